What follows belongs to an exercise in optimizing a design on an open flow for small area, a short achievable clock period and few clock cycles per item; a production flow would make more cautious choices. At most, simulation tests tie the RTL to the original design; equivalence was not proved. Order is by start time. A run may have started before the one above it ended, and the first run may already hold edits. Some runs may be left out. An edit can pass the tests and still lose a function that they never use. Only the layout flow was run in runs 2 to 6, 9, 11 and 16; the RTL was not checked for function there. Power figures rest on the tool's default switching activity, not on a simulated workload.

==> config.mk <==
export PLATFORM = sky130hd
export DESIGN_NAME = top
export DESIGN_NICKNAME = top
export VERILOG_FILES = /design/flow/design.v
export SDC_FILE = /design/flow/constraint.sdc
export NUM_CORES = 4
export LEC_CHECK = 0
export CAP_MARGIN = 20
export CORE_MARGIN = 2
export CORE_UTILIZATION = 40
export SLEW_MARGIN = 20
==> constraint.sdc <==
create_clock -name core_clock -period 9.0 [get_ports {clock}]
set_input_delay 1.8000 -clock core_clock [delete_from_list [all_inputs] [get_ports {clock}]]
set_output_delay 1.8000 -clock core_clock [all_outputs]
set_load 0.01 [all_outputs]
==> design.v <==
module top(
    input start, op, reset, clock,
    input [31:0] data_a, data_b,
    output busy, ready,
    output [31:0] data_o
);
reg [1:0] EA;
reg [23:0] mantissa_a, mantissa_b;
reg [22:0] mantissa_o;
reg [24:0] mantissa_soma;
reg [7:0] expoente_a, expoente_b, expoente_o;
wire[7:0] expoente_calculo;
reg [1:0] count;
reg sinal_o;
wire complemento;
reg erro;
reg [23:0] mantissa_a_inv, mantissa_b_inv;
wire [23:0] mantissa_b_inv_wire, mantissa_a_inv_wire;
wire [7:0] expoente_calculo_1;
always @(posedge clock or posedge reset)
begin
    if(reset == 1'b1)
    begin
        EA <= 2'd0;
    end
    else
    begin
        case(EA)
            2'd0 : begin
                if(start == 1'b1)
                begin
                    EA <= 2'd1;
                end
            end
            2'd1 : begin
                if(count == 2'd3)
                begin
                    EA <= 2'd2;
                end
            end
            2'd2 : begin
                if(ready == 1'b1)
                begin
                    EA <= 2'd0;
                end
            end
        endcase   
    end
end
always @(posedge clock)
begin
    if((EA == 2'd0 || EA == 2'd2 || start == 1'b1) && EA != 2'd1)
    begin
        count <= 2'd0;
    end
    else
    begin
        count <= count + 1'd1;
    end
end
always @(posedge clock or posedge reset)
begin
    if(reset == 1'b1)
    begin
        mantissa_a <= 23'd0;
        mantissa_b <= 23'd0;
        mantissa_o <= 23'd0;
        expoente_a <= 8'd0;
        expoente_b <= 8'd0;
        expoente_o <= 8'd0;
    end
    else
    begin
        case(count)
        2'd0 : begin  
            mantissa_a <= data_a[22:0];
            mantissa_b <= data_b[22:0];
            expoente_a <= data_a[30:23] - 127;
            expoente_b <= data_b[30:23] - 127;
            if(expoente_a < 8'd127)
            begin
                mantissa_a[23] <= 1'b1;
            end
            else
            begin
                mantissa_a[23] <= 1'b1;
            end
            if(expoente_b < 8'd127)
            begin
                mantissa_b[23] <= 1'b1;
            end
            else
            begin
                mantissa_b[23] <= 1'b1;
            end
            if(complemento == 1'b1)
            begin   
                    if(expoente_a > expoente_b)
                    begin
                        sinal_o <= data_a[31];
                    end
                    else
                    begin
                        if(op == 1'b1)
                        begin
                        sinal_o <= ~data_b[31];
                        end
                        else
                        begin
                        sinal_o <= data_b[31];
                        end
                    end
            end
            else if(complemento == 1'b0)
            begin           
            sinal_o <= data_a[31];
            end
            mantissa_b_inv <= ~mantissa_b + 1'b1;
            mantissa_a_inv <= ~mantissa_a + 1'b1;
        end
        2'd1 : begin  
            if(expoente_a > expoente_b)
            begin
                mantissa_b <= mantissa_b >> expoente_calculo;
            end
            else
            begin
                mantissa_a <= mantissa_a >> expoente_calculo;
            end
            if(expoente_calculo > 8'd24)
                begin
                    erro <= 1'b0;
                end
                else
                begin
            if(complemento == 1'b0)
            begin
                if(expoente_a > expoente_b)
                begin
                    erro <= (expoente_calculo_1 < 8'd24) ? mantissa_b[expoente_calculo_1[4:0]] : 1'b0;
                end
                else
                begin
                    erro <= (expoente_calculo_1 < 8'd24) ? mantissa_a[expoente_calculo_1[4:0]] : 1'b0;
                end
            end
                end
                if(expoente_calculo > 8'd24)
                begin
                    erro <= 1'b0;
                end
                else
                begin
            if(complemento == 1'b1)
            begin
                if(expoente_a > expoente_b)
                begin
                    erro <= (expoente_calculo_1 < 8'd24) ? mantissa_b_inv[expoente_calculo_1[4:0]] : 1'b0;
                end
                else
                begin
                    erro <= (expoente_calculo_1 < 8'd24) ? mantissa_a_inv[expoente_calculo_1[4:0]] : 1'b0;
                end
            end
                end
        end
        2'd2 : begin  
              if(expoente_a > expoente_b)
            begin
                expoente_o <= data_a[30:23];
            end
            else
            begin
                expoente_o <= data_b[30:23];
            end  
            if(complemento == 1'b1)
                begin
                    if(expoente_a > expoente_b)
                    begin
                        mantissa_soma <= mantissa_a + mantissa_b_inv_wire;
                    end
                    else
                    begin
                        mantissa_soma <= mantissa_a_inv_wire + mantissa_b;
                    end
                    mantissa_soma[24] <= 1'b0;
                end
                else
                begin
                    mantissa_soma <= mantissa_a + mantissa_b;
                end 
        end
        2'd3 : begin  
            if(mantissa_soma[24] == 1'b1)
            begin
                expoente_o <= expoente_o + 1'd1;
                if(complemento == 1'b1)
                begin
                    mantissa_o <= mantissa_soma[23:1] - erro;
                end
                else
                begin
                    mantissa_o <= mantissa_soma[23:1] + erro;
                end
            end
            else
            begin
                if(complemento == 1'b1)
                begin
                    mantissa_o <= mantissa_soma[22:0] - erro;
                end
                else
                begin
                    mantissa_o <= mantissa_soma[22:0] + erro;
                end
            end
        end
        endcase
    end
end
assign data_o[31] = (EA == 2'd2) ? sinal_o : 1'b0;
assign data_o[30:23] = (EA == 2'd2) ? expoente_o : 8'd0;
assign data_o[22:0] = (EA == 2'd2) ? mantissa_o : 8'd0;
assign expoente_calculo = (expoente_a > expoente_b) ? (expoente_a - expoente_b) : (expoente_b > expoente_a) ? (expoente_b - expoente_a) : 8'd0;
assign busy = (EA == 2'd1) ? 1'b1 : 1'b0;
assign ready = (EA == 2'd2) ? 1'b1 : 1'b0;
assign complemento = ((op == 1'b1 && data_a[31] == data_b[31]) || (op == 1'b0 && data_a[31] != data_b[31])) ? 1'b1 : 1'b0;
assign mantissa_b_inv_wire = (expoente_calculo < 8'd24 && expoente_calculo_1 < 8'd24 && mantissa_b_inv[expoente_calculo_1[4:0]] == 1'b1) ? ~mantissa_b + 1'b1 : ~mantissa_b;
assign mantissa_a_inv_wire = (expoente_calculo < 8'd24 && expoente_calculo_1 < 8'd24 && mantissa_a_inv[expoente_calculo_1[4:0]] == 1'b1) ? ~mantissa_a + 1'b1 : ~mantissa_a;
assign expoente_calculo_1 = expoente_calculo - 8'd1;
endmodule
==> run.sh <==
#!/bin/bash
# synth_recipe.tcl (not shown) runs the flow's synth.tcl, then flattens the netlist and writes it again
# the make line also repeats each setting of config.mk as NAME=value (left out here)
make -C /OpenROAD-flow-scripts/flow DESIGN_CONFIG=/design/flow/config.mk WORK_HOME=/design/flow/orfs CLKGATE_MAP_FILE= SYNTH_SCRIPT=/design/flow/synth_recipe.tcl finish
==> results of run 1 <==
logic make-up after synthesis:
kind of cell    synth area share
fa+ha+maj                 0.0970
buf+inv                   0.0448
xor+xnor                  0.0955
simple gates               0.195
compound gates             0.197
flops                      0.276
mux                       0.0951
per-stage QoR:
step	util	hold slack, ns
finish	0.460	0.474
global route	0.460	0.498
CTS	0.460	0.476
detailed placement	0.445	0.461
global placement	0.445	0.450
floorplan	-	0.433
per-layer routing:
metal  track usage  up-vias  wire length [um]
met3        0.0385      110              4190
met1         0.344     7519             25000
met5             0        -                 0
li1              -     7470                 -
met4        0.0862        0              1520
met2         0.419      684             25800
synth_stat cells, types with 41 or more instances:
cell type and n:
xnor2_1 107, nand2_1 252, mux2_2 41, o21ai_0 129, ha_1 123, dfrtp_1 97, and2_1 46, nand3_1 49
inv_1 59, edfxtp_1 75, a21oi_1 172, nor3_1 41, clkbuf_1 107, nor2_1 185, xor2_1 77, mux2i_1 67
path summary, 6_finish.rpt:
kind / start / endpoint / slack, ns
setup / recovery: expoente_a[5]$_DFFE_PP0P_ / mantissa_soma[23]$_DFFE_PP_ / 0.63
hold / removal: count[0]$_SDFF_PP0_ / count[0]$_SDFF_PP0_ / 0.47
setup reg to reg: expoente_a[5]$_DFFE_PP0P_ / mantissa_soma[23]$_DFFE_PP_ / 0.63
hold reg to reg: count[0]$_SDFF_PP0_ / count[0]$_SDFF_PP0_ / 0.47
max in group asynchronous: reset / mantissa_b[11]$_DFFE_PP0P_ / 5.86
min in group asynchronous: reset / expoente_o[2]$_DFFE_PP0P_ / 1.86
final cells by class:
type,instances,share of cell area
tap,539,0.0349
inverter,60,0.0118
sequential,174,0.244
clock buffer,23,0.0258
clock inverter,9,0.00544
timing repair buffer,152,0.0721
multi-input combinational,1692,0.606
worst reg2reg max path, delay by kind of cell (launching register included):
kind            cells  cell delay [ns]
mux                 1             0.40
compound gates     16             4.17
simple gates        6             0.91
flops               1             0.38
fa+ha+maj           3             1.38
xor+xnor            1             0.34
buf+inv             4             0.53
state kept, by name, summed over array words and instances (netlist names), 23 cells and up:
signal / flops
mantissa_o: 23
mantissa_soma: 25
mantissa_a: 24
mantissa_b: 24
mantissa_b_inv: 24
mantissa_a_inv: 24
repair_timing:
| item | CTS | global route |
|---|---|---|
| hold buffers | 0 | 0 |
| setup endpoints to repair | 0 | 2 |
| resized for setup | 0 | 1 |
==> reports/qor.yml, run 1 <==
dpl_cell_area_um2: 18700
io_pins: 102
antenna_cells: 0
status: "no timing/DRC/antenna violations"
syn_avg_cell_area_um2: 8.29
cp_data_required_time_ns: 9.19
die_h_um: 211
hpwl_mm: 42.7
wl_per_cell_um: 21.3
synth.area.top_cells: "dfrtp_1, edfxtp_1, ha_1, nand2_1, xnor2_1"
syn_to_final_growth_pct: 13.0
path_depth: 31
io_buffer_count: 101
cts_tree: "yes"
drive_above_1_share: 0.0877
grt_overflow: 0
grt_pass1_wl_mm: 88.0
fin_skew_ns: 0.0185
n_fill_cell: 4099
fin_crit_sh: 0.930
clock_sinks: 174
min_delay_path_depth: 1
seq_area_um2: 4720
path_common_cell: "a21oi_1"
crit_arrival_ns: 8.56
crit_path_end_kind: "flip-flop"
grt_pass1_vias: 15604
synthDistinctLibCells: 76
setup_violations: 0
synth-main-ff-cell: "dfrtp_1"
grt_usage: 0.255
final_cell_mix: "nand2_1, nor2_1, a21oi_1"
ys_ff_latch: 174
ys_seq_area_frac: 0.276
cp_num_buf_inv: 4
crit_path_max_incr_delay_ns: 0.64
fin_ws_ns: 0.633
hp-class: "reg2reg"
worstMarginPinSlew_ns: 1.01
cts_root_buffer: "clkbuf_16"
critPathTopFamily: "compound AO/OA/AOI/OAI gates"
clock_path_buffers: 2
multiInputGateArea_um2: 11700
r2r_cells: 31
start_util: 0.407
grt_max_degree: 65
yosysWarnings: 1
synth_edf_count: 75
place_ws_ns: 0.727
fin_area_um2: 19300
tns_ns: 0
cp-start-kind: "flip-flop"
yosysTopAreaCell: "dfrtp_1"
fin_cells: 2649
gp_congestion: 0.943
syn_area_um2: 17100
routed_wl_mm: 56.5
synth_top_cell_area_share: 0.142
fin_nets: 2294
drc_errors: 0
via_count: 15783
relSlewSlack: 0.323
dp_cells: 2617
h-tree-depth: 4
drtPass1Iterations: 9
clk_pin_slew_ns: 0.07
finalHoldViolCount: 0
crit_type: "reg2reg"
drv_cap: 0
die_area_um2: 44400
via_per_inst: 5.96
syn-num-nets: 2260
grt_setup_unrepaired: "false"
min_period_ns: 8.37
cts_setup_buffers: 0
num_rows: 75
core_um2: 42000
synth_cells: 2063
drv_slew: 0
antenna_found_initial: 0
critPathMaxFanout: 12
fmax_mhz: 120
ant_nets: 0
drt-initial-drc-count: 1242
die_x_um: 211
critPathSlowestCell: "ha_1"
worstSkewPairLatency_ns: 0.47
numCtsBuffers: 17
ys_async_sr_fraction: 0.557
final_common_cell: "nand2_1"
Testbench counts, summed over its fixed seeds: cycles 19,200, ops 3,200.
Power of run 1 is not shown: default switching activity piles up to over one toggle a cycle in this logic, so the estimate is an artifact.
==> inputs of run 2 (changes only) <==
==> design.v (replaced) <==
module top(
    input start, op, reset, clock,
    input [31:0] data_a, data_b,
    output busy, ready,
    output [31:0] data_o
);
reg st1, st2;    
always @(posedge clock or posedge reset)
begin
    if(reset == 1'b1)
    begin
        st1 <= 1'b0;
        st2 <= 1'b0;
    end
    else
    begin
        st1 <= start & ~st1 & ~st2;
        st2 <= st1;
    end
end
assign busy  = st1;
assign ready = st2;
wire [7:0] xa = data_a[30:23];
wire [7:0] xb = data_b[30:23];
wire [7:0] ea = xa - 8'd127;
wire [7:0] eb = xb - 8'd127;
wire gt = ea > eb;
wire [7:0] dab = xa - xb;
wire [7:0] dba = xb - xa;
wire [7:0] d = gt ? dab : dba;
wire comp = op ^ data_a[31] ^ data_b[31];
wire sg = (comp & ~gt) ? (op ^ data_b[31]) : data_a[31];
wire [23:0] ma = {1'b1, data_a[22:0]};
wire [23:0] mb = {1'b1, data_b[22:0]};
wire [22:0] ml = gt ? ma[22:0] : mb[22:0];    
wire [23:0] ms = gt ? mb : ma;                
wire big = (d[7:5] != 3'd0) | (d[4:3] == 2'b11 && d[2:0] != 3'd0);
wire [4:0] amt = d[4:0] | {5{big}};
wire [24:0] sh = {ms, 1'b0} >> amt;
wire [23:0] s = sh[24:1];
wire g = sh[0];
wire er24 = (d == 8'd24) & ~|ms[22:0];
wire [23:0] t = comp ? ~{s[23:1], s[0] | er24} : s;
reg [22:0] r_l;
reg [23:0] r_t;
reg r_g, r_nc, r_gt, r_sg;
always @(posedge clock)
begin
    r_l  <= ml;
    r_t  <= t;
    r_g  <= g & ~comp;
    r_nc <= ~comp;
    r_gt <= gt;
    r_sg <= sg;
end
wire [24:0] x = {2'b01, r_l} + {1'b0, r_t};
wire ov = r_nc & x[24];
wire [22:0] y = ov ? x[23:1] : x[22:0];
wire [22:0] fr = y + {22'd0, r_g};
wire [7:0] xl = r_gt ? xa : xb;
wire [7:0] xo = xl + {7'd0, ov};
assign data_o = {r_sg, xo, fr};
endmodule
==> run 2 against run 1 <==
Still clean on timing, DRC and antenna. Synthesized cell count down 53%. Non-clock buffer count fell by 39. Critical path depth is 11 lower. Flip-flop and latch count decreased by 121. Cell count fell by 52%. Via count shrank 53%. Hold slack got worse by 0.044 ns. Sequential share of layout area is 12 points lower.
==> reports/qor.yml, run 2 <==
syn_area_um2: 7170  # -58%
grt_pass1_vias: 6696  # -57%
largest_reg_flops: 24  # -4.0%
reg_top3: "r_t x24, r_l x23"
crit_path_max_incr_delay_ns: 0.70  # +0.06 ns
drv_slew: 0  # unchanged
fmax_mhz: 126  # +5.1%
antenna_found_initial: 2  # +2
crit_path_end_kind: "output pin"
cts_root_buffer: "clkbuf_16"
synth_edf_count: 0  # -100%
yosysWarnings: 1  # unchanged
gp_congestion: 0.944  # +0.13%
min_period_ns: 7.96  # -0.409 ns
cp_data_required_time_ns: 7.20  # -1.99 ns
crit_type: "reg2out"
worstMarginPinSlew_ns: 0.958  # -0.0556 ns
start_util: 0.412  # +0.00467
routed_wl_mm: 22.1  # -61%
yosysTopAreaCell: "dfxtp_1"
numCtsBuffers: 5  # -12
drive_above_1_share: 0.0550  # -0.0327
drv_cap: 0  # unchanged
die_x_um: 138  # -35%
worstSkewPairLatency_ns: 0.29  # -0.18 ns
ant_nets: 0  # unchanged
regMostFlops: "r_t"
synth_cells: 968  # -53%
r2r_cells: 1  # -97%
critPathSlowestCell: "nor4_1"
r2r-end: "st1$_DFF_PP0_"
wl_per_cell_um: 17.5  # -18%
crit_arrival_ns: 6.16  # -2.40 ns
drtPass1Iterations: 8  # -1
cts_setup_buffers: 0  # unchanged
ys_async_sr_fraction: 0.0377  # -0.520
fin_crit_sh: 0.884  # -0.0455
final_cell_mix: "nand2_1, clkdlybuf4s50_1, xnor2_1"
final_common_cell: "nand2_1"
min_from: "st1$_DFF_PP0_"
timing.reg2reg.setup_slack_ns: 8.31  # +7.68 ns
power.density_nw_per_um2: 217
grt_max_degree: 32  # -51%
synthDistinctLibCells: 77  # +1.3%
synth.most_common_cell: "nand2_1"
syn_avg_cell_area_um2: 7.41  # -11%
post-route-util: 0.488  # +0.0279
holdPathEnd: "st2$_DFF_PP0_"
relSlewSlack: 0.362  # +0.0387
hpwl_mm: 17.8  # -58%
via_count: 7342  # -53%
io_pins: 102  # unchanged
synth_top_cell_area_share: 0.142  # +0.000533
syn_to_final_growth_pct: 18.5
die_h_um: 138  # -35%
grt_pass1_wl_mm: 35.4  # -60%
clock_sinks: 53  # -70%
p_leak_nw: 3.41
grt_setup_unrepaired: "false"
io_buffer_count: 101  # unchanged
path_common_cell: "ha_1"
status: "no timing/DRC/antenna violations"
post_cts_resized: 0  # unchanged
fin_ws_ns: 1.04  # +0.409 ns
die_area_um2: 19000  # -57%
tns_ns: 0  # unchanged
grt_overflow: 0  # unchanged
drc_errors: 0  # unchanged
synth.area.top_cells: "dfxtp_1, ha_1, xnor2_1, nand2_1, mux2i_1"
clk_pin_slew_ns: 0.07  # about the same
ctsHoldBuffers: 0  # unchanged
fin_nets: 1157  # -50%
clock_path_buffers: 2  # unchanged
synth_common_cells: "nand2_1, nor2_1, xnor2_1"
synth-main-ff-cell: "dfxtp_1"
num_rows: 48  # -36%
grt_usage: 0.233  # -0.0221
cts_tree: "yes"
min_delay_path_depth: 0  # -1
ys_seq_area_frac: 0.149  # -0.126
fin_skew_ns: 0.000254  # -0.0182 ns
h-tree-depth: 2  # -2
core_um2: 17400  # -59%
crit_chain: "ha_1 > fa_1 > a21o_1 > a221o_1 > a211oi_2 > o211ai_1 > a311o_1 > nand2_2 > nand2_1 > o21ai_0 > ha_1 > and2_1 > nand4_1 > nor4_1 > o2111a_1 > nand4b_1 > nor3_1 > xor2_1 > mux2i_1 > clkdlybuf4s50_1"
drt-initial-drc-count: 520  # -58%
setup_violations: 0  # unchanged
r2r-start: "st1$_DFF_PP0_"
place_ws_ns: 1.37  # +0.641 ns
cp-start-kind: "flip-flop"
irDropWorstVdd_uv: 136
critPathMaxFanout: 9  # -3
hp-class: "reg2reg"
finalHoldViolCount: 0  # unchanged
syn-num-nets: 1089  # -52%
ys_ff_latch: 53  # -70%
via_per_inst: 5.81  # -2.4%
==> run 2: cell types whose count changed after synthesis, moves of 73 or more <==
cell | previous run | this run
edfxtp_1 | 75 | 0
a21oi_1 | 172 | 55
o21ai_0 | 129 | 45
ha_1 | 123 | 50
nor2_1 | 185 | 63
dfrtp_1 | 97 | 2
nand2_1 | 252 | 134
clkbuf_1 | 107 | 29
==> run 2: how the worst max path moves through the flow <==
stage	start	end	slack [ns]	cells after the start
after floorplan	r_l[0]$_DFF_P_	data_o[17]	2.31	20
after global placement	r_l[0]$_DFF_P_	data_o[18]	1.46	19
after detailed placement	r_l[0]$_DFF_P_	data_o[18]	1.37	19
after CTS	r_l[0]$_DFF_P_	data_o[18]	1.03	19
after global routing	r_l[0]$_DFF_P_	data_o[18]	0.56	19
final	r_l[0]$_DFF_P_	data_o[21]	1.04	20
==> run 2: per-stage QoR <==
stage,instance area [um2],hold WS [ns],power [mW],cells
6_report,8500,0.430,1.84,1263
5_1_grt,8490,0.439,1.99,1262
4_1_cts,8490,0.423,1.84,1262
3_5_place_dp,8330,0.403,1.62,1254
3_3_place_gp,8330,0.405,1.62,1254
2_1_floorplan,7170,0.435,1.20,968
==> run 2: area by class of cell <==
| class | count | area, um2 |
|---|---|---|
| repair buffers | 113 | 1100 |
| clock buffers | 6 | 129 |
| multi-input cells | 830 | 5750 |
| well taps | 225 | 282 |
| flip-flops and latches | 53 | 1070 |
| diodes | 1 | 2.50 |
| fillers | 1749 | 8920 |
| clock inverters | 2 | 38.8 |
| inverters | 33 | 124 |
==> run 2: cells by family after synthesis <==
logic type | synth area share
buffers and inverters | 0.0501
multiplexers | 0.105
adder cells (fa/ha/maj) | 0.0956
XOR/XNOR | 0.111
AO/OA/AOI/OAI | 0.243
AND/OR/NAND/NOR | 0.247
flip-flops | 0.149
==> run 2: per-layer routing <==
layer	global-route usage	wire, um	vias up
met5	0	0	-
met4	0.0703	488	0
met3	0.0230	1240	36
met2	0.391	10500	232
met1	0.316	9870	3379
li1	-	-	3695
==> run 2: report_power, final <==
part / internal, mW / leakage, nW / switching (mW)
combinational: 0.577 / 2.87 / 0.748
sequential: 0.277 / 0.455 / 0.0230
clock: 0.132 / 0.0811 / 0.0837
==> run 2: worst max-delay path, delay by kind of cell (launching register included) <==
kind	cells	cell delay, ns
multiplexers	1	0.15
adder cells (fa/ha/maj)	3	0.90
AND/OR/NAND/NOR	7	1.75
buffers and inverters	1	0.55
flip-flops	1	0.30
AO/OA/AOI/OAI	7	2.15
XOR/XNOR	1	0.09
==> inputs of run 3 (changes only) <==
--- a/config.mk
+++ b/config.mk
@@ -10,2 +10,3 @@
 export CORE_UTILIZATION = 40
+export SETUP_SLACK_MARGIN = 3
 export SLEW_MARGIN = 20
==> run 3 against run 2 <==
Die area unchanged. Synthesized cell count unchanged. Design area increased by 11%. Via count increased by 6.3%. Clock skew about the same. First-iteration DRC count increased by 4.2%. Highest routed layer unchanged.
==> reports/qor.yml, run 3 <==
status: "no timing/DRC/antenna violations"
critPathMaxFanout: 3  # -6
synth_cells: 968  # unchanged
ys_seq_area_frac: 0.149  # unchanged
largest_reg_flops: 24  # unchanged
cp-start-kind: "flip-flop"
cp_data_required_time_ns: 7.20  # about the same
die_area_um2: 19000  # unchanged
core_um2: 17400  # unchanged
wl_per_cell_um: 18.5  # +6.1%
io_pins: 102  # unchanged
drv_slew: 0  # unchanged
synth_top_cell_area_share: 0.142  # unchanged
intPower_mw: 1.01  # +2.6%
syn_avg_cell_area_um2: 7.41  # unchanged
hpwl_mm: 18.1  # +1.9%
crit_path_end_kind: "output pin"
reg_top3: "r_t x24, r_l x23"
n_fill_cell: 1683  # -3.8%
clkPwrFrac: 0.098  # -0.019
die_x_um: 138  # unchanged
clock_path_buffers: 2  # unchanged
grt_usage: 0.251  # +0.0179
final_cell_mix: "nand2_1, clkdlybuf4s50_1, xnor2_1"
r2r-start: "st1$_DFF_PP0_"
yosysTopAreaCell: "dfxtp_1"
irDropWorstVdd_uv: 140  # +3.4%
grt_pass1_vias: 7235  # +8.0%
r2r-end: "st1$_DFF_PP0_"
hp-class: "reg2reg"
worstSkewPairLatency_ns: 0.30  # about the same
synth.most_common_cell: "nand2_1"
synthDistinctLibCells: 77  # unchanged
ant_nets: 0  # unchanged
clk_pin_slew_ns: 0.08  # about the same
critPathLaunch: "r_l[0]$_DFF_P_"
syn_area_um2: 7170  # unchanged
final_common_cell: "nand2_1"
grt_setup_unrepaired: "true"
fin_skew_ns: 0.0000275  # -0.000226 ns
grt_overflow: 0  # unchanged
swShare: 0.493  # +0.0289
power.density_nw_per_um2: 211  # -2.3%
yosysWarnings: 1  # unchanged
worstMarginPinSlew_ns: 1.27  # +0.309 ns
crit_type: "reg2out"
finalHoldViolCount: 0  # unchanged
min_period_ns: 6.68  # -1.28 ns
antenna_found_initial: 0  # -2
timing.reg2reg.setup_slack_ns: 8.32  # about the same
ys_async_sr_fraction: 0.0377  # unchanged
r2r_cells: 1  # unchanged
numCtsBuffers: 5  # unchanged
io_buffer_count: 101  # unchanged
drc_errors: 0  # unchanged
drv_cap: 0  # unchanged
syn_to_final_growth_pct: 31.7
p_seq_frac: 0.152  # -0.011
grt_pass1_wl_mm: 38.2  # +7.9%
regMostFlops: "r_t"
clock_sinks: 53  # unchanged
fin_nets: 1225  # +5.9%
routed_wl_mm: 24.6  # +12%
gp_congestion: 0.971  # +2.8%
drive_above_1_share: 0.199  # +0.144
p_comb_frac: 0.750  # +0.030
crit_arrival_ns: 4.88  # -1.28 ns
grt_max_degree: 36  # +13%
start_util: 0.412  # unchanged
fin_total_pwr_mw: 2.00  # +8.5%
p_leak_nw: 3.92  # +15%
fin_crit_sh: 0.742  # -0.142
syn-num-nets: 1089  # unchanged
h-tree-depth: 2  # unchanged
synth.area.top_cells: "dfxtp_1, ha_1, xnor2_1, nand2_1, mux2i_1"
drtPass1Iterations: 5  # -3
synth_common_cells: "nand2_1, nor2_1, xnor2_1"
tns_ns: 0  # unchanged
cts_root_buffer: "clkbuf_16"
synth-main-ff-cell: "dfxtp_1"
num_rows: 48  # unchanged
fmax_mhz: 150  # +19%
setup_violations: 0  # unchanged
via_count: 7807  # +6.3%
ys_ff_latch: 53  # unchanged
die_h_um: 138  # unchanged
ctsHoldBuffers: 0  # unchanged
timing.critical_path.to: "data_o[21]"
via_per_inst: 5.87  # +0.98%
netSwitchingPower_uw: 985  # +15%
relSlewSlack: 0.150  # -0.211
drt-initial-drc-count: 542  # +4.2%
antenna_cells: 0  # -1
cts_tree: "yes"
synth_edf_count: 0  # unchanged
-- run 3: cell counts after synthesis --
No cell type changed its count.
-- run 3: worst min-delay path by stage --
| stage | startpoint | to | slack (ns) | cells after the start |
|---|---|---|---|---|
| 2_1_floorplan | st1$_DFF_PP0_ | st2$_DFF_PP0_ | 0.44 | 0 |
| 5_1_grt | st1$_DFF_PP0_ | st2$_DFF_PP0_ | 0.43 | 0 |
| 3_3_place_gp | st1$_DFF_PP0_ | st2$_DFF_PP0_ | 0.38 | 0 |
| 4_1_cts | st1$_DFF_PP0_ | st2$_DFF_PP0_ | 0.41 | 0 |
| 3_5_place_dp | st1$_DFF_PP0_ | st2$_DFF_PP0_ | 0.39 | 0 |
| 6_report | st1$_DFF_PP0_ | st2$_DFF_PP0_ | 0.41 | 0 |
-- run 3: kinds of logic after synthesis --
logic type,after synthesis,synth area share
and+or+nand+nor,369,0.247
AOI/OAI and AO/OA,252,0.243
xor gates and xnor gates,91,0.111
buffers and inverters,85,0.0501
muxes,65,0.105
adders and majority gates,53,0.0956
DFF,53,0.149
-- run 3: cell type report --
class	count	area (um2)	area share
clock buffer	5	125	0.0133
clock inverter	3	21.3	0.00225
inverter	33	131	0.0139
multi-input combinational	830	6170	0.653
sequential	53	1070	0.114
tap	225	282	0.0298
timing repair buffer	181	1640	0.174
-- run 3: timing repair --
action	4_1_cts	5_1_grt
pin swaps	33	24
resized for setup	137	74
buffers inserted	45	23
endpoints found under the setup margin	55	50
gates cloned	2	1
-- run 3: worst max-delay path, cell delays in order (launching register included) --
cell and delay, ns:
dfxtp_2 0.33, ha_4 0.16, fa_2 0.34, a21o_1 0.20, a221o_1 0.37, a211oi_4 0.27
o211ai_1 0.15, a311o_1 0.32, nand2_2 0.10, buf_12 0.11, nand2_4 0.04, o21ai_2 0.05
ha_2 0.20, and2_4 0.14, nand4_1 0.18, nor4_4 0.36, o2111a_2 0.31, buf_6 0.11
nand4b_1 0.16, buf_4 0.20, nor3_2 0.11, xor2_1 0.15, mux2i_1 0.08, buf_2 0.14
-- run 3: power by group through the flow --
stage	clock network (mW)	logic (mW)	registers (mW)
final	0.195	1.50	0.304
after global routing	0.207	1.62	0.308
after CTS	0.199	1.40	0.304
after detailed placement	0	1.34	0.307
after global placement	0	1.34	0.307
after floorplan	0	0.934	0.294
-- run 3: metrics by stage --
step / area [um2] / utilization / worst slack (ns) / hold slack (ns) / cells
2_1_floorplan: 7260 / - / 2.63 / 0.435 / 968
4_1_cts: 9080 / 0.521 / 2.39 / 0.410 / 1306
3_5_place_dp: 8380 / 0.481 / 1.59 / 0.392 / 1251
5_1_grt: 9440 / 0.542 / 2.17 / 0.434 / 1330
3_3_place_gp: 8380 / 0.481 / 1.68 / 0.382 / 1251
6_report: 9440 / 0.542 / 2.32 / 0.410 / 1330
-- run 3: metal layers --
| metal | share of wire | GRT usage | vias to the layer above |
|---|---|---|---|
| met4 | 0.026 | 0.0737 | 0 |
| met2 | 0.49 | 0.437 | 293 |
| met3 | 0.055 | 0.0227 | 50 |
| met1 | 0.43 | 0.329 | 3639 |
| li1 | - | - | 3825 |
| met5 | 0 | 0 | - |
==> inputs of run 4 (changes only) <==
--- a/config.mk
+++ b/config.mk
@@ -9,4 +9,4 @@
 export CORE_MARGIN = 2
-export CORE_UTILIZATION = 40
-export SETUP_SLACK_MARGIN = 3
+export CORE_UTILIZATION = 60
+export SETUP_SLACK_MARGIN = 2
 export SLEW_MARGIN = 20
==> run 4 against run 3 <==
Global-route usage is 9.1 points higher. Hold slack better by 0.0025 ns. Non-clock buffer count is 49 lower. Maximum frequency is 3.0% lower. Cell count is 9.8% lower. Routed wire length is 9.8% lower. First-iteration DRC count is 52% higher. Register-to-register slack hardly changed. Sequential power hardly changed. Largest power group unchanged.
==> reports/qor.yml, run 4 <==
status: "no timing/DRC/antenna violations"
critPathSlowestCell: "clkdlybuf4s50_1"
grt_usage: 0.342  # +0.0911
routed_wl_mm: 22.2  # -9.8%
die_x_um: 113  # -18%
critPathMaxFanout: 6  # +3
cp_data_required_time_ns: 7.20  # about the same
holdPathEnd: "st2$_DFF_PP0_"
worstSkewPairLatency_ns: 0.30  # about the same
r2r_cells: 1  # unchanged
fin_nets: 1176  # -4.0%
hp-class: "reg2reg"
synth_cells: 968  # unchanged
relSlewSlack: 0.354  # +0.204
intPower_uw: 963  # -4.8%
syn-num-nets: 1089  # unchanged
tns_ns: 0  # unchanged
fin_skew_ns: 0.0000392  # +0.0000117 ns
min_delay_path_depth: 0  # unchanged
r2r-start: "st1$_DFF_PP0_"
min_period_ns: 6.89  # +0.204 ns
cts_root_buffer: "clkbuf_16"
crit_chain: "ha_2 > fa_2 > a21o_1 > a221o_1 > a211oi_4 > o211ai_1 > a311o_1 > nand2_2 > nand2_1 > o21ai_0 > ha_2 > ha_2 > nand4_1 > nor4_4 > buf_4 > and2_4 > nand2_1 > xor2_1 > a21oi_1 > clkdlybuf4s50_1"
path_common_cell: "ha_2"
timing.reg2reg.setup_slack_ns: 8.32  # about the same
fmax_mhz: 145  # -3.0%
grt_pass1_vias: 7105  # -1.8%
via_per_inst: 6.51  # +11%
clock_sinks: 53  # unchanged
min_from: "st1$_DFF_PP0_"
drive_above_1_share: 0.0956  # -0.103
largest_reg_flops: 24  # unchanged
cp-start-kind: "flip-flop"
fin_crit_sh: 0.765  # +0.0226
final_common_cell: "nand2_1"
worstMarginPinSlew_ns: 0.969  # -0.298 ns
regMostFlops: "r_t"
grt_max_degree: 32  # -11%
ant_nets: 0  # unchanged
clk_pin_slew_ns: 0.08  # about the same
syn_to_final_growth_pct: 20.5
power.density_nw_per_um2: 216  # +2.0%
ys_seq_area_frac: 0.149  # unchanged
clkPwrFrac: 0.105  # +0.007
netSwitchingPower_uw: 901  # -8.5%
drv_cap: 0  # unchanged
synth_common_cells: "nand2_1, nor2_1, xnor2_1"
clock_path_buffers: 2  # unchanged
gp_congestion: 1.03  # +6.5%
ys_async_sr_fraction: 0.0377  # unchanged
grt_setup_unrepaired: "true"
p_seq_frac: 0.162  # +0.010
crit_type: "reg2out"
drtPass1Iterations: 8  # +3
synth_edf_count: 0  # unchanged
final_cell_mix: "nand2_1, clkdlybuf4s50_1, xnor2_1"
die_area_um2: 12800  # -32%
finalHoldViolCount: 0  # unchanged
drv_slew: 0  # unchanged
irDropWorstVdd_uv: 91.3  # -35%
wl_per_cell_um: 18.5  # about the same
io_pins: 102  # unchanged
crit_arrival_ns: 5.09  # +0.21 ns
crit_path_end_kind: "output pin"
grt_overflow: 0  # unchanged
setup_violations: 0  # unchanged
via_count: 7808  # +0.013%
p_leak_nw: 3.54  # -9.6%
die_h_um: 113  # -18%
synth_top_cell_area_share: 0.142  # unchanged
grt_pass1_wl_mm: 35.8  # -6.2%
synth.area.top_cells: "dfxtp_1, ha_1, xnor2_1, nand2_1, mux2i_1"
antenna_found_initial: 2  # +2
synth-main-ff-cell: "dfxtp_1"
drc_errors: 0  # unchanged
io_buffer_count: 101  # unchanged
syn_avg_cell_area_um2: 7.41  # unchanged
reg_top3: "r_t x24, r_l x23"
synthDistinctLibCells: 77  # unchanged
r2r-end: "st1$_DFF_PP0_"
drt-initial-drc-count: 826  # +52%
cts_tree: "yes"
hpwl_mm: 17.3  # -4.5%
start_util: 0.623  # +0.211
synth.most_common_cell: "nand2_1"
core_um2: 11500  # -34%
h-tree-depth: 2  # unchanged
crit_path_max_incr_delay_ns: 0.54  # +0.17 ns
yosysWarnings: 1  # unchanged
num_rows: 39  # -19%
numCtsBuffers: 5  # unchanged
yosysTopAreaCell: "dfxtp_1"
p_comb_frac: 0.733  # -0.017
post-route-util: 0.750  # +0.208
swShare: 0.483  # -0.00989
n_fill_cell: 960  # -43%
syn_area_um2: 7170  # unchanged
ys_ff_latch: 53  # unchanged
-- run 4: cell counts after synthesis --
No cell type changed its count.
-- run 4: cells by family after synthesis --
kind of cell / share of synthesized area
xor+xnor: 0.111
mux: 0.105
buf+inv: 0.0501
compound gates: 0.243
fa+ha+maj: 0.0956
simple gates: 0.247
flops: 0.149
-- run 4: routing by layer --
metal  routed length (um)  vias to the layer above  global-route usage
met1                 9390                     3613               0.456
met4                  686                        2              0.0992
li1                     -                     3740                   -
met3                 1840                       65              0.0648
met5                   14                        -                   0
met2                10300                      388               0.565
-- run 4: power groups by stage --
stage          clock network, mW  logic [mW]  registers, mW
2_1_floorplan                  0       0.904          0.294
3_3_place_gp                   0        1.28          0.306
3_5_place_dp                   0        1.30          0.306
4_1_cts                    0.199        1.33          0.301
5_1_grt                    0.206        1.48          0.305
6_report                   0.196        1.37          0.301
-- run 4: worst max path at each step --
stage / to / startpoint
2_1_floorplan: data_o[17] / r_l[0]$_DFF_P_
5_1_grt: data_o[21] / r_t[0]$_DFF_P_
3_5_place_dp: data_o[18] / r_t[0]$_DFF_P_
6_report: data_o[10] / r_t[0]$_DFF_P_
3_3_place_gp: data_o[17] / r_t[0]$_DFF_P_
4_1_cts: data_o[17] / r_t[0]$_DFF_P_
-- run 4: critical path: cells and delay by family (launching register included) --
family / cells / cell delay [ns]
xor+xnor: 1 / 0.16
fa+ha+maj: 4 / 1.02
simple gates: 6 / 0.88
flops: 1 / 0.34
buf+inv: 2 / 0.73
compound gates: 7 / 1.64
-- run 4: per-stage QoR --
stage	cell area (um2)	worst slack, ns	hold slack, ns	power [mW]	instances
after floorplan	7170	2.31	0.435	1.20	968
after global placement	8220	1.54	0.390	1.59	1172
after detailed placement	8220	1.44	0.400	1.60	1172
after CTS	8500	1.85	0.415	1.83	1188
after global routing	8640	1.92	0.422	1.99	1199
final	8640	2.11	0.412	1.86	1200
-- run 4: area by class of cell --
class | instances | area (um2) | share of cell area
inverters | 33 | 124 | 0.0143
flip-flops and latches | 53 | 1070 | 0.124
clock buffers | 5 | 125 | 0.0145
multi-input cells | 830 | 5870 | 0.679
well taps | 143 | 179 | 0.0207
clock inverters | 3 | 25.0 | 0.00290
diodes | 1 | 2.50 | 0.000290
repair buffers | 132 | 1240 | 0.144
-- run 4: repair_timing --
| action | 4_1_cts | 5_1_grt |
|---|---|---|
| gates resized for setup | 17 | 23 |
| hold buffers | 0 | 0 |
| endpoints found under the setup margin | 16 | 28 |
| buffers inserted | 8 | 11 |
| pin swaps | 9 | 17 |
==> inputs of run 5 (changes only) <==
==> flow/run.sh (new file) <==
#!/bin/bash
cp standard.sh standard_sh_copy.txt
cp config.mk config_copy.txt
export BUFFER_PORTS_ARGS="-buffer_cell sky130_fd_sc_hd__buf_1"
bash standard.sh > standard.log 2>&1
==> standard.sh (new file) <==
#!/bin/bash
# synth_recipe.tcl (not shown) runs the flow's synth.tcl, then flattens the netlist and writes it again
# the make line also repeats each setting of config.mk as NAME=value (left out here)
make -C /OpenROAD-flow-scripts/flow DESIGN_CONFIG=/design/flow/config.mk WORK_HOME=/design/flow/orfs CLKGATE_MAP_FILE= SYNTH_SCRIPT=/design/flow/synth_recipe.tcl "${@:-finish}"
--- a/config.mk
+++ b/config.mk
@@ -9,4 +9,3 @@
 export CORE_MARGIN = 2
-export CORE_UTILIZATION = 60
-export SETUP_SLACK_MARGIN = 2
+export CORE_UTILIZATION = 40
 export SLEW_MARGIN = 20
removed: run.sh
==> run 5 against run 4 <==
Non-clock buffer count fell by 23. Flip-flop and latch count did not move. Die area rose by 48%. Worst setup slack got worse by 0.93 ns. Cell count rose by 4.9%. Core utilization fell by 30 points. Synthesized cell count did not move. Maximum frequency fell by 12%. Via count fell by 5.6%. Critical path type unchanged. Critical endpoint is now data_o[18].
==> reports/qor.yml, run 5 <==
status: "no timing/DRC/antenna violations"
num_rows: 48  # +23%
cts_tree: "yes"
critPathSlowestCell: "nor4_1"
path_common_cell: "ha_1"
crit_path_max_incr_delay_ns: 0.76  # +0.22 ns
worstMarginPinSlew_ns: 0.976  # +0.00774 ns
power.density_nw_per_um2: 221  # +2.5%
start_util: 0.412  # -0.211
crit_arrival_ns: 6.02  # +0.93 ns
synth.most_common_cell: "nand2_1"
synth.area.mux_share: 0.105  # unchanged
antenna_found_initial: 1  # -1
synthXorXnorAreaFrac: 0.111  # unchanged
core_um2: 17400  # +51%
grt_pass1_wl_mm: 33.9  # -5.4%
cts_setup_buffers: 0  # -8
ant_nets: 0  # unchanged
ys_ff_latch: 53  # unchanged
wl_per_cell_um: 17.1  # -7.7%
synth.area.top_cells: "dfxtp_1, ha_1, xnor2_1, nand2_1, mux2i_1"
drive_above_1_share: 0.0523  # -0.0434
synth_top_family_by_area: "simple AND/OR/NAND/NOR gates"
yosys.area_share.simple: 0.247  # unchanged
clk_pin_slew_ns: 0.07  # about the same
syn_to_final_growth_pct: 9.60
n_fill_cell: 1839  # +92%
via_count: 7373  # -5.6%
grt_usage: 0.222  # -0.120
cts_root_buffer: "clkbuf_16"
hp-class: "reg2reg"
crit_chain: "ha_1 > fa_1 > a21o_1 > a221o_1 > a211oi_2 > o211ai_1 > a311o_1 > nand2_2 > nand2_1 > o21ai_0 > ha_1 > ha_1 > nand4_1 > nor4_1 > o2111ai_1 > nor3_1 > xnor2_1 > a21oi_1 > buf_1"
synth_edf_count: 0  # unchanged
crit_path_end_kind: "output pin"
relSlewSlack: 0.349  # -0.00516
synthDistinctLibCells: 77  # unchanged
regMostFlops: "r_t"
fin_crit_sh: 0.868  # +0.103
routed_wl_mm: 21.5  # -3.2%
yosysWarnings: 1  # unchanged
io_buffer_count: 101  # unchanged
final_common_cell: "nand2_1"
grt_setup_unrepaired: "false"
die_area_um2: 19000  # +48%
dp_cells: 1250  # +6.7%
h-tree-depth: 2  # unchanged
ys_seq_area_frac: 0.149  # unchanged
die_h_um: 138  # +22%
min_period_ns: 7.82  # +0.930 ns
syn-num-nets: 1089  # unchanged
synth_top_cell_area_share: 0.142  # unchanged
synth_common_cells: "nand2_1, nor2_1, xnor2_1"
crit_type: "reg2out"
fin_total_pwr_mw: 1.74  # -6.8%
grt_overflow: 0  # unchanged
drt-initial-drc-count: 602  # -27%
setup_violations: 0  # unchanged
numCtsBuffers: 5  # unchanged
dpl_cell_area_um2: 7660  # -6.8%
hpwl_mm: 17.4  # +0.42%
synth-main-ff-cell: "dfxtp_1"
fin_skew_ns: 0.0000887  # +0.0000495 ns
io_pins: 102  # unchanged
syn_avg_cell_area_um2: 7.41  # unchanged
fmax_mhz: 128  # -12%
fin_nets: 1153  # -2.0%
p_leak_nw: 3.12  # -12%
clock_path_buffers: 2  # unchanged
cp_data_required_time_ns: 7.20  # about the same
fin_cells: 1259  # +4.9%
largest_reg_flops: 24  # unchanged
via_per_inst: 5.86  # -10%
ctsHoldBuffers: 0  # unchanged
post_cts_resized: 0  # -17
ys_async_sr_fraction: 0.0377  # unchanged
irDropWorstVdd_uv: 113  # +24%
drv_cap: 0  # unchanged
syn_area_um2: 7170  # unchanged
final_cell_mix: "nand2_1, buf_1, xnor2_1"
grt_max_degree: 57  # +78%
reg_top3: "r_t x24, r_l x23"
gp_congestion: 0.951  # -8.0%
synth_compound_area_frac: 0.243  # unchanged
worstSkewPairLatency_ns: 0.29  # about the same
synthAdderAreaFrac: 0.0956  # unchanged
drc_errors: 0  # unchanged
grt_pass1_vias: 6596  # -7.2%
cp-start-kind: "flip-flop"
drtPass1Iterations: 6  # -2
die_x_um: 138  # +22%
synth_cells: 968  # unchanged
fin_area_um2: 7860  # -9.1%
drv_slew: 0  # unchanged
yosysTopAreaCell: "dfxtp_1"
critPathMaxFanout: 36  # +30
tns_ns: 0  # unchanged
clock_sinks: 53  # unchanged
finalHoldViolCount: 0  # unchanged
[run 5: cell count changes in the layout (fill, tap and decap cells not counted), moves of 4 or more]
cell             change
dlymetal6s2s_1       -5
buf_4               -23
clkdlybuf4s50_1     -93
nor3_2               -4
nor3_1               +5
buf_1              +101
[run 5: logic make-up (layout without fill, tap and decap cells)]
kind of cell | Yosys count | count (layout)
compound gates | 252 | 252
xor+xnor | 91 | 91
fa+ha+maj | 53 | 53
buf+inv | 85 | 150
flops | 53 | 53
mux | 65 | 65
other cells | 0 | 1
simple gates | 369 | 369
[run 5: final timing paths]
path                            cells after the start           start             to  slack, ns
worst min register to register                      0   st1$_DFF_PP0_  st2$_DFF_PP0_       0.40
max in group asynchronous                           2           reset  st1$_DFF_PP0_       7.57
worst min-delay path                                0   st1$_DFF_PP0_  st2$_DFF_PP0_       0.40
worst max-delay path                               19  r_l[0]$_DFF_P_     data_o[18]       1.18
min in group asynchronous                           2           reset  st2$_DFF_PP0_       1.32
worst max register to register                      1   st1$_DFF_PP0_  st1$_DFF_PP0_       8.27
[run 5: metal layers]
layer,vias to the layer above,GRT usage,part of all wire
li1,3698,-,-
met1,3394,0.299,0.46
met2,252,0.377,0.47
met3,29,0.0223,0.054
met4,0,0.0607,0.021
met5,-,0,0
[run 5: per-stage QoR]
stage / util / worst slack, ns / hold slack, ns
finish: 0.451 / 1.18 / 0.404
floorplan: - / 2.31 / 0.435
global placement: 0.440 / 1.68 / 0.386
detailed placement: 0.440 / 1.49 / 0.390
global route: 0.451 / 0.683 / 0.422
CTS: 0.451 / 1.17 / 0.405
[run 5: worst max-delay path, delay by kind of cell, from the launching register on]
family,cells,cell delay (ns)
AOI/OAI and AO/OA,8,2.21
and+or+nand+nor,5,1.82
adders and majority gates,4,1.12
DFF,1,0.31
buffers and inverters,1,0.16
xor gates and xnor gates,1,0.09
[run 5: layout make-up]
type	instances	area, um2	area share
clock buffer	5	125	0.0159
tap	225	282	0.0358
timing repair buffer	109	439	0.0559
clock inverter	3	65.1	0.00828
sequential	53	1070	0.136
multi-input combinational	830	5750	0.732
inverter	33	124	0.0158
antenna	1	2.50	0.000318
[run 5: power breakdown]
group / internal (mW) / total, mW / switching (mW)
Sequential: 0.277 / 0.300 / 0.0228
Combinational: 0.446 / 1.19 / 0.747
Clock: 0.159 / 0.243 / 0.0846
Total: 0.881 / 1.74 / 0.855
==> inputs of run 6 (changes only) <==
==> design.v (replaced) <==
module top(
    input start, op, reset, clock,
    input [31:0] data_a, data_b,
    output busy, ready,
    output [31:0] data_o
);
reg st1, st2;    
always @(posedge clock or posedge reset)
begin
    if(reset == 1'b1)
    begin
        st1 <= 1'b0;
        st2 <= 1'b0;
    end
    else
    begin
        st1 <= start & ~st1 & ~st2;
        st2 <= st1;
    end
end
assign busy  = st1;
assign ready = st2;
wire [7:0] xa = data_a[30:23];
wire [7:0] xb = data_b[30:23];
wire a127 = (xa == 8'd127);
wire b127 = (xb == 8'd127);
wire gt = ~a127 & (b127 | ((xa ^ 8'h80) > (xb ^ 8'h80)));
wire [7:0] dab = xa - xb;
wire [7:0] dba = xb - xa;
wire [7:0] d = gt ? dab : dba;
wire big  = (d[7:5] != 3'd0) | (d[4:3] == 2'b11 && d[2:0] != 3'd0);   
wire eq24 = (d == 8'd24);
wire [4:0] amt = d[4:0] | {5{big}};    
wire comp = op ^ data_a[31] ^ data_b[31];
wire sg = (comp & ~gt) ? (op ^ data_b[31]) : data_a[31];
wire [23:0] ma = {1'b1, data_a[22:0]};
wire [23:0] mb = {1'b1, data_b[22:0]};
wire za = ~|data_a[22:0];
wire zb = ~|data_b[22:0];
wire [22:0] ml = gt ? ma[22:0] : mb[22:0];    
wire [23:0] ms = gt ? mb : ma;                
wire [24:0] sh = {ms, 1'b0} >> amt;
wire [23:0] s = sh[24:1];
wire g = sh[0];
wire er24 = eq24 & (gt ? zb : za);
wire [23:0] t = comp ? ~{s[23:1], s[0] | er24} : s;
wire [23:0] lf = {1'b1, ml};
wire [23:0] hp = lf ^ t;
wire [23:0] hq = lf & t;
reg [22:0] r_a, r_b;
reg r_q24, r_x0, r_g, r_nc, r_gt, r_sg;
always @(posedge clock)
begin
    r_a   <= hp[23:1];
    r_b   <= hq[22:0];
    r_q24 <= hq[23];
    r_x0  <= hp[0];
    r_g   <= g & ~comp;
    r_nc  <= ~comp;
    r_gt  <= gt;
    r_sg  <= sg;
end
wire [22:0] pp = r_a ^ r_b;
wire [22:0] gg = r_a & r_b;
reg [22:0] gc, pc;    
reg [22:0] gn, pn;
integer l, i, k;
always @*
begin
    gc = gg;
    pc = pp;
    for (l = 0; l < 5; l = l + 1)
    begin
        gn = gc;
        pn = pc;
        for (i = 0; i < 23; i = i + 1)
            if (i & (1 << l))
            begin
                k = ((i >> l) << l) - 1;
                gn[i] = gc[i] | (pc[i] & gc[k]);
                pn[i] = pc[i] & pc[k];
            end
        gc = gn;
        pc = pn;
    end
end    
wire ov = r_nc & (gc[22] | r_q24);
wire e  = r_g & (ov | r_x0);
wire [22:0] cin = {gc[21:0], 1'b0} | ({pc[21:0], 1'b1} & {23{e}});
wire [22:0] u = pp ^ cin;    
wire [22:0] fr = ov ? u : {u[21:0], r_x0 ^ r_g};
wire [7:0] xl = r_gt ? xa : xb;
wire [7:0] xo = xl + {7'd0, ov};
assign data_o = {r_sg, xo, fr};
endmodule
==> run.sh (new file) <==
#!/bin/bash
# synth_recipe.tcl (not shown) runs the flow's synth.tcl, then flattens the netlist and writes it again
# the make line also repeats each setting of config.mk as NAME=value (left out here)
make -C /OpenROAD-flow-scripts/flow DESIGN_CONFIG=/design/flow/config.mk WORK_HOME=/design/flow/orfs CLKGATE_MAP_FILE= SYNTH_SCRIPT=/design/flow/synth_recipe.tcl finish
--- a/config.mk
+++ b/config.mk
@@ -9,3 +9,4 @@
 export CORE_MARGIN = 2
-export CORE_UTILIZATION = 40
+export CORE_UTILIZATION = 60
+export SETUP_SLACK_MARGIN = 2
 export SLEW_MARGIN = 20
removed: flow/run.sh
removed: standard.sh
==> run 6 against run 5 <==
Clock skew barely moved. Largest power group unchanged. Power fell by 2.1%. Critical endpoint is now r_a[3]$_DFF_P_. Sequential share of layout area fell by 0.57 points. Global-route usage rose by 13 points. Register-to-register slack improved by 0.06 ns. Highest routed layer unchanged. Worst setup slack improved by 0.96 ns. Flip-flop and latch count rose by 1. Non-clock buffer count rose by 8. Still clean on timing, DRC and antenna. Largest cell class unchanged.
==> reports/qor.yml, run 6 <==
status: "no timing/DRC/antenna violations"
fin_total_pwr_mw: 1.70  # -2.1%
cp_data_required_time_ns: 9.17  # +1.97 ns
dpl_cell_area_um2: 8060  # +5.2%
clk_pin_slew_ns: 0.06  # about the same
synthDistinctLibCells: 82  # +6.5%
syn_avg_cell_area_um2: 7.22  # -2.5%
relSlewSlack: 0.331  # -0.0184
min_from: "st1$_DFF_PP0_"
yosysTopAreaCell: "dfxtp_1"
min_delay_path_depth: 0  # unchanged
setup_violations: 0  # unchanged
crit_path_end_kind: "flip-flop"
drt-initial-drc-count: 940  # +56%
reg_top3: "r_a x23, r_b x23"
drtPass1Iterations: 6  # unchanged
cts_root_buffer: "clkbuf_16"
grt_setup_unrepaired: "true"
drc_errors: 0  # unchanged
r2r_cells: 1  # unchanged
numCtsBuffers: 5  # unchanged
die_x_um: 112  # -19%
wl_met1_mm: 9.48  # -3.8%
drive_above_1_share: 0.0644  # +0.0121
cp-start-kind: "input pin"
syn_to_final_growth_pct: 18.7
syn_area_um2: 7040  # -1.9%
irDropWorstVdd_uv: 236  # +110%
min_period_ns: 6.85  # -0.963 ns
top_layer_used: "met4"
via_per_inst: 6.71  # +15%
start_util: 0.616  # +0.205
worstSkewPairLatency_ns: 0.28  # about the same
final_cell_mix: "nand2_1, clkdlybuf4s50_1, nor2_1"
worstMarginPinSlew_ns: 0.999  # +0.0227 ns
ys_seq_area_frac: 0.155  # +0.00569
fmax_mhz: 146  # +14%
route.met2.wl_mm: 10.4  # +3.8%
grt_pass1_wl_mm: 36.7  # +8.1%
die_area_um2: 12600  # -34%
dp_cells: 1172  # -6.2%
synth_edf_count: 0  # unchanged
grt_usage: 0.356  # +0.134
grt_max_degree: 54  # -5.3%
fin_crit_sh: 0.761  # -0.107
whs_ns: 0.401  # -0.00219 ns
r2r-start: "st1$_DFF_PP0_"
synth-main-ff-cell: "dfxtp_1"
cts_tree: "yes"
fin_cells: 1183  # -6.0%
critPathMaxFanout: 53  # +47%
drv_cap: 0  # unchanged
crit_type: "in2reg"
ys_ff_latch: 54  # +1.9%
synth_common_cells: "nand2_1, nor2_1, a21oi_1"
holdPathEnd: "st2$_DFF_PP0_"
n_fill_cell: 936  # -49%
clock_path_buffers: 2  # unchanged
antenna_found_initial: 0  # -1
io_buffer_count: 101  # unchanged
fin_skew_ns: 0.00000600  # -0.0000827 ns
r2r-end: "st1$_DFF_PP0_"
h-tree-depth: 2  # unchanged
ant_nets: 0  # unchanged
hpwl_mm: 18.2  # +4.6%
synth.most_common_cell: "nand2_1"
fin_area_um2: 8350  # +6.3%
die_h_um: 112  # -19%
synth_cells: 974  # +0.62%
gp_congestion: 1.10  # +16%
yosysWarnings: 1  # unchanged
timing.reg2reg.setup_slack_ns: 8.33  # +0.06 ns
drv_slew: 0  # unchanged
via_count: 7936  # +7.6%
ys_async_sr_fraction: 0.0370  # -0.000699
io_pins: 102  # unchanged
grt_pass1_vias: 7160  # +8.6%
num_rows: 39  # -19%
hp-class: "reg2reg"
syn-num-nets: 1108  # +1.7%
p_leak_nw: 3.40  # +8.7%
routed_wl_mm: 23.4  # +8.9%
synth.area.top_cells: "dfxtp_1, ha_1, nand2_1, mux2i_1, a21oi_1"
power.density_nw_per_um2: 204  # -7.9%
grt_overflow: 0  # unchanged
clock_sinks: 54  # +1.9%
tns_ns: 0  # unchanged
finalHoldViolCount: 0  # unchanged
crit_arrival_ns: 7.02  # +1.00 ns
core_um2: 11400  # -34%
antenna_cells: 0  # -1
synth_top_cell_area_share: 0.148  # +0.00556
fin_nets: 1173  # +1.7%
final_common_cell: "nand2_1"
wl_per_cell_um: 19.8  # +16%
route.met3.wl_mm: 2.34  # +100%
-- run 6: cell count changes in the layout (fill, tap and decap cells not counted), moves of 12 or more --
cell / change
buf_1: -101
a21o_1: -14
ha_1: +13
mux2i_1: -19
nand2_1: +30
o211ai_1: +23
nand3_1: -20
xnor2_1: -27
clkdlybuf4s50_1: +101
xor2_1: -17
and3_1: -12
-- run 6: layout make-up --
type,count,area (um2),share of cell area
Clock buffer,7,133,0.0159
Clock inverter,1,30.0,0.00360
Tap cell,143,179,0.0214
Timing Repair Buffer,117,1140,0.137
Inverter,35,134,0.0160
Multi-Input combinational cell,826,5640,0.676
Sequential cell,54,1090,0.131
-- run 6: kinds of logic after synthesis --
kind of cell	count (synthesis)	share of synthesized area
xor gates and xnor gates	47	0.0585
AOI/OAI and AO/OA	291	0.286
DFF	54	0.155
and+or+nand+nor	370	0.245
buffers and inverters	94	0.0569
adders and majority gates	66	0.121
muxes	52	0.0775
-- run 6: through the flow --
stage	util	setup WS (ns)
global route	0.731	1.96
CTS	0.723	2.07
detailed placement	0.706	1.47
global placement	0.706	1.53
floorplan	-	3.03
finish	0.731	2.15
-- run 6: what timing repair did --
item / CTS / global route
resized for setup: 6 / 16
setup endpoints to repair: 27 / 23
pin swaps: 1 / 1
hold buffers: 0 / 0
gates cloned: 0 / 0
buffers inserted: 2 / 1
-- run 6: how the worst max path moves through the flow --
stage                from             end  slack (ns)  cells after the start
2_1_floorplan  data_a[25]  r_a[3]$_DFF_P_        3.03                     16
3_3_place_gp   data_a[25]  r_a[3]$_DFF_P_        1.53                     16
3_5_place_dp   data_a[25]  r_a[3]$_DFF_P_        1.47                     16
4_1_cts        data_a[25]  r_a[3]$_DFF_P_        2.07                     16
5_1_grt        data_a[25]  r_a[3]$_DFF_P_        1.96                     18
6_report       data_a[25]  r_a[3]$_DFF_P_        2.15                     17
-- run 6: routing by layer --
metal  up-vias  GRT usage
met2       509      0.573
met5         -          0
met1      3572      0.466
met4         0      0.161
li1       3751          -
met3       104     0.0653
-- run 6: report_power, final --
group	switching [mW]	total, mW	internal, mW	leakage (nW)
sequential	0.0285	0.324	0.295	0.461
combinational	0.641	1.17	0.528	2.86
clock	0.0759	0.207	0.131	0.0781
total	0.746	1.70	0.954	3.40
-- run 6: worst max-delay path: stages --
cell	delay [ns]
clkdlybuf4s50_1	0.56
inv_1	0.07
ha_1	0.40
nor2b_4	0.18
o31a_1	0.27
or4_4	0.44
a221oi_4	0.36
inv_2	0.22
buf_4	0.38
mux2_2	0.41
nor3_1	0.35
a21o_1	0.14
or3_1	0.27
nor3_1	0.08
a311oi_1	0.26
or4b_1	0.49
ha_1	0.29
==> inputs of run 7 (changes only) <==
--- a/design.v
+++ b/design.v
@@ -26,5 +26,7 @@
 wire b127 = (xb == 8'd127);
-wire gt = ~a127 & (b127 | ((xa ^ 8'h80) > (xb ^ 8'h80)));
+wire [7:0] dba;
+wire bor;
+assign {bor, dba} = {1'b0, xb ^ 8'h80} - {1'b0, xa ^ 8'h80};
 wire [7:0] dab = xa - xb;
-wire [7:0] dba = xb - xa;
+wire gt = ~a127 & (b127 | bor);
 wire [7:0] d = gt ? dab : dba;
@@ -49,3 +51,5 @@
 wire [23:0] hq = lf & t;
-reg [22:0] r_a, r_b;
+wire [22:0] up = hp[23:1] ^ hq[22:0];
+wire [22:0] ug = hp[23:1] & hq[22:0];
+reg [22:0] r_p, r_k;
 reg r_q24, r_x0, r_g, r_nc, r_gt, r_sg;
@@ -53,4 +57,4 @@
 begin
-    r_a   <= hp[23:1];
-    r_b   <= hq[22:0];
+    r_p   <= up;
+    r_k   <= ug;
     r_q24 <= hq[23];
@@ -62,4 +66,4 @@
 end
-wire [22:0] pp = r_a ^ r_b;
-wire [22:0] gg = r_a & r_b;
+wire [22:0] pp = r_p;
+wire [22:0] gg = r_k;
 reg [22:0] gc, pc;    
==> flow/run.sh (new file) <==
#!/bin/bash
export BUFFER_PORTS_ARGS="-buffer_cell sky130_fd_sc_hd__buf_1"
bash standard.sh > standard.log 2>&1
==> standard.sh (new file) <==
#!/bin/bash
# synth_recipe.tcl (not shown) runs the flow's synth.tcl, then flattens the netlist and writes it again
# the make line also repeats each setting of config.mk as NAME=value (left out here)
make -C /OpenROAD-flow-scripts/flow DESIGN_CONFIG=/design/flow/config.mk WORK_HOME=/design/flow/orfs CLKGATE_MAP_FILE= SYNTH_SCRIPT=/design/flow/synth_recipe.tcl "${@:-finish}"
--- a/config.mk
+++ b/config.mk
@@ -10,3 +10,3 @@
 export CORE_UTILIZATION = 60
-export SETUP_SLACK_MARGIN = 2
+export SETUP_SLACK_MARGIN = 3.5
 export SLEW_MARGIN = 20
removed: run.sh
==> run 7 against run 6 <==
Clock skew is essentially flat. Register-to-register slack lost 0.02 ns. Largest cell class unchanged. Routed wire length grew 13%.
==> reports/qor.yml, run 7 <==
cp_data_required_time_ns: 9.25  # +0.08 ns
r2r-start: "st1$_DFF_PP0_"
busiest_layer: "met2"
crit_path_end_kind: "flip-flop"
crit_type: "in2reg"
io_buffer_count: 101  # unchanged
syn-num-nets: 1012  # -8.7%
power.density_nw_per_um2: 207  # +1.7%
clock_path_buffers: 2  # unchanged
min_from: "st1$_DFF_PP0_"
irDropWorstVdd_uv: 174  # -26%
p_leak_nw: 3.63  # +7.0%
clk_pin_slew_ns: 0.09  # +0.03 ns
cts_root_buffer: "clkbuf_8"
crit_path_max_incr_delay_ns: 0.38  # -0.18 ns
h-tree-depth: 2  # unchanged
whs_ns: 0.413  # +0.0113 ns
fin_crit_sh: 0.636  # -0.125
die_h_um: 109  # -3.2%
fin_area_um2: 8850  # +5.9%
crit_arrival_ns: 5.97  # -1.05 ns
gp_congestion: 1.01  # -8.4%
synth.area.top_cells: "dfxtp_1, ha_1, nand2_1, mux2i_1, xnor2_1"
timing.reg2reg.setup_slack_ns: 8.31  # -0.02 ns
synthDistinctLibCells: 89  # +8.5%
min_delay_path_depth: 0  # unchanged
yosysWarnings: 1  # unchanged
synth_edf_count: 0  # unchanged
crit_chain: "clkbuf_2 > inv_2 > ha_4 > nor2b_4 > buf_4 > o21a_4 > o21a_1 > o211ai_1 > nand2_2 > a311oi_4 > buf_4 > nor2_4 > buf_12 > buf_12 > mux4_2 > mux2i_2 > mux2i_1 > a21oi_2 > xnor2_1 > ha_1 > ha_2"
min_period_ns: 5.72  # -1.13 ns
critPathSlowestCell: "o211ai_1"
die_x_um: 109  # -3.2%
fin_cells: 1184  # +0.085%
drv_slew: 0  # unchanged
cts_tree: "yes"
via_count: 8153  # +2.7%
drt-initial-drc-count: 1014  # +7.9%
syn_avg_cell_area_um2: 7.49  # +3.7%
final_cell_mix: "nand2_1, buf_1, buf_4"
ys_seq_area_frac: 0.166  # +0.0108
via_per_inst: 6.89  # +2.6%
dpl_cell_area_um2: 7070  # -12%
fin_total_pwr_mw: 1.83  # +7.8%
synth_top_cell_area_share: 0.158  # +0.0103
globalRouteMet3Util: 0.0359  # -0.0295
drv_cap: 0  # unchanged
dp_cells: 1080  # -7.8%
drive_above_1_share: 0.262  # +0.198
clock_sinks: 54  # unchanged
critPathMaxFanout: 9  # -83%
yosysTopAreaCell: "dfxtp_1"
relSlewSlack: 0.513  # +0.182
cp_num_buf_inv: 6  # +2
start_util: 0.612  # -0.00402
setup_violations: 0  # unchanged
synth.most_common_cell: "nand2_1"
ys_ff_latch: 54  # unchanged
r2r-end: "st1$_DFF_PP0_"
synth-main-ff-cell: "dfxtp_1"
grt_max_degree: 35  # -35%
antenna_cells: 0  # unchanged
status: "no timing/DRC/antenna violations"
numCtsBuffers: 5  # unchanged
tns_ns: 0  # unchanged
holdPathEnd: "st2$_DFF_PP0_"
r2r_cells: 1  # unchanged
worstMarginPinSlew_ns: 0.730  # -0.269 ns
hpwl_mm: 16.8  # -7.7%
critPathTopFamily: "compound AO/OA/AOI/OAI gates"
drtPass1Iterations: 8  # +2
grt_usage: 0.389  # +0.0330
io_pins: 102  # unchanged
met1_usage: 0.498  # +0.0322
fin_nets: 1177  # +0.34%
hp-class: "reg2reg"
antenna_found_initial: 0  # unchanged
wl_per_cell_um: 22.3  # +12%
grt_pass1_wl_mm: 36.1  # -1.5%
grt_overflow: 0  # unchanged
core_um2: 10700  # -5.9%
fmax_mhz: 175  # +20%
num_rows: 38  # -2.6%
syn_to_final_growth_pct: 34.5
grt_setup_unrepaired: "true"
grt_pass1_vias: 7132  # -0.39%
ys_async_sr_fraction: 0.0370  # unchanged
ant_nets: 0  # unchanged
drc_errors: 0  # unchanged
fin_skew_ns: 0.0000410  # +0.0000350 ns
grtUsageMet2: 0.662  # +0.0885
worstSkewPairLatency_ns: 0.30  # +0.02 ns
reg_top3: "r_k x23, r_p x23"
syn_area_um2: 6580  # -6.5%
cp-start-kind: "input pin"
die_area_um2: 11800  # -6.3%
routed_wl_mm: 26.4  # +13%
finalHoldViolCount: 0  # unchanged
final_common_cell: "nand2_1"
synth_common_cells: "nand2_1, ha_1, nor2_1"
synth_cells: 878  # -9.9%
## run 7: report_power, final
part	switching, mW	internal (mW)	total (mW)
Sequential	0.0977	0.316	0.414
Clock	0.0766	0.0620	0.139
Combinational	0.741	0.538	1.28
Total	0.916	0.916	1.83
## run 7: what timing repair did
item | CTS | global route
buffers inserted | 64 | 28
gates cloned | 4 | 0
hold buffers | 0 | 0
endpoints found under the setup margin | 67 | 53
pin swaps | 43 | 52
gates resized for setup | 96 | 96
## run 7: cell type report
cell class | count | area [um2]
Multi-Input combinational cell | 755 | 6050
Fill cell | 651 | 1900
Timing Repair Buffer | 198 | 1310
Sequential cell | 54 | 1090
Tap cell | 140 | 175
Inverter | 28 | 125
Clock buffer | 6 | 82.6
Clock inverter | 2 | 12.5
Timing Repair inverter | 1 | 6.26
## run 7: worst max path at each step
stage / start / endpoint / cells past startpoint
5_1_grt: data_a[25] / r_p[1]$_DFF_P_ / 21
3_3_place_gp: data_b[23] / r_p[1]$_DFF_P_ / 19
3_5_place_dp: data_b[23] / r_p[1]$_DFF_P_ / 19
2_1_floorplan: data_b[23] / r_p[0]$_DFF_P_ / 19
6_report: data_a[25] / r_p[2]$_DFF_P_ / 21
4_1_cts: data_b[23] / r_p[13]$_DFF_P_ / 19
## run 7: cells by family (layout without fill, tap and decap cells)
| family | Yosys count | in the layout | synth area share |
|---|---|---|---|
| buf+inv | 72 | 235 | 0.0487 |
| fa+ha+maj | 66 | 66 | 0.128 |
| compound gates | 225 | 225 | 0.241 |
| xor+xnor | 48 | 48 | 0.0639 |
| flops | 54 | 54 | 0.166 |
| mux | 55 | 55 | 0.0890 |
| simple gates | 358 | 361 | 0.264 |
## run 7: layer usage
layer / up-vias / share of wire
met2: 618 / 0.46
met4: 0 / 0.068
met5: - / 0
met1: 3793 / 0.37
met3: 189 / 0.11
li1: 3553 / -
## run 7: stage by stage
| stage | utilization | setup WS [ns] |
|---|---|---|
| final | 0.823 | 3.28 |
| after global routing | 0.823 | 3.22 |
| after detailed placement | 0.658 | 1.77 |
| after floorplan | - | 3.39 |
| after global placement | 0.658 | 1.93 |
| after CTS | 0.758 | 3.46 |
Testbench counts for the RTL of run 7, summed over its fixed seeds: cycles 9,600, ops 3,200.
==> inputs of run 8 (changes only) <==
--- a/config.mk
+++ b/config.mk
@@ -10,3 +10,3 @@
 export CORE_UTILIZATION = 60
-export SETUP_SLACK_MARGIN = 3.5
+export SETUP_SLACK_MARGIN = 2
 export SLEW_MARGIN = 20
==> run 8 against run 7 <==
Clock power rose by 17%. Hold slack improved by 0.0089 ns. Critical path depth fell by 2. Critical path type unchanged. Largest power group unchanged.
==> reports/qor.yml, run 8 <==
numCtsBuffers: 5  # unchanged
ctsHoldBuffers: 0  # unchanged
worstSkewPairLatency_ns: 0.30  # about the same
critPathMaxFanout: 20  # +11
grt_pass1_wl_mm: 33.5  # -7.3%
clk_pin_slew_ns: 0.10  # about the same
p_leak_nw: 3.03  # -17%
grt_max_degree: 56  # +60%
seq_area_um2: 1090  # -0.11%
n_fill_cell: 926  # +42%
finalHoldViolCount: 0  # unchanged
drc_errors: 0  # unchanged
ys_seq_area_frac: 0.166  # unchanged
tns_ns: 0  # unchanged
reg_top3: "r_k x23, r_p x23"
synth_edf_count: 0  # unchanged
setup_violations: 0  # unchanged
crit_chain: "buf_1 > inv_1 > ha_1 > fa_1 > nor2b_1 > o21ai_1 > and4_4 > nor2_8 > mux2_4 > a311oi_4 > buf_4 > nor3_4 > mux2i_1 > mux2i_1 > a211oi_1 > a22oi_1 > xnor2_1 > ha_1 > ha_1"
whs_ns: 0.422  # +0.00889 ns
critPathSlowestCell: "a211oi_1"
drtPass1Iterations: 6  # -2
irDropWorstVdd_uv: 173  # -0.34%
synth_top_cell_area_share: 0.158  # unchanged
crit_path_max_incr_delay_ns: 0.53  # +0.15 ns
final_common_cell: "nand2_1"
clock_sinks: 54  # unchanged
antenna_found_initial: 0  # unchanged
hpwl_mm: 17.0  # +1.4%
core_um2: 10700  # unchanged
wl_per_cell_um: 19.9  # -11%
path_common_cell: "ha_1"
cp_data_required_time_ns: 9.20  # -0.05 ns
syn_avg_cell_area_um2: 7.49  # unchanged
start_util: 0.612  # unchanged
gp_congestion: 0.971  # -3.9%
cp-start-kind: "input pin"
syn_area_um2: 6580  # unchanged
drive_above_1_share: 0.0661  # -0.196
routed_wl_mm: 21.7  # -18%
num_rows: 38  # unchanged
status: "no timing/DRC/antenna violations"
worstMarginPinSlew_ns: 0.954  # +0.224 ns
hp-class: "reg2reg"
relSlewSlack: 0.364  # -0.149
grt_pass1_vias: 6534  # -8.4%
fin_crit_sh: 0.736  # +0.100
io_buffer_count: 101  # unchanged
route.met2.wl_mm: 9.92  # -18%
wl_met1_mm: 8.91  # -7.5%
r2r-start: "st1$_DFF_PP0_"
io_pins: 102  # unchanged
min_from: "st1$_DFF_PP0_"
fin_skew_ns: 0.00000708  # -0.0000339 ns
synth_cells: 878  # unchanged
min_period_ns: 6.63  # +0.901 ns
synth_common_cells: "nand2_1, ha_1, nor2_1"
synthDistinctLibCells: 89  # unchanged
power.density_nw_per_um2: 219  # +5.8%
top_layer_used: "met4"
crit_type: "in2reg"
ys_ff_latch: 54  # unchanged
grt_overflow: 0  # unchanged
h-tree-depth: 2  # unchanged
cts_tree: "yes"
via_per_inst: 6.59  # -4.3%
synth.area.top_cells: "dfxtp_1, ha_1, nand2_1, mux2i_1, xnor2_1"
final_cell_mix: "nand2_1, buf_1, ha_1"
multiInputGateArea_um2: 5200  # -14%
ys_async_sr_fraction: 0.0370  # unchanged
yosysTopAreaCell: "dfxtp_1"
fmax_mhz: 151  # -14%
crit_arrival_ns: 6.83  # +0.86 ns
crit_path_end_kind: "flip-flop"
die_x_um: 109  # unchanged
grt_usage: 0.359  # -0.0302
grt_setup_unrepaired: "false"
yosysWarnings: 1  # unchanged
via_count: 7205  # -12%
synth-main-ff-cell: "dfxtp_1"
ant_nets: 0  # unchanged
syn-num-nets: 1012  # unchanged
synth.most_common_cell: "nand2_1"
die_h_um: 109  # unchanged
antenna_cells: 0  # unchanged
cts_root_buffer: "clkbuf_8"
critPathLaunch: "data_b[23]"
syn_to_final_growth_pct: 8.43
clock_path_buffers: 2  # unchanged
drv_cap: 0  # unchanged
drt-initial-drc-count: 1023  # +0.89%
route.met3.wl_mm: 1.99  # -29%
drv_slew: 0  # unchanged
fin_total_pwr_mw: 1.56  # -15%
fin_nets: 1086  # -7.7%
die_area_um2: 11800  # unchanged
[run 8: metal layers]
metal,global-route usage,vias up
met5,0,-
met4,0.141,0
met2,0.605,469
li1,-,3360
met3,0.0460,85
met1,0.465,3291
[run 8: worst paths after layout]
path	slack (ns)	cells past startpoint	end
min in group asynchronous	1.30	2	st2$_DFF_PP0_
max in group asynchronous	7.59	2	st1$_DFF_PP0_
hold reg to reg	0.42	0	st2$_DFF_PP0_
setup reg to reg	8.31	1	st1$_DFF_PP0_
hold / removal	0.42	0	st2$_DFF_PP0_
setup / recovery	2.37	19	r_p[8]$_DFF_P_
[run 8: metrics by stage]
stage	setup WS, ns	utilization	instance area, um2	std cells
global placement	1.92	0.648	6960	1081
detailed placement	1.81	0.648	6960	1081
global route	2.07	0.664	7130	1093
floorplan	3.14	-	6580	878
finish	2.37	0.664	7130	1093
CTS	2.12	0.658	7070	1089
[run 8: what timing repair did]
| action | CTS | global route |
|---|---|---|
| hold endpoints to repair | 0 | 0 |
| setup buffers | 0 | 3 |
| setup endpoints to repair | 0 | 33 |
| resized for setup | 0 | 4 |
[run 8: report_power, final]
group	leakage [nW]	total [mW]	internal (mW)	switching, mW
clock network	0.0585	0.163	0.0834	0.0794
registers	0.459	0.411	0.315	0.0953
logic	2.51	0.989	0.383	0.606
[run 8: critical path: cells and delay by family]
kind	cells	cell delay (ns)
compound gates	4	1.07
xor+xnor	1	0.23
fa+ha+maj	4	1.17
buf+inv	3	0.44
mux	3	0.81
simple gates	4	1.30
[run 8: logic make-up (layout without fill, tap and decap cells)]
family,after synthesis,in the layout,synth area share
xor gates and xnor gates,48,48,0.0639
and+or+nand+nor,358,359,0.264
AOI/OAI and AO/OA,225,225,0.241
buffers and inverters,72,146,0.0487
adders and majority gates,66,66,0.128
DFF,54,54,0.166
muxes,55,55,0.0890
[run 8: area by class of cell]
type	instances	share of cell area
clock buffer	5	0.00965
clock inverter	3	0.00614
inverter	28	0.0147
multi-input combinational	753	0.729
sequential	54	0.153
tap	140	0.0246
timing repair buffer	110	0.0626
==> inputs of run 9 (changes only) <==
--- a/design.v
+++ b/design.v
@@ -48,22 +48,21 @@
 wire [23:0] t = comp ? ~{s[23:1], s[0] | er24} : s;
-wire [23:0] lf = {1'b1, ml};
-wire [23:0] hp = lf ^ t;
-wire [23:0] hq = lf & t;
-wire [22:0] up = hp[23:1] ^ hq[22:0];
-wire [22:0] ug = hp[23:1] & hq[22:0];
-reg [22:0] r_p, r_k;
-reg r_q24, r_x0, r_g, r_nc, r_gt, r_sg;
+reg [22:0] r_l;
+reg [23:0] r_t;
+reg r_g, r_nc, r_gt, r_sg;
 always @(posedge clock)
 begin
-    r_p   <= up;
-    r_k   <= ug;
-    r_q24 <= hq[23];
-    r_x0  <= hp[0];
-    r_g   <= g & ~comp;
-    r_nc  <= ~comp;
-    r_gt  <= gt;
-    r_sg  <= sg;
+    r_l  <= ml;
+    r_t  <= t;
+    r_g  <= g & ~comp;
+    r_nc <= ~comp;
+    r_gt <= gt;
+    r_sg <= sg;
 end
-wire [22:0] pp = r_p;
-wire [22:0] gg = r_k;
+wire [23:0] lf = {1'b1, r_l};
+wire [23:0] hp = lf ^ r_t;
+wire [23:0] hq = lf & r_t;
+wire x0  = hp[0];
+wire q24 = hq[23];
+wire [22:0] pp = hp[23:1] ^ hq[22:0];
+wire [22:0] gg = hp[23:1] & hq[22:0];
 reg [22:0] gc, pc;    
@@ -90,7 +89,7 @@
 end    
-wire ov = r_nc & (gc[22] | r_q24);
-wire e  = r_g & (ov | r_x0);
+wire ov = r_nc & (gc[22] | q24);
+wire e  = r_g & (ov | x0);
 wire [22:0] cin = {gc[21:0], 1'b0} | ({pc[21:0], 1'b1} & {23{e}});
 wire [22:0] u = pp ^ cin;    
-wire [22:0] fr = ov ? u : {u[21:0], r_x0 ^ r_g};
+wire [22:0] fr = ov ? u : {u[21:0], x0 ^ r_g};
 wire [7:0] xl = r_gt ? xa : xb;
==> run 9 against run 8 <==
Maximum frequency is 2.5% lower. Clock skew barely moved. Via count decreased by 4.0%. Critical endpoint is now r_t[15]$_DFF_P_. Critical path type unchanged. Non-clock buffer count fell by 3. Die area is 3.4% lower. Hold slack got worse by 0.013 ns. Sequential share of layout area increased by 0.36 points. Flip-flop and latch count is 1 lower. Routed wire length is 7.6% lower. Cell count shrank 0.73%. Combinational power is 7.3% lower.
==> reports/qor.yml, run 9 <==
status: "no timing/DRC/antenna violations"
io_pins: 102  # unchanged
wl_met1_mm: 8.69  # -2.4%
drc_errors: 0  # unchanged
route.met2.wl_mm: 9.05  # -8.8%
crit_path_max_incr_delay_ns: 0.65  # +0.12 ns
cts_root_buffer: "clkbuf_8"
setup_violations: 0  # unchanged
fin_skew_ns: 0.0000328  # +0.0000257 ns
tns_ns: 0  # unchanged
cp_num_buf_inv: 3  # unchanged
relSlewSlack: 0.376  # +0.0129
multiInputGateArea_um2: 4930  # -5.1%
r2r_cells: 1  # unchanged
syn_avg_cell_area_um2: 7.22  # -3.6%
grt_pass1_wl_mm: 31.3  # -6.4%
hpwl_mm: 15.8  # -6.9%
crit_chain: "buf_1 > inv_1 > ha_1 > and3_2 > o21ai_2 > a211oi_4 > or2_2 > buf_4 > or4_4 > a32oi_4 > nand2_1 > nand3_1 > o31ai_1 > a211oi_1 > mux2_2 > nand2_1 > xnor2_1"
largest_reg_flops: 24
drv_slew: 0  # unchanged
crit_path_end_kind: "flip-flop"
gp_congestion: 1.08  # +12%
fmax_mhz: 147  # -2.5%
core_um2: 10300  # -4.4%
drive_above_1_share: 0.0506  # -0.0155
finalHoldViolCount: 0  # unchanged
routed_wl_mm: 20.1  # -7.6%
synth_cells: 879  # +0.11%
via_count: 6920  # -4.0%
critPathTopFamily: "simple AND/OR/NAND/NOR gates"
grt_pass1_vias: 6179  # -5.4%
hp-class: "reg2reg"
final_cell_mix: "nand2_1, buf_1, ha_1"
clk_pin_slew_ns: 0.09  # about the same
synth_edf_count: 0  # unchanged
drtPass1Iterations: 5  # -1
syn_to_final_growth_pct: 7.79
dp_cells: 1077  # -0.37%
p_leak_nw: 2.93  # -3.2%
min_from: "st1$_DFF_PP0_"
synth.most_common_cell: "nand2_1"
ctsHoldBuffers: 0  # unchanged
r2r-start: "st1$_DFF_PP0_"
holdPathEnd: "st2$_DFF_PP0_"
die_h_um: 107  # -1.7%
synth_common_cells: "nand2_1, ha_1, a21oi_1"
drv_cap: 0  # unchanged
antenna_found_initial: 1  # +1
yosysTopAreaCell: "dfxtp_1"
timing.reg2reg.setup_slack_ns: 8.29  # -0.02 ns
antenna_cells: 0  # unchanged
synth_top_cell_area_share: 0.161  # +0.00259
io_buffer_count: 101  # unchanged
num_rows: 37  # -2.6%
critPathSlowestCell: "a211oi_1"
route.met3.wl_mm: 1.67  # -16%
post_cts_resized: 0  # unchanged
irDropWorstVdd_uv: 137  # -21%
power.density_nw_per_um2: 200  # -8.5%
crit_type: "in2reg"
h-tree-depth: 2  # unchanged
grt_setup_unrepaired: "true"
worstSkewPairLatency_ns: 0.31  # about the same
reg_top3: "r_t x24, r_l x23"
seq_area_um2: 1070  # -1.8%
cts_setup_buffers: 0  # unchanged
critPathMaxFanout: 39  # +95%
min_delay_path_depth: 0  # unchanged
grt_max_degree: 56  # unchanged
cp_data_required_time_ns: 9.19  # about the same
path_common_cell: "nand2_1"
fin_nets: 1081  # -0.46%
fin_cells: 1085  # -0.73%
grt_usage: 0.341  # -0.0175
ys_ff_latch: 53  # -1.9%
ys_seq_area_frac: 0.169  # +0.00286
drt-initial-drc-count: 1016  # -0.68%
crit_arrival_ns: 6.98  # +0.15 ns
yosysWarnings: 1  # unchanged
via_per_inst: 6.38  # -3.2%
min_period_ns: 6.80  # +0.169 ns
n_fill_cell: 975  # +5.3%
die_area_um2: 11400  # -3.4%
ant_nets: 0  # unchanged
die_x_um: 107  # -1.7%
wl_per_cell_um: 18.5  # -6.9%
synth.area.top_cells: "dfxtp_1, ha_1, nand2_1, xnor2_1, a21oi_1"
regMostFlops: "r_t"
syn-num-nets: 1012  # unchanged
r2r-end: "st1$_DFF_PP0_"
top_layer_used: "met5"
ys_async_sr_fraction: 0.0377  # +0.000699
worstMarginPinSlew_ns: 0.935  # -0.0183 ns
numCtsBuffers: 5  # unchanged
fin_crit_sh: 0.755  # +0.0188
cp-start-kind: "input pin"
grt_overflow: 0  # unchanged
cts_tree: "yes"
synth-main-ff-cell: "dfxtp_1"
clock_sinks: 53  # -1.9%
final_common_cell: "nand2_1"
clock_path_buffers: 2  # unchanged
start_util: 0.618  # +0.00547
syn_area_um2: 6350  # -3.5%
synthDistinctLibCells: 82  # -7.9%
==> run 9: cell count changes after synthesis, sizes merged, moves of 5 or more <==
cell	previous run	this run
a21o	8	13
a21oi	52	61
mux2	12	6
mux2i	42	30
nand2	162	188
nor2	62	49
nor3	24	19
o21ai	43	56
==> run 9: layout make-up <==
cell class	instances	area share
multi-input cells	750	0.721
clock inverters	2	0.00549
repair buffers	107	0.0620
inverters	31	0.0179
flip-flops and latches	53	0.157
clock buffers	6	0.0121
well taps	136	0.0249
==> run 9: worst max path at each step <==
stage                            endpoint  depth (start not counted)  slack [ns]      startpoint
after detailed placement   r_t[5]$_DFF_P_                         17        1.77      data_b[23]
after CTS                  r_t[5]$_DFF_P_                         17        2.08      data_b[23]
after floorplan                data_o[29]                         19        3.31  r_t[2]$_DFF_P_
after global placement    r_t[15]$_DFF_P_                         17        1.91      data_b[23]
final                     r_t[15]$_DFF_P_                         17        2.20      data_a[26]
after global routing       r_t[5]$_DFF_P_                         16        1.92      data_a[26]
==> run 9: where the power goes <==
| group | switching, mW | internal, mW | leakage (nW) |
|---|---|---|---|
| clock | 0.0725 | 0.0903 | 0.0574 |
| combinational | 0.568 | 0.349 | 2.42 |
| sequential | 0.0181 | 0.273 | 0.455 |
| total | 0.659 | 0.713 | 2.93 |
==> run 9: logic make-up after synthesis <==
family / count (synthesis) / share of synthesized area
compound gates: 238 / 0.256
xor+xnor: 48 / 0.0662
fa+ha+maj: 65 / 0.130
buf+inv: 76 / 0.0578
flops: 53 / 0.169
mux: 36 / 0.0585
simple gates: 363 / 0.262
==> run 9: per-stage QoR <==
stage / instance area (um2) / util / hold slack [ns] / power, mW / setup slack (ns)
global placement: 6700 / 0.652 / 0.384 / 1.16 / 1.91
floorplan: 6350 / - / 0.435 / 0.961 / 3.31
global route: 6840 / 0.666 / 0.422 / 1.47 / 1.92
CTS: 6820 / 0.664 / 0.407 / 1.35 / 2.08
finish: 6840 / 0.666 / 0.409 / 1.37 / 2.20
detailed placement: 6700 / 0.652 / 0.388 / 1.19 / 1.77
==> run 9: routing by layer <==
metal	GRT usage	up-vias
met5	0	-
met4	0.117	2
met3	0.0334	62
met2	0.556	350
met1	0.472	3203
li1	-	3303
==> inputs of run 10 (changes only) <==
--- a/design.v
+++ b/design.v
@@ -47,3 +47,3 @@
 wire er24 = eq24 & (gt ? zb : za);
-wire [23:0] t = comp ? ~{s[23:1], s[0] | er24} : s;
+wire [23:0] sx = {s[23:1], s[0] | (er24 & comp)};
 reg [22:0] r_l;
@@ -54,3 +54,3 @@
     r_l  <= ml;
-    r_t  <= t;
+    r_t  <= sx;
     r_g  <= g & ~comp;
@@ -61,4 +61,5 @@
 wire [23:0] lf = {1'b1, r_l};
-wire [23:0] hp = lf ^ r_t;
-wire [23:0] hq = lf & r_t;
+wire [23:0] tt = r_t ^ {24{~r_nc}};    
+wire [23:0] hp = lf ^ tt;
+wire [23:0] hq = lf & tt;
 wire x0  = hp[0];
==> run 10 against run 9 <==
Register-to-register slack about the same. Clock power decreased by 14%. Power about the same. Critical path type is now reg2out. Synthesized area is 1.6% higher. Largest cell class unchanged. Sequential share of layout area decreased by 0.25 points. Die area grew 1.5%. Highest routed layer is now met4.
==> reports/qor.yml, run 10 <==
drv_cap: 0  # unchanged
hp-class: "reg2reg"
place_ws_ns: 1.99  # +0.216 ns
power.density_nw_per_um2: 197  # -1.7%
route.met2.wl_mm: 9.32  # +3.1%
syn_avg_cell_area_um2: 7.81  # +8.1%
die_x_um: 108  # +0.76%
grt_usage: 0.333  # -0.00859
drtPass1Iterations: 7  # +2
grt_pass1_wl_mm: 30.7  # -2.2%
irDropWorstVdd_uv: 116  # -15%
cp_data_required_time_ns: 7.20  # -1.99 ns
num_rows: 37  # unchanged
drv_slew: 0  # unchanged
relSlewSlack: 0.378  # +0.00141
critPathMaxFanout: 27  # -31%
wl_met1_mm: 8.24  # -5.2%
routed_wl_mm: 19.7  # -1.8%
synth_compound_area_frac: 0.235  # -0.0217
yosys.area_share.simple: 0.206  # -0.0561
crit_path_end_kind: "output pin"
fin_nets: 1028  # -4.9%
synth-main-ff-cell: "dfxtp_1"
gp_congestion: 1.02  # -5.4%
start_util: 0.622  # +0.00426
route.met3.wl_mm: 1.46  # -12%
via_count: 6662  # -3.7%
p_leak_nw: 2.94  # +0.47%
clk_pin_slew_ns: 0.11  # +0.02 ns
syn-num-nets: 959  # -5.2%
drc_errors: 0  # unchanged
critPathTopFamily: "compound AO/OA/AOI/OAI gates"
io_buffer_count: 101  # unchanged
cts_tree: "yes"
synth.area.top_cells: "dfxtp_1, ha_1, mux2i_1, nand2_1, mux2_2"
crit_chain: "buf_4 > xnor2_1 > ha_1 > ha_1 > a21o_1 > a21o_1 > a21oi_1 > o21ai_0 > a21oi_1 > o211a_1 > o31ai_1 > a21bo_2 > a21oi_1 > o21ai_0 > a21oi_1 > a311oi_1 > buf_1"
die_area_um2: 11600  # +1.5%
synthAdderAreaFrac: 0.128  # -0.00205
syn_to_final_growth_pct: 7.84  # about the same
regMostFlops: "r_t"
grt_overflow: 0  # unchanged
synth_top_cell_area_share: 0.158  # -0.00253
cts_root_buffer: "clkbuf_8"
synthDistinctLibCells: 79  # -3.7%
antenna_found_initial: 0  # -1
fmax_mhz: 150  # +1.9%
numCtsBuffers: 5  # unchanged
h-tree-depth: 2  # unchanged
crit_path_max_incr_delay_ns: 0.74  # +0.09 ns
largest_reg_flops: 24  # unchanged
fin_crit_sh: 0.741  # -0.0142
drt-initial-drc-count: 913  # -10%
hpwl_mm: 15.7  # -0.92%
synth_cells: 826  # -6.0%
io_pins: 102  # unchanged
timing.reg2reg.setup_slack_ns: 8.30  # about the same
synth.most_common_cell: "nand2_1"
reg_top3: "r_t x24, r_l x23"
grt_max_degree: 46  # -18%
ys_async_sr_fraction: 0.0377  # unchanged
grt_pass1_vias: 6003  # -2.8%
ys_seq_area_frac: 0.166  # -0.00265
final_common_cell: "buf_1"
cp_num_buf_inv: 2  # -1
tns_ns: 0  # unchanged
grt_setup_unrepaired: "false"
syn_area_um2: 6450  # +1.6%
crit_arrival_ns: 4.87  # -2.11 ns
antenna_cells: 0  # unchanged
synthXorXnorAreaFrac: 0.0784  # +0.0122
worstSkewPairLatency_ns: 0.32  # about the same
drive_above_1_share: 0.0781  # +0.0275
finalHoldViolCount: 0  # unchanged
ys_ff_latch: 53  # unchanged
via_per_inst: 6.46  # +1.2%
status: "no timing/DRC/antenna violations"
wl_per_cell_um: 19.1  # +3.2%
final_cell_mix: "buf_1, nand2_1, ha_1"
top_layer_used: "met4"
critPathSlowestCell: "o31ai_1"
setup_violations: 0  # unchanged
fin_skew_ns: 0.0000705  # +0.0000377 ns
fin_ws_ns: 2.33  # +0.127 ns
synth_top_family_by_area: "compound AO/OA/AOI/OAI gates"
synth_edf_count: 0  # unchanged
die_h_um: 108  # +0.76%
worstMarginPinSlew_ns: 0.931  # -0.00472 ns
ctsHoldBuffers: 0  # unchanged
clock_path_buffers: 2  # unchanged
yosysTopAreaCell: "dfxtp_1"
yosysWarnings: 1  # unchanged
clock_sinks: 53  # unchanged
min_period_ns: 6.67  # -0.127 ns
cp-start-kind: "flip-flop"
synth.area.mux_share: 0.135  # +0.0769
synth_common_cells: "nand2_1, ha_1, nor2_1"
path_common_cell: "a21oi_1"
crit_type: "reg2out"
core_um2: 10400  # +0.90%
ant_nets: 0  # unchanged
## run 10: cell types whose count changed in the layout (fill, tap and decap cells not counted), sizes merged, moves of 8 or more
| cell | previous run | this run |
|---|---|---|
| mux2i | 30 | 49 |
| mux2 | 6 | 33 |
| a21oi | 61 | 48 |
| o21ai | 56 | 39 |
| nand2 | 188 | 100 |
| nor2 | 49 | 57 |
## run 10: what timing repair did
action                                  in CTS  in global routing
buffers inserted                             0                  1
resized for setup                            0                  2
endpoints found under the setup margin       0                  7
## run 10: cell families after synthesis
family          after synthesis
simple gates                275
compound gates              215
fa+ha+maj                    65
mux                          82
buf+inv                      80
xor+xnor                     56
flops                        53
## run 10: layer usage
metal  global-route usage  vias to the layer above
met2                0.549                      327
met5                    0                        -
met1                0.443                     3103
met3               0.0448                       66
met4                0.122                        0
li1                     -                     3166
## run 10: worst paths after layout
kind / startpoint / to / cells after the start
setup / recovery: r_nc$_DFF_P_ / data_o[22] / 17
hold / removal: st1$_DFF_PP0_ / st2$_DFF_PP0_ / 0
setup reg to reg: st1$_DFF_PP0_ / st1$_DFF_PP0_ / 1
min in group asynchronous: reset / st2$_DFF_PP0_ / 2
max in group asynchronous: reset / st1$_DFF_PP0_ / 2
hold reg to reg: st1$_DFF_PP0_ / st2$_DFF_PP0_ / 0
## run 10: cell type report
| type | count | area, um2 |
|---|---|---|
| repair inverters | 1 | 5.00 |
| flip-flops and latches | 53 | 1070 |
| inverters | 34 | 131 |
| well taps | 136 | 170 |
| repair buffers | 107 | 424 |
| clock inverters | 3 | 26.3 |
| fillers | 930 | 3420 |
| clock buffers | 5 | 68.8 |
| multi-input cells | 693 | 5060 |
## run 10: through the flow
| step | instances | utilization | cell area (um2) | total power, mW | hold WS, ns |
|---|---|---|---|---|---|
| 6_report | 1032 | 0.671 | 6950 | 1.37 | 0.425 |
| 5_1_grt | 1032 | 0.671 | 6950 | 1.48 | 0.447 |
| 4_1_cts | 1030 | 0.668 | 6930 | 1.35 | 0.429 |
| 3_5_place_dp | 1022 | 0.659 | 6840 | 1.21 | 0.403 |
| 3_3_place_gp | 1022 | 0.659 | 6840 | 1.19 | 0.384 |
| 2_1_floorplan | 826 | - | 6450 | 0.980 | 0.435 |
## run 10: power breakdown
part	switching (mW)	leakage, nW	internal (mW)
sequential	0.0144	0.447	0.256
combinational	0.581	2.45	0.380
clock	0.0830	0.0423	0.0567
total	0.679	2.94	0.692
Testbench counts for the RTL of run 10, summed over its fixed seeds: cycles 9,600, ops 3,200.
==> inputs of run 11 (changes only) <==
--- a/design.v
+++ b/design.v
@@ -47,3 +47,3 @@
 wire er24 = eq24 & (gt ? zb : za);
-wire [23:0] sx = {s[23:1], s[0] | (er24 & comp)};
+wire [23:0] t = comp ? ~{s[23:1], s[0] | er24} : s;
 reg [22:0] r_l;
@@ -54,3 +54,3 @@
     r_l  <= ml;
-    r_t  <= sx;
+    r_t  <= t;
     r_g  <= g & ~comp;
@@ -61,5 +61,4 @@
 wire [23:0] lf = {1'b1, r_l};
-wire [23:0] tt = r_t ^ {24{~r_nc}};    
-wire [23:0] hp = lf ^ tt;
-wire [23:0] hq = lf & tt;
+wire [23:0] hp = lf ^ r_t;
+wire [23:0] hq = lf & r_t;
 wire x0  = hp[0];
--- a/config.mk
+++ b/config.mk
@@ -10,3 +10,3 @@
 export CORE_UTILIZATION = 60
-export SETUP_SLACK_MARGIN = 2
+export SETUP_SLACK_MARGIN = 1.2
 export SLEW_MARGIN = 20
==> run 11 against run 10 <==
Via count is 4.3% higher. Power is 0.15% lower. Sequential share of layout area is 0.30 points higher. Sequential power is 7.8% higher. Clock power is 17% higher. First-iteration DRC count is 0.77% lower. Register-to-register slack hardly changed. Critical path depth stayed put. Routed wire length is 1.6% higher. Global-route usage is 0.86 points higher. Critical path type is now in2reg.
==> reports/qor.yml, run 11 <==
critPathMaxFanout: 55  # +100%
cp_data_required_time_ns: 9.16  # +1.96 ns
fin_nets: 1081  # +5.2%
ys_ff_latch: 53  # unchanged
via_per_inst: 6.41  # -0.77%
min_period_ns: 7.13  # +0.458 ns
holdPathEnd: "st2$_DFF_PP0_"
power.density_nw_per_um2: 201  # +1.8%
io_pins: 102  # unchanged
hpwl_mm: 15.8  # +0.93%
ys_seq_area_frac: 0.169  # +0.00265
setup_violations: 0  # unchanged
routed_wl_mm: 20.0  # +1.6%
die_area_um2: 11400  # -1.5%
cts_setup_buffers: 0  # unchanged
worstSkewPairLatency_ns: 0.31  # about the same
clock_sinks: 53  # unchanged
min_from: "st1$_DFF_PP0_"
grt_overflow: 0  # unchanged
drtPass1Iterations: 6  # -1
synth_edf_count: 0  # unchanged
crit_path_end_kind: "flip-flop"
antenna_cells: 0  # unchanged
die_x_um: 107  # -0.76%
synth_top_cell_area_share: 0.161  # +0.00253
status: "no timing/DRC/antenna violations"
final_cell_mix: "nand2_1, buf_1, ha_1"
die_h_um: 107  # -0.76%
cts_tree: "yes"
cp-start-kind: "input pin"
regMostFlops: "r_t"
syn-num-nets: 1012  # +5.5%
reg_top3: "r_t x24, r_l x23"
grt_pass1_vias: 6179  # +2.9%
relSlewSlack: 0.322  # -0.0556
num_rows: 37  # unchanged
post_cts_resized: 0  # unchanged
yosysWarnings: 1  # unchanged
gp_congestion: 1.08  # +5.7%
start_util: 0.618  # -0.00426
clk_pin_slew_ns: 0.09  # -0.02 ns
syn_to_final_growth_pct: 7.47
fin_crit_sh: 0.792  # +0.0509
ant_nets: 0  # unchanged
grt_usage: 0.341  # +0.00859
antenna_found_initial: 1  # +1
drc_errors: 0  # unchanged
p_leak_nw: 2.92  # -0.67%
cts_root_buffer: "clkbuf_8"
crit_arrival_ns: 7.29  # +2.42 ns
irDropWorstVdd_uv: 137  # +18%
min_delay_path_depth: 0  # unchanged
worstMarginPinSlew_ns: 1.02  # +0.0849 ns
final_common_cell: "nand2_1"
wl_per_cell_um: 18.5  # -3.3%
synth.area.top_cells: "dfxtp_1, ha_1, nand2_1, xnor2_1, a21oi_1"
drv_cap: 0  # unchanged
via_count: 6950  # +4.3%
largest_reg_flops: 24  # unchanged
drive_above_1_share: 0.0464  # -0.0318
fin_skew_ns: 0.0000327  # -0.0000378 ns
r2r-end: "st1$_DFF_PP0_"
io_buffer_count: 101  # unchanged
finalHoldViolCount: 0  # unchanged
synthDistinctLibCells: 82  # +3.8%
crit_type: "in2reg"
r2r_cells: 1  # unchanged
clock_path_buffers: 2  # unchanged
synth-main-ff-cell: "dfxtp_1"
hp-class: "reg2reg"
numCtsBuffers: 5  # unchanged
synth_cells: 879  # +6.4%
grt_max_degree: 56  # +22%
grt_setup_unrepaired: "false"
core_um2: 10300  # -0.89%
drv_slew: 0  # unchanged
h-tree-depth: 2  # unchanged
synth.most_common_cell: "nand2_1"
syn_area_um2: 6350  # -1.6%
drt-initial-drc-count: 906  # -0.77%
synth_common_cells: "nand2_1, ha_1, a21oi_1"
ys_async_sr_fraction: 0.0377  # unchanged
grt_pass1_wl_mm: 31.3  # +2.2%
yosysTopAreaCell: "dfxtp_1"
syn_avg_cell_area_um2: 7.22  # -7.5%
r2r-start: "st1$_DFF_PP0_"
ctsHoldBuffers: 0  # unchanged
tns_ns: 0  # unchanged
timing.reg2reg.setup_slack_ns: 8.29  # about the same
whs_ns: 0.408  # -0.0170 ns
fmax_mhz: 140  # -6.4%
-- run 11: cell types whose count changed in the layout (fill, tap and decap cells not counted), sizes merged, moves of 6 or more --
cell | previous run | this run
xor2 | 15 | 9
nand2 | 100 | 188
mux2 | 33 | 6
a21oi | 48 | 61
o21ai | 39 | 56
a21o | 19 | 13
nand3 | 22 | 28
nor2 | 57 | 49
mux2i | 49 | 30
-- run 11: metal layers --
metal  GRT usage  vias to the layer above  part of all wire
met3      0.0334                       57             0.074
met1       0.472                     3232              0.44
met4       0.117                        2             0.029
met5           0                        -           0.00080
met2       0.556                      354              0.46
li1            -                     3305                 -
-- run 11: critical path, cell delays in order --
cell	delay, ns
buf_1	0.17
inv_1	0.09
ha_1	0.23
fa_1	0.41
nor2b_1	0.26
o21ai_2	0.14
a211oi_4	0.39
or2_2	0.41
inv_4	0.30
mux2i_1	0.21
xnor2_1	0.71
nand2_1	0.70
nor2_1	0.48
a21oi_1	0.17
and4_1	0.23
a2111oi_0	0.41
o311ai_1	0.17
-- run 11: how the worst max path moves through the flow --
stage / from / end / slack (ns) / cells past startpoint
floorplan: r_t[2]$_DFF_P_ / data_o[29] / 3.31 / 19
global placement: data_b[23] / r_t[15]$_DFF_P_ / 1.91 / 17
detailed placement: data_b[23] / r_t[5]$_DFF_P_ / 1.77 / 17
CTS: data_b[23] / r_t[5]$_DFF_P_ / 2.08 / 17
global route: data_b[23] / r_t[5]$_DFF_P_ / 1.54 / 17
finish: data_b[23] / r_t[5]$_DFF_P_ / 1.87 / 17
-- run 11: final cells by class --
cell class | instances | area, um2
Timing Repair Buffer | 107 | 424
Inverter | 31 | 119
Clock inverter | 2 | 37.5
Multi-Input combinational cell | 750 | 4920
Clock buffer | 6 | 82.6
Tap cell | 136 | 170
Sequential cell | 53 | 1070
Fill cell | 981 | 3460
-- run 11: where the power goes --
| part | internal (mW) | switching [mW] |
|---|---|---|
| logic | 0.348 | 0.566 |
| clock network | 0.0903 | 0.0733 |
| registers | 0.273 | 0.0179 |
-- run 11: kinds of logic (layout without fill, tap and decap cells) --
family	count (synthesis)	after routing	synth area share
compound gates	238	238	0.256
xor+xnor	48	48	0.0662
fa+ha+maj	65	65	0.130
buf+inv	76	146	0.0578
flops	53	53	0.169
mux	36	36	0.0585
simple gates	363	363	0.262
-- run 11: per-stage QoR --
| step | instance area, um2 | setup slack [ns] | power [mW] | util | cells |
|---|---|---|---|---|---|
| after floorplan | 6350 | 3.31 | 0.961 | - | 879 |
| after global placement | 6700 | 1.91 | 1.16 | 0.652 | 1077 |
| after detailed placement | 6700 | 1.77 | 1.19 | 0.652 | 1077 |
| after CTS | 6820 | 2.08 | 1.35 | 0.664 | 1085 |
| after global routing | 6820 | 1.54 | 1.47 | 0.664 | 1085 |
| final | 6820 | 1.87 | 1.37 | 0.664 | 1085 |
==> inputs of run 12 (changes only) <==
--- a/design.v
+++ b/design.v
@@ -47,3 +47,3 @@
 wire er24 = eq24 & (gt ? zb : za);
-wire [23:0] t = comp ? ~{s[23:1], s[0] | er24} : s;
+wire [23:0] sx = {s[23:1], s[0] | (er24 & comp)};
 reg [22:0] r_l;
@@ -54,3 +54,3 @@
     r_l  <= ml;
-    r_t  <= t;
+    r_t  <= sx;
     r_g  <= g & ~comp;
@@ -61,4 +61,5 @@
 wire [23:0] lf = {1'b1, r_l};
-wire [23:0] hp = lf ^ r_t;
-wire [23:0] hq = lf & r_t;
+wire [23:0] tt = r_t ^ {24{~r_nc}};    
+wire [23:0] hp = lf ^ tt;
+wire [23:0] hq = lf & tt;
 wire x0  = hp[0];
--- a/config.mk
+++ b/config.mk
@@ -9,4 +9,4 @@
 export CORE_MARGIN = 2
-export CORE_UTILIZATION = 60
-export SETUP_SLACK_MARGIN = 1.2
+export CORE_UTILIZATION = 72
+export SETUP_SLACK_MARGIN = 2
 export SLEW_MARGIN = 20
==> run 12 against run 11 <==
Highest routed layer is now met4. Core utilization up 13 points. Synthesized cell count down 6.0%. Power up 2.4%. Flip-flop and latch count unchanged. Synthesized area up 1.6%. Still clean on timing, DRC and antenna.
==> reports/qor.yml, run 12 <==
grt_pass1_vias: 6472  # +4.7%
ctsHoldBuffers: 0  # unchanged
grt_usage: 0.411  # +0.0698
yosysTopAreaCell: "dfxtp_1"
critPathMaxFanout: 45  # -18%
min_from: "st1$_DFF_PP0_"
clk_pin_slew_ns: 0.11  # +0.02 ns
cp_num_buf_inv: 5  # +2
irDropWorstVdd_uv: 105  # -23%
r2r_cells: 1  # unchanged
yosysWarnings: 1  # unchanged
syn-num-nets: 959  # -5.2%
routed_wl_mm: 20.7  # +3.4%
holdPathEnd: "st2$_DFF_PP0_"
worstMarginPinSlew_ns: 0.992  # -0.0234 ns
drt-initial-drc-count: 818  # -9.7%
power.density_nw_per_um2: 202  # +0.69%
hp-class: "reg2reg"
io_pins: 102  # unchanged
ys_ff_latch: 53  # unchanged
io_buffer_count: 101  # unchanged
synth_cells: 826  # -6.0%
relSlewSlack: 0.337  # +0.0145
worstSkewPairLatency_ns: 0.32  # about the same
ys_async_sr_fraction: 0.0377  # unchanged
grt_max_degree: 46  # -18%
synth_top_cell_area_share: 0.158  # -0.00253
finalHoldViolCount: 0  # unchanged
antenna_cells: 0  # unchanged
synth.area.top_cells: "dfxtp_1, ha_1, mux2i_1, nand2_1, mux2_2"
drive_above_1_share: 0.0802  # +0.0338
path_common_cell: "nand2_1"
die_h_um: 98.6  # -7.7%
timing.reg2reg.setup_slack_ns: 8.30  # about the same
wl_per_cell_um: 20.6  # +12%
num_rows: 34  # -8.1%
tns_ns: 0  # unchanged
ant_nets: 0  # unchanged
critPathTopFamily: "compound AO/OA/AOI/OAI gates"
cp-start-kind: "input pin"
min_delay_path_depth: 0  # unchanged
via_count: 6914  # -0.52%
dp_cells: 995  # -7.6%
drv_cap: 0  # unchanged
final_common_cell: "buf_1"
crit_arrival_ns: 7.07  # -0.22 ns
drv_slew: 0  # unchanged
p_leak_nw: 2.95  # +1.1%
fin_crit_sh: 0.763  # -0.0288
core_um2: 8720  # -15%
grt_setup_unrepaired: "false"
regMostFlops: "r_t"
crit_chain: "buf_1 > inv_1 > ha_1 > and3_4 > a221oi_2 > o311ai_4 > buf_4 > inv_2 > buf_4 > nand2_1 > nand2_1 > a31oi_1 > and2_1 > mux2i_1 > nand2_1 > a31o_1 > o21a_1 > a221oi_2"
crit_path_max_incr_delay_ns: 0.70  # about the same
synthDistinctLibCells: 79  # -3.7%
antenna_found_initial: 0  # -1
r2r-end: "st1$_DFF_PP0_"
grt_overflow: 0  # unchanged
synth-main-ff-cell: "dfxtp_1"
min_period_ns: 6.87  # -0.259 ns
crit_path_end_kind: "flip-flop"
clock_path_buffers: 2  # unchanged
ys_seq_area_frac: 0.166  # -0.00265
reg_top3: "r_t x24, r_l x23"
syn_avg_cell_area_um2: 7.81  # +8.1%
r2r-start: "st1$_DFF_PP0_"
synth.most_common_cell: "nand2_1"
synth_common_cells: "nand2_1, ha_1, nor2_1"
setup_violations: 0  # unchanged
hpwl_mm: 16.2  # +2.3%
drtPass1Iterations: 6  # unchanged
fmax_mhz: 146  # +3.8%
fin_cells: 1006  # -7.3%
fin_nets: 1030  # -4.7%
die_area_um2: 9730  # -15%
largest_reg_flops: 24  # unchanged
fin_skew_ns: 0.0000191  # -0.0000136 ns
cts_root_buffer: "clkbuf_8"
synth_edf_count: 0  # unchanged
syn_area_um2: 6450  # +1.6%
status: "no timing/DRC/antenna violations"
gp_congestion: 1.07  # -0.86%
cts_tree: "yes"
drc_errors: 0  # unchanged
cp_data_required_time_ns: 9.20  # +0.04 ns
final_cell_mix: "buf_1, nand2_1, ha_1"
die_x_um: 98.6  # -7.7%
via_per_inst: 6.87  # +7.3%
critPathSlowestCell: "and2_1"
crit_type: "in2reg"
start_util: 0.739  # +0.122
clock_sinks: 53  # unchanged
h-tree-depth: 2  # unchanged
syn_to_final_growth_pct: 7.55  # about the same
numCtsBuffers: 5  # unchanged
grt_pass1_wl_mm: 32.8  # +4.5%
n_fill_cell: 597  # -39%
[run 12: kinds of logic (layout without fill, tap and decap cells)]
| kind of cell | count (synthesis) | count (layout) | share of synthesized area |
|---|---|---|---|
| buffers and inverters | 80 | 152 | 0.0512 |
| AO/OA/AOI/OAI | 215 | 215 | 0.235 |
| adder cells (fa/ha/maj) | 65 | 65 | 0.128 |
| AND/OR/NAND/NOR | 275 | 275 | 0.206 |
| flip-flops | 53 | 53 | 0.166 |
| multiplexers | 82 | 82 | 0.135 |
| XOR/XNOR | 56 | 56 | 0.0784 |
[run 12: how the worst max path moves through the flow]
stage / start / end / slack, ns / cells after the start
floorplan: r_nc$_DFF_P_ / data_o[30] / 2.76 / 21
global placement: data_a[27] / r_t[1]$_DFF_P_ / 2.02 / 17
detailed placement: r_nc$_DFF_P_ / data_o[29] / 1.90 / 18
CTS: r_nc$_DFF_P_ / data_o[29] / 2.11 / 18
global route: data_a[27] / r_t[0]$_DFF_P_ / 2.02 / 18
finish: data_a[27] / r_t[0]$_DFF_P_ / 2.13 / 18
[run 12: final cells by class]
cell class                      instances  area, um2  share of cell area
Clock inverter                          3       26.3             0.00379
Timing Repair inverter                  1       5.00            0.000722
Inverter                               34        131              0.0189
Sequential cell                        53       1070               0.155
Timing Repair Buffer                  109        439              0.0633
Tap cell                              108        135              0.0195
Clock buffer                            5       68.8             0.00992
Multi-Input combinational cell        693       5050               0.729
[run 12: what timing repair did]
item | in CTS | in global routing
cloned | 0 | 1
gates resized for setup | 2 | 2
setup buffers | 0 | 2
setup endpoints to repair | 13 | 6
[run 12: through the flow]
stage / util / total power, mW / worst slack (ns) / hold WS (ns) / instance area (um2)
floorplan: - / 0.980 / 2.76 / 0.435 / 6450
global placement: 0.781 / 1.17 / 2.02 / 0.385 / 6810
detailed placement: 0.781 / 1.22 / 1.90 / 0.396 / 6810
CTS: 0.792 / 1.36 / 2.11 / 0.424 / 6910
global route: 0.795 / 1.50 / 2.02 / 0.436 / 6940
finish: 0.795 / 1.40 / 2.13 / 0.426 / 6940
[run 12: where the power goes]
part / internal (mW) / total [mW] / switching (mW)
Clock: 0.0568 / 0.144 / 0.0873
Sequential: 0.256 / 0.277 / 0.0206
Combinational: 0.384 / 0.980 / 0.597
Total: 0.696 / 1.40 / 0.705
[run 12: per-layer routing]
metal	GRT usage	vias to the layer above	wire, um
met5	0	-	0
met4	0.191	0	1220
met3	0.0709	129	2000
met2	0.696	507	9590
met1	0.510	3118	7910
li1	-	3160	-
Testbench counts for the RTL of run 12, summed over its fixed seeds: cycles 9,600, ops 3,200.
==> inputs of run 13 (changes only) <==
--- a/config.mk
+++ b/config.mk
@@ -9,4 +9,4 @@
 export CORE_MARGIN = 2
-export CORE_UTILIZATION = 72
-export SETUP_SLACK_MARGIN = 2
+export CORE_UTILIZATION = 60
+export SETUP_SLACK_MARGIN = 2.6
 export SLEW_MARGIN = 20
==> run 13 against run 12 <==
Flip-flop and latch count stayed put. Clock-buffer cell count unchanged. Critical path depth shrank 3. Clock skew hardly changed. Routed wire length fell by 3.1%. Sequential power fell by 2%. Sequential share of layout area fell by 0.31 points.
==> reports/qor.yml, run 13 <==
seq_area_um2: 1070  # -0.35%
cp_num_buf_inv: 3  # -2
synth_compound_area_frac: 0.235  # unchanged
yosysWarnings: 1  # unchanged
relSlewSlack: 0.525  # +0.188
ys_seq_area_frac: 0.166  # unchanged
globalRouteMet3Util: 0.0466  # -0.0243
hpwl_mm: 15.7  # -3.2%
io_pins: 102  # unchanged
regMostFlops: "r_t"
synthXorXnorAreaFrac: 0.0784  # unchanged
reg_top3: "r_t x24, r_l x23"
grtUsageMet2: 0.557  # -0.139
drt-initial-drc-count: 959  # +17%
r2r-start: "st1$_DFF_PP0_"
min_from: "st1$_DFF_PP0_"
cts_root_buffer: "clkbuf_8"
setup_violations: 0  # unchanged
antenna_cells: 0  # unchanged
synthAdderAreaFrac: 0.128  # unchanged
clk_pin_slew_ns: 0.12  # about the same
n_fill_cell: 914  # +53%
worstMarginPinSlew_ns: 0.712  # -0.281 ns
cp-start-kind: "input pin"
whs_ns: 0.426  # +0.000136 ns
die_x_um: 108  # +9.2%
crit_type: "in2reg"
h-tree-depth: 2  # unchanged
crit_arrival_ns: 6.42  # -0.65 ns
synth-main-ff-cell: "dfxtp_1"
synth_edf_count: 0  # unchanged
clkPwrFrac: 0.100  # -0.003
multiInputGateArea_um2: 5100  # +0.89%
synth_top_cell_area_share: 0.158  # unchanged
grt_setup_unrepaired: "false"
critPathTopFamily: "compound AO/OA/AOI/OAI gates"
path_common_cell: "mux2i_1"
ys_ff_latch: 53  # unchanged
antenna_found_initial: 0  # unchanged
swShare: 0.496  # -0.00661
drive_above_1_share: 0.0922  # +0.0120
via_per_inst: 6.44  # -6.4%
final_cell_mix: "buf_1, nand2_1, ha_1"
drtPass1Iterations: 7  # +1
synth_top_family_by_area: "compound AO/OA/AOI/OAI gates"
grt_overflow: 0  # unchanged
synth.most_common_cell: "nand2_1"
fmax_mhz: 160  # +10%
critPathSlowestCell: "fa_1"
routed_wl_mm: 20.1  # -3.1%
clock_path_buffers: 2  # unchanged
largest_reg_flops: 24  # unchanged
holdPathEnd: "st2$_DFF_PP0_"
fin_ws_ns: 2.76  # +0.628 ns
fin_skew_ns: 0.0000706  # +0.0000515 ns
crit_path_max_incr_delay_ns: 0.52  # -0.18 ns
intPower_uw: 708  # +1.7%
cts_tree: "yes"
crit_chain: "buf_1 > inv_1 > fa_1 > a21o_1 > a221oi_2 > o311ai_4 > buf_4 > mux2i_2 > xor2_1 > a31oi_1 > nand2_1 > mux2i_1 > mux2i_1 > a211o_1 > a21oi_1"
place_ws_ns: 1.99  # +0.0834 ns
clock_sinks: 53  # unchanged
irDropWorstVdd_uv: 134  # +27%
synth.area.mux_share: 0.135  # unchanged
syn_avg_cell_area_um2: 7.81  # unchanged
die_h_um: 108  # +9.2%
min_delay_path_depth: 0  # unchanged
numCtsBuffers: 5  # unchanged
p_comb_frac: 0.707  # +0.007
yosysTopAreaCell: "dfxtp_1"
grt_usage: 0.335  # -0.0764
finalHoldViolCount: 0  # unchanged
grt_pass1_wl_mm: 30.9  # -5.8%
worstSkewPairLatency_ns: 0.32  # about the same
synth_common_cells: "nand2_1, ha_1, nor2_1"
final_common_cell: "buf_1"
fin_crit_sh: 0.693  # -0.0698
wl_per_cell_um: 19.4  # -5.9%
min_period_ns: 6.24  # -0.628 ns
critPathMaxFanout: 20  # -56%
syn_area_um2: 6450  # unchanged
busiest_layer: "met2"
synth_cells: 826  # unchanged
r2r_cells: 1  # unchanged
hp-class: "reg2reg"
fin_nets: 1032  # +0.19%
netSwitchingPower_uw: 698  # -0.95%
io_buffer_count: 101  # unchanged
crit_path_end_kind: "flip-flop"
cp_data_required_time_ns: 9.18  # -0.02 ns
ys_async_sr_fraction: 0.0377  # unchanged
met1_usage: 0.442  # -0.0679
die_area_um2: 11600  # +19%
yosys.area_share.simple: 0.206  # unchanged
p_leak_nw: 2.98  # +0.72%
grt_max_degree: 46  # unchanged
synth.area.top_cells: "dfxtp_1, ha_1, mux2i_1, nand2_1, mux2_2"
syn_to_final_growth_pct: 9.35
status: "no timing/DRC/antenna violations"
tns_ns: 0  # unchanged
timing.reg2reg.setup_slack_ns: 8.30  # about the same
syn-num-nets: 959  # unchanged
ant_nets: 0  # unchanged
via_count: 6668  # -3.6%
gp_congestion: 1.02  # -4.6%
core_um2: 10400  # +19%
r2r-end: "st1$_DFF_PP0_"
synthDistinctLibCells: 79  # unchanged
drv_cap: 0  # unchanged
num_rows: 37  # +8.8%
start_util: 0.622  # -0.118
power.density_nw_per_um2: 199  # -1.3%
grt_pass1_vias: 6021  # -7.0%
drv_slew: 0  # unchanged
drc_errors: 0  # unchanged
p_seq_frac: 0.192  # -0.006
run 13: logic make-up (layout without fill, tap and decap cells):
group,count (synthesis),count (layout)
AOI/OAI and AO/OA,215,215
xor gates and xnor gates,56,56
adders and majority gates,65,65
buffers and inverters,80,154
DFF,53,53
muxes,82,82
and+or+nand+nor,275,275
run 13: area by class of cell:
cell class / count / area share
timing repair inverter: 1 / 0.000710
tap: 136 / 0.0241
sequential: 53 / 0.152
clock buffer: 5 / 0.00976
timing repair buffer: 111 / 0.0680
multi-input combinational: 693 / 0.723
clock inverter: 3 / 0.00373
inverter: 34 / 0.0186
run 13: timing repair:
action | in CTS | in global routing
pin swaps | 0 | 2
hold buffers | 0 | 0
setup buffers | 1 | 4
endpoints found under the setup margin | 31 | 43
resized for setup | 7 | 13
cloned | 1 | 0
run 13: how the worst max path moves through the flow:
| stage | from | to | slack [ns] | cells past startpoint |
|---|---|---|---|---|
| finish | data_a[24] | r_t[14]$_SDFF_PP0_ | 2.76 | 15 |
| global route | r_nc$_DFF_P_ | data_o[14] | 2.60 | 17 |
| CTS | data_a[27] | r_t[14]$_SDFF_PP0_ | 2.60 | 15 |
| detailed placement | data_a[27] | r_t[1]$_DFF_P_ | 1.99 | 16 |
| global placement | data_a[27] | r_t[1]$_DFF_P_ | 2.09 | 16 |
| floorplan | r_nc$_DFF_P_ | data_o[30] | 2.76 | 21 |
run 13: stage by stage:
stage | utilization | cells | total power, mW | cell area (um2)
2_1_floorplan | - | 826 | 0.980 | 6450
3_3_place_gp | 0.659 | 1022 | 1.19 | 6840
3_5_place_dp | 0.659 | 1022 | 1.21 | 6840
4_1_cts | 0.672 | 1032 | 1.36 | 6970
5_1_grt | 0.680 | 1036 | 1.51 | 7050
6_report | 0.680 | 1036 | 1.41 | 7050
run 13: power by group through the flow:
| stage | registers [mW] | logic, mW | clock network (mW) |
|---|---|---|---|
| 5_1_grt | 0.272 | 1.09 | 0.149 |
| 6_report | 0.271 | 0.994 | 0.141 |
| 4_1_cts | 0.270 | 0.949 | 0.143 |
| 3_5_place_dp | 0.275 | 0.935 | 0 |
| 3_3_place_gp | 0.275 | 0.912 | 0 |
| 2_1_floorplan | 0.267 | 0.712 | 0 |
run 13: per-layer routing:
metal / vias up / share of wire
li1: 3171 / -
met1: 3095 / 0.41
met2: 335 / 0.47
met3: 67 / 0.086
met4: 0 / 0.031
met5: - / 0
==> inputs of run 14 (changes only) <==
--- a/config.mk
+++ b/config.mk
@@ -10,3 +10,3 @@
 export CORE_UTILIZATION = 60
-export SETUP_SLACK_MARGIN = 2.6
+export SETUP_SLACK_MARGIN = 3.3
 export SLEW_MARGIN = 20
==> run 14 against run 13 <==
Global-route usage increased by 4.1 points. Non-clock buffer count increased by 59. Routed wire length increased by 43%. Cell count increased by 5.9%. Sequential share of layout area decreased by 2.6 points. Hold slack got worse by 0.0067 ns. Synthesized cell count unchanged. Critical path type is now reg2out. Die area unchanged. Core utilization increased by 14 points. Synthesized area unchanged. Maximum frequency decreased by 0.92%.
==> reports/qor.yml, run 14 <==
antenna_found_initial: 2  # +2
p_leak_nw: 3.55  # +19%
drv_cap: 0  # unchanged
h-tree-depth: 2  # unchanged
synthDistinctLibCells: 79  # unchanged
setup_violations: 0  # unchanged
fin_crit_sh: 0.700  # +0.00641
irDropWorstVdd_uv: 182  # +36%
syn_to_final_growth_pct: 32.0
synth_compound_area_frac: 0.235  # unchanged
clock_path_buffers: 2  # unchanged
drv_slew: 0  # unchanged
synth_cells: 826  # unchanged
crit_type: "reg2out"
ys_ff_latch: 53  # unchanged
clk_pin_slew_ns: 0.12  # about the same
power.density_nw_per_um2: 237  # +19%
wl_per_cell_um: 26.2  # +35%
die_h_um: 108  # unchanged
syn_avg_cell_area_um2: 7.81  # unchanged
grt_setup_unrepaired: "true"
status: "no timing/DRC/antenna violations"
largest_reg_flops: 24  # unchanged
die_area_um2: 11600  # unchanged
critPathTopFamily: "compound AO/OA/AOI/OAI gates"
synth-main-ff-cell: "dfxtp_1"
drtPass1Iterations: 13  # +6
syn_area_um2: 6450  # unchanged
synthAdderAreaFrac: 0.128  # unchanged
worstSkewPairLatency_ns: 0.34  # +0.02 ns
worstMarginPinSlew_ns: 0.760  # +0.0487 ns
grt_max_degree: 47  # +2.2%
synth_top_family_by_area: "compound AO/OA/AOI/OAI gates"
regMostFlops: "r_t"
yosysTopAreaCell: "dfxtp_1"
hpwl_mm: 15.9  # +1.3%
cp_num_buf_inv: 4  # +1
fin_nets: 1093  # +5.9%
io_pins: 102  # unchanged
num_rows: 37  # unchanged
cp-start-kind: "flip-flop"
synth.most_common_cell: "nand2_1"
min_period_ns: 6.30  # +0.0577 ns
ctsHoldBuffers: 0  # unchanged
synth_top_cell_area_share: 0.158  # unchanged
grt_overflow: 0  # unchanged
drc_errors: 0  # unchanged
critPathMaxFanout: 7  # -65%
crit_path_end_kind: "output pin"
fmax_mhz: 159  # -0.92%
via_count: 8113  # +22%
drt-initial-drc-count: 1920  # +100%
crit_chain: "buf_12 > buf_12 > xnor2_1 > ha_1 > ha_4 > a21o_1 > a21o_1 > a21oi_2 > o21ai_2 > a21oi_4 > buf_4 > o221ai_2 > and3_1 > a21oi_1 > xnor2_1 > nand2_1 > o21ai_1 > buf_2"
synth_common_cells: "nand2_1, ha_1, nor2_1"
final_cell_mix: "nand2_1, buf_1, buf_4, dfxtp_1, nor2_1"
tns_ns: 0  # unchanged
yosys.area_share.simple: 0.206  # unchanged
syn-num-nets: 959  # unchanged
synth.area.top_cells: "dfxtp_1, ha_1, mux2i_1, nand2_1, mux2_2"
reg_top3: "r_t x24, r_l x23"
via_per_inst: 7.40  # +15%
crit_arrival_ns: 4.50  # -1.92 ns
final_common_cell: "nand2_1"
fin_skew_ns: 0.0000937  # +0.0000231 ns
fin_total_pwr_mw: 2.01  # +43%
synth.area.mux_share: 0.135  # unchanged
numCtsBuffers: 5  # unchanged
die_x_um: 108  # unchanged
drive_above_1_share: 0.286  # +0.194
ys_async_sr_fraction: 0.0377  # unchanged
cts_tree: "yes"
ant_nets: 0  # unchanged
finalHoldViolCount: 0  # unchanged
n_fill_cell: 570  # -38%
routed_wl_mm: 28.8  # +43%
crit_path_max_incr_delay_ns: 0.36  # -0.16 ns
ys_seq_area_frac: 0.166  # unchanged
grt_pass1_vias: 6575  # +9.2%
cp_data_required_time_ns: 7.20  # -1.98 ns
synthXorXnorAreaFrac: 0.0784  # unchanged
grt_usage: 0.376  # +0.0413
cts_root_buffer: "clkbuf_8"
core_um2: 10400  # unchanged
synth_edf_count: 0  # unchanged
critPathSlowestCell: "dfxtp_2"
io_buffer_count: 101  # unchanged
hp-class: "reg2reg"
start_util: 0.622  # unchanged
clock_sinks: 53  # unchanged
yosysWarnings: 1  # unchanged
timing.reg2reg.setup_slack_ns: 8.31  # about the same
gp_congestion: 1.08  # +5.8%
relSlewSlack: 0.490  # -0.0354
antenna_cells: 0  # unchanged
grt_pass1_wl_mm: 34.1  # +10%
run 14: cell counts after synthesis:
No cell type changed its count.
run 14: kinds of logic (layout without fill, tap and decap cells):
logic type | Yosys count | count (layout)
AOI/OAI and AO/OA | 215 | 215
xor gates and xnor gates | 56 | 56
adders and majority gates | 65 | 65
buffers and inverters | 80 | 214
DFF | 53 | 53
muxes | 82 | 82
and+or+nand+nor | 275 | 276
run 14: routing by layer:
metal	up-vias	routed length [um]	GRT usage
li1	3304	-	-
met4	4	3280	0.195
met1	3648	9480	0.449
met3	333	4010	0.0623
met2	824	12000	0.646
met5	-	57	0
run 14: stage by stage:
stage	utilization	worst slack [ns]	cell area (um2)	hold WS [ns]	cells
global placement	0.660	2.53	6840	0.385	1023
finish	0.821	2.70	8510	0.419	1097
floorplan	-	3.24	6460	0.435	826
global route	0.821	2.55	8510	0.441	1097
detailed placement	0.660	2.36	6840	0.391	1023
CTS	0.733	3.16	7600	0.418	1064
run 14: worst paths after layout:
path,end,start,depth (start not counted)
max,data_o[7],r_nc$_DFF_P_,18
min,st2$_DFF_PP0_,st1$_DFF_PP0_,0
max reg2reg,st1$_DFF_PP0_,st1$_DFF_PP0_,1
min reg2reg,st2$_DFF_PP0_,st1$_DFF_PP0_,0
max in group asynchronous,st2$_DFF_PP0_,reset,2
min in group asynchronous,st1$_DFF_PP0_,reset,2
run 14: where the power goes:
part	switching [mW]	total [mW]	internal (mW)
clock	0.0929	0.150	0.0568
sequential	0.0191	0.275	0.256
combinational	0.909	1.59	0.680
run 14: timing repair:
item	in CTS	in global routing
endpoints found under the setup margin	51	47
endpoints found under the hold margin	0	0
buffers inserted	28	32
gates resized for setup	85	164
cloned	5	1
pin swaps	16	71
run 14: final cells by class:
cell class | instances | area [um2] | share of cell area
Tap cell | 136 | 170 | 0.0200
Clock buffer | 5 | 68.8 | 0.00808
Sequential cell | 53 | 1070 | 0.126
Multi-Input combinational cell | 694 | 5910 | 0.694
Timing Repair inverter | 2 | 15.0 | 0.00176
Clock inverter | 3 | 26.3 | 0.00309
Inverter | 34 | 131 | 0.0154
Timing Repair Buffer | 170 | 1120 | 0.131
==> inputs of run 15 (changes only) <==
--- a/config.mk
+++ b/config.mk
@@ -10,3 +10,3 @@
 export CORE_UTILIZATION = 60
-export SETUP_SLACK_MARGIN = 3.3
+export SETUP_SLACK_MARGIN = 3.0
 export SLEW_MARGIN = 20
==> run 15 against run 14 <==
Worst setup slack better by 0.39 ns. Core utilization is 10 points lower. Routed wire length is 26% lower. Still clean. Clock skew hardly changed. Via count is 14% lower. Highest routed layer unchanged. Sequential share of layout area is 1.8 points higher. First-iteration DRC count is 52% lower. Cell count is 3.7% lower. Design area is 12% lower. Flip-flop and latch count stayed put. Maximum frequency is 6.6% higher.
==> reports/qor.yml, run 15 <==
ys_async_sr_fraction: 0.0377  # unchanged
worstSkewPairLatency_ns: 0.31  # -0.03 ns
grt_usage: 0.347  # -0.0292
min_from: "st1$_DFF_PP0_"
p_leak_nw: 3.14  # -12%
drc_errors: 0  # unchanged
r2r-end: "st1$_DFF_PP0_"
routed_wl_mm: 21.3  # -26%
synth_edf_count: 0  # unchanged
cp-start-kind: "flip-flop"
drive_above_1_share: 0.146  # -0.140
synth_common_cells: "nand2_1, ha_1, nor2_1"
ys_seq_area_frac: 0.166  # unchanged
via_per_inst: 6.62  # -10%
ant_nets: 0  # unchanged
die_x_um: 108  # unchanged
p_seq_frac: 0.180  # +0.043
clkPwrFrac: 0.094  # +0.020
power.density_nw_per_um2: 202  # -15%
die_area_um2: 11600  # unchanged
drtPass1Iterations: 7  # -6
yosysWarnings: 1  # unchanged
finalHoldViolCount: 0  # unchanged
synth.most_common_cell: "nand2_1"
numCtsBuffers: 5  # unchanged
clock_path_buffers: 2  # unchanged
largest_reg_flops: 24  # unchanged
drv_slew: 0  # unchanged
synth_cells: 826  # unchanged
multiInputGateArea_um2: 5270  # -11%
synth.area.top_cells: "dfxtp_1, ha_1, mux2i_1, nand2_1, mux2_2"
netSwitchingPower_uw: 744  # -27%
syn-num-nets: 959  # unchanged
critPathSlowestCell: "ha_1"
num_rows: 37  # unchanged
critPathMaxFanout: 8  # +1
swShare: 0.494  # -0.0125
wl_per_cell_um: 20.2  # -23%
grt_pass1_wl_mm: 32.2  # -5.6%
crit_arrival_ns: 4.11  # -0.39 ns
io_buffer_count: 101  # unchanged
regMostFlops: "r_t"
r2r_cells: 1  # unchanged
dpl_cell_area_um2: 6850  # +0.11%
status: "no timing/DRC/antenna violations"
crit_path_end_kind: "output pin"
n_fill_cell: 809  # +42%
die_h_um: 108  # unchanged
clock_sinks: 53  # unchanged
drv_cap: 0  # unchanged
grt_max_degree: 48  # +2.1%
via_count: 6993  # -14%
crit_chain: "buf_4 > xnor2_1 > ha_1 > ha_1 > a21o_1 > a21oi_1 > o21ai_1 > a21oi_2 > o211a_1 > o31ai_4 > a21bo_2 > a21oi_2 > o21ai_0 > a21oi_1 > a311oi_2 > buf_1"
p_comb_frac: 0.725  # -0.064
crit_type: "reg2out"
synth_top_cell_area_share: 0.158  # unchanged
drt-initial-drc-count: 924  # -52%
intPower_uw: 761  # -23%
clk_pin_slew_ns: 0.11  # about the same
irDropWorstVdd_uv: 134  # -26%
seq_area_um2: 1070  # +0.23%
synth-main-ff-cell: "dfxtp_1"
io_pins: 102  # unchanged
synthDistinctLibCells: 79  # unchanged
cts_tree: "yes"
yosysTopAreaCell: "dfxtp_1"
gp_congestion: 0.977  # -9.9%
ys_ff_latch: 53  # unchanged
min_period_ns: 5.91  # -0.389 ns
cp_data_required_time_ns: 7.20  # about the same
relSlewSlack: 0.495  # +0.00508
reg_top3: "r_t x24, r_l x23"
final_common_cell: "buf_1"
h-tree-depth: 2  # unchanged
syn_to_final_growth_pct: 15.5
hp-class: "reg2reg"
hpwl_mm: 15.7  # -1.1%
cts_root_buffer: "clkbuf_8"
fin_area_um2: 7450  # -12%
crit_path_max_incr_delay_ns: 0.43  # +0.07 ns
critPathLaunch: "r_nc$_DFF_P_"
fmax_mhz: 169  # +6.6%
syn_area_um2: 6450  # unchanged
antenna_found_initial: 2  # unchanged
fin_crit_sh: 0.656  # -0.0432
grt_setup_unrepaired: "false"
syn_avg_cell_area_um2: 7.81  # unchanged
core_um2: 10400  # unchanged
grt_pass1_vias: 6437  # -2.1%
start_util: 0.622  # unchanged
setup_violations: 0  # unchanged
ctsHoldBuffers: 0  # unchanged
grt_overflow: 0  # unchanged
fin_skew_ns: 0.0000312  # -0.0000625 ns
final_cell_mix: "buf_1, nand2_1, nor2_1"
fin_nets: 1051  # -3.8%
timing.critical_path.to: "data_o[22]"
tns_ns: 0  # unchanged
timing.reg2reg.setup_slack_ns: 8.32  # about the same
worstMarginPinSlew_ns: 0.758  # -0.00251 ns
r2r-start: "st1$_DFF_PP0_"
-- run 15: worst min path at each step --
stage	end	slack [ns]	cells after the start
2_1_floorplan	st2$_DFF_PP0_	0.44	0
3_3_place_gp	st2$_DFF_PP0_	0.39	0
3_5_place_dp	st2$_DFF_PP0_	0.39	0
4_1_cts	st2$_DFF_PP0_	0.43	0
5_1_grt	st2$_DFF_PP0_	0.43	0
6_report	st2$_DFF_PP0_	0.42	0
-- run 15: what timing repair did --
item	4_1_cts	5_1_grt
gates cloned	1	3
endpoints found under the setup margin	51	42
resized for setup	21	52
setup buffers	11	8
pin swaps	2	8
hold endpoints to repair	0	0
-- run 15: through the flow --
step / hold slack (ns) / setup WS [ns] / total power [mW] / std cells / utilization
finish: 0.423 / 3.09 / 1.51 / 1056 / 0.719
global route: 0.428 / 2.93 / 1.61 / 1055 / 0.718
CTS: 0.425 / 2.96 / 1.40 / 1044 / 0.686
detailed placement: 0.392 / 1.96 / 1.22 / 1024 / 0.661
global placement: 0.386 / 2.21 / 1.19 / 1024 / 0.661
floorplan: 0.435 / 3.14 / 0.981 / 826 / -
-- run 15: area by class of cell --
class / instances / area share
Antenna cell: 1 / 0.000336
Clock buffer: 5 / 0.00924
Clock inverter: 3 / 0.00336
Inverter: 34 / 0.0176
Multi-Input combinational cell: 693 / 0.707
Sequential cell: 53 / 0.144
Tap cell: 136 / 0.0228
Timing Repair Buffer: 130 / 0.0944
Timing Repair inverter: 1 / 0.000672
-- run 15: worst max-delay path: cells and delay by family, from the launching register on --
kind	cells	cell delay, ns
adder cells (fa/ha/maj)	2	0.68
AO/OA/AOI/OAI	11	2.19
XOR/XNOR	1	0.16
flip-flops	1	0.40
buffers and inverters	2	0.35
-- run 15: power by group through the flow --
| stage | clock network (mW) | logic, mW | registers [mW] |
|---|---|---|---|
| detailed placement | 0 | 0.939 | 0.280 |
| floorplan | 0 | 0.713 | 0.267 |
| global route | 0.152 | 1.18 | 0.274 |
| global placement | 0 | 0.913 | 0.280 |
| CTS | 0.142 | 0.983 | 0.271 |
| finish | 0.142 | 1.09 | 0.272 |
-- run 15: cell families (layout without fill, tap and decap cells) --
family	count (synthesis)	after routing	synth area share
DFF	53	53	0.166
AOI/OAI and AO/OA	215	215	0.235
muxes	82	82	0.135
adders and majority gates	65	65	0.128
buffers and inverters	80	173	0.0512
other	0	1	0
and+or+nand+nor	275	275	0.206
xor gates and xnor gates	56	56	0.0784
-- run 15: per-layer routing --
layer,global-route usage,vias to the layer above,part of all wire
met1,0.442,3263,0.39
met5,0,-,0.00061
li1,-,3199,-
met3,0.0502,76,0.095
met4,0.116,2,0.037
met2,0.598,453,0.47
==> inputs of run 16 (changes only) <==
--- a/design.v
+++ b/design.v
@@ -96,3 +96,4 @@
 wire [7:0] xl = r_gt ? xa : xb;
-wire [7:0] xo = xl + {7'd0, ov};
+wire [7:0] xl1 = xl + 8'd1;
+wire [7:0] xo = ov ? xl1 : xl;
 assign data_o = {r_sg, xo, fr};
==> run 16 against run 15 <==
Clock power is 9.9% lower. Die area is 3.1% higher. Power grew 6.2%. Clock skew about the same. Combinational power up about 10%. Maximum frequency is essentially flat. Via count is 7.5% higher. Worst setup slack improved by 0.0045 ns. Non-clock buffer count rose by 3. Hold slack better by 0.0038 ns.
==> reports/qor.yml, run 16 <==
status: "no timing/DRC/antenna violations"
ant_nets: 0  # unchanged
top_layer_used: "met4"
clock_path_buffers: 2  # unchanged
synth_edf_count: 0  # unchanged
drc_errors: 0  # unchanged
fin_cells: 1144  # +8.3%
synthDistinctLibCells: 77  # -2.5%
drv_cap: 0  # unchanged
critPathMaxFanout: 6  # -2
hp-class: "reg2reg"
ys_async_sr_fraction: 0.0377  # unchanged
place_ws_ns: 1.91  # -0.0552 ns
final_cell_mix: "nand2_1, buf_1, nor2_1"
grt_max_degree: 61  # +27%
yosysWarnings: 1  # unchanged
num_rows: 38  # +2.7%
synth_top_family_by_area: "simple AND/OR/NAND/NOR gates"
gp_congestion: 0.978  # +0.11%
route.met2.wl_mm: 10.1  # -0.67%
core_um2: 10800  # +4.5%
cp_data_required_time_ns: 7.20  # about the same
grt_usage: 0.345  # -0.00245
die_area_um2: 11900  # +3.1%
largest_reg_flops: 24  # unchanged
synth_common_cells: "nand2_1, ha_1, nor2_1"
fin_total_pwr_mw: 1.60  # +6.2%
cts_root_buffer: "clkbuf_8"
syn-num-nets: 1047  # +9.2%
io_buffer_count: 101  # unchanged
synth-main-ff-cell: "dfxtp_1"
reg_top3: "r_t x24, r_l x23"
p_leak_nw: 3.22  # +2.6%
dp_cells: 1109  # +8.3%
final_common_cell: "nand2_1"
hpwl_mm: 15.8  # +0.45%
route.met3.wl_mm: 1.98  # -2.5%
cp-start-kind: "flip-flop"
ys_seq_area_frac: 0.161  # -0.00509
fin_area_um2: 7770  # +4.3%
via_count: 7518  # +7.5%
fin_nets: 1134  # +7.9%
fin_ws_ns: 3.10  # +0.00452 ns
regMostFlops: "r_t"
clk_pin_slew_ns: 0.09  # -0.02 ns
crit_type: "reg2out"
yosysTopAreaCell: "dfxtp_1"
synth_cells: 915  # +11%
worstMarginPinSlew_ns: 0.663  # -0.0948 ns
synth_compound_area_frac: 0.242  # +0.00767
io_pins: 102  # unchanged
grt_pass1_wl_mm: 32.7  # +1.7%
grt_overflow: 0  # unchanged
drtPass1Iterations: 6  # -1
h-tree-depth: 2  # unchanged
synthAdderAreaFrac: 0.123  # -0.00582
crit_path_end_kind: "output pin"
wl_per_cell_um: 19.2  # -5.2%
start_util: 0.614  # -0.00817
yosys.area_share.simple: 0.257  # +0.0512
routed_wl_mm: 21.9  # +2.7%
synth.area.top_cells: "dfxtp_1, ha_1, nand2_1, xnor2_1, mux2i_1"
drive_above_1_share: 0.123  # -0.0232
power.density_nw_per_um2: 206  # +1.8%
drt-initial-drc-count: 1014  # +9.7%
wl_met1_mm: 9.14  # +9.0%
grt_setup_unrepaired: "true"
synthXorXnorAreaFrac: 0.0711  # -0.00729
tns_ns: 0  # unchanged
die_x_um: 109  # +1.5%
post-route-util: 0.717  # -0.00175
finalHoldViolCount: 0  # unchanged
syn_to_final_growth_pct: 16.8
setup_violations: 0  # unchanged
seq_area_um2: 1070  # unchanged
synth_top_cell_area_share: 0.153  # -0.00485
fin_skew_ns: 0.000111  # +0.0000799 ns
antenna_found_initial: 1  # -1
cts_tree: "yes"
relSlewSlack: 0.557  # +0.0626
grt_pass1_vias: 6513  # +1.2%
die_h_um: 109  # +1.5%
via_per_inst: 6.57  # -0.76%
dpl_cell_area_um2: 7010  # +2.4%
worstSkewPairLatency_ns: 0.30  # about the same
synth.area.mux_share: 0.0848  # -0.0506
fin_crit_sh: 0.656  # about the same
min_period_ns: 5.90  # -0.00452 ns
crit_arrival_ns: 4.10  # about the same
ys_ff_latch: 53  # unchanged
n_fill_cell: 912  # +13%
irDropWorstVdd_uv: 197  # +46%
multiInputGateArea_um2: 5570  # +5.8%
clock_sinks: 53  # unchanged
fmax_mhz: 169  # about the same
drv_slew: 0  # unchanged
syn_avg_cell_area_um2: 7.27  # -6.9%
numCtsBuffers: 5  # unchanged
syn_area_um2: 6650  # +3.2%
synth.most_common_cell: "nand2_1"
whs_ns: 0.427  # +0.00383 ns
[run 16: timing repair]
item / in CTS / in global routing
gates cloned: 3 / 1
pin swaps: 8 / 24
hold endpoints to repair: 0 / 0
buffers inserted: 8 / 14
resized for setup: 33 / 62
hold buffers: 0 / 0
endpoints found under the setup margin: 52 / 47
[run 16: power breakdown]
part           switching [mW]  internal, mW
Combinational           0.698         0.501
Sequential             0.0163         0.257
Clock                  0.0727        0.0548
[run 16: logic make-up (layout without fill, tap and decap cells)]
group,count (synthesis),after routing
other cells,0,1
compound gates,238,240
simple gates,363,363
buf+inv,91,177
mux,52,52
flops,53,53
xor+xnor,54,54
fa+ha+maj,64,64
[run 16: cell type report]
| cell class | instances | share of cell area |
|---|---|---|
| Clock buffer | 6 | 0.00934 |
| Clock inverter | 2 | 0.00193 |
| Tap cell | 140 | 0.0225 |
| Timing Repair Buffer | 133 | 0.0928 |
| Inverter | 36 | 0.0174 |
| Sequential cell | 53 | 0.138 |
| Multi-Input combinational cell | 773 | 0.717 |
| Antenna cell | 1 | 0.000322 |
[run 16: worst paths after layout]
path | slack, ns | endpoint | start | cells after the start
max in group asynchronous | 7.59 | st1$_DFF_PP0_ | reset | 2
worst max register to register | 8.32 | st1$_DFF_PP0_ | st1$_DFF_PP0_ | 1
worst min-delay path | 0.43 | st2$_DFF_PP0_ | st1$_DFF_PP0_ | 0
min in group asynchronous | 1.30 | st2$_DFF_PP0_ | reset | 2
worst min register to register | 0.43 | st2$_DFF_PP0_ | st1$_DFF_PP0_ | 0
worst max-delay path | 3.10 | data_o[21] | r_nc$_DFF_P_ | 17
[run 16: per-layer routing]
layer / track usage / vias up
met2: 0.547 / 473
met3: 0.0385 / 79
met1: 0.487 / 3449
li1: - / 3517
met4: 0.113 / 0
met5: 0 / -
[run 16: worst max-delay path, stage by stage (launching register included)]
cell and delay (ns):
dfxtp_4 0.38, clkbuf_16 0.16, xnor2_1 0.18, ha_1 0.30
ha_4 0.25, a21oi_1 0.16, o21ai_2 0.10, a221o_1 0.31
a21oi_2 0.19, o21ai_2 0.09, a21oi_4 0.26, o21ai_4 0.15
a21o_1 0.25, a31oi_4 0.21, o21a_4 0.18, mux2_2 0.32
and3_1 0.18, buf_1 0.12
==> inputs of run 17 (changes only) <==
--- a/design.v
+++ b/design.v
@@ -96,4 +96,3 @@
 wire [7:0] xl = r_gt ? xa : xb;
-wire [7:0] xl1 = xl + 8'd1;
-wire [7:0] xo = ov ? xl1 : xl;
+wire [7:0] xo = xl + {7'd0, ov};
 assign data_o = {r_sg, xo, fr};
--- a/config.mk
+++ b/config.mk
@@ -7,3 +7,3 @@
 export LEC_CHECK = 0
-export CAP_MARGIN = 20
+export CAP_MARGIN = 0
 export CORE_MARGIN = 2
@@ -11,2 +11,2 @@
 export SETUP_SLACK_MARGIN = 3.0
-export SLEW_MARGIN = 20
+export SLEW_MARGIN = 0
==> run 17 against run 16 <==
Still clean on timing, DRC and antenna. Core utilization rose by 0.17 points. Cell count shrank 7.7%. First-iteration DRC count decreased by 8.9%. Clock power is 11% higher. Critical endpoint is now data_o[22]. Largest power group unchanged. Highest routed layer is now met5.
==> reports/qor.yml, run 17 <==
crit_arrival_ns: 4.11  # about the same
grt_overflow: 0  # unchanged
whs_ns: 0.423  # -0.00383 ns
yosysWarnings: 1  # unchanged
crit_path_end_kind: "output pin"
drv_slew: 0  # unchanged
syn_area_um2: 6450  # -3.1%
n_fill_cell: 809  # -11%
cts_root_buffer: "clkbuf_8"
drc_errors: 0  # unchanged
fin_nets: 1051  # -7.3%
worstMarginPinSlew_ns: 0.758  # +0.0948 ns
ys_async_sr_fraction: 0.0377  # unchanged
fin_crit_sh: 0.656  # about the same
synth_common_cells: "nand2_1, ha_1, nor2_1"
multiInputGateArea_um2: 5270  # -5.5%
fmax_mhz: 169  # about the same
drv_cap: 0  # unchanged
swShare: 0.494  # +0.00237
top_layer_used: "met5"
clock_sinks: 53  # unchanged
setup_violations: 0  # unchanged
route.met2.wl_mm: 10.1  # +0.68%
wl_met1_mm: 8.38  # -8.3%
yosysTopAreaCell: "dfxtp_1"
fin_skew_ns: 0.0000312  # -0.0000799 ns
p_leak_nw: 3.14  # -2.5%
drtPass1Iterations: 7  # +1
io_buffer_count: 101  # unchanged
cp_data_required_time_ns: 7.20  # about the same
crit_type: "reg2out"
grt_usage: 0.347  # +0.00245
min_period_ns: 5.91  # +0.00452 ns
clock_path_buffers: 2  # unchanged
seq_area_um2: 1070  # unchanged
numCtsBuffers: 5  # unchanged
synth_edf_count: 0  # unchanged
hp-class: "reg2reg"
via_per_inst: 6.62  # +0.77%
grt_setup_unrepaired: "false"
intPower_uw: 761  # -6.3%
netSwitchingPower_uw: 744  # -5.4%
cts_tree: "yes"
drive_above_1_share: 0.146  # +0.0232
ys_seq_area_frac: 0.166  # +0.00509
synth_top_cell_area_share: 0.158  # +0.00485
die_area_um2: 11600  # -3.0%
clkPwrFrac: 0.094  # +0.014
synthDistinctLibCells: 79  # +2.6%
num_rows: 37  # -2.6%
wl_per_cell_um: 20.2  # +5.4%
via_count: 6993  # -7.0%
route.met3.wl_mm: 2.04  # +2.6%
drt-initial-drc-count: 924  # -8.9%
grt_pass1_vias: 6437  # -1.2%
synth.area.top_cells: "dfxtp_1, ha_1, mux2i_1, nand2_1, mux2_2"
die_x_um: 108  # -1.5%
synth-main-ff-cell: "dfxtp_1"
worstSkewPairLatency_ns: 0.31  # about the same
ctsHoldBuffers: 0  # unchanged
cp-start-kind: "flip-flop"
post-route-util: 0.719  # +0.00175
ys_ff_latch: 53  # unchanged
syn_avg_cell_area_um2: 7.81  # +7.4%
synth_cells: 826  # -9.7%
p_seq_frac: 0.180  # +0.009
tns_ns: 0  # unchanged
irDropWorstVdd_uv: 134  # -32%
grt_pass1_wl_mm: 32.2  # -1.7%
status: "no timing/DRC/antenna violations"
relSlewSlack: 0.495  # -0.0626
routed_wl_mm: 21.3  # -2.7%
core_um2: 10400  # -4.3%
antenna_found_initial: 2  # +1
power.density_nw_per_um2: 202  # -1.8%
start_util: 0.622  # +0.00817
grt_max_degree: 48  # -21%
io_pins: 102  # unchanged
clk_pin_slew_ns: 0.11  # +0.02 ns
ant_nets: 0  # unchanged
h-tree-depth: 2  # unchanged
final_cell_mix: "buf_1, nand2_1, nor2_1"
p_comb_frac: 0.725  # -0.024
finalHoldViolCount: 0  # unchanged
largest_reg_flops: 24  # unchanged
die_h_um: 108  # -1.5%
critPathMaxFanout: 8  # +2
regMostFlops: "r_t"
syn_to_final_growth_pct: 15.5
final_common_cell: "buf_1"
hpwl_mm: 15.7  # -0.45%
syn-num-nets: 959  # -8.4%
synth.most_common_cell: "nand2_1"
reg_top3: "r_t x24, r_l x23"
gp_congestion: 0.977  # -0.11%
## run 17: routing by layer
layer,track usage,up-vias
met5,0,-
met4,0.116,2
met3,0.0502,76
met2,0.598,453
met1,0.442,3263
li1,-,3199
## run 17: area by class of cell
cell class                 count  share of cell area
antenna                        1            0.000336
clock buffer                   5             0.00924
clock inverter                 3             0.00336
inverter                      34              0.0176
multi-input combinational    693               0.707
sequential                    53               0.144
tap                          136              0.0228
timing repair buffer         130              0.0944
timing repair inverter         1            0.000672
## run 17: cell families (layout without fill, tap and decap cells)
| logic type | Yosys count | count (layout) | synth area share |
|---|---|---|---|
| muxes | 82 | 82 | 0.135 |
| and+or+nand+nor | 275 | 275 | 0.206 |
| xor gates and xnor gates | 56 | 56 | 0.0784 |
| adders and majority gates | 65 | 65 | 0.128 |
| buffers and inverters | 80 | 173 | 0.0512 |
| AOI/OAI and AO/OA | 215 | 215 | 0.235 |
| DFF | 53 | 53 | 0.166 |
| other | 0 | 1 | 0 |
## run 17: metrics by stage
| step | cell area [um2] | setup slack, ns | cells | power, mW |
|---|---|---|---|---|
| floorplan | 6450 | 3.14 | 826 | 0.981 |
| global placement | 6850 | 2.21 | 1024 | 1.19 |
| detailed placement | 6850 | 1.96 | 1024 | 1.22 |
| CTS | 7110 | 2.96 | 1044 | 1.40 |
| global route | 7450 | 2.93 | 1055 | 1.61 |
| finish | 7450 | 3.09 | 1056 | 1.51 |
## run 17: final timing paths
check                                     end  cells past startpoint          start  slack (ns)
min in group asynchronous       st2$_DFF_PP0_                      2          reset        1.28
worst max register to register  st1$_DFF_PP0_                      1  st1$_DFF_PP0_        8.32
max in group asynchronous       st1$_DFF_PP0_                      2          reset        7.61
worst max-delay path               data_o[22]                     16   r_nc$_DFF_P_        3.09
worst min register to register  st2$_DFF_PP0_                      0  st1$_DFF_PP0_        0.42
worst min-delay path            st2$_DFF_PP0_                      0  st1$_DFF_PP0_        0.42
## run 17: power by group through the flow
stage	Clock, mW	Sequential, mW	Combinational (mW)
finish	0.142	0.272	1.09
global route	0.152	0.274	1.18
CTS	0.142	0.271	0.983
detailed placement	0	0.280	0.939
global placement	0	0.280	0.913
floorplan	0	0.267	0.713
## run 17: worst max-delay path, stage by stage (launching register included)
cell,delay (ns)
dfxtp_4,0.40
buf_4,0.16
xnor2_1,0.16
ha_1,0.25
ha_1,0.43
a21o_1,0.20
a21oi_1,0.11
o21ai_1,0.23
a21oi_2,0.13
o211a_1,0.29
o31ai_4,0.32
a21bo_2,0.25
a21oi_2,0.10
o21ai_0,0.16
a21oi_1,0.10
a311oi_2,0.30
buf_1,0.19
## run 17: timing repair
item / 4_1_cts / 5_1_grt
hold endpoints to repair: 0 / 0
resized for setup: 21 / 52
setup endpoints to repair: 51 / 42
cloned: 1 / 3
buffers inserted: 11 / 8
pin swaps: 2 / 8
Testbench counts for the RTL of run 17, summed over its fixed seeds: cycles 9,600, ops 3,200.
==> inputs of run 18 (changes only) <==
==> flow/run.sh (replaced) <==
#!/bin/bash
export BUFFER_PORTS_ARGS="-buffer_cell sky130_fd_sc_hd__buf_1"
export RECOVER_POWER=100
bash standard.sh > standard.log 2>&1
--- a/config.mk
+++ b/config.mk
@@ -7,3 +7,3 @@
 export LEC_CHECK = 0
-export CAP_MARGIN = 0
+export CAP_MARGIN = 20
 export CORE_MARGIN = 2
@@ -11,2 +11,2 @@
 export SETUP_SLACK_MARGIN = 3.0
-export SLEW_MARGIN = 0
+export SLEW_MARGIN = 20
==> run 18 against run 17 <==
Routed wire length about the same. Flip-flop and latch count did not move. Still clean. Synthesized area did not move. Maximum frequency shrank 18%. Worst setup slack got worse by 1.3 ns. First-iteration DRC count is 0.65% higher.
==> reports/qor.yml, run 18 <==
status: "no timing/DRC/antenna violations"
clock_sinks: 53  # unchanged
relSlewSlack: 0.154  # -0.340
syn_to_final_growth_pct: 13.2
via_per_inst: 6.56  # -0.90%
core_um2: 10400  # unchanged
io_pins: 102  # unchanged
drv_slew: 0  # unchanged
ant_nets: 0  # unchanged
die_area_um2: 11600  # unchanged
synth.area.mux_share: 0.135  # unchanged
finalHoldViolCount: 0  # unchanged
drtPass1Iterations: 8  # +1
drv_cap: 0  # unchanged
io_buffer_count: 101  # unchanged
syn_avg_cell_area_um2: 7.81  # unchanged
ctsHoldBuffers: 0  # unchanged
tns_ns: 0  # unchanged
num_rows: 37  # unchanged
regMostFlops: "r_t"
fmax_mhz: 138  # -18%
hp-class: "reg2reg"
grt_overflow: 0  # unchanged
grt_pass1_vias: 6437  # unchanged
crit_arrival_ns: 7.37  # +3.26 ns
synth_edf_count: 0  # unchanged
die_x_um: 108  # unchanged
route.met2.wl_mm: 9.99  # -1.3%
setup_violations: 0  # unchanged
reg_top3: "r_t x24, r_l x23"
power.density_nw_per_um2: 203  # +0.33%
ys_ff_latch: 53  # unchanged
top_layer_used: "met5"
synth_cells: 826  # unchanged
fin_crit_sh: 0.804  # +0.148
via_count: 6930  # -0.90%
synth_top_cell_area_share: 0.158  # unchanged
yosys.area_share.simple: 0.206  # unchanged
worstMarginPinSlew_ns: 1.27  # +0.511 ns
synth_top_family_by_area: "compound AO/OA/AOI/OAI gates"
synth-main-ff-cell: "dfxtp_1"
grt_max_degree: 48  # unchanged
synthAdderAreaFrac: 0.128  # unchanged
largest_reg_flops: 24  # unchanged
drt-initial-drc-count: 930  # +0.65%
drc_errors: 0  # unchanged
ys_seq_area_frac: 0.166  # unchanged
crit_type: "in2reg"
cts_root_buffer: "clkbuf_8"
yosysTopAreaCell: "dfxtp_1"
cp_data_required_time_ns: 9.14  # +1.94 ns
clk_pin_slew_ns: 0.11  # about the same
synth_compound_area_frac: 0.235  # unchanged
synth_common_cells: "nand2_1, ha_1, nor2_1"
grt_pass1_wl_mm: 32.2  # unchanged
crit_path_end_kind: "flip-flop"
h-tree-depth: 2  # unchanged
clock_path_buffers: 2  # unchanged
synthDistinctLibCells: 79  # unchanged
ys_async_sr_fraction: 0.0377  # unchanged
start_util: 0.622  # unchanged
fin_skew_ns: 0.0000312  # +0.0000000277 ns
wl_met1_mm: 8.56  # +2.1%
fin_nets: 1051  # unchanged
numCtsBuffers: 5  # unchanged
final_cell_mix: "nand2_1, buf_1, nor2_1"
fin_total_pwr_mw: 1.48  # -1.7%
worstSkewPairLatency_ns: 0.31  # about the same
syn_area_um2: 6450  # unchanged
die_h_um: 108  # unchanged
hpwl_mm: 15.7  # unchanged
yosysWarnings: 1  # unchanged
critPathMaxFanout: 25  # +17
route.met3.wl_mm: 1.88  # -7.7%
synthXorXnorAreaFrac: 0.0784  # unchanged
cp-start-kind: "input pin"
wl_per_cell_um: 20.2  # about the same
antenna_found_initial: 2  # unchanged
irDropWorstVdd_uv: 131  # -2.7%
drive_above_1_share: 0.118  # -0.0283
min_period_ns: 7.24  # +1.33 ns
grt_usage: 0.347  # unchanged
syn-num-nets: 959  # unchanged
synth.most_common_cell: "nand2_1"
p_leak_nw: 3.08  # -1.9%
grt_setup_unrepaired: "false"
cts_tree: "yes"
gp_congestion: 0.977  # unchanged
routed_wl_mm: 21.4  # about the same
synth.area.top_cells: "dfxtp_1, ha_1, mux2i_1, nand2_1, mux2_2"
==> run 18: layout make-up <==
type,count,area [um2]
Sequential cell,53,1070
Timing Repair inverter,1,5.00
Tap cell,136,170
Clock buffer,5,68.8
Clock inverter,3,25.0
Inverter,34,129
Multi-Input combinational cell,693,5180
Timing Repair Buffer,130,647
Antenna cell,1,2.50
Fill cell,836,3070
==> run 18: worst paths after layout <==
check / start / end / slack [ns] / cells past startpoint
max in group asynchronous: reset / st1$_DFF_PP0_ / 7.61 / 2
worst min-delay path: st1$_DFF_PP0_ / st2$_DFF_PP0_ / 0.42 / 0
worst min register to register: st1$_DFF_PP0_ / st2$_DFF_PP0_ / 0.42 / 0
worst max-delay path: data_a[26] / r_t[2]$_DFF_P_ / 1.76 / 17
worst max register to register: st1$_DFF_PP0_ / st1$_DFF_PP0_ / 8.32 / 1
min in group asynchronous: reset / st2$_DFF_PP0_ / 1.28 / 2
==> run 18: cells by family (layout without fill, tap and decap cells) <==
kind of cell,after synthesis,after routing
compound gates,215,215
fa+ha+maj,65,65
buf+inv,80,173
other cells,0,1
xor+xnor,56,56
mux,82,82
simple gates,275,275
flops,53,53
==> run 18: worst max-delay path: stages <==
cell       delay [ns]
clkbuf_1         0.23
inv_1            0.10
ha_1             0.54
and3_1           0.30
a221oi_1         0.12
o311ai_0         0.76
buf_12           0.28
inv_1            0.19
a2111oi_0        0.54
nand3_1          0.16
o41ai_1          0.10
clkbuf_1         0.47
nand3_2          0.55
nor2_1           0.32
a221oi_1         0.14
o21a_1           0.14
o32ai_1          0.61
==> run 18: per-stage QoR <==
stage | worst slack, ns | hold WS [ns] | utilization | cells | cell area [um2]
final | 1.76 | 0.423 | 0.704 | 1056 | 7300
after global routing | 1.50 | 0.428 | 0.704 | 1055 | 7300
after CTS | 2.96 | 0.425 | 0.686 | 1044 | 7110
after detailed placement | 1.96 | 0.392 | 0.661 | 1024 | 6850
after global placement | 2.21 | 0.386 | 0.661 | 1024 | 6850
after floorplan | 3.14 | 0.435 | - | 826 | 6450
==> run 18: metal layers <==
layer	global-route usage	up-vias
li1	-	3207
met1	0.442	3232
met2	0.598	403
met3	0.0502	86
met4	0.116	2
met5	0	-
==> run 18: where the power goes <==
| part | leakage [nW] | total (mW) | switching (mW) | internal (mW) |
|---|---|---|---|---|
| sequential | 0.447 | 0.271 | 0.0154 | 0.256 |
| combinational | 2.59 | 1.07 | 0.636 | 0.432 |
| clock | 0.0447 | 0.141 | 0.0850 | 0.0564 |
==> run 18: repair_timing <==
item / CTS / global route
gates resized for setup: 21 / 52
endpoints found under the setup margin: 51 / 42
pin swaps: 2 / 8
gates cloned: 1 / 3
endpoints found under the hold margin: 0 / 0
setup buffers: 11 / 8

[re-timing with driven ports]
The flow's constraints put no driver on any port. The routed layouts listed below were extracted and timed again, unchanged, in two steps. Step 1: set_driving_cell puts a clkbuf_16 on clock and a buf_2 on each other input, an assumption about the parent block. Step 2 adds t to the input delays and takes it off the output delays; t is the mean of the earliest and latest rising clock arrival at the registers after step 1. Input paths then give back, and output paths get back, about the clock's delay inside the block. Three values: ideal ports, drivers, drivers and shift; two values: the first two.
| run | t, ns | setup WS [ns] | slew at the worst register clock pin (ns) |
|---|---|---|---|
| run 1 | 0.512 | 0.633 / 0.633 / 0.633 | 0.08 / 0.08 |
| run 2 | 0.327 | 1.042 / 1.005 / 1.332 | 0.07 / 0.07 |
| run 3 | 0.336 | 2.318 / 2.278 / 2.614 | 0.08 / 0.08 |
| run 4 | 0.333 | 2.114 / 2.075 / 1.970 | 0.08 / 0.08 |
| run 5 | 0.323 | 1.184 / 1.149 / 1.472 | 0.07 / 0.07 |
| run 6 | 0.320 | 2.147 / 2.161 / 1.841 | 0.07 / 0.07 |
| run 7 | 0.332 | 3.275 / 3.268 / 2.936 | 0.10 / 0.10 |
| run 8 | 0.332 | 2.374 / 2.370 / 2.038 | 0.10 / 0.10 |
| run 9 | 0.330 | 2.205 / 2.209 / 1.880 | 0.09 / 0.09 |
| run 10 | 0.342 | 2.332 / 2.300 / 2.066 | 0.11 / 0.11 |
| run 11 | 0.333 | 1.874 / 1.880 / 1.547 | 0.09 / 0.09 |
| run 12 | 0.344 | 2.133 / 2.141 / 1.797 | 0.11 / 0.11 |
| run 13 | 0.346 | 2.761 / 2.769 / 2.423 | 0.12 / 0.12 |
| run 14 | 0.363 | 2.703 / 2.670 / 2.620 | 0.12 / 0.12 |
| run 15 | 0.343 | 3.092 / 3.056 / 2.773 | 0.11 / 0.11 |
| run 16 | 0.326 | 3.097 / 3.067 / 2.931 | 0.09 / 0.09 |
| run 17 | 0.343 | 3.092 / 3.056 / 2.773 | 0.11 / 0.11 |
| run 18 | 0.341 | 1.764 / 1.774 / 1.434 | 0.11 / 0.11 |
After both steps every run listed still meets setup and hold. For run 7, which loses most, drivers alone change the setup slack by -0.007 ns; drivers and shift together by -0.339 ns.
